What follows belongs to an exercise in optimizing a design on an open flow for a short achievable clock period and few clock cycles; a production flow would make more cautious choices. RTL that was checked went through simulation tests only; none was proved equivalent to the original. Runs are listed by start time; runs that overlapped did not see each other's results, and the first one shown may already differ from the original design. The series may have gaps, and a smaller design here may also do less where the tests do not look. For run 2, only the layout was checked, not whether the RTL still works. No activity file was given, so power comes from the tool's default toggle rates.

==> design.v <==
`timescale 1ns/100ps
module AddressLogic (
  PCside, Rside, Iside, ALout, ResetPC, PCplusI, PCplus1, RplusI, Rplus0
);
input [15:0] PCside;
input [15:0] Rside;
input [7:0] Iside;
input ResetPC;
input PCplusI;
input PCplus1;
input RplusI;
input Rplus0;
output [15:0] ALout;
reg [15:0] ALout;
  always @(PCside or Rside or Iside or ResetPC or PCplusI or PCplus1 or RplusI or Rplus0)
    case ({ResetPC, PCplusI, PCplus1, RplusI, Rplus0})
      5'b10000: ALout = 0;
      5'b01000: ALout = PCside + Iside;
      5'b00100: ALout = PCside + 1;
      5'b00010: ALout = Rside + Iside;
      5'b00001: ALout = Rside;
      default: ALout = PCside;
    endcase
endmodule
`timescale 1ns/100ps
module ProgramCounter (in, enable, clk, out);
input [15:0] in;
input enable;
input clk;
output [15:0] out;
reg [15:0] out;
  always @(posedge clk)
    if (enable) out <= in;
endmodule
`timescale 1ns/100ps
module AddressingUnit (
  Rside, Iside, Address, clk, ResetPC, PCplusI, PCplus1, RplusI, Rplus0, PCenable
);
input [15:0] Rside;
input [7:0] Iside;
input ResetPC;
input PCplusI;
input PCplus1;
input RplusI;
input Rplus0;
input PCenable;
input clk;
output [15:0] Address;
wire [15:0] PCout;
  ProgramCounter PC (Address, PCenable, clk, PCout);
  AddressLogic AL (PCout, Rside, Iside, Address, ResetPC, PCplusI, PCplus1, RplusI, Rplus0);
endmodule
`timescale 1ns/100ps
module ArithmeticUnit (
  A, B, 
  B15to0, AandB, AorB, notB, shlB, shrB, AaddB, AsubB, AmulB, AcmpB,  
  aluout, cin, zout, cout
);
input [15:0] A;
input [15:0] B;
input B15to0;
input AandB;
input AorB;
input notB;
input shlB;
input shrB;
input AaddB;
input AsubB;
input AmulB;
input AcmpB;
input cin;
output [15:0] aluout;
output zout;
output cout;
reg [15:0] aluout;
reg zout;
reg cout;
  always @(
    A or B or B15to0 or AandB or AorB or notB or shlB or shrB or AaddB or AsubB  or AmulB  or AcmpB or cin
  ) 
  begin
    zout = 0; cout = 0; aluout = 0;
    case ({B15to0, AandB, AorB, notB, shlB, shrB, AaddB, AsubB, AmulB, AcmpB})
      10'b1000000000:aluout = B;
      10'b0100000000: aluout = A & B;
      10'b0010000000:  aluout = A | B;
      10'b0001000000:  aluout = ~B;
      10'b0000100000:  aluout = {B[14:0], B[0]};
      10'b0000010000:  aluout = {B[15], B[15:1]};
      10'b0000001000: {cout, aluout} = A + B + cin;
      10'b0000000100:  {cout, aluout} = A - B - cin;
      10'b0000000010:  aluout = A[7:0] * B[7:0];
      10'b0000000001: begin
          aluout = A;
        if (A> B) cout = 1; else cout = 0;
        if (A==B) zout = 1; else zout = 0;
      end
      default: aluout = 0;
    endcase
    if (aluout == 0) zout = 1'b1;
    end
endmodule
`timescale 1ns/1ns
module RegisterFile (in, clk, Laddr, Raddr, Base, RFLwrite, RFHwrite, Lout, Rout);
input [15:0] in;
input clk;
input RFLwrite;
input RFHwrite;
input [1:0] Laddr;
input [1:0] Raddr;
input [5:0] Base;
output [15:0] Lout;
output [15:0] Rout;
reg [15:0] MemoryFile [0:63];  
wire [5:0] Laddress = Base + Laddr;
wire [5:0] Raddress = Base + Raddr;
assign Lout = MemoryFile [Laddress];
assign Rout = MemoryFile [Raddress];
  always @(posedge clk) begin
    if (RFLwrite) MemoryFile [Laddress][7:0] <= in [7:0];
    if (RFHwrite) MemoryFile [Laddress][15:8] <= in [15:8];
  end
endmodule
`timescale 1ns/100ps
module InstructionRegister (in, IRload, clk, out);
input [15:0] in;
input IRload;
input clk;
output [15:0] out;
reg [15:0] out;
  always @(posedge clk)
    if (IRload == 1) out <= in;
endmodule
`timescale 1ns/100ps
module StatusRegister (Cin, Zin, SRload, clk, Cset, Creset, Zset, Zreset, Cout, Zout);
input Cin;
input Zin;
input Cset;
input Creset;
input Zset;
input Zreset;
input SRload;
input clk;
output Cout;
output Zout;
reg Cout;
reg Zout;
  always @(posedge clk) 
    if (SRload == 1) begin
      Cout <= Cin;
      Zout <= Zin;
    end else if (Cset)
      Cout <= 1;
    else if (Creset)
      Cout <= 0;
    else if (Zset)
      Zout <= 1;
    else if (Zreset)
      Zout <= 0;
endmodule
`timescale 1ns/100ps
module WindowPointer (in, clk, WPreset, WPadd, out);
input [5:0] in;
input clk;
input WPreset;
input WPadd;
output [5:0] out;
reg [5:0] out;
  always @(posedge clk)
    if (WPreset == 1) out <= 0;
    else if (WPadd == 1) begin
      out <= out + in;
    end
endmodule
`timescale 1ns/100ps
module DataPath (
  clk, Addressbus, 
    ResetPC, PCplusI, PCplus1, RplusI, Rplus0,
    Rs_on_AddressUnitRSide, Rd_on_AddressUnitRSide, EnablePC,
    B15to0, AandB, AorB, notB, shlB, shrB, AaddB, AsubB, AmulB, AcmpB,
    RFLwrite, RFHwrite,
    WPreset, WPadd, IRload, SRload, 
    Address_on_Databus, ALU_on_Databus, IR_on_LOpndBus, IR_on_HOpndBus, RFright_on_OpndBus,
    Cset, Creset, Zset, Zreset, Shadow, 
    Instruction, Cout, Zout, Databus_in, Databus_out
);
input clk;
input [15:0] Databus_in;
output [15:0] Addressbus;
input ResetPC;
input PCplusI;
input PCplus1;
input RplusI;
input Rplus0;
input Rs_on_AddressUnitRSide;
input Rd_on_AddressUnitRSide;
input EnablePC;
input B15to0;
input AandB;
input AorB;
input notB;
input shlB;
input shrB;
input AaddB;
input AsubB;
input AmulB;
input AcmpB;
input RFLwrite;
input RFHwrite;
input WPreset;
input WPadd;
input IRload;
input SRload;
input Address_on_Databus;
input ALU_on_Databus;
input IR_on_LOpndBus;
input IR_on_HOpndBus;
input RFright_on_OpndBus;
input Cset;
input Creset;
input Zset;
input Zreset;
input Shadow;
output [15:0] Databus_out;
output [15:0] Instruction;
output Cout;
output Zout;
wire [15:0] Right, Left, OpndBus, IRout, Address, AddressUnitRSideBus, ALUout;
wire SRCin, SRZin, SRZout, SRCout;  
wire [5:0] WPout;
wire 
  ResetPC, PCplusI, PCplus1, RplusI, Rplus0,
  Rs_on_AddressUnitRSide, Rd_on_AddressUnitRSide, EnablePC,
  B15to0, AandB, AorB, notB, shlB, shrB, AaddB, AsubB, AmulB, AcmpB,
  RFHwrite,
  WPreset, WPadd, IRload, SRload, 
  Address_on_Databus, ALU_on_Databus, IR_on_LOpndBus, IR_on_HOpndBus, RFright_on_OpndBus,
  Cset, Creset, Zset, Zreset, Shadow;
wire [1:0] Raddr, Laddr;
wire [15:0]intermediateWire;
  AddressingUnit AU (
    AddressUnitRSideBus, IRout[7:0], Address, clk, ResetPC, PCplusI, PCplus1, RplusI, Rplus0, EnablePC
  );
  ArithmeticUnit AL (
    Left, OpndBus, B15to0, AandB, AorB, notB, shlB, shrB, AaddB, AsubB, AmulB, AcmpB,
    ALUout, SRCout, SRZin, SRCin
  );
  RegisterFile RF (
    intermediateWire, clk, Laddr, Raddr, WPout, RFLwrite, RFHwrite, Left, Right
  );
  InstructionRegister IR (intermediateWire, IRload, clk, IRout);
  StatusRegister SR (SRCin, SRZin, SRload, clk, Cset, Creset, Zset, Zreset, SRCout, SRZout);
  WindowPointer WP (IRout[5:0], clk, WPreset, WPadd, WPout);
  assign AddressUnitRSideBus = 
    (Rs_on_AddressUnitRSide) ? Right : (Rd_on_AddressUnitRSide) ? Left : 16'd 0;
  assign Addressbus = Address;
  assign intermediateWire = (Address_on_Databus) ? Address : (ALU_on_Databus) ? ALUout : Databus_in;
  assign Databus_out = (Address_on_Databus) ? Address : (ALU_on_Databus) ? ALUout : 16'd 0;
  assign OpndBus[7:0] = IR_on_LOpndBus == 1 ? IRout[7:0] :
						RFright_on_OpndBus == 1 ? Right[7:0] : 8'd 0;
  assign OpndBus[15:8] = IR_on_HOpndBus == 1 ? IRout[7:0] :
						RFright_on_OpndBus == 1 ? Right[15:8] : 8'd 0;
  assign Zout = SRZout;
  assign Cout = SRCout;
  assign Instruction = IRout[15:0];
  assign Laddr = (~Shadow) ? IRout[11:10] : IRout[3:2];
  assign Raddr = (~Shadow) ? IRout[09:08] : IRout[1:0];
endmodule
`timescale 1ns/100ps
module controller (
  ExternalReset, clk,
    ResetPC, PCplusI, PCplus1, RplusI, Rplus0,
    Rs_on_AddressUnitRSide, Rd_on_AddressUnitRSide, EnablePC, 
    B15to0, AandB, AorB, notB, shlB, shrB, AaddB, AsubB, AmulB, AcmpB,
    RFLwrite, RFHwrite,
    WPreset, WPadd, IRload, SRload, 
    Address_on_Databus, ALU_on_Databus, IR_on_LOpndBus, IR_on_HOpndBus, RFright_on_OpndBus,
    ReadMem, WriteMem, ReadIO, WriteIO, Cset, Creset, Zset, Zreset, Shadow,
  Instruction,
  Cflag, Zflag, memDataReady
);
input ExternalReset;
input clk;
input[15:0] Instruction;
input Cflag;
input Zflag;
input memDataReady;
output ResetPC;
output PCplusI;
output PCplus1;
output RplusI;
output Rplus0;
output Rs_on_AddressUnitRSide;
output Rd_on_AddressUnitRSide;
output EnablePC;
output B15to0;
output AandB;
output AorB;
output notB;
output shlB;
output shrB;
output AaddB;
output AsubB;
output AmulB;
output AcmpB;
output RFLwrite;
output RFHwrite;
output WPreset;
output WPadd;
output IRload;
output SRload;
output Address_on_Databus;
output ALU_on_Databus;
output IR_on_LOpndBus;
output IR_on_HOpndBus;
output RFright_on_OpndBus;
output ReadMem;
output WriteMem;
output ReadIO;
output WriteIO;
output Cset;
output Creset;
output Zset;
output Zreset;
output Shadow;
reg ResetPC;
reg PCplusI;
reg PCplus1;
reg RplusI;
reg Rplus0;
reg Rs_on_AddressUnitRSide;
reg Rd_on_AddressUnitRSide;
reg EnablePC;
reg B15to0;
reg AandB;
reg AorB;
reg notB;
reg shlB;
reg shrB;
reg AaddB;
reg AsubB;
reg AmulB;
reg AcmpB;
reg RFLwrite;
reg RFHwrite;
reg WPreset;
reg WPadd;
reg IRload;
reg SRload;
reg Address_on_Databus;
reg ALU_on_Databus;
reg IR_on_LOpndBus;
reg IR_on_HOpndBus;
reg RFright_on_OpndBus;
reg ReadMem;
reg WriteMem;
reg ReadIO;
reg WriteIO;
reg Cset;
reg Creset;
reg Zset;
reg Zreset;
reg Shadow;
reg[3:0] Pstate, Nstate;
reg Regd_MemDataReady;
wire ShadowEn = ~(Instruction[7:0] == 8'b00001111);
  always @ (Instruction or Pstate or ExternalReset or Cflag or Zflag or Regd_MemDataReady)
  begin    
    ResetPC 			   = 1'b0;
    PCplusI 			   = 1'b0;
    PCplus1 			   = 1'b0;
    RplusI 				   = 1'b0;
    Rplus0  			   = 1'b0;
    EnablePC 			   = 1'b0;
    B15to0 				   = 1'b0;
    AandB 				   = 1'b0;
    AorB 				   = 1'b0;
    notB 				   = 1'b0;
    shrB 				   = 1'b0;
    shlB 				   = 1'b0;
    AaddB  				   = 1'b0;
    AsubB 				   = 1'b0;
    AmulB  				   = 1'b0;
    AcmpB  				   = 1'b0;
    RFLwrite			   = 1'b0;
    RFHwrite 			   = 1'b0;
    WPreset				   = 1'b0;
    WPadd				   = 1'b0;
    IRload 				   = 1'b0;
    SRload  			   = 1'b0;
    Address_on_Databus 	   = 1'b0;
    ALU_on_Databus 		   = 1'b0;
    IR_on_LOpndBus 		   = 1'b0;
    IR_on_HOpndBus		   = 1'b0;
    RFright_on_OpndBus 	   = 1'b0;
    ReadMem 			   = 1'b0;
    WriteMem 			   = 1'b0;
    ReadIO 				   = 1'b0;
    WriteIO 			   = 1'b0;
    Shadow				   = 1'b0;
    Cset				   = 1'b0;
    Creset				   = 1'b0;
    Zset				   = 1'b0;
    Zreset				   = 1'b0;
    Rs_on_AddressUnitRSide = 1'b0;
    Rd_on_AddressUnitRSide = 1'b0;
    case (Pstate)
    4'b0000 :  
      if(ExternalReset == 1'b1) begin
        WPreset = 1'b1;
        ResetPC = 1'b1;
        EnablePC=1'b1;
        Creset = 1'b1;
        Zreset = 1'b1;
        Nstate = 4'b0000;
      end
      else
        Nstate = 4'b0010;
    4'b0001 :  
      if(ExternalReset == 1'b1)
        Nstate = 4'b0010;
      else
        Nstate = 4'b0001;
    4'b0010 :  
      if(ExternalReset == 1'b1)
        Nstate = 4'b0000;
      else begin
        ReadMem = 1'b1;
        Nstate = 4'b0011;
      end 
    4'b0011 :  
      if(ExternalReset == 1'b1)
        Nstate = 4'b0000;
      else begin
        if (Regd_MemDataReady == 1'b0) begin
          ReadMem = 1'b1;
          Nstate = 4'b0011;
        end
        else begin   
          ReadMem = 1'b1;
          IRload = 1'b1;   
          Nstate = 4'b0100;
        end
      end
    4'b0100 :  
      if(ExternalReset == 1'b1)
        Nstate = 4'b0000;
      else begin
        case (Instruction[15:12])
        4'b0000 :
          case (Instruction[11:8]) 
          4'b0000 :
            if (ShadowEn==1'b1)  
              Nstate = 4'b0101;
            else begin
              PCplus1 = 1'b1;
              EnablePC=1'b1;
              Nstate = 4'b0010;
            end
          4'b0001 :
            Nstate = 4'b0001;
          4'b0010 : begin
            Zset = 1'b1;
            if (ShadowEn==1'b1)  
              Nstate = 4'b0101;
            else begin
              PCplus1 = 1'b1;
              EnablePC=1'b1;
              Nstate = 4'b0010; 
            end
          end
          4'b0011 : begin
            Zreset = 1'b1;
            if (ShadowEn==1'b1)  
              Nstate = 4'b0101;
            else begin
              PCplus1 = 1'b1;
              EnablePC=1'b1;
              Nstate = 4'b0010; 
            end
          end
          4'b0100 : begin
            Cset = 1'b1;
            if (ShadowEn==1'b1)  
              Nstate = 4'b0101;
            else begin
              PCplus1 = 1'b1;
              EnablePC=1'b1;
              Nstate = 4'b0010; 
            end
          end
          4'b0101 : begin
            Creset = 1'b1;
            if (ShadowEn==1'b1)  
              Nstate = 4'b0101;
            else begin
              PCplus1 = 1'b1;
              EnablePC=1'b1;
              Nstate = 4'b0010; 
            end
          end
          4'b0110 : begin
            WPreset = 1'b1;
            if (ShadowEn==1'b1)  
              Nstate = 4'b0101;
            else begin
              PCplus1 = 1'b1;
              EnablePC=1'b1;
              Nstate = 4'b0010; 
            end
          end
          4'b0111 : begin
            PCplusI = 1'b1;
            EnablePC=1'b1;
            Nstate = 4'b0010;
          end
          4'b1000 : begin
            if(Zflag == 1'b1) begin
              PCplusI = 1'b1;
              EnablePC=1'b1;
            end
            else begin
              PCplus1 = 1'b1;
              EnablePC=1'b1;
            end
            Nstate = 4'b0010;
          end
          4'b1001 : begin
            if(Cflag == 1'b1) begin 
              PCplusI = 1'b1;
              EnablePC=1'b1;
            end
            else begin
              PCplus1 = 1'b1;
              EnablePC=1'b1;
            end  
            Nstate = 4'b0010;
          end
          4'b1010 : begin
            PCplus1 = 1'b1;
            EnablePC = 1'b1;
            WPadd = 1'b1;
            Nstate = 4'b0010;
          end
          default: begin
            PCplus1 = 1'b1;
            EnablePC = 1'b1;
            Nstate = 4'b0010;
          end
          endcase
        4'b0001 : begin
          RFright_on_OpndBus = 1'b1;
          B15to0 = 1'b1;
          ALU_on_Databus = 1'b1;
          RFLwrite = 1'b1;
          RFHwrite = 1'b1;
          SRload = 1'b1;
          if (ShadowEn==1'b1)  
            Nstate = 4'b0101;
          else begin
            PCplus1 = 1'b1;
            EnablePC=1'b1;
            Nstate = 4'b0010; 
          end
        end
        4'b0010 : begin
          Rplus0 = 1'b1;
          Rs_on_AddressUnitRSide = 1'b1;
          ReadMem = 1'b1;
            RFLwrite = 1'b1;
            RFHwrite = 1'b1;
          Nstate = 4'b0110;
        end
        4'b0011 : begin
          Rplus0 = 1'b1;
          Rd_on_AddressUnitRSide = 1'b1;
          RFright_on_OpndBus = 1'b1;
          B15to0 = 1'b1;
          ALU_on_Databus = 1'b1;
          WriteMem = 1'b1;
            Nstate = 4'b1001;
        end
        4'b0100 : begin
          Rplus0 = 1'b1;
          Rs_on_AddressUnitRSide = 1'b1;
          ReadIO = 1'b1;
          RFLwrite = 1'b1;
          RFHwrite = 1'b1;
          SRload = 1'b1;
          if (ShadowEn==1'b1)  
            Nstate = 4'b0101;
          else
            Nstate = 4'b1000; 
        end
        4'b0101 : begin
          Rplus0 = 1'b1;
          Rd_on_AddressUnitRSide = 1'b1;
          B15to0 = 1'b1;
          ALU_on_Databus = 1'b1;
          RFright_on_OpndBus = 1'b1;
          WriteIO = 1'b1;
          if (ShadowEn==1'b1)  
            Nstate = 4'b0101;
          else
            Nstate = 4'b1000; 
        end
        4'b0110 : begin
          RFright_on_OpndBus = 1'b1;
          AandB = 1'b1;
          ALU_on_Databus = 1'b1;
          RFLwrite = 1'b1;
          RFHwrite = 1'b1;
          SRload = 1'b1;
          if (ShadowEn==1'b1)  
            Nstate = 4'b0101;
          else begin
            PCplus1 = 1'b1;
            EnablePC=1'b1;
            Nstate = 4'b0010; 
          end
        end
        4'b0111 : begin
          RFright_on_OpndBus = 1'b1;
          AorB = 1'b1;
          ALU_on_Databus = 1'b1;
          RFLwrite = 1'b1;
          RFHwrite = 1'b1;
          SRload = 1'b1;
          if (ShadowEn==1'b1)  
            Nstate = 4'b0101;
          else begin
            PCplus1 = 1'b1;
            EnablePC=1'b1;
            Nstate = 4'b0010; 
          end
        end
        4'b1000 : begin
          RFright_on_OpndBus = 1'b1;
          notB = 1'b1;
          ALU_on_Databus = 1'b1;
          RFLwrite = 1'b1;
          RFHwrite = 1'b1;
          SRload = 1'b1;
          if (ShadowEn==1'b1)
            Nstate = 4'b0101;
          else begin
            PCplus1 = 1'b1;
            EnablePC=1'b1;
            Nstate = 4'b0010; 
          end
        end
        4'b1001 : begin
          RFright_on_OpndBus = 1'b1;
          shlB = 1'b1;
          ALU_on_Databus = 1'b1;
          RFLwrite = 1'b1;
          RFHwrite = 1'b1;
          SRload = 1'b1;
          if (ShadowEn==1'b1)  
            Nstate = 4'b0101;
          else begin
            PCplus1 = 1'b1;
            EnablePC=1'b1;
            Nstate = 4'b0010; 
          end
        end
        4'b1010 : begin
          RFright_on_OpndBus = 1'b1;
          shrB = 1'b1;
          ALU_on_Databus = 1'b1;
          RFLwrite = 1'b1;
          RFHwrite = 1'b1;
          SRload = 1'b1;
          if (ShadowEn==1'b1)  
            Nstate = 4'b0101;
          else begin
            PCplus1 = 1'b1;
            EnablePC=1'b1;
            Nstate = 4'b0010; 
          end
        end
        4'b1011 : begin
          RFright_on_OpndBus = 1'b1;
          AaddB = 1'b1;
          ALU_on_Databus = 1'b1;
          RFLwrite = 1'b1;
          RFHwrite = 1'b1;
          SRload = 1'b1;
          if (ShadowEn==1'b1)  
            Nstate = 4'b0101;
          else begin
            PCplus1 = 1'b1;
            EnablePC=1'b1;
            Nstate = 4'b0010; 
          end
        end
        4'b1100 : begin
          RFright_on_OpndBus = 1'b1;
          AsubB = 1'b1;
          ALU_on_Databus = 1'b1;
          RFLwrite = 1'b1;
          RFHwrite = 1'b1;
          SRload = 1'b1;
          if (ShadowEn==1'b1)  
            Nstate = 4'b0101;
          else begin
            PCplus1 = 1'b1;
            EnablePC=1'b1;
            Nstate = 4'b0010; 
          end
        end
        4'b1101 : begin
          RFright_on_OpndBus = 1'b1;
          AmulB = 1'b1;
          ALU_on_Databus = 1'b1;
          RFLwrite = 1'b1;
          RFHwrite = 1'b1;
          SRload = 1'b1;
          if (ShadowEn==1'b1)  
            Nstate = 4'b0101;
          else begin
            PCplus1 = 1'b1;
            EnablePC=1'b1;
            Nstate = 4'b0010; 
          end
        end
        4'b1110 : begin
          RFright_on_OpndBus = 1'b1;
          AcmpB = 1'b1;
          SRload = 1'b1;
          if (ShadowEn==1'b1)  
            Nstate = 4'b0101;
          else begin
            PCplus1 = 1'b1;
            EnablePC=1'b1;
            Nstate = 4'b0010; 
          end
        end
        4'b1111 :
          case (Instruction[9: 8]) 
          2'b00 : begin
            IR_on_LOpndBus = 1'b1;
            ALU_on_Databus = 1'b1;
            B15to0 = 1'b1;
            RFLwrite = 1'b1;
            SRload = 1'b1;
            PCplus1 = 1'b1;
            EnablePC=1'b1;
            Nstate = 4'b0010;
          end
          2'b01 : begin
            IR_on_HOpndBus = 1'b1;
            ALU_on_Databus = 1'b1;
            B15to0 = 1'b1;
            RFHwrite = 1'b1;
            SRload = 1'b1;
            PCplus1 = 1'b1;
            EnablePC=1'b1;
            Nstate = 4'b0010;
          end
          2'b10 : begin
            PCplusI = 1'b1;
            Address_on_Databus = 1'b1;
            RFLwrite = 1'b1;
            RFHwrite = 1'b1;
		   Nstate = 4'b1000;  
          end
          2'b11 : begin
            Rd_on_AddressUnitRSide = 1'b1;
            RplusI = 1'b1;
            EnablePC=1'b1;
            Nstate = 4'b0010; 
          end
          default:
            Nstate = 4'b0010;
          endcase
        default :
          Nstate = 4'b0010;
        endcase
      end 
    4'b0110 : 
      if(ExternalReset == 1'b1)
        Nstate = 4'b0000;
      else begin
        if (Regd_MemDataReady == 1'b0) begin
          Rplus0 = 1'b1;
          Rs_on_AddressUnitRSide = 1'b1;
          ReadMem = 1'b1;
           RFLwrite = 1'b1;
            RFHwrite = 1'b1;
            Nstate = 4'b0110;
        end
        else begin  
          if (ShadowEn==1'b1)  
            Nstate = 4'b0101;
          else begin
            PCplus1 = 1'b1;
            EnablePC=1'b1;
            Nstate = 4'b0010;
          end
        end
      end
    4'b1001 :
     if (ExternalReset ==1'b1) 
            Nstate = 4'b0000;
     else begin
       if (Regd_MemDataReady == 1'b0) begin
             Rplus0 = 1'b1;
             Rd_on_AddressUnitRSide = 1'b1;
             RFright_on_OpndBus = 1'b1;
             B15to0 = 1'b1;
             ALU_on_Databus = 1'b1;
             WriteMem = 1'b1;
             Nstate = 4'b1001;
        end
        else begin  
         if (ShadowEn == 1'b1)
              Nstate = 4'b0101;
         else
            Nstate = 4'b1000; 
        end
    end
    4'b0101 : begin  
      Shadow=1'b1;
      if(ExternalReset == 1'b1)
        Nstate = 4'b0000;
      else begin
        case (Instruction[7:4])
        4'b0000 :
          case (Instruction[3: 0]) 
          4'b0001 :
            Nstate = 4'b0001;
          4'b0010 : begin
            Zset = 1'b1;
            PCplus1 = 1'b1;
            EnablePC = 1'b1;
            Nstate = 4'b0010;
          end
          4'b0011 : begin
            Zreset = 1'b1;
            PCplus1 = 1'b1;
            EnablePC = 1'b1;
            Nstate = 4'b0010; 
          end
          4'b0100 : begin
            Cset = 1'b1;
            PCplus1 = 1'b1;
            EnablePC = 1'b1;
            Nstate = 4'b0010; 
          end
          4'b0101 : begin
            Creset = 1'b1;
            PCplus1 = 1'b1;
            EnablePC = 1'b1;
            Nstate = 4'b0010; 
          end
          4'b0110 : begin
            WPreset = 1'b1;
            PCplus1 = 1'b1;
            EnablePC = 1'b1;
            Nstate = 4'b0010; 
          end
          default : begin
            PCplus1 = 1'b1;
            EnablePC = 1'b1;
            Nstate = 4'b0010;
          end
          endcase
        4'b0001 : begin
          RFright_on_OpndBus = 1'b1;
          B15to0 = 1'b1;
          ALU_on_Databus = 1'b1;
          RFLwrite = 1'b1;
          RFHwrite = 1'b1;
          SRload = 1'b1;
          PCplus1 = 1'b1;
          EnablePC = 1'b1;
          Nstate = 4'b0010; 
        end
        4'b0010 : begin
          Rplus0 = 1'b1;
          Rs_on_AddressUnitRSide = 1'b1;
          ReadMem = 1'b1;
           RFLwrite = 1'b1;
            RFHwrite = 1'b1;
          Nstate = 4'b0111;
        end
        4'b0011 : begin
          Rplus0 = 1'b1;
          Rd_on_AddressUnitRSide = 1'b1;
          RFright_on_OpndBus = 1'b1;
          B15to0 = 1'b1;
          ALU_on_Databus = 1'b1;
          WriteMem = 1'b1;
          Nstate = 4'b1010; 
        end
        4'b0100 : begin
          Rplus0 = 1'b1;
          Rs_on_AddressUnitRSide = 1'b1;
          ReadIO = 1'b1;
          RFLwrite = 1'b1;
          RFHwrite = 1'b1;
          SRload = 1'b1;
          Nstate = 4'b1000; 
        end
        4'b0101 : begin
          Rplus0 = 1'b1;
          Rd_on_AddressUnitRSide = 1'b1;
          B15to0 = 1'b1;
          ALU_on_Databus = 1'b1;
          RFright_on_OpndBus = 1'b1;
          WriteIO = 1'b1;
          Nstate = 4'b1000; 
        end
        4'b0110 : begin
          RFright_on_OpndBus = 1'b1;
          AandB = 1'b1;
          ALU_on_Databus = 1'b1;
          RFLwrite = 1'b1;
          RFHwrite = 1'b1;
          SRload = 1'b1;
          PCplus1 = 1'b1;
          EnablePC = 1'b1;
          Nstate = 4'b0010; 
        end
        4'b0111 : begin
          RFright_on_OpndBus = 1'b1;
          AorB = 1'b1;
          ALU_on_Databus = 1'b1;
          RFLwrite = 1'b1;
          RFHwrite = 1'b1;
          SRload = 1'b1;
          PCplus1 = 1'b1;
          EnablePC = 1'b1;
          Nstate = 4'b0010; 
        end
        4'b1000 : begin
          RFright_on_OpndBus = 1'b1;
          notB = 1'b1;
          ALU_on_Databus = 1'b1;
          RFLwrite = 1'b1;
          RFHwrite = 1'b1;
          SRload = 1'b1;
          PCplus1 = 1'b1;
          EnablePC = 1'b1;
          Nstate = 4'b0010; 
        end
        4'b1001 : begin
          RFright_on_OpndBus = 1'b1;
          shlB = 1'b1;
          ALU_on_Databus = 1'b1;
          RFLwrite = 1'b1;
          RFHwrite = 1'b1;
          SRload = 1'b1;
          PCplus1 = 1'b1;
          EnablePC = 1'b1;
          Nstate = 4'b0010; 
        end
        4'b1010 : begin
          RFright_on_OpndBus = 1'b1;
          shrB = 1'b1;
          ALU_on_Databus = 1'b1;
          RFLwrite = 1'b1;
          RFHwrite = 1'b1;
          SRload = 1'b1;
          PCplus1 = 1'b1;
          EnablePC = 1'b1;
          Nstate = 4'b0010; 
        end
        4'b1011 : begin
          RFright_on_OpndBus = 1'b1;
          AaddB = 1'b1;
          ALU_on_Databus = 1'b1;
          RFLwrite = 1'b1;
          RFHwrite = 1'b1;
          SRload = 1'b1;
          PCplus1 = 1'b1;
          EnablePC = 1'b1;
          Nstate = 4'b0010; 
        end
        4'b1100 : begin
          RFright_on_OpndBus = 1'b1;
          AsubB = 1'b1;
          ALU_on_Databus = 1'b1;
          RFLwrite = 1'b1;
          RFHwrite = 1'b1;
          SRload = 1'b1;
          PCplus1 = 1'b1;
          EnablePC = 1'b1;
          Nstate = 4'b0010; 
        end
        4'b1101 : begin
          RFright_on_OpndBus = 1'b1;
          AmulB = 1'b1;
          ALU_on_Databus = 1'b1;
          RFLwrite = 1'b1;
          RFHwrite = 1'b1;
          SRload = 1'b1;
          PCplus1 = 1'b1;
          EnablePC = 1'b1;
          Nstate = 4'b0010; 
        end
        4'b1110 : begin
          RFright_on_OpndBus = 1'b1;
          AcmpB = 1'b1;
          SRload = 1'b1;
          PCplus1 = 1'b1;
          EnablePC = 1'b1;
          Nstate = 4'b0010; 
        end
        default:
          Nstate = 4'b0010;
        endcase
      end
    end
    4'b0111 : begin
      Shadow=1'b1;
      if(ExternalReset == 1'b1)
        Nstate = 4'b0000;
      else begin
        if (Regd_MemDataReady == 1'b0) begin
          Rplus0 = 1'b1;
          Rs_on_AddressUnitRSide = 1'b1;
          ReadMem = 1'b1;
            RFLwrite = 1'b1;
            RFHwrite = 1'b1;
          Nstate = 4'b0111;
        end
        else begin   
          PCplus1 = 1'b1;
          EnablePC = 1'b1;
          Nstate = 4'b0010;
        end
      end
    end
    4'b1010 : begin
     Shadow = 1'b1;
     if (ExternalReset == 1'b1) 
            Nstate = 4'b0000;
     else begin
       if (Regd_MemDataReady == 1'b0) begin
             Rplus0 = 1'b1;
             Rd_on_AddressUnitRSide = 1'b1;
             RFright_on_OpndBus = 1'b1;
             B15to0 = 1'b1;
             ALU_on_Databus = 1'b1;
             WriteMem = 1'b1;
             Nstate = 4'b1001;
        end
        else begin  
             Nstate = 4'b1000; 
        end
      end
    end
    4'b1000 : begin
      PCplus1 = 1'b1;
      EnablePC = 1'b1;
      Nstate = 4'b0010;
    end
    default:  Nstate = 4'b0000;
    endcase
  end
  always @ (posedge clk) begin
    Regd_MemDataReady <= memDataReady;
    Pstate <= Nstate;
  end
endmodule
`timescale 1ns/100ps
module Sayeh (
  clk,
  ReadMem, WriteMem, ReadIO, WriteIO,
  Addressbus,
  ExternalReset, MemDataready, Databus_in, Databus_out
);
input clk;
output ReadMem;
output WriteMem;
output ReadIO;
output WriteIO;
input [15: 0] Databus_in;
output [15: 0] Databus_out;
output [15: 0] Addressbus;
input ExternalReset;
input MemDataready;
reg [49:0] temp;
wire[15:0] Instruction;
wire
  ResetPC, PCplusI, PCplus1, RplusI, Rplus0,
  Rs_on_AddressUnitRSide, Rd_on_AddressUnitRSide, EnablePC,
  B15to0, AandB, AorB, notB, shlB, shrB, AaddB, AsubB, AmulB, AcmpB,
  RFHwrite, RFLwrite, 
  WPreset, WPadd, IRload, SRload, 
  Address_on_Databus, ALU_on_Databus, IR_on_LOpndBus, IR_on_HOpndBus, RFright_on_OpndBus,
  Cset, Creset, Zset, Zreset, Shadow,
  Cflag, Zflag;  
  DataPath dp (
    clk, Addressbus, ResetPC, PCplusI, PCplus1, RplusI, Rplus0,
    Rs_on_AddressUnitRSide, Rd_on_AddressUnitRSide, EnablePC,
    B15to0, AandB, AorB, notB, shlB, shrB, AaddB, AsubB, AmulB, AcmpB,
    RFLwrite, RFHwrite,
    WPreset, WPadd, IRload, SRload, 
    Address_on_Databus, ALU_on_Databus, IR_on_LOpndBus, IR_on_HOpndBus, RFright_on_OpndBus,
    Cset, Creset, Zset, Zreset, Shadow,
    Instruction, Cflag, Zflag, Databus_in, Databus_out
  );
  controller ctrl (
    ExternalReset, clk,
    ResetPC, PCplusI, PCplus1, RplusI, Rplus0, 
    Rs_on_AddressUnitRSide, Rd_on_AddressUnitRSide, EnablePC, 
    B15to0, AandB, AorB, notB, shlB, shrB, AaddB, AsubB, AmulB, AcmpB,
    RFLwrite, RFHwrite,
    WPreset, WPadd,IRload, SRload, 
    Address_on_Databus, ALU_on_Databus, IR_on_LOpndBus, IR_on_HOpndBus, RFright_on_OpndBus,
    ReadMem, WriteMem,ReadIO, WriteIO, Cset, Creset, Zset, Zreset, Shadow, 
    Instruction, Cflag, Zflag, MemDataready
  );
endmodule 
==> run.sh <==
#!/bin/bash
# synth_recipe.tcl (not shown) runs the flow's synth.tcl, then flattens the netlist and writes it again
# the make line also repeats each setting of config.mk as NAME=value (left out here)
make -C /OpenROAD-flow-scripts/flow DESIGN_CONFIG=/design/flow/config.mk WORK_HOME=/design/flow/orfs CLKGATE_MAP_FILE= SYNTH_SCRIPT=/design/flow/synth_recipe.tcl finish
==> config.mk <==
export PLATFORM = sky130hd
export DESIGN_NAME = Sayeh
export DESIGN_NICKNAME = Sayeh
export VERILOG_FILES = /design/flow/design.v
export SDC_FILE = /design/flow/constraint.sdc
export NUM_CORES = 4
export LEC_CHECK = 0
export CAP_MARGIN = 20
export CORE_MARGIN = 2
export CORE_UTILIZATION = 40
export SLEW_MARGIN = 20
==> constraint.sdc <==
create_clock -name core_clock -period 13.0 [get_ports {clk}]
set_input_delay 2.6000 -clock core_clock [delete_from_list [all_inputs] [get_ports {clk}]]
set_output_delay 2.6000 -clock core_clock [all_outputs]
set_load 0.01 [all_outputs]
==> run summary, run 1 <==
Run status:
- The flow ran to the end and the layout has no timing, DRC or antenna violations.

Floorplan:
- The initial utilization of the core area, before any placement, comes to 0.402.
- The overall die area is 154000 um2.
- Row generation in the floorplan step produced 142 rows.
- The die outline height is 392 um.
- The overall die width is 392 um.
- Pin placement for this block handled 55 I/O pins.
- The floorplan core area is 150000 um2.

Place:
- Prior to clock tree synthesis, the placed netlist has a worst setup slack of -0.258 ns.
- Routability-driven placement finished with a final weighted congestion of 1.01.
- The number of buffer cells added on primary ports is 54.
- After detailed placement, the design holds a cell count of 6833.
- Once detailed placement completed, the half-perimeter wirelength came to 158000 um.
- After detailed placement, the total cell area comes to 64400 um2.

Timing:
- The remaining max-slew budget at the tightest pin is 0.203.
- The post-route minimum period is 12.75 ns.
- In the finished design, the share of the clock period the worst path needs comes to 0.981.
- The worst hold margin is 0.610 ns.
- The setup clock skew after layout is 0.0728 ns.
- The actual transition at the worst max-transition pin is 1.20 ns.
- For this run, the top clock speed supported by timing is 78.4 MHz.
- The setup violation total in the final timing report is 0.
- The number of slew-limit violations in the final report is 0.
- The smallest setup slack after layout is 0.246 ns.
- Setup repair after global routing left no endpoint under its margin.
- The number of failing hold endpoints at the final stage was 0.

Pwr:
- IR analysis of the VDD net gives a maximum drop of 0.116 mV.
- The leakage component of the power is 23.4 nW.
- The power density over the cells is 120 nW/um2.

Worst setup path:
- For the worst setup path, the data arrival time is 10.15 ns.
- The endpoint type of the worst setup path is an output pin.
- On the critical path, the stage with the largest delay is an instance of sky130_fd_sc_hd__mux4_2.
- The type of the worst setup path is reg2out.
- The worst register-to-register path has a depth of 40.
- The largest single stage delay on the critical path is 0.57 ns.
- The largest driver fanout on the critical path is 12.
- The capturing point of the worst reg2reg path is dp.SR.Zout.
- The minimum setup slack among reg-to-reg paths is 2.78 ns.
- STA classifies the critical path startpoint as a flop.
- The cell with the most instances on the worst path is sky130_fd_sc_hd__buf_4.
- The worst register-to-register path begins at ctrl.Pstate[3].
- The required time of the worst setup path is 10.40 ns.

Flow run:
- Max-cap violations in this run came to 0.

Clock network:
- After clock tree synthesis, the clock-pin slew on the worst setup and hold paths is 0.06 ns.
- The deepest level of the CTS H-tree is 3.
- For this design, the sink count on the clock tree is 1069.
- The buffer levels on the longest clock path is 3.
- The number of CTS-inserted buffers is 110.
- The later pin in the worst-skew pair is clocked with a latency of 0.80 ns.
- TritonCTS built the clock tree.
- The library cell used as clock root buffer is sky130_fd_sc_hd__clkbuf_16.

GRT:
- The number of antenna violations at the first check in global routing is 8.
- The total congestion overflow after global routing is 0.
- The via count of the first global-routing pass is 43900.
- The first global-routing pass estimated 324000 um of wire.
- Entering global routing, the biggest net connects 109 pins.
- The overall routing resource usage is 0.294.

Yosys:
- The count of flip-flops with a built-in enable after synthesis is 1058.
- The most used flip-flop cell after synthesis is sky130_fd_sc_hd__edfxtp_1.
- The synthesized area per cell is 12.6 um2.
- The most common cell in the synthesized netlist is sky130_fd_sc_hd__edfxtp_1.
- The combined area of all synthesized cells is 60200 um2.
- In the synthesized netlist, the number of instances is 4767.
- The number of different library cells used by synthesis comes to 112.
- The synthesized design contains 1069 register bits.
- In the synthesized netlist the async set-or-reset flop fraction comes to 0.
- Counting instances in the post-synthesis netlist gives the leading cell types as sky130_fd_sc_hd__edfxtp_1, sky130_fd_sc_hd__nand2_1, sky130_fd_sc_hd__nor2_1.
- Yosys attributes the largest share of cell area to sky130_fd_sc_hd__edfxtp_1, sky130_fd_sc_hd__mux4_2, sky130_fd_sc_hd__nand2_1.
- The largest total area in the synthesized netlist belongs to sky130_fd_sc_hd__edfxtp_1.
- Yosys printed 8 warnings.
- Of the synthesized area, sequential elements account for 0.532.
- Of the post-synthesis cell area, the dominant cell type holds 0.528.
- The number of nets in the synthesized netlist is 4965.

Route:
- The first-pass detailed-route iteration total is 6.
- The detailed-route vias per instance is 6.52.
- The post-detailed-route wirelength per cell is 32.5 um.
- Once detail routing completed, the nets flagged for antenna violations numbered 0.
- The detailed router's first-iteration violation count is 6893.
- In the routed design, unresolved DRC markers number 0.
- The final wirelength is 230000 um.
- The count of vias placed by the detailed router is 46200.

Finish:
- The footprint of the multi-input gates is 26400 um2.
- The share of post-route cells with drive strength above 1 is 0.198.
- The storage element area is 32000 um2.
- The layout filler cell count is 13400.
- Leaving out filler cells and counting taps, the final layout contains 7082.
- The final cell area excluding filler cells is 69000 um2.
- The final layout contains 5170 nets.
- The synthesis-to-layout area growth is 14.6%.

Min path:
- The worst hold-check path type is reg2reg.
- The worst hold path was traced through 2 stages.
- The worst hold path terminates at dp.WP.out[1].
- The origin of the worst min-delay path is dp.WP.out[1].
## area by class of cell
class / count / share of cell area
antenna: 4 / 0.000145
clock inverter: 71 / 0.0101
multi-input combinational: 3219 / 0.383
timing repair buffer: 429 / 0.0568
tap: 2016 / 0.0366
sequential: 1069 / 0.464
clock buffer: 131 / 0.0415
inverter: 143 / 0.00789
## registers in the layout (all words and copies together) (netlist names)
register / cells
ctrl.Regd_MemDataReady: 1
dp.IR.out: 16
dp.RF.MemoryFile: 1024
dp.AU.PC.out: 16
dp.SR.Cout: 1
dp.SR.Zout: 1
dp.WP.out: 6
ctrl.Pstate: 4
## logic make-up after synthesis
| group | share of synthesized area |
|---|---|
| adder cells (fa/ha/maj) | 0.0427 |
| multiplexers | 0.155 |
| AO/OA/AOI/OAI | 0.107 |
| buffers and inverters | 0.0388 |
| AND/OR/NAND/NOR | 0.114 |
| XOR/XNOR | 0.0102 |
| flip-flops | 0.532 |
## critical path: cells and delay by family (launching register included)
kind,cells,cell delay [ns]
adders and majority gates,7,3.01
AOI/OAI and AO/OA,11,2.09
buffers and inverters,11,1.87
muxes,2,0.83
and+or+nand+nor,6,0.82
xor gates and xnor gates,2,0.37
DFF,1,0.32
## what timing repair did
action,in CTS,in global routing
pin swaps,13,16
endpoints found under the setup margin,8,9
buffers inserted,21,17
resized for setup,55,51
hold buffers,0,0
gates cloned,3,2
## worst max path at each step
stage | cells after the start | slack, ns | end | startpoint
2_1_floorplan | 36 | 1.30 | Databus_out[14] | ctrl.Pstate[3]
3_3_place_gp | 30 | -0.08 | Databus_out[14] | ExternalReset
3_5_place_dp | 30 | -0.26 | Databus_out[14] | ExternalReset
4_1_cts | 40 | 0.03 | Databus_out[10] | ctrl.Pstate[3]
5_1_grt | 38 | 0.008 | Databus_out[14] | ctrl.Pstate[3]
6_report | 39 | 0.25 | Databus_out[14] | ctrl.Pstate[3]
## cells in the final DEF, fill, tap and decap left out, types with 54 or more instances in the layout
| cell type | instances |
|---|---|
| sky130_fd_sc_hd__edfxtp_1 | 1058 |
| sky130_fd_sc_hd__nand2_1 | 623 |
| sky130_fd_sc_hd__buf_4 | 331 |
| sky130_fd_sc_hd__nor2_1 | 317 |
| sky130_fd_sc_hd__mux4_2 | 301 |
| sky130_fd_sc_hd__mux2i_1 | 218 |
| sky130_fd_sc_hd__nand3_1 | 184 |
| sky130_fd_sc_hd__a21oi_1 | 143 |
| sky130_fd_sc_hd__inv_1 | 135 |
| sky130_fd_sc_hd__o21ai_0 | 134 |
| sky130_fd_sc_hd__ha_1 | 132 |
| sky130_fd_sc_hd__nor3_1 | 121 |
| sky130_fd_sc_hd__clkbuf_16 | 113 |
| sky130_fd_sc_hd__o22ai_1 | 71 |
| sky130_fd_sc_hd__a31oi_1 | 56 |
| sky130_fd_sc_hd__o221ai_1 | 54 |
## layer usage
metal	wire length, um	global-route usage
met1	86500	0.389
met2	102000	0.448
met3	27000	0.0689
met4	14700	0.161
met5	75	0
## stage by stage
step            util  power [W]  TNS [ns]
2_1_floorplan      -    0.00464         0
3_5_place_dp   0.431    0.00513    -0.629
5_1_grt        0.461    0.00849         0
6_report       0.461    0.00830         0
3_3_place_gp   0.431    0.00512   -0.0886
4_1_cts        0.458    0.00827         0
## where the power goes
part | internal [W] | switching [W] | total, W
Sequential | 0.00384 | 0.0000246 | 0.00386
Combinational | 0.000466 | 0.000801 | 0.00127
Clock | 0.00174 | 0.00143 | 0.00317
Total | 0.00604 | 0.00226 | 0.00830
Testbench counts, summed over its fixed seeds: cycles 68,670.
==> inputs of run 2 (changes only) <==
==> design.v (replaced) <==
`timescale 1ns/100ps
module Sayeh (
  clk,
  ReadMem, WriteMem, ReadIO, WriteIO,
  Addressbus,
  ExternalReset, MemDataready, Databus_in, Databus_out
);
input clk;
output ReadMem;
output WriteMem;
output ReadIO;
output WriteIO;
input [15: 0] Databus_in;
output [15: 0] Databus_out;
output [15: 0] Addressbus;
input ExternalReset;
input MemDataready;
wire rst = ExternalReset;
reg b_rm, b_wm, b_ri, b_wi;
reg [15:0] b_addr, b_dout;
assign ReadMem = b_rm;
assign WriteMem = b_wm;
assign ReadIO = b_ri;
assign WriteIO = b_wi;
assign Addressbus = b_addr;
assign Databus_out = b_dout;
reg [15:0] rf [0:63];
reg [15:0] win0, win1, win2, win3;
reg [5:0] wp;
reg cf, zf;
reg halted;
reg pw_v, pv_v;                  
reg [5:0] pw_a, pv_a;
reg [15:0] pw_d, pv_d;
reg [15:0] fa;                   
reg inf;                         
reg q0v, q1v;
reg [15:0] q0w, q1w, q0a, q1a;
reg xv;                          
reg xup;                         
reg xlo;                         
reg xpair;                       
reg xfirst;                      
reg xph2;                        
reg [7:0] xi;                    
reg [7:0] ximm;                  
reg [15:0] xpc;                  
reg [3:0] stale;                 
reg bar;                         
reg rl_pend;                     
reg [5:0] ld0, ld1, ld2, ld3;    
function [15:0] wsel;
  input [1:0] n;
  input [15:0] w0, w1, w2, w3;
  begin
    case (n)
      2'd0: wsel = w0;
      2'd1: wsel = w1;
      2'd2: wsel = w2;
      default: wsel = w3;
    endcase
  end
endfunction
function up_ok;
  input [7:0] u;
  begin
    up_ok = (u[7:4] != 4'h0 && u[7:4] != 4'hF) || (u == 8'h00) ||
            (u >= 8'h02 && u <= 8'h06);
  end
endfunction
function lo_ok;
  input [7:0] l;
  begin
    lo_ok = (l[7:4] != 4'h0 && l[7:4] != 4'hF) || (l >= 8'h01 && l <= 8'h06);
  end
endfunction
function pairable;
  input [7:0] u, l;
  reg [3:0] uo, lo;
  reg uok, lok, uw, lrd, lrs, ubus, lbus, lrc, uwc;
  begin
    uo = u[7:4]; lo = l[7:4];
    uok = (u == 8'h00) || (u >= 8'h02 && u <= 8'h05) || (uo == 4'h1) || (uo == 4'h3) ||
          (uo >= 4'h6 && uo <= 4'hE);
    lok = (l >= 8'h02 && l <= 8'h05) || (lo == 4'h1) || (lo == 4'h3) || (lo == 4'h5) ||
          (lo >= 4'h6 && lo <= 4'hE);
    uw = (uo == 4'h1) || (uo >= 4'h6 && uo <= 4'hD);
    lrd = (lo == 4'h3) || (lo == 4'h5) || (lo == 4'h6) || (lo == 4'h7) ||
          (lo >= 4'hB && lo <= 4'hE);
    lrs = (lo != 4'h0);
    ubus = (uo == 4'h3) || (uo == 4'h5);
    lbus = (lo == 4'h3) || (lo == 4'h5);
    lrc = (lo == 4'hB) || (lo == 4'hC);
    uwc = (uo == 4'hB) || (uo == 4'hC) || (uo == 4'hE);
    pairable = uok && lok && !(ubus && lbus) &&
               !(uw && ((lrd && l[3:2] == u[3:2]) || (lrs && l[1:0] == u[3:2]))) &&
               !(lrc && uwc);
  end
endfunction
function [31:0] csa_mul;
  input [7:0] a, b;
  reg [15:0] r0, r1, r2, r3, r4, r5, r6, r7;
  reg [15:0] s1, c1, s2, c2, s3, c3, s4, c4, s5, c5, s6, c6;
  begin
    r0 = b[0] ? {8'd0, a}       : 16'd0;
    r1 = b[1] ? {7'd0, a, 1'b0} : 16'd0;
    r2 = b[2] ? {6'd0, a, 2'b0} : 16'd0;
    r3 = b[3] ? {5'd0, a, 3'b0} : 16'd0;
    r4 = b[4] ? {4'd0, a, 4'b0} : 16'd0;
    r5 = b[5] ? {3'd0, a, 5'b0} : 16'd0;
    r6 = b[6] ? {2'd0, a, 6'b0} : 16'd0;
    r7 = b[7] ? {1'd0, a, 7'b0} : 16'd0;
    s1 = r0 ^ r1 ^ r2; c1 = ((r0 & r1) | (r0 & r2) | (r1 & r2)) << 1;
    s2 = r3 ^ r4 ^ r5; c2 = ((r3 & r4) | (r3 & r5) | (r4 & r5)) << 1;
    s3 = s1 ^ c1 ^ s2; c3 = ((s1 & c1) | (s1 & s2) | (c1 & s2)) << 1;
    s4 = c2 ^ r6 ^ r7; c4 = ((c2 & r6) | (c2 & r7) | (r6 & r7)) << 1;
    s5 = s3 ^ c3 ^ s4; c5 = ((s3 & c3) | (s3 & s4) | (c3 & s4)) << 1;
    s6 = s5 ^ c5 ^ c4; c6 = ((s5 & c5) | (s5 & c4) | (c5 & c4)) << 1;
    csa_mul = {s6, c6};
  end
endfunction
reg [31:0] p00, p01, p02, p03, p11, p12, p13, p22, p23, p33;
always @(posedge clk) begin
  p00 <= csa_mul(win0[7:0], win0[7:0]);
  p01 <= csa_mul(win0[7:0], win1[7:0]);
  p02 <= csa_mul(win0[7:0], win2[7:0]);
  p03 <= csa_mul(win0[7:0], win3[7:0]);
  p11 <= csa_mul(win1[7:0], win1[7:0]);
  p12 <= csa_mul(win1[7:0], win2[7:0]);
  p13 <= csa_mul(win1[7:0], win3[7:0]);
  p22 <= csa_mul(win2[7:0], win2[7:0]);
  p23 <= csa_mul(win2[7:0], win3[7:0]);
  p33 <= csa_mul(win3[7:0], win3[7:0]);
end
function [31:0] psel;
  input [3:0] rr;
  begin
    case (rr)
      4'b0000: psel = p00;
      4'b0001, 4'b0100: psel = p01;
      4'b0010, 4'b1000: psel = p02;
      4'b0011, 4'b1100: psel = p03;
      4'b0101: psel = p11;
      4'b0110, 4'b1001: psel = p12;
      4'b0111, 4'b1101: psel = p13;
      4'b1010: psel = p22;
      4'b1011, 4'b1110: psel = p23;
      default: psel = p33;
    endcase
  end
endfunction
function [20:0] alu;
  input [7:0] op;
  input [15:0] a, b;
  input cin;
  input [31:0] pp;
  reg [16:0] s;
  reg [15:0] r;
  reg wr, wc, c, wz, z;
  begin
    wr = 1'b0; wc = 1'b0; c = 1'b0; wz = 1'b0; z = 1'b0; r = 16'd0;
    case (op[7:4])
      4'h0: begin
        case (op[3:0])
          4'h2: begin wz = 1'b1; z = 1'b1; end
          4'h3: begin wz = 1'b1; z = 1'b0; end
          4'h4: begin wc = 1'b1; c = 1'b1; end
          4'h5: begin wc = 1'b1; c = 1'b0; end
          default: ;
        endcase
      end
      4'h1: begin wr = 1'b1; r = b; end
      4'h4: begin wc = 1'b1; wz = 1'b1; z = 1'b1; end      
      4'h6: begin wr = 1'b1; r = a & b; end
      4'h7: begin wr = 1'b1; r = a | b; end
      4'h8: begin wr = 1'b1; r = ~b; end
      4'h9: begin wr = 1'b1; r = {b[14:0], b[0]}; end
      4'hA: begin wr = 1'b1; r = {b[15], b[15:1]}; end
      4'hB: begin wr = 1'b1; s = {1'b0, a} + {1'b0, b} + {16'd0, cin}; r = s[15:0]; c = s[16]; end
      4'hC: begin wr = 1'b1; s = {1'b0, a} - {1'b0, b} - {16'd0, cin}; r = s[15:0]; c = s[16]; end
      4'hD: begin wr = 1'b1; r = pp[31:16] + pp[15:0]; end
      4'hE: begin wc = 1'b1; wz = 1'b1; c = (a > b); z = (a == b) | (a == 16'd0); end
      default: ;
    endcase
    if (wr) begin
      wc = 1'b1; wz = 1'b1; z = (r == 16'd0);
    end
    alu = {wr, r, wc, c, wz, z};
  end
endfunction
wire [3:0] xop = xi[7:4];
wire [1:0] xrd = xi[3:2];
wire [1:0] xrs = xi[1:0];
wire x_ctl = (xop == 4'h0);
wire d_hlt = x_ctl & (xi[3:0] == 4'h1);
wire d_cwp = x_ctl & (xi[3:0] == 4'h6);
wire d_jpr = xup & x_ctl & (xi[3:0] == 4'h7);
wire d_brz = xup & x_ctl & (xi[3:0] == 4'h8);
wire d_brc = xup & x_ctl & (xi[3:0] == 4'h9);
wire d_awp = xup & x_ctl & (xi[3:0] == 4'hA);
wire d_lda = (xop == 4'h2);
wire d_sta = (xop == 4'h3);
wire d_inp = (xop == 4'h4);
wire d_oup = (xop == 4'h5);
wire d_mul = (xop == 4'hD);
wire d_f   = xup & (xop == 4'hF);
wire d_mil = d_f & (xi[1:0] == 2'b00);
wire d_mih = d_f & (xi[1:0] == 2'b01);
wire d_spc = d_f & (xi[1:0] == 2'b10);
wire d_jpa = d_f & (xi[1:0] == 2'b11);
wire lv = xup & xpair;           
wire [1:0] lrd = ximm[3:2];
wire [1:0] lrs = ximm[1:0];
wire l_sta = (ximm[7:4] == 4'h3);
wire l_oup = (ximm[7:4] == 4'h5);
wire l_mul = (ximm[7:4] == 4'hD);
wire mstall = (d_mul & (stale[xrd] | stale[xrs])) |
              (lv & l_mul & (stale[lrd] | stale[lrs]));
wire run = xv & ~halted & ~mstall & ~bar;
wire [15:0] A = wsel(xrd, win0, win1, win2, win3);
wire [15:0] B = wsel(xrs, win0, win1, win2, win3);
wire [15:0] LA = wsel(lrd, win0, win1, win2, win3);
wire [15:0] LB = wsel(lrs, win0, win1, win2, win3);
wire u_setc = x_ctl & (xi[3:0] == 4'h4);
wire u_clrc = (x_ctl & (xi[3:0] == 4'h5)) | (xop == 4'h1) | (xop >= 4'h6 && xop <= 4'hA) | d_mul;
wire l_cin = u_setc | (~u_clrc & cf);
wire [20:0] au = alu(xi, A, B, cf, psel({xrd, xrs}));
wire [20:0] al = alu(ximm, LA, LB, l_cin, psel({lrd, lrs}));
wire [15:0] pc_imm = xpc + {8'd0, ximm};
wire [15:0] rd_imm = A + {8'd0, ximm};
wire u_wr = au[20] | d_mil | d_mih | d_spc;
wire [15:0] u_res = d_mil ? {A[15:8], ximm} :
                    d_mih ? {ximm, A[7:0]} :
                    d_spc ? pc_imm : au[19:4];
wire u_wc = au[3] | d_mil | d_mih;
wire u_c  = au[2] & ~(d_mil | d_mih);
wire u_wz = au[1] | d_mil | d_mih;
wire u_z  = (d_mil | d_mih) ? (ximm == 8'd0) : au[0];
wire inph1 = (d_lda | d_inp) & ~xph2;                 
wire wr_u = run & ((u_wr & ~d_lda & ~d_inp) | ((d_lda | d_inp) & xph2));
wire [15:0] wd_u = ((d_lda | d_inp) & xph2) ? Databus_in : u_res;
wire wr_l = run & lv & al[20];
wire [15:0] wd_l = al[19:4];
wire taken = run & (d_jpr | (d_brz & zf) | (d_brc & cf) | d_jpa);
wire [15:0] target = d_jpa ? rd_imm : pc_imm;
wire u_bus = inph1 | d_sta | d_oup;
wire iss = run & (u_bus | (lv & (l_sta | l_oup)));
wire [15:0] iss_addr = u_bus ? ((d_lda | d_inp) ? B : A) : LA;
wire [15:0] iss_data = u_bus ? B : LB;
wire [15:0] st_addr = d_sta ? A : LA;
wire st = run & (d_sta | (lv & l_sta));
wire smc = st & ((q0v & (q0a == st_addr)) | (q1v & (q1a == st_addr)) | (inf & (b_addr == st_addr)));
wire bar_set = run & ((d_oup & (A == 16'hFFFF)) | (lv & l_oup & (LA == 16'hFFFF)));
wire x_adv = run & ~inph1 & ~d_hlt;
wire to_lo = x_adv & xup & xlo;
wire need = ~xv | (x_adv & ~to_lo);
wire arr = inf;                          
wire [15:0] nw = q0v ? q0w : Databus_in;
wire [15:0] na = q0v ? q0a : b_addr;
wire nwv = q0v | arr;
wire n_lo = lo_ok(nw[7:0]);
wire n_skip = (nw[15:8] == 8'h00) & n_lo;           
wire n_has = up_ok(nw[15:8]) & n_lo & ~n_skip;
wire n_pair = n_has & pairable(nw[15:8], nw[7:0]);
wire flush = taken | smc;
wire pop = need & q0v;
wire direct = need & ~q0v;               
wire push = arr & ~direct;
wire [1:0] qcnt = {1'b0, q0v} + {1'b0, q1v};
wire fetch = ~halted & ~(run & d_hlt) & ({1'b0, qcnt} + {2'b0, inf} < 3'd2);
wire reload = rl_pend | (run & (d_awp | d_cwp));
wire wp_upd = reload & ~(rst & ~rl_pend);
wire [5:0] wp_next = reload ? ld0 : wp;
always @(posedge clk) begin
  if (pop & q1v) begin
    q0w <= q1w; q0a <= q1a;
  end else if (pop | ~q0v) begin
    q0w <= Databus_in; q0a <= b_addr;
  end
  if (q0v & ~(pop ^ q1v)) begin
    q1w <= Databus_in; q1a <= b_addr;
  end
  if (rst || flush) begin
    q0v <= 1'b0;
    q1v <= 1'b0;
  end else begin
    case ({pop, push})
      2'b10: begin q0v <= q1v; q1v <= 1'b0; end
      2'b01: begin q0v <= 1'b1; q1v <= q0v; end
      2'b11: begin q0v <= 1'b1; q1v <= q1v; end
      default: ;
    endcase
  end
  if (to_lo) begin
    xup <= 1'b0;
    xlo <= 1'b0;
    xfirst <= 1'b0;
    xi <= ximm;
  end else if (need) begin
    xup <= ~n_skip;
    xlo <= n_has & ~n_pair;
    xpair <= n_pair;
    xfirst <= 1'b1;
    xi <= n_skip ? nw[7:0] : nw[15:8];
    ximm <= nw[7:0];
    xpc <= na;
  end else if (run) begin
    xfirst <= 1'b0;
  end
  xph2 <= ~rst & run & inph1;
  if (rst | to_lo | (need & (n_skip | (nw[15:8] != 8'h0A)))) begin
    ld0 <= 6'd0; ld1 <= 6'd1; ld2 <= 6'd2; ld3 <= 6'd3;
  end else if (need) begin
    ld0 <= wp_next + nw[5:0];
    ld1 <= wp_next + nw[5:0] + 6'd1;
    ld2 <= wp_next + nw[5:0] + 6'd2;
    ld3 <= wp_next + nw[5:0] + 6'd3;
  end
  if (rst || taken) xv <= 1'b0;
  else if (need) xv <= nwv & ~smc;
  if (rst) bar <= 1'b0;
  else if (bar_set) bar <= 1'b1;
  else if (b_rm & MemDataready) bar <= 1'b0;
  if (rst) halted <= 1'b0;
  else if (run & d_hlt) halted <= 1'b1;
  b_addr <= taken ? target : iss ? iss_addr : fa;
  b_dout <= iss_data;
  if (rst) begin
    b_rm <= 1'b0; b_wm <= 1'b0; b_ri <= 1'b0; b_wi <= 1'b0;
    inf <= 1'b0;
  end else begin
    b_rm <= taken | (run & d_lda & ~xph2) | (~iss & (fetch | bar));
    b_wm <= run & (d_sta | (lv & l_sta));
    b_ri <= run & d_inp & ~xph2;
    b_wi <= run & (d_oup | (lv & l_oup));
    inf <= taken | (~iss & fetch);
  end
  if (rst) fa <= 16'd0;
  else if (taken) fa <= target + 16'd1;
  else if (smc) fa <= xpc + 16'd1;
  else if (~iss & fetch) fa <= fa + 16'd1;
end
always @(posedge clk) begin
  if (rst) cf <= 1'b0;
  else if (run) begin
    if (lv & al[3]) cf <= al[2];
    else if (u_wc & ~xph2) cf <= u_c;
    if (lv & al[1]) zf <= al[0];
    else if (u_wz & ~xph2) zf <= u_z;
  end
end
function [15:0] rf_eff;
  input [5:0] i;
  begin
    rf_eff = (pv_v && pv_a == i) ? pv_d : (pw_v && pw_a == i) ? pw_d : rf[i];
  end
endfunction
always @(posedge clk) begin
  if (pw_v) rf[pw_a] <= pw_d;
  if (pv_v) rf[pv_a] <= pv_d;
  pw_v <= ~rst & wr_u;
  pw_a <= wp + {4'd0, xrd};
  pw_d <= wd_u;
  pv_v <= ~rst & wr_l;
  pv_a <= wp + {4'd0, lrd};
  pv_d <= wd_l;
  rl_pend <= rst;
  stale[0] <= wp_upd | (~rst & ((wr_u & (xrd == 2'd0)) | (wr_l & (lrd == 2'd0))));
  stale[1] <= wp_upd | (~rst & ((wr_u & (xrd == 2'd1)) | (wr_l & (lrd == 2'd1))));
  stale[2] <= wp_upd | (~rst & ((wr_u & (xrd == 2'd2)) | (wr_l & (lrd == 2'd2))));
  stale[3] <= wp_upd | (~rst & ((wr_u & (xrd == 2'd3)) | (wr_l & (lrd == 2'd3))));
  if (wp_upd) begin
    wp <= ld0;
    win0 <= rf_eff(ld0);
    win1 <= rf_eff(ld1);
    win2 <= rf_eff(ld2);
    win3 <= rf_eff(ld3);
  end else if (~rst) begin
    if (wr_l & (lrd == 2'd0)) win0 <= wd_l; else if (wr_u & (xrd == 2'd0)) win0 <= wd_u;
    if (wr_l & (lrd == 2'd1)) win1 <= wd_l; else if (wr_u & (xrd == 2'd1)) win1 <= wd_u;
    if (wr_l & (lrd == 2'd2)) win2 <= wd_l; else if (wr_u & (xrd == 2'd2)) win2 <= wd_u;
    if (wr_l & (lrd == 2'd3)) win3 <= wd_l; else if (wr_u & (xrd == 2'd3)) win3 <= wd_u;
  end
end
endmodule
==> flow/run.sh (new file) <==
#!/bin/bash
set -euo pipefail
export SETUP_SLACK_MARGIN=9.0
bash standard.sh > standard_flow.log 2>&1
==> standard.sh (new file) <==
#!/bin/bash
# synth_recipe.tcl (not shown) runs the flow's synth.tcl, then flattens the netlist and writes it again
# the make line also repeats each setting of config.mk as NAME=value (left out here)
make -C /OpenROAD-flow-scripts/flow DESIGN_CONFIG=/design/flow/config.mk WORK_HOME=/design/flow/orfs CLKGATE_MAP_FILE= SYNTH_SCRIPT=/design/flow/synth_recipe.tcl "${@:-finish}"
--- a/config.mk
+++ b/config.mk
@@ -5,6 +5,7 @@
 export SDC_FILE = /design/flow/constraint.sdc
 export NUM_CORES = 4
 export LEC_CHECK = 0
+export ABC_CLOCK_PERIOD_IN_PS = 3000
 export CAP_MARGIN = 20
 export CORE_MARGIN = 2
 export CORE_UTILIZATION = 40
removed: run.sh
==> run summary, run 2 <==
Finish:
- The count of placed standard cells in the final layout, fillers left out was 14200 (+100%).
- The storage element area is 44200 um2 (+38%).
- The layout filler cell count is 27100 (+100%).
- The number of flip-flops under the largest register name is 1024 (unchanged).
- The synthesis-to-layout area growth is 18.9%.
- The register with the most flip-flops in the final layout is rf.
- Leaving out fill and tap cells, the most frequent cell in the layout is sky130_fd_sc_hd__mux4_2.
- The footprint of the multi-input gates is 80800 um2 (+210%).
- The post-layout net count is 10600 (+110%).
- The share of post-route cells with drive strength above 1 came to 0.446 (+0.249).
- The top cell types in the final layout, fill and taps aside, are sky130_fd_sc_hd__mux4_2, sky130_fd_sc_hd__edfxtp_1, sky130_fd_sc_hd__mux2_2, sky130_fd_sc_hd__buf_4, sky130_fd_sc_hd__inv_1.
- The post-layout utilization of the core is 0.477 (+0.0161).

Pwr:
- The leakage component of the power came to 54.0 nW (+130%).
- The power density over the cells is 206 nW/um2 (+71%).
- The overall power of the completed layout was 0.0309 W (+270%).
- The peak supply drop is 0.171 mV (+47%).

Clock network:
- The number of sinks handled by clock tree synthesis is 1605 (+50%).
- The clock-pin transition on the worst setup and hold timing paths is 0.06 ns (about the same).
- The deepest level of the CTS H-tree came to 4 (+1).
- The clock latency on the worst-skew pair is 0.95 ns (+0.15 ns).
- The buffer levels on the longest clock path is 4 (+1).
- The number of CTS-inserted buffers is 197 (+79%).
- TritonCTS built the clock tree.
- The library cell used as clock root buffer is sky130_fd_sc_hd__clkbuf_16.
- The quantity of hold-fixing buffers added after cts was 0 (unchanged).

Yosys:
- The synthesized netlist cell count is 9730 (+100%).
- The count of yosys warnings during synthesis is 1 (-7).
- The number of nets in the synthesized netlist is 10500 (+110%).
- The register area share after synthesis is 0.349 (-0.182).
- The number of synthesized register bits is 1605 (+50%).
- The most common cell in the synthesized netlist is sky130_fd_sc_hd__mux4_2.
- Among all flip-flop cells after synthesis, the most frequent one is sky130_fd_sc_hd__edfxtp_1.
- Summed over all instances, the cell type with the most area after synthesis is sky130_fd_sc_hd__edfxtp_1.
- The combined area of all synthesized cells came to 126000 um2 (+110%).
- Sorting the synthesized cells by area gives the leading types as sky130_fd_sc_hd__edfxtp_1, sky130_fd_sc_hd__mux4_2, sky130_fd_sc_hd__mux2_2.
- The count of flip-flops with a built-in enable after synthesis came to 1192 (+13%).
- Ranked by instance count, the synthesized netlist is headed by sky130_fd_sc_hd__mux4_2, sky130_fd_sc_hd__edfxtp_1, sky130_fd_sc_hd__mux2_2.
- The synthesized area per cell is 13.0 um2 (+2.7%).
- The share of flip-flops with an asynchronous set or reset is 0 (unchanged).
- The count of unique library cells instantiated by Yosys is 100 (-11%).
- The area share of the largest cell type after synthesis is 0.284 (-0.244).

Worst setup path:
- The arrival time of data at the critical path endpoint is 5.91 ns (-4.24 ns).
- The largest driver fanout on the critical path came to 7 (-5).
- STA classifies the critical path startpoint as a flop.
- The endpoint type of the worst setup path is a flop.
- The required time of the worst setup path is 13.70 ns (+3.30 ns).
- The type of the worst setup path is reg2reg.

Timing:
- The setup clock skew after layout is 0.127 ns (+0.0538 ns).
- The setup violation total in the final timing report was 0 (unchanged).
- The achievable frequency is 192 MHz (+150%).
- Setup repair after global routing could not meet its margin everywhere.
- The worst hold margin came to 0.512 ns (-0.0975 ns).
- The final period utilization is 0.400 (-0.581).
- The actual transition at the worst max-transition pin came to 1.22 ns (+0.0239 ns).
- The number of failing hold endpoints at the final stage is 0 (unchanged).
- The remaining max-slew budget at the tightest pin is 0.187 (-0.0159).
- The post-route minimum period is 5.20 ns (-7.55 ns).
- The number of slew-limit violations in the final report was 0 (unchanged).
- The total negative slack is 0 ns (unchanged).

Floorplan:
- The die outline height came to 565 um (+44%).
- The overall die width is 565 um (+44%).
- The standard-cell row count was 206 (+45%).
- The overall die area is 320000 um2 (+110%).
- The starting density of the core is 0.401 (-0.000928).
- The floorplan core area came to 314000 um2 (+110%).
- The total I/O pin count is 55 (unchanged).

Run status:
- The run finished with no timing, DRC or antenna violations.

GRT:
- The total congestion overflow after global routing is 0 (unchanged).
- The wire length of the first global-routing pass is 802000 um (+150%).
- The pin count of the biggest net entering global routing is 69 (-37%).
- The overall routing resource usage is 0.362 (+0.0680).
- The via count of the first global-routing pass is 96900 (+120%).
- The number of antenna violations at the first check in global routing is 60 (+52).

Min path:
- The worst hold-check path type is reg2reg.

Route:
- The detailed router's first-iteration violation count was 16900 (+150%).
- The count of vias placed by the detailed router came to 101000 (+120%).
- The residual DRC count is 0 (unchanged).
- The post-detailed-route wirelength per cell came to 41.7 um (+28%).
- The detailed-route vias per instance was 7.10 (+8.9%).
- The post-route antenna net violation count is 0 (unchanged).
- The first-pass detailed-route iteration total is 11 (+5).
- The final wirelength is 593000 um (+160%).

Place:
- The number of buffer cells added on primary ports is 54 (unchanged).
- The HPWL after detailed placement is 365000 um (+130%).
- The last weighted congestion value of the routability-driven placer came to 1.04 (+2.9%).
- The number of cells in the design after placement is 13300 (+94%).

Flow run:
- The reported max-cap violation count was 0 (unchanged).
-- run 2: changes by cell type in the layout (fill, tap and decap cells not counted), moves of 86 or more --
cell                        before   now
sky130_fd_sc_hd__buf_4         331   590
sky130_fd_sc_hd__mux2_2         30  1083
sky130_fd_sc_hd__nand2_1       623   461
sky130_fd_sc_hd__mux4_2        301  1408
sky130_fd_sc_hd__ha_1          132   318
sky130_fd_sc_hd__a21oi_1       143   239
sky130_fd_sc_hd__dfxtp_1        10   347
sky130_fd_sc_hd__fa_1           42   336
sky130_fd_sc_hd__xnor2_1        28   141
sky130_fd_sc_hd__and2_1         15   359
sky130_fd_sc_hd__edfxtp_1     1058  1192
sky130_fd_sc_hd__clkbuf_16     113   211
sky130_fd_sc_hd__mux2i_1       218   132
sky130_fd_sc_hd__inv_1         135   496
-- run 2: final cells by class --
class / count / share of cell area
clock inverters: 114 / 0.00860
repair buffers: 935 / 0.0722
multi-input cells: 6586 / 0.539
repair inverters: 1 / 0.0000584
well taps: 4160 / 0.0347
clock buffers: 247 / 0.0354
inverters: 551 / 0.0146
diodes: 31 / 0.000517
flip-flops and latches: 1605 / 0.295
-- run 2: timing repair --
item	4_1_cts	5_1_grt
cloned	68	8
setup endpoints to repair	425	290
resized for setup	880	297
setup buffers	359	139
pin swaps	145	124
-- run 2: where the power goes --
group          internal (W)  switching, W  leakage (nW)  total [W]
Combinational       0.00700        0.0105          36.3     0.0175
Sequential          0.00663      0.000941          14.5    0.00757
Clock               0.00334       0.00248          3.23    0.00583
Total                0.0170        0.0139          54.0     0.0309
-- run 2: through the flow --
| step | worst slack (ns) | cell area, um2 |
|---|---|---|
| after floorplan | 8.36 | 127000 |
| after global placement | 6.23 | 132000 |
| after detailed placement | 6.48 | 132000 |
| after CTS | 8.00 | 147000 |
| after global routing | 7.80 | 150000 |
| final | 7.80 | 150000 |
-- run 2: layer usage --
layer / global-route usage / up-vias / wire, um
li1: - / 38200 / -
met1: 0.430 / 51600 / 199000
met2: 0.534 / 8672 / 254000
met3: 0.138 / 2496 / 83200
met4: 0.271 / 48 / 56300
met5: 0.00461 / - / 522
-- run 2: path summary, 6_finish.rpt --
| kind | startpoint | cells past startpoint | endpoint | slack [ns] |
|---|---|---|---|---|
| worst min-delay path | fa[14] | 2 | fa[14] | 0.51 |
| worst max register to register | xi[3] | 23 | win2[14] | 7.80 |
| worst max-delay path | xi[3] | 23 | win2[14] | 7.80 |
| worst min register to register | fa[14] | 2 | fa[14] | 0.51 |
-- run 2: critical path, stage by stage (launching register included) --
cell	delay (ns)
sky130_fd_sc_hd__edfxtp_1	0.56
sky130_fd_sc_hd__buf_12	0.23
sky130_fd_sc_hd__nor2b_4	0.13
sky130_fd_sc_hd__a22o_4	0.27
sky130_fd_sc_hd__buf_12	0.16
sky130_fd_sc_hd__a222oi_1	0.30
sky130_fd_sc_hd__nand3_1	0.14
sky130_fd_sc_hd__a211o_1	0.30
sky130_fd_sc_hd__o21a_1	0.13
sky130_fd_sc_hd__ha_1	0.29
sky130_fd_sc_hd__a21o_1	0.18
sky130_fd_sc_hd__a21oi_4	0.23
sky130_fd_sc_hd__o21ai_2	0.10
sky130_fd_sc_hd__a2111o_1	0.43
sky130_fd_sc_hd__a31o_2	0.23
sky130_fd_sc_hd__a21oi_2	0.13
sky130_fd_sc_hd__xnor2_1	0.13
sky130_fd_sc_hd__nand2_1	0.13
sky130_fd_sc_hd__o211ai_1	0.16
sky130_fd_sc_hd__a211oi_2	0.05
sky130_fd_sc_hd__buf_4	0.19
sky130_fd_sc_hd__buf_6	0.12
sky130_fd_sc_hd__mux2_4	0.26
sky130_fd_sc_hd__a21oi_2	0.13
-- run 2: cell families (layout without fill, tap and decap cells) --
logic type,Yosys count,count (layout),share of synthesized area
buffers and inverters,1545,1848,0.0468
flip-flops,1605,1605,0.349
XOR/XNOR,222,222,0.0154
AND/OR/NAND/NOR,1760,1766,0.0699
AO/OA/AOI/OAI,1230,1230,0.0656
adder cells (fa/ha/maj),709,709,0.0910
other,0,31,0
multiplexers,2659,2659,0.362
==> inputs of run 3 (changes only) <==
--- a/design.v
+++ b/design.v
@@ -33,15 +33,18 @@
 reg [5:0] pw_a, pv_a;
 reg [15:0] pw_d, pv_d;
 reg [15:0] fa;                   
+reg fa_lazy;                     
 reg inf;                         
-reg q0v, q1v;
-reg [15:0] q0w, q1w, q0a, q1a;
+reg [1:0] qn;                    
+reg qh;                          
+reg [15:0] qw0, qw1, qa0, qa1;   
 reg xv;                          
 reg xup;                         
 reg xlo;                         
 reg xpair;                       
 reg xfirst;                      
 reg xph2;                        
+reg xpre;                        
 reg [7:0] xi;                    
 reg [7:0] ximm;                  
 reg [15:0] xpc;                  
@@ -149,16 +152,30 @@
     endcase
   end
 endfunction
+function zsum;
+  input [15:0] x, y;
+  input c;
+  reg [15:0] p, k;
+  begin
+    p = x ^ y;
+    k = x | y;
+    zsum = (p[0] == c) && (p[15:1] == k[14:0]);
+  end
+endfunction
 function [20:0] alu;
   input [7:0] op;
+  input up, ph2;
   input [15:0] a, b;
   input cin;
   input [31:0] pp;
+  input [7:0] imm;
+  input [15:0] pcimm;
+  input [15:0] din;
   reg [16:0] s;
   reg [15:0] r;
   reg wr, wc, c, wz, z;
   begin
-    wr = 1'b0; wc = 1'b0; c = 1'b0; wz = 1'b0; z = 1'b0; r = 16'd0;
+    wr = 1'b0; wc = 1'b0; c = 1'b0; wz = 1'b0; z = 1'b0; r = 16'd0; s = 17'd0;
     case (op[7:4])
       4'h0: begin
         case (op[3:0])
@@ -169,22 +186,39 @@
           default: ;
         endcase
       end
-      4'h1: begin wr = 1'b1; r = b; end
-      4'h4: begin wc = 1'b1; wz = 1'b1; z = 1'b1; end      
-      4'h6: begin wr = 1'b1; r = a & b; end
-      4'h7: begin wr = 1'b1; r = a | b; end
-      4'h8: begin wr = 1'b1; r = ~b; end
-      4'h9: begin wr = 1'b1; r = {b[14:0], b[0]}; end
-      4'hA: begin wr = 1'b1; r = {b[15], b[15:1]}; end
-      4'hB: begin wr = 1'b1; s = {1'b0, a} + {1'b0, b} + {16'd0, cin}; r = s[15:0]; c = s[16]; end
-      4'hC: begin wr = 1'b1; s = {1'b0, a} - {1'b0, b} - {16'd0, cin}; r = s[15:0]; c = s[16]; end
-      4'hD: begin wr = 1'b1; r = pp[31:16] + pp[15:0]; end
+      4'h1: begin wr = 1'b1; r = b; wc = 1'b1; wz = 1'b1; z = (b == 16'd0); end
+      4'h2: begin wr = ph2; r = din; end
+      4'h4: begin wr = ph2; r = din; wc = ph2; wz = ph2; z = 1'b1; end
+      4'h6: begin wr = 1'b1; r = a & b; wc = 1'b1; wz = 1'b1; z = ((a & b) == 16'd0); end
+      4'h7: begin wr = 1'b1; r = a | b; wc = 1'b1; wz = 1'b1; z = ((a | b) == 16'd0); end
+      4'h8: begin wr = 1'b1; r = ~b; wc = 1'b1; wz = 1'b1; z = (b == 16'hFFFF); end
+      4'h9: begin wr = 1'b1; r = {b[14:0], b[0]}; wc = 1'b1; wz = 1'b1; z = (b[14:0] == 15'd0); end
+      4'hA: begin wr = 1'b1; r = {b[15], b[15:1]}; wc = 1'b1; wz = 1'b1; z = (b[15:1] == 15'd0); end
+      4'hB: begin
+        wr = 1'b1; s = {1'b0, a} + {1'b0, b} + {16'd0, cin}; r = s[15:0];
+        wc = 1'b1; c = s[16]; wz = 1'b1; z = zsum(a, b, cin);
+      end
+      4'hC: begin
+        wr = 1'b1; s = {1'b0, a} - {1'b0, b} - {16'd0, cin}; r = s[15:0];
+        wc = 1'b1; c = s[16]; wz = 1'b1; z = zsum(a, ~b, ~cin);
+      end
+      4'hD: begin
+        wr = 1'b1; r = pp[31:16] + pp[15:0];
+        wc = 1'b1; wz = 1'b1; z = (a[7:0] == 8'd0) | (b[7:0] == 8'd0);
+      end
       4'hE: begin wc = 1'b1; wz = 1'b1; c = (a > b); z = (a == b) | (a == 16'd0); end
+      4'hF: begin
+        if (up) begin
+          case (op[1:0])
+            2'b00: begin wr = 1'b1; r = {a[15:8], imm}; wc = 1'b1; wz = 1'b1; z = (imm == 8'd0); end
+            2'b01: begin wr = 1'b1; r = {imm, a[7:0]}; wc = 1'b1; wz = 1'b1; z = (imm == 8'd0); end
+            2'b10: begin wr = 1'b1; r = pcimm; end
+            default: ;
+          endcase
+        end
+      end
       default: ;
     endcase
-    if (wr) begin
-      wc = 1'b1; wz = 1'b1; z = (r == 16'd0);
-    end
     alu = {wr, r, wc, c, wz, z};
   end
 endfunction
@@ -224,37 +258,65 @@
 wire u_setc = x_ctl & (xi[3:0] == 4'h4);
 wire u_clrc = (x_ctl & (xi[3:0] == 4'h5)) | (xop == 4'h1) | (xop >= 4'h6 && xop <= 4'hA) | d_mul;
 wire l_cin = u_setc | (~u_clrc & cf);
-wire [20:0] au = alu(xi, A, B, cf, psel({xrd, xrs}));
-wire [20:0] al = alu(ximm, LA, LB, l_cin, psel({lrd, lrs}));
-wire [15:0] pc_imm = xpc + {8'd0, ximm};
-wire [15:0] rd_imm = A + {8'd0, ximm};
-wire u_wr = au[20] | d_mil | d_mih | d_spc;
-wire [15:0] u_res = d_mil ? {A[15:8], ximm} :
-                    d_mih ? {ximm, A[7:0]} :
-                    d_spc ? pc_imm : au[19:4];
-wire u_wc = au[3] | d_mil | d_mih;
-wire u_c  = au[2] & ~(d_mil | d_mih);
-wire u_wz = au[1] | d_mil | d_mih;
-wire u_z  = (d_mil | d_mih) ? (ximm == 8'd0) : au[0];
+function [15:0] addcs;
+  input [15:0] base;
+  input [7:0] hi1;
+  input [7:0] imm;
+  input c;
+  reg [8:0] lo;
+  begin
+    lo = {1'b0, base[7:0]} + {1'b0, imm} + {8'd0, c};
+    addcs = {lo[8] ? hi1 : base[15:8], lo[7:0]};
+  end
+endfunction
+function [7:0] wsel8;
+  input [1:0] n;
+  input [7:0] w0, w1, w2, w3;
+  begin
+    case (n)
+      2'd0: wsel8 = w0;
+      2'd1: wsel8 = w1;
+      2'd2: wsel8 = w2;
+      default: wsel8 = w3;
+    endcase
+  end
+endfunction
+wire [7:0] w0_hi1 = win0[15:8] + 8'd1;
+wire [7:0] w1_hi1 = win1[15:8] + 8'd1;
+wire [7:0] w2_hi1 = win2[15:8] + 8'd1;
+wire [7:0] w3_hi1 = win3[15:8] + 8'd1;
+wire [7:0] xpc_hi1 = xpc[15:8] + 8'd1;
+wire [15:0] pc_imm = addcs(xpc, xpc_hi1, ximm, 1'b0);
+wire [15:0] t_base = d_jpa ? A : xpc;
+wire [7:0] t_hi1 = d_jpa ? wsel8(xrd, w0_hi1, w1_hi1, w2_hi1, w3_hi1) : xpc_hi1;
+wire [15:0] target = addcs(t_base, t_hi1, ximm, 1'b0);
+wire [20:0] au = alu(xi, xup, xph2, A, B, cf, psel({xrd, xrs}), ximm, pc_imm, Databus_in);
+wire [20:0] al = alu(ximm, 1'b0, 1'b0, LA, LB, l_cin, psel({lrd, lrs}), 8'd0, 16'd0, 16'd0);
+wire u_wc = au[3];
+wire u_c  = au[2];
+wire u_wz = au[1];
+wire u_z  = au[0];
 wire inph1 = (d_lda | d_inp) & ~xph2;                 
-wire wr_u = run & ((u_wr & ~d_lda & ~d_inp) | ((d_lda | d_inp) & xph2));
-wire [15:0] wd_u = ((d_lda | d_inp) & xph2) ? Databus_in : u_res;
+wire wr_u = run & au[20];
+wire [15:0] wd_u = au[19:4];
 wire wr_l = run & lv & al[20];
 wire [15:0] wd_l = al[19:4];
-wire taken = run & (d_jpr | (d_brz & zf) | (d_brc & cf) | d_jpa);
-wire [15:0] target = d_jpa ? rd_imm : pc_imm;
+wire taken = run & ~xpre & (d_jpr | (d_brz & zf) | (d_brc & cf) | d_jpa);
 wire u_bus = inph1 | d_sta | d_oup;
 wire iss = run & (u_bus | (lv & (l_sta | l_oup)));
 wire [15:0] iss_addr = u_bus ? ((d_lda | d_inp) ? B : A) : LA;
 wire [15:0] iss_data = u_bus ? B : LB;
 wire [15:0] st_addr = d_sta ? A : LA;
 wire st = run & (d_sta | (lv & l_sta));
-wire smc = st & ((q0v & (q0a == st_addr)) | (q1v & (q1a == st_addr)) | (inf & (b_addr == st_addr)));
+wire smc = st & (((qn != 2'd0) & (qa0 == st_addr)) | ((qn != 2'd0) & (qa1 == st_addr)) | (inf & (b_addr == st_addr)));
 wire bar_set = run & ((d_oup & (A == 16'hFFFF)) | (lv & l_oup & (LA == 16'hFFFF)));
 wire x_adv = run & ~inph1 & ~d_hlt;
 wire to_lo = x_adv & xup & xlo;
 wire need = ~xv | (x_adv & ~to_lo);
 wire arr = inf;                          
+wire q0v = (qn != 2'd0);
+wire [15:0] q0w = qh ? qw1 : qw0;
+wire [15:0] q0a = qh ? qa1 : qa0;
 wire [15:0] nw = q0v ? q0w : Databus_in;
 wire [15:0] na = q0v ? q0a : b_addr;
 wire nwv = q0v | arr;
@@ -266,37 +328,59 @@
 wire pop = need & q0v;
 wire direct = need & ~q0v;               
 wire push = arr & ~direct;
-wire [1:0] qcnt = {1'b0, q0v} + {1'b0, q1v};
+wire [1:0] qcnt = qn;
 wire fetch = ~halted & ~(run & d_hlt) & ({1'b0, qcnt} + {2'b0, inf} < 3'd2);
+wire u_wr_dec = (xop == 4'h1) | (xop >= 4'h6 && xop <= 4'hD) | d_mil | d_mih | d_spc |
+                ((d_lda | d_inp) & xph2);
+wire l_wr_dec = lv & ((ximm[7:4] == 4'h1) | (ximm[7:4] >= 4'h6 && ximm[7:4] <= 4'hD));
+wire x_wp = rl_pend | (xv & (d_awp | d_cwp));
+wire [3:0] xw_may;
+assign xw_may[0] = x_wp | (xv & ((u_wr_dec & (xrd == 2'd0)) | (l_wr_dec & (lrd == 2'd0))));
+assign xw_may[1] = x_wp | (xv & ((u_wr_dec & (xrd == 2'd1)) | (l_wr_dec & (lrd == 2'd1))));
+assign xw_may[2] = x_wp | (xv & ((u_wr_dec & (xrd == 2'd2)) | (l_wr_dec & (lrd == 2'd2))));
+assign xw_may[3] = x_wp | (xv & ((u_wr_dec & (xrd == 2'd3)) | (l_wr_dec & (lrd == 2'd3))));
+wire xwz = xv & (u_wz | (lv & al[1]));
+wire xwc = xv & (u_wc | (lv & al[3]));
+wire nxt_v = to_lo | (need & nwv);
+wire [7:0] nb = to_lo ? ximm : nw[15:8];
+wire ok_e = nxt_v & ~flush & ~bar_set & ~bar & ~halted & ~iss;
+wire nb_ld = (nb[7:4] == 4'h2);
+wire nb_in = (nb[7:4] == 4'h4);
+wire e_ld = ok_e & (nb_ld | nb_in) & ~xw_may[nb[1:0]];
+wire [15:0] e_ld_addr = wsel(nb[1:0], win0, win1, win2, win3);
+wire nw_jpa = (nw[15:12] == 4'hF) & (nw[9:8] == 2'b11);
+wire [7:0] nwu = nw[15:8];
+wire e_br = ok_e & ~to_lo & ((nwu == 8'h07) | ((nwu == 8'h08) & ~xwz & zf) |
+                             ((nwu == 8'h09) & ~xwc & cf) | (nw_jpa & ~xw_may[nw[11:10]]));
+wire [7:0] na_hi1 = q0v ? (q0a[15:8] + 8'd1) : (b_addr[15:8] + 8'd1);
+wire [15:0] j_base = wsel(nw[11:10], win0, win1, win2, win3);
+wire [7:0] j_hi1 = wsel8(nw[11:10], w0_hi1, w1_hi1, w2_hi1, w3_hi1);
+wire [15:0] e_t0 = addcs(win0, w0_hi1, nw[7:0], 1'b0);
+wire [15:0] e_t1 = addcs(win1, w1_hi1, nw[7:0], 1'b0);
+wire [15:0] e_t2 = addcs(win2, w2_hi1, nw[7:0], 1'b0);
+wire [15:0] e_t3 = addcs(win3, w3_hi1, nw[7:0], 1'b0);
+wire [15:0] e_tj = wsel(nw[11:10], e_t0, e_t1, e_t2, e_t3);
+wire [15:0] e_target = nw_jpa ? e_tj : addcs(na, na_hi1, nw[7:0], 1'b0);
+wire [15:0] fa_eff = fa_lazy ? b_addr + 16'd1 : fa;
 wire reload = rl_pend | (run & (d_awp | d_cwp));
 wire wp_upd = reload & ~(rst & ~rl_pend);
 wire [5:0] wp_next = reload ? ld0 : wp;
 always @(posedge clk) begin
-  if (pop & q1v) begin
-    q0w <= q1w; q0a <= q1a;
-  end else if (pop | ~q0v) begin
-    q0w <= Databus_in; q0a <= b_addr;
-  end
-  if (q0v & ~(pop ^ q1v)) begin
-    q1w <= Databus_in; q1a <= b_addr;
-  end
-  if (rst || flush) begin
-    q0v <= 1'b0;
-    q1v <= 1'b0;
+  if (arr & (qh ^ qn[0]) == 1'b0) begin qw0 <= Databus_in; qa0 <= b_addr; end
+  if (arr & (qh ^ qn[0]) == 1'b1) begin qw1 <= Databus_in; qa1 <= b_addr; end
+  if (rst || flush || e_br) begin
+    qn <= 2'd0;
   end else begin
-    case ({pop, push})
-      2'b10: begin q0v <= q1v; q1v <= 1'b0; end
-      2'b01: begin q0v <= 1'b1; q1v <= q0v; end
-      2'b11: begin q0v <= 1'b1; q1v <= q1v; end
-      default: ;
-    endcase
+    qn <= qn + {1'b0, push} - {1'b0, pop};
   end
+  if (pop) qh <= ~qh;
   if (to_lo) begin
     xup <= 1'b0;
     xlo <= 1'b0;
     xfirst <= 1'b0;
     xi <= ximm;
   end else if (need) begin
+    xpre <= e_br;
     xup <= ~n_skip;
     xlo <= n_has & ~n_pair;
     xpair <= n_pair;
@@ -307,7 +391,7 @@
   end else if (run) begin
     xfirst <= 1'b0;
   end
-  xph2 <= ~rst & run & inph1;
+  xph2 <= ~rst & ((run & inph1) | e_ld);
   if (rst | to_lo | (need & (n_skip | (nw[15:8] != 8'h0A)))) begin
     ld0 <= 6'd0; ld1 <= 6'd1; ld2 <= 6'd2; ld3 <= 6'd3;
   end else if (need) begin
@@ -323,30 +407,37 @@
   else if (b_rm & MemDataready) bar <= 1'b0;
   if (rst) halted <= 1'b0;
   else if (run & d_hlt) halted <= 1'b1;
-  b_addr <= taken ? target : iss ? iss_addr : fa;
+  b_addr <= taken ? target : iss ? iss_addr : e_br ? e_target : e_ld ? e_ld_addr : fa_eff;
   b_dout <= iss_data;
   if (rst) begin
     b_rm <= 1'b0; b_wm <= 1'b0; b_ri <= 1'b0; b_wi <= 1'b0;
     inf <= 1'b0;
   end else begin
-    b_rm <= taken | (run & d_lda & ~xph2) | (~iss & (fetch | bar));
+    b_rm <= taken | (run & d_lda & ~xph2) | e_br | (e_ld & nb_ld) | (~iss & ~e_ld & (fetch | bar));
     b_wm <= run & (d_sta | (lv & l_sta));
-    b_ri <= run & d_inp & ~xph2;
+    b_ri <= (run & d_inp & ~xph2) | (e_ld & nb_in);
     b_wi <= run & (d_oup | (lv & l_oup));
-    inf <= taken | (~iss & fetch);
+    inf <= taken | e_br | (~iss & ~e_ld & fetch);
+  end
+  if (rst) begin
+    fa <= 16'd0; fa_lazy <= 1'b0;
+  end else if (taken | e_br) begin
+    fa_lazy <= 1'b1;
+  end else if (smc) begin
+    fa <= xpc + 16'd1; fa_lazy <= 1'b0;
+  end else if (~iss & ~e_ld & fetch) begin
+    fa_lazy <= 1'b1;
+  end else begin
+    fa <= fa_eff; fa_lazy <= 1'b0;
   end
-  if (rst) fa <= 16'd0;
-  else if (taken) fa <= target + 16'd1;
-  else if (smc) fa <= xpc + 16'd1;
-  else if (~iss & fetch) fa <= fa + 16'd1;
 end
 always @(posedge clk) begin
   if (rst) cf <= 1'b0;
   else if (run) begin
     if (lv & al[3]) cf <= al[2];
-    else if (u_wc & ~xph2) cf <= u_c;
+    else if (u_wc) cf <= u_c;
     if (lv & al[1]) zf <= al[0];
-    else if (u_wz & ~xph2) zf <= u_z;
+    else if (u_wz) zf <= u_z;
   end
 end
 function [15:0] rf_eff;
==> config.mk (replaced) <==
export PLATFORM = sky130hd
export DESIGN_NAME = Sayeh
export DESIGN_NICKNAME = Sayeh
export VERILOG_FILES = /design/flow/design.v
export SDC_FILE = /design/flow/constraint.sdc
export NUM_CORES = 4
export LEC_CHECK = 0
export ABC_CLOCK_PERIOD_IN_PS = 1000
export CAP_MARGIN = 30
export CORE_MARGIN = 2
export CORE_UTILIZATION = 40
export SLEW_MARGIN = 30
==> run summary, run 3 <==
Clock network:
- The clock latency on the worst-skew pair is 0.97 ns (+0.02 ns).
- Clock tree synthesis selected as its root buffer the cell sky130_fd_sc_hd__clkbuf_16.
- TritonCTS built the clock tree.
- The deepest level of the CTS H-tree was 4 (unchanged).
- The clock-pin transition on the worst setup and hold timing paths is 0.06 ns (about the same).
- The number of sinks handled by clock tree synthesis is 1608 (+0.19%).
- The quantity of hold-fixing buffers added after cts came to 0 (unchanged).
- The buffer levels on the longest clock path was 4 (unchanged).
- The number of CTS-inserted buffers was 189 (-4.1%).

Place:
- The number of buffer cells added on primary ports is 54 (unchanged).
- The last weighted congestion value of the routability-driven placer is 1.04 (about the same).
- The HPWL after detailed placement came to 379000 um (+3.9%).
- The number of cells in the design after placement is 14100 (+6.0%).

Worst setup path:
- The startpoint identified for the worst register-to-register timing path is win1[14].
- The largest driver fanout on the critical path came to 5 (-2).
- The endpoint type of the worst setup path is a flop.
- The worst setup path is launched from an input pin.
- The type of the worst setup path is in2reg.
- The longest individual stage delay on the worst path is 0.52 ns (-0.04 ns).
- The master of the slowest instance on the critical path is sky130_fd_sc_hd__a2111o_1.
- The number of cells on the worst reg-to-reg path is 11 (-52%).
- The required time of the worst setup path is 13.78 ns (+0.08 ns).
- The minimum setup slack among reg-to-reg paths is 8.04 ns (+0.24 ns).
- The critical path starts at Databus_in[2].
- The most critical setup path has its endpoint at b_addr[14].
- In this run the critical register-to-register path is captured at win1[14].
- Traced cell by cell, the critical path runs through buf_2, a21oi_4, clkinvlp_4, buf_8, ha_4, a211oi_2, o21bai_2, a2111o_1, buf_6, nand3_2, xor2_1, o22ai_1, a211o_1, a21oi_2, a221o_1, a21oi_1.
- The arrival time of data at the critical path endpoint came to 5.77 ns (-0.14 ns).

Finish:
- Leaving out fill and tap cells, the most frequent cells in the layout are sky130_fd_sc_hd__mux4_2, sky130_fd_sc_hd__edfxtp_1, sky130_fd_sc_hd__mux2_2, sky130_fd_sc_hd__buf_4, sky130_fd_sc_hd__inv_1.
- The post-layout net count came to 11200 (+6.0%).
- The share of post-route cells with drive strength above 1 is 0.430 (-0.0163).
- The library cell used most frequently in the layout, excluding fill and tap cells, is sky130_fd_sc_hd__mux4_2.
- The synthesis-to-layout area growth is 18.6%.
- The most flop-heavy register is rf.
- The count of placed standard cells in the final layout, fillers left out was 15000 (+5.4%).
- The number of flip-flops under the largest register name came to 1024 (unchanged).

Route:
- The detailed-route vias per instance was 7.14 (+0.60%).
- The final wirelength is 611000 um (+3.1%).
- The post-route antenna net violation count is 0 (unchanged).
- The count of vias placed by the detailed router is 107000 (+6.0%).
- The first-pass detailed-route iteration total is 9 (-2).
- The post-detailed-route wirelength per cell is 40.8 um (-2.2%).
- The residual DRC count was 0 (unchanged).
- The detailed router's first-iteration violation count was 18800 (+11%).

Yosys:
- The number of synthesized register bits came to 1608 (+0.19%).
- The synthesized netlist cell count is 10400 (+6.9%).
- After synthesis, the cell types taking the most area are sky130_fd_sc_hd__edfxtp_1, sky130_fd_sc_hd__mux4_2, sky130_fd_sc_hd__mux2_2.
- The combined area of all synthesized cells was 131000 um2 (+3.9%).
- The count of flip-flops with a built-in enable after synthesis was 1194 (+0.17%).
- The register area share after synthesis came to 0.337 (-0.0124).
- The area share of the largest cell type after synthesis is 0.274 (-0.0101).
- By count the netlist is led by sky130_fd_sc_hd__mux4_2, sky130_fd_sc_hd__edfxtp_1, sky130_fd_sc_hd__mux2_2.
- sky130_fd_sc_hd__edfxtp_1 takes more of the synthesized area than any other cell.
- The count of yosys warnings during synthesis came to 1 (unchanged).
- The count of unique library cells instantiated by Yosys is 96 (-4.0%).
- The number of nets in the synthesized netlist is 11200 (+6.9%).
- The synthesized area per cell is 12.6 um2 (-2.8%).
- The share of flip-flops with an asynchronous set or reset is 0 (unchanged).
- Yosys instantiated no cell more often than sky130_fd_sc_hd__mux4_2.
- The most used flip-flop cell after synthesis is sky130_fd_sc_hd__edfxtp_1.

Flow run:
- The reported max-cap violation count is 0 (unchanged).

Timing:
- The remaining max-slew budget at the tightest pin came to 0.255 (+0.0682).
- The setup clock skew after layout is 0.0999 ns (-0.0266 ns).
- The number of slew-limit violations in the final report is 0 (unchanged).
- The total negative slack came to 0 ns (unchanged).
- The number of failing hold endpoints at the final stage is 0 (unchanged).
- The post-route minimum period is 4.99 ns (-0.213 ns).
- Setup repair after global routing could not meet its margin everywhere.
- The setup violation total in the final timing report is 0 (unchanged).
- The achievable frequency is 200 MHz (+4.3%).
- The final period utilization was 0.384 (-0.0164).
- The actual transition at the worst max-transition pin is 1.11 ns (-0.105 ns).

Floorplan:
- The total I/O pin count is 55 (unchanged).
- The starting density of the core is 0.401 (about the same).
- The overall die area was 332000 um2 (+3.9%).
- The die outline height came to 576 um (+1.9%).
- The standard-cell row count is 210 (+1.9%).
- The floorplan core area is 327000 um2 (+3.9%).
- The overall die width is 576 um (+1.9%).

GRT:
- The pin count of the biggest net entering global routing came to 104 (+51%).
- The number of antenna violations at the first check in global routing is 84 (+40%).
- The wire length of the first global-routing pass was 832000 um (+3.7%).
- The total congestion overflow after global routing is 0 (unchanged).
- The via count of the first global-routing pass is 103000 (+5.8%).
- The overall routing resource usage is 0.358 (-0.00491).

Run status:
- The run finished with no timing, DRC or antenna violations.

Min path:
- The min-delay analysis places its worst path in the category reg2reg.
## run 3: cell types whose count changed in the layout (fill, tap and decap cells not counted), moves of 42 or more
| cell | before | now |
|---|---|---|
| sky130_fd_sc_hd__nor2_1 | 346 | 388 |
| sky130_fd_sc_hd__xnor2_1 | 141 | 221 |
| sky130_fd_sc_hd__a222oi_1 | 83 | 32 |
| sky130_fd_sc_hd__nand4_1 | 46 | 90 |
| sky130_fd_sc_hd__xor2_1 | 43 | 160 |
| sky130_fd_sc_hd__buf_6 | 87 | 131 |
| sky130_fd_sc_hd__mux2_2 | 1083 | 1012 |
| sky130_fd_sc_hd__a22o_1 | 7 | 75 |
| sky130_fd_sc_hd__mux2i_1 | 132 | 233 |
## run 3: cell families (layout without fill, tap and decap cells)
logic type / count (synthesis) / after routing / share of synthesized area
AND/OR/NAND/NOR: 1898 / 1901 / 0.0716
adder cells (fa/ha/maj): 763 / 763 / 0.0931
other: 0 / 37 / 0
multiplexers: 2678 / 2678 / 0.350
AO/OA/AOI/OAI: 1418 / 1423 / 0.0729
flip-flops: 1608 / 1608 / 0.337
buffers and inverters: 1608 / 1812 / 0.0470
XOR/XNOR: 428 / 428 / 0.0286
## run 3: critical path: cells and delay by family
| family | cells | cell delay [ns] |
|---|---|---|
| and+or+nand+nor | 1 | 0.06 |
| xor gates and xnor gates | 1 | 0.16 |
| buffers and inverters | 4 | 0.66 |
| adders and majority gates | 1 | 0.24 |
| AOI/OAI and AO/OA | 9 | 2.02 |
## run 3: worst min-delay path by stage
stage	start	cells past startpoint	slack, ns	to
2_1_floorplan	win0[0]	0	0.37	p00[16]
3_3_place_gp	fa[12]	1	0.46	fa[12]
3_5_place_dp	fa[12]	1	0.46	fa[12]
4_1_cts	fa[12]	1	0.48	fa[12]
5_1_grt	fa[2]	1	0.49	fa[2]
6_report	fa[2]	1	0.48	fa[2]
## run 3: what timing repair did
action,in CTS,in global routing
setup endpoints to repair,374,249
pin swaps,255,248
buffers inserted,369,122
cloned,53,11
gates resized for setup,1077,341
## run 3: final cells by class
type,instances,area (um2)
timing repair buffer,931,10600
sequential,1608,44300
fill,28200,171000
multi-input combinational,7193,86300
timing repair inverter,2,11.3
clock buffer,225,5070
antenna,37,92.6
clock inverter,118,1390
inverter,536,2110
tap,4346,5440
## run 3: metrics by stage
stage / hold WS (ns) / worst slack (ns) / area [um2] / utilization
final: 0.480 / 8.01 / 155000 / 0.476
after global routing: 0.493 / 7.98 / 155000 / 0.475
after CTS: 0.479 / 8.10 / 153000 / 0.467
after detailed placement: 0.461 / 5.93 / 137000 / 0.421
after global placement: 0.457 / 5.86 / 137000 / 0.419
after floorplan: 0.375 / 7.58 / 132000 / -
## run 3: metal layers
layer	track usage	share of wire	routed length [um]
met1	0.446	0.35	211000
met2	0.500	0.41	251000
met3	0.160	0.16	99100
met4	0.229	0.081	49300
met5	0.0106	0.0012	750
Testbench counts for the RTL of run 3, summed over its fixed seeds: cycles 24,360.
Power of run 3 is not shown: the default activity estimate is doubtful for this run.
==> inputs of run 4 (changes only) <==
==> design.v (replaced) <==
`timescale 1ns/100ps
module Sayeh (
  clk,
  ReadMem, WriteMem, ReadIO, WriteIO,
  Addressbus,
  ExternalReset, MemDataready, Databus_in, Databus_out
);
input clk;
output ReadMem;
output WriteMem;
output ReadIO;
output WriteIO;
input [15: 0] Databus_in;
output [15: 0] Databus_out;
output [15: 0] Addressbus;
input ExternalReset;
input MemDataready;
wire rst = ExternalReset;
reg b_rm, b_wm, b_ri, b_wi;
reg [15:0] b_addr, b_dout;
assign ReadMem = b_rm;
assign WriteMem = b_wm;
assign ReadIO = b_ri;
assign WriteIO = b_wi;
assign Addressbus = b_addr;
assign Databus_out = b_dout;
reg [15:0] rf [0:63];
reg [15:0] win0, win1, win2, win3;
reg [5:0] wp;
reg cf, zf;
reg halted;
reg pw_v, pv_v;                  
reg [5:0] pw_a, pv_a;
reg [15:0] pw_d, pv_d;
reg [15:0] fa;                   
reg fa_lazy;                     
reg [15:0] fadr;                 
reg inf;                         
reg [31:0] cv;
reg [10:0] ct [0:31];
reg [15:0] cd [0:31];
reg cfv;                         
reg [2:0] qn;                    
reg [1:0] qh;                    
reg [15:0] qw [0:3];             
reg [15:0] qa [0:3];             
wire [1:0] qt = qh + qn[1:0];    
reg xv;                          
reg xup;                         
reg xlo;                         
reg xpair;                       
reg xfirst;                      
reg xph2;                        
reg xpre;                        
reg [7:0] xi;                    
reg [7:0] ximm;                  
reg [15:0] xpc;                  
reg [3:0] u_rdo, u_rso, l_rdo, l_rso;    
reg [15:0] u_opo, l_opo;         
reg u_setc, u_clrc;              
reg [2:0] u_fsel;                
reg [3:0] stale;                 
reg bar;                         
reg rl_pend;                     
reg [5:0] ld0, ld1, ld2, ld3;    
function [15:0] wsel;
  input [1:0] n;
  input [15:0] w0, w1, w2, w3;
  begin
    case (n)
      2'd0: wsel = w0;
      2'd1: wsel = w1;
      2'd2: wsel = w2;
      default: wsel = w3;
    endcase
  end
endfunction
function up_ok;
  input [7:0] u;
  begin
    up_ok = (u[7:4] != 4'h0 && u[7:4] != 4'hF) || (u == 8'h00) ||
            (u >= 8'h02 && u <= 8'h06);
  end
endfunction
function lo_ok;
  input [7:0] l;
  begin
    lo_ok = (l[7:4] != 4'h0 && l[7:4] != 4'hF) || (l >= 8'h01 && l <= 8'h06);
  end
endfunction
function pairable;
  input [7:0] u, l;
  reg [3:0] uo, lo;
  reg uok, lok, uw, lrd, lrs, ubus, lbus, lrc, uwc;
  begin
    uo = u[7:4]; lo = l[7:4];
    uok = (u == 8'h00) || (u >= 8'h02 && u <= 8'h05) || (uo == 4'h1) || (uo == 4'h3) ||
          (uo >= 4'h6 && uo <= 4'hE) || (((uo == 4'h2) || (uo == 4'h4)) && (lo != 4'hD));
    lok = (l >= 8'h02 && l <= 8'h05) || (lo == 4'h1) || (lo == 4'h3) || (lo == 4'h5) ||
          (lo >= 4'h6 && lo <= 4'hE);
    uw = (uo == 4'h1) || (uo == 4'h2) || (uo == 4'h4) || (uo >= 4'h6 && uo <= 4'hD);
    lrd = (lo == 4'h3) || (lo == 4'h5) || (lo == 4'h6) || (lo == 4'h7) ||
          (lo >= 4'hB && lo <= 4'hE);
    lrs = (lo != 4'h0);
    ubus = (uo == 4'h3) || (uo == 4'h5);
    lbus = (lo == 4'h3) || (lo == 4'h5);
    lrc = (lo == 4'hB) || (lo == 4'hC);
    uwc = (uo == 4'hB) || (uo == 4'hC) || (uo == 4'hE);
    pairable = uok && lok && !(ubus && lbus) &&
               !(uw && ((lrd && l[3:2] == u[3:2]) || (lrs && l[1:0] == u[3:2]))) &&
               !(lrc && uwc);
  end
endfunction
function [31:0] csa_mul;
  input [7:0] a, b;
  reg [15:0] r0, r1, r2, r3, r4, r5, r6, r7;
  reg [15:0] s1, c1, s2, c2, s3, c3, s4, c4, s5, c5, s6, c6;
  begin
    r0 = b[0] ? {8'd0, a}       : 16'd0;
    r1 = b[1] ? {7'd0, a, 1'b0} : 16'd0;
    r2 = b[2] ? {6'd0, a, 2'b0} : 16'd0;
    r3 = b[3] ? {5'd0, a, 3'b0} : 16'd0;
    r4 = b[4] ? {4'd0, a, 4'b0} : 16'd0;
    r5 = b[5] ? {3'd0, a, 5'b0} : 16'd0;
    r6 = b[6] ? {2'd0, a, 6'b0} : 16'd0;
    r7 = b[7] ? {1'd0, a, 7'b0} : 16'd0;
    s1 = r0 ^ r1 ^ r2; c1 = ((r0 & r1) | (r0 & r2) | (r1 & r2)) << 1;
    s2 = r3 ^ r4 ^ r5; c2 = ((r3 & r4) | (r3 & r5) | (r4 & r5)) << 1;
    s3 = s1 ^ c1 ^ s2; c3 = ((s1 & c1) | (s1 & s2) | (c1 & s2)) << 1;
    s4 = c2 ^ r6 ^ r7; c4 = ((c2 & r6) | (c2 & r7) | (r6 & r7)) << 1;
    s5 = s3 ^ c3 ^ s4; c5 = ((s3 & c3) | (s3 & s4) | (c3 & s4)) << 1;
    s6 = s5 ^ c5 ^ c4; c6 = ((s5 & c5) | (s5 & c4) | (c5 & c4)) << 1;
    csa_mul = {s6, c6};
  end
endfunction
reg [31:0] p00, p01, p02, p03, p11, p12, p13, p22, p23, p33;
always @(posedge clk) begin
  p00 <= csa_mul(win0[7:0], win0[7:0]);
  p01 <= csa_mul(win0[7:0], win1[7:0]);
  p02 <= csa_mul(win0[7:0], win2[7:0]);
  p03 <= csa_mul(win0[7:0], win3[7:0]);
  p11 <= csa_mul(win1[7:0], win1[7:0]);
  p12 <= csa_mul(win1[7:0], win2[7:0]);
  p13 <= csa_mul(win1[7:0], win3[7:0]);
  p22 <= csa_mul(win2[7:0], win2[7:0]);
  p23 <= csa_mul(win2[7:0], win3[7:0]);
  p33 <= csa_mul(win3[7:0], win3[7:0]);
end
function [9:0] pair_oh;
  input [1:0] rd, rs;
  begin
    case ({rd, rs})
      4'b0000: pair_oh = 10'b0000000001;
      4'b0001, 4'b0100: pair_oh = 10'b0000000010;
      4'b0010, 4'b1000: pair_oh = 10'b0000000100;
      4'b0011, 4'b1100: pair_oh = 10'b0000001000;
      4'b0101: pair_oh = 10'b0000010000;
      4'b0110, 4'b1001: pair_oh = 10'b0000100000;
      4'b0111, 4'b1101: pair_oh = 10'b0001000000;
      4'b1010: pair_oh = 10'b0010000000;
      4'b1011, 4'b1110: pair_oh = 10'b0100000000;
      default: pair_oh = 10'b1000000000;
    endcase
  end
endfunction
function [9:0] pso_of;
  input [3:0] d, s;
  begin
    pso_of = {d[3] & s[3],
              (d[2] & s[3]) | (d[3] & s[2]),
              d[2] & s[2],
              (d[1] & s[3]) | (d[3] & s[1]),
              (d[1] & s[2]) | (d[2] & s[1]),
              d[1] & s[1],
              (d[0] & s[3]) | (d[3] & s[0]),
              (d[0] & s[2]) | (d[2] & s[0]),
              (d[0] & s[1]) | (d[1] & s[0]),
              d[0] & s[0]};
  end
endfunction
function [31:0] psel_oh;
  input [9:0] o;
  begin
    psel_oh = ({32{o[0]}} & p00) | ({32{o[1]}} & p01) | ({32{o[2]}} & p02) | ({32{o[3]}} & p03) |
              ({32{o[4]}} & p11) | ({32{o[5]}} & p12) | ({32{o[6]}} & p13) | ({32{o[7]}} & p22) |
              ({32{o[8]}} & p23) | ({32{o[9]}} & p33);
  end
endfunction
function [30:0] udec;
  input [7:0] u;
  input up;
  reg [3:0] o;
  begin
    o = u[7:4];
    udec = {onehot4(u[3:2]), onehot4(u[1:0]), onehot16(o),
            (u == 8'h04),
            (u == 8'h05) | (o == 4'h1) | (o == 4'h4) | (o >= 4'h6 && o <= 4'hA) | (o == 4'hD),
            up & (o == 4'hF) & (u[1:0] == 2'b10),
            up & (o == 4'hF) & (u[1:0] == 2'b01),
            up & (o == 4'hF) & (u[1:0] == 2'b00)};
  end
endfunction
function [23:0] ldec;
  input [7:0] l;
  begin
    ldec = {onehot4(l[3:2]), onehot4(l[1:0]), onehot16(l[7:4])};
  end
endfunction
function [31:0] psel;
  input [3:0] rr;
  begin
    case (rr)
      4'b0000: psel = p00;
      4'b0001, 4'b0100: psel = p01;
      4'b0010, 4'b1000: psel = p02;
      4'b0011, 4'b1100: psel = p03;
      4'b0101: psel = p11;
      4'b0110, 4'b1001: psel = p12;
      4'b0111, 4'b1101: psel = p13;
      4'b1010: psel = p22;
      4'b1011, 4'b1110: psel = p23;
      default: psel = p33;
    endcase
  end
endfunction
function zsum;
  input [15:0] x, y;
  input c;
  reg [15:0] p, k;
  begin
    p = x ^ y;
    k = x | y;
    zsum = (p[0] == c) && (p[15:1] == k[14:0]);
  end
endfunction
function [20:0] alu;
  input [15:0] oh;
  input [3:0] sub;               
  input [2:0] fsel;              
  input ph2;
  input [15:0] a, b;
  input cin;
  input [31:0] pp;
  input [7:0] imm;
  input [15:0] pcimm;
  input [15:0] din;
  reg [16:0] sa, ss;
  reg [15:0] r;
  reg wr, wc, c, wz, z, f_mil, f_mih, f_spc, ldin, logic_op;
  begin
    sa = ks16(a, b, cin);
    ss = ks16(a, ~b, ~cin);
    ss[16] = ~ss[16];
    f_mil = fsel[0];
    f_mih = fsel[1];
    f_spc = fsel[2];
    ldin = (oh[2] | oh[4]) & ph2;
    r = ({16{oh[1]}} & b) |
        ({16{ldin}} & din) |
        ({16{oh[6]}} & (a & b)) |
        ({16{oh[7]}} & (a | b)) |
        ({16{oh[8]}} & ~b) |
        ({16{oh[9]}} & {b[14:0], b[0]}) |
        ({16{oh[10]}} & {b[15], b[15:1]}) |
        ({16{oh[11]}} & sa[15:0]) |
        ({16{oh[12]}} & ss[15:0]) |
        ({16{oh[13]}} & (pp[31:16] + pp[15:0])) |
        ({16{f_mil}} & {a[15:8], imm}) |
        ({16{f_mih}} & {imm, a[7:0]}) |
        ({16{f_spc}} & pcimm);
    logic_op = oh[1] | oh[6] | oh[7] | oh[8] | oh[9] | oh[10] | oh[13];
    wr = logic_op | ldin | oh[11] | oh[12] | f_mil | f_mih | f_spc;
    wc = logic_op | oh[11] | oh[12] | oh[14] | f_mil | f_mih | (oh[4] & ph2) |
         (oh[0] & (sub == 4'h4 || sub == 4'h5));
    c = (oh[11] & sa[16]) | (oh[12] & ss[16]) | (oh[14] & (a > b)) | (oh[0] & (sub == 4'h4));
    wz = logic_op | oh[11] | oh[12] | oh[14] | f_mil | f_mih | (oh[4] & ph2) |
         (oh[0] & (sub == 4'h2 || sub == 4'h3));
    z = (oh[1] & (b == 16'd0)) |
        (oh[4]) |
        (oh[6] & ((a & b) == 16'd0)) |
        (oh[7] & ((a | b) == 16'd0)) |
        (oh[8] & (b == 16'hFFFF)) |
        (oh[9] & (b[14:0] == 15'd0)) |
        (oh[10] & (b[15:1] == 15'd0)) |
        (oh[11] & zsum(a, b, cin)) |
        (oh[12] & zsum(a, ~b, ~cin)) |
        (oh[13] & ((a[7:0] == 8'd0) | (b[7:0] == 8'd0))) |
        (oh[14] & ((a == b) | (a == 16'd0))) |
        ((f_mil | f_mih) & (imm == 8'd0)) |
        (oh[0] & (sub == 4'h2));
    alu = {wr, r, wc, c, wz, z};
  end
endfunction
function [15:0] onehot16;
  input [3:0] v;
  begin
    onehot16 = 16'd1 << v;
  end
endfunction
function [3:0] onehot4;
  input [1:0] v;
  begin
    onehot4 = 4'd1 << v;
  end
endfunction
function [15:0] wsel_oh;
  input [3:0] o;
  input [15:0] w0, w1, w2, w3;
  begin
    wsel_oh = ({16{o[0]}} & w0) | ({16{o[1]}} & w1) | ({16{o[2]}} & w2) | ({16{o[3]}} & w3);
  end
endfunction
wire [3:0] xop = xi[7:4];
wire [1:0] xrd = xi[3:2];
wire [1:0] xrs = xi[1:0];
wire x_ctl = (xop == 4'h0);
wire d_hlt = x_ctl & (xi[3:0] == 4'h1);
wire d_cwp = x_ctl & (xi[3:0] == 4'h6);
wire d_jpr = xup & x_ctl & (xi[3:0] == 4'h7);
wire d_brz = xup & x_ctl & (xi[3:0] == 4'h8);
wire d_brc = xup & x_ctl & (xi[3:0] == 4'h9);
wire d_awp = xup & x_ctl & (xi[3:0] == 4'hA);
wire d_lda = (xop == 4'h2);
wire d_sta = (xop == 4'h3);
wire d_inp = (xop == 4'h4);
wire d_oup = (xop == 4'h5);
wire d_mul = (xop == 4'hD);
wire d_f   = xup & (xop == 4'hF);
wire d_mil = d_f & (xi[1:0] == 2'b00);
wire d_mih = d_f & (xi[1:0] == 2'b01);
wire d_spc = d_f & (xi[1:0] == 2'b10);
wire d_jpa = d_f & (xi[1:0] == 2'b11);
wire lv = xup & xpair & ~((xop == 4'h2 || xop == 4'h4) & ~xph2);    
wire [1:0] lrd = ximm[3:2];
wire [1:0] lrs = ximm[1:0];
wire l_sta = (ximm[7:4] == 4'h3);
wire l_oup = (ximm[7:4] == 4'h5);
wire l_mul = (ximm[7:4] == 4'hD);
wire mstall = (u_opo[13] & |(stale & (u_rdo | u_rso))) |
              (lv & l_opo[13] & |(stale & (l_rdo | l_rso)));
wire run = xv & ~halted & ~mstall & ~bar;
wire [15:0] A = wsel_oh(u_rdo, win0, win1, win2, win3);
wire [15:0] B = wsel_oh(u_rso, win0, win1, win2, win3);
wire [15:0] LA = wsel_oh(l_rdo, win0, win1, win2, win3);
wire [15:0] LB = wsel_oh(l_rso, win0, win1, win2, win3);
wire [7:0] w0_hi1 = win0[15:8] + 8'd1;
wire [7:0] w1_hi1 = win1[15:8] + 8'd1;
wire [7:0] w2_hi1 = win2[15:8] + 8'd1;
wire [7:0] w3_hi1 = win3[15:8] + 8'd1;
wire l_cin = u_setc | (~u_clrc & cf);
function [4:0] cla4;
  input [3:0] a, b;
  input c0;
  reg [3:0] g, p;
  reg c1, c2, c3, c4;
  begin
    g = a & b;
    p = a ^ b;
    c1 = g[0] | (p[0] & c0);
    c2 = g[1] | (p[1] & g[0]) | (p[1] & p[0] & c0);
    c3 = g[2] | (p[2] & g[1]) | (p[2] & p[1] & g[0]) | (p[2] & p[1] & p[0] & c0);
    c4 = g[3] | (p[3] & g[2]) | (p[3] & p[2] & g[1]) | (p[3] & p[2] & p[1] & g[0]) |
         (p[3] & p[2] & p[1] & p[0] & c0);
    cla4 = {c4, p ^ {c3, c2, c1, c0}};
  end
endfunction
function [8:0] cla8;
  input [7:0] a, b;
  input c0;
  reg [4:0] l, h0, h1;
  begin
    l = cla4(a[3:0], b[3:0], c0);
    h0 = cla4(a[7:4], b[7:4], 1'b0);
    h1 = cla4(a[7:4], b[7:4], 1'b1);
    cla8 = l[4] ? {h1, l[3:0]} : {h0, l[3:0]};
  end
endfunction
function [5:0] add6;
  input [5:0] a, b;
  reg [4:0] l;
  reg [2:0] g, p;
  reg [2:0] h0, h1;
  begin
    l = cla4({1'b0, a[2:0]}, {1'b0, b[2:0]}, 1'b0);
    g = a[5:3] & b[5:3];
    p = a[5:3] ^ b[5:3];
    h0 = p ^ {g[1] | (p[1] & g[0]), g[0], 1'b0};
    h1 = p ^ {g[1] | (p[1] & g[0]) | (p[1] & p[0]), g[0] | p[0], 1'b1};
    add6 = {l[3] ? h1 : h0, l[2:0]};
  end
endfunction
function [16:0] ks16;
  input [15:0] a, b;
  input c0;
  reg [16:0] g, p, g2, p2;
  integer i, d;
  begin
    g = {a & b, c0};
    p = {a ^ b, 1'b0};
    for (d = 1; d < 17; d = d * 2) begin
      g2 = g; p2 = p;
      for (i = d; i < 17; i = i + 1) begin
        g2[i] = g[i] | (p[i] & g[i - d]);
        p2[i] = p[i] & p[i - d];
      end
      g = g2; p = p2;
    end
    ks16 = {g[16], (a ^ b) ^ g[15:0]};
  end
endfunction
function [15:0] addcs;
  input [15:0] base;
  input [7:0] hi1;
  input [7:0] imm;
  input c;
  reg [8:0] lo;
  begin
    lo = cla8(base[7:0], imm, c);
    addcs = {lo[8] ? hi1 : base[15:8], lo[7:0]};
  end
endfunction
function [7:0] wsel8;
  input [1:0] n;
  input [7:0] w0, w1, w2, w3;
  begin
    case (n)
      2'd0: wsel8 = w0;
      2'd1: wsel8 = w1;
      2'd2: wsel8 = w2;
      default: wsel8 = w3;
    endcase
  end
endfunction
wire [7:0] xpc_hi1 = xpc[15:8] + 8'd1;
wire [15:0] pc_imm = addcs(xpc, xpc_hi1, ximm, 1'b0);
wire [15:0] t_base = d_jpa ? A : xpc;
wire [7:0] t_hi1 = d_jpa ? wsel8(xrd, w0_hi1, w1_hi1, w2_hi1, w3_hi1) : xpc_hi1;
wire [15:0] target = addcs(t_base, t_hi1, ximm, 1'b0);
wire [20:0] au = alu(u_opo, xi[3:0], u_fsel, xph2, A, B, cf, psel_oh(pso_of(u_rdo, u_rso)), ximm, pc_imm, Databus_in);
wire [20:0] al = alu(l_opo, ximm[3:0], 3'b000, 1'b1, LA, LB, l_cin, psel_oh(pso_of(l_rdo, l_rso)), 8'd0, 16'd0, Databus_in);
wire u_wc = au[3];
wire u_c  = au[2];
wire u_wz = au[1];
wire u_z  = au[0];
wire inph1 = (d_lda | d_inp) & ~xph2;                 
wire wr_u = run & au[20];
wire [15:0] wd_u = au[19:4];
wire wr_l = run & lv & al[20];
wire [15:0] wd_l = al[19:4];
wire taken = run & ~xpre & (d_jpr | (d_brz & zf) | (d_brc & cf) | d_jpa);
wire u_bus = inph1 | d_sta | d_oup;
wire iss = run & (u_bus | (lv & (l_sta | l_oup)));
wire [15:0] iss_addr = u_bus ? ((d_lda | d_inp) ? B : A) : LA;
wire [15:0] iss_data = u_bus ? B : LB;
wire [15:0] st_addr = d_sta ? A : LA;
wire st = run & (d_sta | (lv & l_sta));
wire smc = st & ((qn != 3'd0) & ((qa[0] == st_addr) | (qa[1] == st_addr) | (qa[2] == st_addr) |
                                  (qa[3] == st_addr)) |
                 ((inf | cfv) & (fadr == st_addr)));
wire bar_set = run & ((d_oup & (A == 16'hFFFF)) | (lv & l_oup & (LA == 16'hFFFF)));
wire x_adv = run & ~inph1 & ~d_hlt;
wire to_lo = x_adv & xup & xlo;
wire need = ~xv | (x_adv & ~to_lo);
wire [15:0] cw = cd[fadr[4:0]];
wire hit = cfv & cv[fadr[4:0]] & (ct[fadr[4:0]] == fadr[15:5]);
wire arr = inf | hit;                    
wire q0v = (qn != 3'd0);
wire [15:0] q0w = qw[qh];
wire [15:0] q0a = qa[qh];
wire [15:0] nw = q0v ? q0w : inf ? Databus_in : cw;
wire [15:0] na = q0v ? q0a : fadr;
wire nwv = q0v | arr;
function pairable_ld;
  input [7:0] u, l;
  reg [3:0] uo;
  reg uok, uw;
  begin
    uo = u[7:4];
    uok = (u == 8'h00) || (u >= 8'h02 && u <= 8'h05) || (uo == 4'h1) ||
          (uo >= 4'h6 && uo <= 4'hC) || (uo == 4'hE);
    uw = (uo == 4'h1) || (uo >= 4'h6 && uo <= 4'hC);
    pairable_ld = uok && ((l[7:4] == 4'h2) || (l[7:4] == 4'h4)) && !(uw && (l[1:0] == u[3:2]));
  end
endfunction
function [3:0] wdec;
  input [15:0] w;
  reg lo, sk, hs;
  begin
    lo = lo_ok(w[7:0]);
    sk = (w[15:8] == 8'h00) & lo;
    hs = up_ok(w[15:8]) & lo & ~sk;
    wdec = {sk, hs, hs & pairable(w[15:8], w[7:0]), hs & pairable_ld(w[15:8], w[7:0])};
  end
endfunction
wire [3:0] wd_q0 = wdec(q0w);
wire [3:0] wd_d0 = wdec(Databus_in);
wire [3:0] wd_c0 = wdec(cw);
wire [2:0] wd_q = wd_q0[3:1];
wire [2:0] wd_d = wd_d0[3:1];
wire [2:0] wd_c = wd_c0[3:1];
wire [2:0] wdn = q0v ? wd_q : inf ? wd_d : wd_c;
wire n_skip = wdn[2];
wire n_has = wdn[1];
wire n_pair_b = wdn[0];
wire [30:0] ud_q = wd_q[2] ? udec(q0w[7:0], 1'b0) : udec(q0w[15:8], 1'b1);
wire [30:0] ud_d = wd_d[2] ? udec(Databus_in[7:0], 1'b0) : udec(Databus_in[15:8], 1'b1);
wire [30:0] ud_c = wd_c[2] ? udec(cw[7:0], 1'b0) : udec(cw[15:8], 1'b1);
wire [30:0] ud_n = to_lo ? udec(ximm, 1'b0) : (q0v ? ud_q : inf ? ud_d : ud_c);
wire [23:0] ld_n = q0v ? ldec(q0w[7:0]) : inf ? ldec(Databus_in[7:0]) : ldec(cw[7:0]);
wire [7:0] xi_q = wd_q[2] ? q0w[7:0] : q0w[15:8];
wire [7:0] xi_d = wd_d[2] ? Databus_in[7:0] : Databus_in[15:8];
wire [7:0] xi_c = wd_c[2] ? cw[7:0] : cw[15:8];
wire flush = taken | smc;
wire pop = need & q0v;
wire direct = need & ~q0v;               
wire push = arr & ~direct;
wire [2:0] qcnt = qn;
wire fetch = ~halted & ~(run & d_hlt) & (qcnt + {2'b0, inf | cfv} < 3'd4);
wire u_wr_dec = (xop == 4'h1) | (xop >= 4'h6 && xop <= 4'hD) | d_mil | d_mih | d_spc |
                ((d_lda | d_inp) & xph2);
wire l_wr_dec = lv & ((ximm[7:4] == 4'h1) | (ximm[7:4] == 4'h2) | (ximm[7:4] == 4'h4) |
                      (ximm[7:4] >= 4'h6 && ximm[7:4] <= 4'hD));
wire x_wp = rl_pend | (xv & (d_awp | d_cwp));
wire [3:0] xw_may;
assign xw_may[0] = x_wp | (xv & ((u_wr_dec & (xrd == 2'd0)) | (l_wr_dec & (lrd == 2'd0))));
assign xw_may[1] = x_wp | (xv & ((u_wr_dec & (xrd == 2'd1)) | (l_wr_dec & (lrd == 2'd1))));
assign xw_may[2] = x_wp | (xv & ((u_wr_dec & (xrd == 2'd2)) | (l_wr_dec & (lrd == 2'd2))));
assign xw_may[3] = x_wp | (xv & ((u_wr_dec & (xrd == 2'd3)) | (l_wr_dec & (lrd == 2'd3))));
wire xwz = xv & (u_wz | (lv & al[1]));
wire xwc = xv & (u_wc | (lv & al[3]));
wire nxt_v = to_lo | (need & nwv);
wire ok_e = nxt_v & ~flush & ~bar_set & ~bar & ~halted & ~iss;
function [16:0] eld;
  input [7:0] b;
  input [3:0] busy;
  input [15:0] w0, w1, w2, w3;
  begin
    eld = {((b[7:4] == 4'h2) | (b[7:4] == 4'h4)) & ~busy[b[1:0]], wsel(b[1:0], w0, w1, w2, w3)};
  end
endfunction
wire [16:0] eld_lo = eld(ximm, xw_may, win0, win1, win2, win3);
wire [16:0] eld_q = eld(q0w[15:8], xw_may, win0, win1, win2, win3);
wire [16:0] eld_d = eld(Databus_in[15:8], xw_may, win0, win1, win2, win3);
wire [16:0] eld_n = to_lo ? eld_lo : (q0v ? eld_q : inf ? eld_d : 17'd0);
wire [7:0] nb = to_lo ? ximm : nw[15:8];
wire nb_ld = (nb[7:4] == 4'h2);
wire nb_in = (nb[7:4] == 4'h4);
wire e_ld = ok_e & eld_n[16];
wire [15:0] e_ld_addr = eld_n[15:0];
wire [17:0] eldL_q = {wd_q0[0] & ~xw_may[q0w[1:0]], q0w[6], wsel(q0w[1:0], win0, win1, win2, win3)};
wire [17:0] eldL_d = {wd_d0[0] & ~xw_may[Databus_in[1:0]], Databus_in[6],
                      wsel(Databus_in[1:0], win0, win1, win2, win3)};
wire [17:0] eldL_n = q0v ? eldL_q : inf ? eldL_d : 18'd0;
wire e_ldL = ok_e & ~to_lo & eldL_n[17];
wire n_pair = n_pair_b | e_ldL;
wire e_lda = e_ld | e_ldL;               
function [16:0] ebr;
  input [15:0] w;
  input [15:0] a;
  input [7:0] a_hi1;
  input [3:0] busy;
  input wz, wc, z, c;
  input [15:0] w0, w1, w2, w3;
  input [7:0] h0, h1, h2, h3;
  reg jpa;
  reg [15:0] t0, t1, t2, t3;
  begin
    jpa = (w[15:12] == 4'hF) & (w[9:8] == 2'b11);
    t0 = addcs(w0, h0, w[7:0], 1'b0);
    t1 = addcs(w1, h1, w[7:0], 1'b0);
    t2 = addcs(w2, h2, w[7:0], 1'b0);
    t3 = addcs(w3, h3, w[7:0], 1'b0);
    ebr = {(w[15:8] == 8'h07) | ((w[15:8] == 8'h08) & ~wz & z) | ((w[15:8] == 8'h09) & ~wc & c) |
           (jpa & ~busy[w[11:10]]),
           jpa ? wsel(w[11:10], t0, t1, t2, t3) : addcs(a, a_hi1, w[7:0], 1'b0)};
  end
endfunction
wire [16:0] ebr_q = ebr(q0w, q0a, q0a[15:8] + 8'd1, xw_may, xwz, xwc, zf, cf,
                        win0, win1, win2, win3, w0_hi1, w1_hi1, w2_hi1, w3_hi1);
wire [16:0] ebr_d = ebr(Databus_in, fadr, fadr[15:8] + 8'd1, xw_may, xwz, xwc, zf, cf,
                        win0, win1, win2, win3, w0_hi1, w1_hi1, w2_hi1, w3_hi1);
wire [16:0] ebr_n = q0v ? ebr_q : inf ? ebr_d : 17'd0;
wire e_br = ok_e & ~to_lo & ebr_n[16];
wire [15:0] e_target = ebr_n[15:0];
wire [15:0] fa_eff = (fa_lazy | hit) ? fadr + 16'd1 : fa;
function [23:0] eawp;
  input [5:0] imm;
  input [5:0] b0, b1, b2, b3;
  begin
    eawp = {add6(b3, imm), add6(b2, imm), add6(b1, imm), add6(b0, imm)};
  end
endfunction
wire reload = rl_pend | (run & (d_awp | d_cwp));
wire wp_upd = reload & ~(rst & ~rl_pend);
wire [5:0] wp_next = reload ? ld0 : wp;
wire reload_dec = rl_pend | (xv & (d_awp | d_cwp));
wire [5:0] lb0 = reload_dec ? ld0 : wp;
wire [5:0] lb1 = reload_dec ? ld1 : wp + 6'd1;
wire [5:0] lb2 = reload_dec ? ld2 : wp + 6'd2;
wire [5:0] lb3 = reload_dec ? ld3 : wp + 6'd3;
always @(posedge clk) begin
  if (arr) begin qw[qt] <= inf ? Databus_in : cw; qa[qt] <= fadr; end
  if (inf & MemDataready) begin
    cd[fadr[4:0]] <= Databus_in;
    ct[fadr[4:0]] <= fadr[15:5];
  end
  if (rst) cv <= 32'd0;
  else if (st) cv[st_addr[4:0]] <= 1'b0;
  else if (inf & MemDataready) cv[fadr[4:0]] <= 1'b1;
  if (rst || flush || e_br) begin
    qn <= 3'd0;
  end else begin
    qn <= qn + {2'b0, push} - {2'b0, pop};
  end
  if (pop) qh <= qh + 2'd1;
  if (to_lo | need) {u_rdo, u_rso, u_opo, u_setc, u_clrc, u_fsel} <= ud_n;
  if (to_lo) begin
    xup <= 1'b0;
    xlo <= 1'b0;
    xfirst <= 1'b0;
    xi <= ximm;
  end else if (need) begin
    {l_rdo, l_rso, l_opo} <= ld_n;
    xpre <= e_br;
    xup <= ~n_skip;
    xlo <= n_has & ~n_pair;
    xpair <= n_pair;
    xfirst <= 1'b1;
    xi <= q0v ? xi_q : inf ? xi_d : xi_c;
    ximm <= nw[7:0];
    xpc <= na;
  end else if (run) begin
    xfirst <= 1'b0;
  end
  xph2 <= ~rst & ((run & inph1) | e_ld);
  if (rst | to_lo | (need & ~(q0v ? (~wd_q[2] & (q0w[15:8] == 8'h0A)) :
                               inf ? (~wd_d[2] & (Databus_in[15:8] == 8'h0A)) :
                                     (~wd_c[2] & (cw[15:8] == 8'h0A))))) begin
    ld0 <= 6'd0; ld1 <= 6'd1; ld2 <= 6'd2; ld3 <= 6'd3;
  end else if (need) begin
    {ld3, ld2, ld1, ld0} <= q0v ? eawp(q0w[5:0], lb0, lb1, lb2, lb3) :
                            inf ? eawp(Databus_in[5:0], lb0, lb1, lb2, lb3) : eawp(cw[5:0], lb0, lb1, lb2, lb3);
  end
  if (rst || taken) xv <= 1'b0;
  else if (need) xv <= nwv & ~smc;
  if (rst) bar <= 1'b0;
  else if (bar_set) bar <= 1'b1;
  else if (b_rm & MemDataready) bar <= 1'b0;
  if (rst) halted <= 1'b0;
  else if (run & d_hlt) halted <= 1'b1;
  b_addr <= ({16{taken}} & target) | ({16{iss}} & iss_addr) | ({16{e_br}} & e_target) |
            ({16{e_ld}} & e_ld_addr) | ({16{e_ldL}} & eldL_n[15:0]) |
            ({16{~(taken | iss | e_br | e_lda)}} & fa_eff);
  fadr <= ({16{taken}} & target) | ({16{e_br}} & e_target) | ({16{~(taken | e_br)}} & fa_eff);
  b_dout <= iss_data;
  if (rst) begin
    b_rm <= 1'b0; b_wm <= 1'b0; b_ri <= 1'b0; b_wi <= 1'b0;
    inf <= 1'b0;
    cfv <= 1'b0;
  end else begin
    cfv <= ~taken & ~e_br & (iss | e_lda) & ~smc & fetch;
    b_rm <= taken | (run & d_lda & ~xph2) | e_br | (e_ld & nb_ld) | (e_ldL & ~eldL_n[16]) |
            (~iss & ~e_lda & (fetch | bar));
    b_wm <= run & (d_sta | (lv & l_sta));
    b_ri <= (run & d_inp & ~xph2) | (e_ld & nb_in) | (e_ldL & eldL_n[16]);
    b_wi <= run & (d_oup | (lv & l_oup));
    inf <= taken | e_br | (~iss & ~e_lda & fetch);
  end
  if (rst) begin
    fa <= 16'd0; fa_lazy <= 1'b0;
  end else if (taken | e_br) begin
    fa_lazy <= 1'b1;
  end else if (smc) begin
    fa <= xpc + 16'd1; fa_lazy <= 1'b0;
  end else if (~iss & ~e_lda & fetch) begin
    fa_lazy <= 1'b1;
  end else begin
    fa <= fa_eff; fa_lazy <= 1'b0;
  end
end
always @(posedge clk) begin
  if (rst) cf <= 1'b0;
  else if (run) begin
    if (lv & al[3]) cf <= al[2];
    else if (u_wc) cf <= u_c;
    if (lv & al[1]) zf <= al[0];
    else if (u_wz) zf <= u_z;
  end
end
function [15:0] rf_eff;
  input [5:0] i;
  begin
    rf_eff = (pv_v && pv_a == i) ? pv_d : (pw_v && pw_a == i) ? pw_d : rf[i];
  end
endfunction
always @(posedge clk) begin
  if (pw_v) rf[pw_a] <= pw_d;
  if (pv_v) rf[pv_a] <= pv_d;
  pw_v <= ~rst & wr_u;
  pw_a <= wp + {4'd0, xrd};
  pw_d <= wd_u;
  pv_v <= ~rst & wr_l;
  pv_a <= wp + {4'd0, lrd};
  pv_d <= wd_l;
  rl_pend <= rst;
  stale[0] <= wp_upd | (~rst & ((wr_u & (xrd == 2'd0)) | (wr_l & (lrd == 2'd0))));
  stale[1] <= wp_upd | (~rst & ((wr_u & (xrd == 2'd1)) | (wr_l & (lrd == 2'd1))));
  stale[2] <= wp_upd | (~rst & ((wr_u & (xrd == 2'd2)) | (wr_l & (lrd == 2'd2))));
  stale[3] <= wp_upd | (~rst & ((wr_u & (xrd == 2'd3)) | (wr_l & (lrd == 2'd3))));
  if (wp_upd) begin
    wp <= ld0;
    win0 <= rf_eff(ld0);
    win1 <= rf_eff(ld1);
    win2 <= rf_eff(ld2);
    win3 <= rf_eff(ld3);
  end else if (~rst) begin
    if (wr_l & l_rdo[0]) win0 <= wd_l; else if (wr_u & u_rdo[0]) win0 <= wd_u;
    if (wr_l & l_rdo[1]) win1 <= wd_l; else if (wr_u & u_rdo[1]) win1 <= wd_u;
    if (wr_l & l_rdo[2]) win2 <= wd_l; else if (wr_u & u_rdo[2]) win2 <= wd_u;
    if (wr_l & l_rdo[3]) win3 <= wd_l; else if (wr_u & u_rdo[3]) win3 <= wd_u;
  end
end
endmodule
==> run summary, run 4 <==
Place:
- The post-placement setup slack came to 6.16 ns (+0.222 ns).
- The last weighted congestion value of the routability-driven placer came to 1.05 (+1.0%).
- The standard cell area after detailed placement is 192000 um2 (+40%).
- The number of buffer cells added on primary ports came to 54 (unchanged).
- The HPWL after detailed placement came to 551000 um (+45%).

Clock network:
- The number of sinks handled by clock tree synthesis came to 2640 (+64%).
- The clock-pin transition on the worst setup and hold timing paths is 0.06 ns (about the same).
- TritonCTS built the clock tree.
- The number of CTS-inserted buffers is 310 (+64%).
- The clock latency on the worst-skew pair is 1.02 ns (+0.05 ns).
- The library cell used as clock root buffer is sky130_fd_sc_hd__clkbuf_16.
- The deepest level of the CTS H-tree is 5 (+1).
- The buffer levels on the longest clock path is 4 (unchanged).

Yosys:
- The count of yosys warnings during synthesis is 1 (unchanged).
- The xor and xnor fraction of the mapped netlist area is 0.0232 (-0.00539).
- The combined area of all synthesized cells came to 182000 um2 (+39%).
- The simple-gate share of the synthesized area is 0.0754 (+0.00384).
- The synthesized netlist cell count came to 14400 (+39%).
- In the post-synthesis netlist, the biggest area contributors are sky130_fd_sc_hd__edfxtp_1, sky130_fd_sc_hd__mux4_2, sky130_fd_sc_hd__mux2_2.
- The area share of fa/ha/maj cells after synthesis was 0.0753 (-0.0179).
- sky130_fd_sc_hd__edfxtp_1 is the most common cell in the netlist.
- The synthesized area per cell is 12.6 um2 (+0.22%).
- The count of unique library cells instantiated by Yosys is 109 (+14%).
- The main combinational cell family by area after synthesis is multiplexers.
- By count the netlist is led by sky130_fd_sc_hd__edfxtp_1, sky130_fd_sc_hd__mux4_2, sky130_fd_sc_hd__mux2_2.
- The register area share after synthesis is 0.409 (+0.0724).
- The multiplexer share of the synthesized area was 0.279 (-0.0705).
- The top flip-flop cell by instance count after synthesis is sky130_fd_sc_hd__edfxtp_1.
- The share of the synthesized area in compound gates (AO/OA/AOI/OAI) is 0.0937 (+0.0208).
- The count of flip-flops with a built-in enable after synthesis is 2170 (+82%).
- The number of synthesized register bits came to 2640 (+64%).
- The biggest area consumer among synthesized cells is sky130_fd_sc_hd__edfxtp_1.
- The share of flip-flops with an asynchronous set or reset is 0 (unchanged).
- The number of nets in the synthesized netlist is 15300 (+37%).
- The area share of the largest cell type after synthesis came to 0.358 (+0.0840).

Worst setup path:
- The required time of the worst setup path came to 13.72 ns (-0.06 ns).
- The origin of the worst setup path is l_rso[1].
- The worst setup path is captured at a flop.
- The critical register-to-register path startpoint is l_rso[1].
- The largest driver fanout on the critical path came to 21 (+16).
- The setup path with the least slack is of type reg2reg.
- The arrival time of data at the critical path endpoint is 5.60 ns (-0.17 ns).
- The type of element launching the critical path is a flop.

Route:
- The count of vias placed by the detailed router was 150000 (+40%).
- The final wirelength came to 894000 um (+46%).
- The detailed-route vias per instance is 7.12 (-0.28%).
- The post-route antenna net violation count was 0 (unchanged).
- The post-detailed-route wirelength per cell is 42.4 um (+4.0%).
- The first-pass detailed-route iteration total is 10 (+1).
- The residual DRC count came to 0 (unchanged).
- The detailed router's first-iteration violation count is 27700 (+47%).

Floorplan:
- The starting density of the core is 0.402 (+0.000964).
- The standard-cell row count was 247 (+18%).
- The die outline height is 679 um (+18%).
- The total I/O pin count is 55 (unchanged).
- The overall die width is 679 um (+18%).
- The floorplan core area was 453000 um2 (+39%).
- The overall die area came to 461000 um2 (+39%).

Finish:
- The footprint of the multi-input gates is 108000 um2 (+25%).
- The most flop-heavy register is rf.
- The layout filler cell count came to 39300 (+40%).
- The number of flip-flops under the largest register name is 1024 (unchanged).
- The post-layout net count came to 15700 (+40%).
- The final cell area excluding filler cells is 221000 um2 (+42%).
- The storage element area was 74800 um2 (+69%).
- The library cell used most frequently in the layout, excluding fill and tap cells, is sky130_fd_sc_hd__edfxtp_1.
- The synthesis-to-layout area growth is 21.2%.
- The share of post-route cells with drive strength above 1 was 0.379 (-0.0508).
- The top cell types in the final layout, fill and taps aside, are sky130_fd_sc_hd__edfxtp_1, sky130_fd_sc_hd__mux4_2, sky130_fd_sc_hd__mux2_2, sky130_fd_sc_hd__buf_4, sky130_fd_sc_hd__nand2_1.

Timing:
- The actual transition at the worst max-transition pin is 1.21 ns (+0.0992 ns).
- The total negative slack is 0 ns (unchanged).
- The final period utilization is 0.376 (-0.00828).
- The number of failing hold endpoints at the final stage came to 0 (unchanged).
- The remaining max-slew budget at the tightest pin is 0.187 (-0.0682).
- The post-route minimum period is 4.88 ns (-0.108 ns).
- Setup repair after global routing could not meet its margin everywhere.
- The setup violation total in the final timing report came to 0 (unchanged).
- The number of slew-limit violations in the final report is 0 (unchanged).
- The achievable frequency is 205 MHz (+2.2%).
- The smallest setup slack after layout is 8.12 ns (+0.108 ns).
- The setup clock skew after layout came to 0.103 ns (+0.00312 ns).

Run status:
- The flow ran to the end and the layout has no timing, DRC or antenna violations.

GRT:
- The wire length of the first global-routing pass came to 1190000 um (+44%).
- The pin count of the biggest net entering global routing was 112 (+7.7%).
- The total congestion overflow after global routing is 0 (unchanged).
- The overall routing resource usage is 0.373 (+0.0158).
- The via count of the first global-routing pass was 140000 (+36%).
- The number of antenna violations at the first check in global routing is 93 (+11%).

Min path:
- The origin of the worst min-delay path is cv[13].
- The worst hold-check path type is reg2reg.

Flow run:
- The reported max-cap violation count is 0 (unchanged).
[run 4: changes by cell type after synthesis, moves of 135 or more]
cell / delta
sky130_fd_sc_hd__edfxtp_1: +976
sky130_fd_sc_hd__mux2i_1: +339
sky130_fd_sc_hd__nor2_1: +220
sky130_fd_sc_hd__o21ai_0: +135
sky130_fd_sc_hd__nand2_1: +315
sky130_fd_sc_hd__o22ai_1: +232
sky130_fd_sc_hd__a21oi_1: +135
sky130_fd_sc_hd__a22oi_1: +236
sky130_fd_sc_hd__clkbuf_1: +203
[run 4: per-layer routing]
layer | vias up | track usage | share of wire
li1 | 57200 | - | -
met1 | 76900 | 0.479 | 0.36
met2 | 13100 | 0.513 | 0.40
met3 | 3011 | 0.158 | 0.16
met4 | 54 | 0.242 | 0.083
met5 | - | 0.00364 | 0.00062
[run 4: cell families (layout without fill, tap and decap cells)]
group | Yosys count | in the layout
other | 0 | 55
AOI/OAI and AO/OA | 2506 | 2507
buffers and inverters | 2001 | 2632
adders and majority gates | 876 | 876
DFF | 2640 | 2640
and+or+nand+nor | 2805 | 2808
xor gates and xnor gates | 483 | 483
muxes | 3120 | 3122
[run 4: path summary, 6_finish.rpt]
kind               to  slack [ns]  cells past startpoint
max          win0[14]        8.12                     14
min            cv[13]        0.48                      2
max reg2reg  win0[14]        8.12                     14
min reg2reg    cv[13]        0.48                      2
[run 4: per-stage QoR]
stage / utilization / instances / hold WS, ns
after floorplan: - / 14400 / 0.437
after global placement: 0.422 / 19600 / 0.458
after detailed placement: 0.423 / 19600 / 0.467
after CTS: 0.476 / 20800 / 0.474
after global routing: 0.487 / 21100 / 0.499
final: 0.487 / 21100 / 0.476
[run 4: what timing repair did]
action / 4_1_cts / 5_1_grt
setup endpoints to repair: 1505 / 818
cloned: 115 / 14
resized for setup: 1547 / 537
endpoints found under the hold margin: 0 / 0
setup buffers: 498 / 248
pin swaps: 252 / 289
hold buffers: 0 / 0
[run 4: critical path: stages, from the launching register on]
cell and delay [ns]:
sky130_fd_sc_hd__edfxtp_1 0.36, sky130_fd_sc_hd__buf_4 0.25, sky130_fd_sc_hd__and2_4 0.23, sky130_fd_sc_hd__buf_12 0.14
sky130_fd_sc_hd__buf_4 0.18, sky130_fd_sc_hd__a22o_1 0.18, sky130_fd_sc_hd__a221oi_1 0.49, sky130_fd_sc_hd__nand4_1 0.30
sky130_fd_sc_hd__ha_1 0.46, sky130_fd_sc_hd__a21o_1 0.26, sky130_fd_sc_hd__a21oi_4 0.24, sky130_fd_sc_hd__nor4b_2 0.08
sky130_fd_sc_hd__a211o_1 0.38, sky130_fd_sc_hd__or4_4 0.63, sky130_fd_sc_hd__a221o_1 0.35
[run 4: cell type report]
cell class | instances | area share
tap | 5976 | 0.0339
sequential | 2640 | 0.339
inverter | 594 | 0.0108
antenna | 55 | 0.000623
multi-input combinational | 9796 | 0.488
timing repair buffer | 1481 | 0.0839
clock buffer | 420 | 0.0384
clock inverter | 137 | 0.00590
Testbench counts for the RTL of run 4, summed over its fixed seeds: cycles 23,386.
Power of run 4 is not shown: the default activity estimate is doubtful for this run.
==> inputs of run 5 (changes only) <==
--- a/design.v
+++ b/design.v
@@ -56,6 +56,7 @@
 reg [7:0] ximm;                  
 reg [15:0] xpc;                  
 reg [3:0] u_rdo, u_rso, l_rdo, l_rso;    
+reg [9:0] u_pso, l_pso;          
 reg [15:0] u_opo, l_opo;         
 reg u_setc, u_clrc;              
 reg [2:0] u_fsel;                
@@ -186,7 +187,7 @@
               ({32{o[8]}} & p23) | ({32{o[9]}} & p33);
   end
 endfunction
-function [30:0] udec;
+function [28:0] udec;
   input [7:0] u;
   input up;
   reg [3:0] o;
@@ -244,13 +245,14 @@
   input [7:0] imm;
   input [15:0] pcimm;
   input [15:0] din;
-  reg [16:0] sa, ss;
+  reg [16:0] sa, ss, pm;
   reg [15:0] r;
   reg wr, wc, c, wz, z, f_mil, f_mih, f_spc, ldin, logic_op;
   begin
     sa = ks16(a, b, cin);
     ss = ks16(a, ~b, ~cin);
     ss[16] = ~ss[16];
+    pm = ks16(pp[31:16], pp[15:0], 1'b0);
     f_mil = fsel[0];
     f_mih = fsel[1];
     f_spc = fsel[2];
@@ -264,7 +266,7 @@
         ({16{oh[10]}} & {b[15], b[15:1]}) |
         ({16{oh[11]}} & sa[15:0]) |
         ({16{oh[12]}} & ss[15:0]) |
-        ({16{oh[13]}} & (pp[31:16] + pp[15:0])) |
+        ({16{oh[13]}} & pm[15:0]) |
         ({16{f_mil}} & {a[15:8], imm}) |
         ({16{f_mih}} & {imm, a[7:0]}) |
         ({16{f_spc}} & pcimm);
@@ -436,8 +438,8 @@
 wire [15:0] t_base = d_jpa ? A : xpc;
 wire [7:0] t_hi1 = d_jpa ? wsel8(xrd, w0_hi1, w1_hi1, w2_hi1, w3_hi1) : xpc_hi1;
 wire [15:0] target = addcs(t_base, t_hi1, ximm, 1'b0);
-wire [20:0] au = alu(u_opo, xi[3:0], u_fsel, xph2, A, B, cf, psel_oh(pso_of(u_rdo, u_rso)), ximm, pc_imm, Databus_in);
-wire [20:0] al = alu(l_opo, ximm[3:0], 3'b000, 1'b1, LA, LB, l_cin, psel_oh(pso_of(l_rdo, l_rso)), 8'd0, 16'd0, Databus_in);
+wire [20:0] au = alu(u_opo, xi[3:0], u_fsel, xph2, A, B, cf, psel_oh(u_pso), ximm, pc_imm, Databus_in);
+wire [20:0] al = alu(l_opo, ximm[3:0], 3'b000, 1'b1, LA, LB, l_cin, psel_oh(l_pso), 8'd0, 16'd0, Databus_in);
 wire u_wc = au[3];
 wire u_c  = au[2];
 wire u_wz = au[1];
@@ -502,11 +504,36 @@
 wire n_skip = wdn[2];
 wire n_has = wdn[1];
 wire n_pair_b = wdn[0];
-wire [30:0] ud_q = wd_q[2] ? udec(q0w[7:0], 1'b0) : udec(q0w[15:8], 1'b1);
-wire [30:0] ud_d = wd_d[2] ? udec(Databus_in[7:0], 1'b0) : udec(Databus_in[15:8], 1'b1);
-wire [30:0] ud_c = wd_c[2] ? udec(cw[7:0], 1'b0) : udec(cw[15:8], 1'b1);
-wire [30:0] ud_n = to_lo ? udec(ximm, 1'b0) : (q0v ? ud_q : inf ? ud_d : ud_c);
+wire [28:0] ud_q = wd_q[2] ? udec(q0w[7:0], 1'b0) : udec(q0w[15:8], 1'b1);
+wire [28:0] ud_d = wd_d[2] ? udec(Databus_in[7:0], 1'b0) : udec(Databus_in[15:8], 1'b1);
+wire [28:0] ud_c = wd_c[2] ? udec(cw[7:0], 1'b0) : udec(cw[15:8], 1'b1);
+wire [28:0] ud_n = to_lo ? udec(ximm, 1'b0) : (q0v ? ud_q : inf ? ud_d : ud_c);
 wire [23:0] ld_n = q0v ? ldec(q0w[7:0]) : inf ? ldec(Databus_in[7:0]) : ldec(cw[7:0]);
+wire [3:0] u_nd = ud_n[28:25];
+wire [3:0] u_ns = ud_n[24:21];
+wire [3:0] l_nd = ld_n[23:20];
+wire [3:0] l_ns = ld_n[19:16];
+wire [9:0] u_pso_n, l_pso_n;
+assign u_pso_n[0] = u_nd[0] & u_ns[0];
+assign u_pso_n[1] = (u_nd[0] & u_ns[1]) | (u_nd[1] & u_ns[0]);
+assign u_pso_n[2] = (u_nd[0] & u_ns[2]) | (u_nd[2] & u_ns[0]);
+assign u_pso_n[3] = (u_nd[0] & u_ns[3]) | (u_nd[3] & u_ns[0]);
+assign u_pso_n[4] = u_nd[1] & u_ns[1];
+assign u_pso_n[5] = (u_nd[1] & u_ns[2]) | (u_nd[2] & u_ns[1]);
+assign u_pso_n[6] = (u_nd[1] & u_ns[3]) | (u_nd[3] & u_ns[1]);
+assign u_pso_n[7] = u_nd[2] & u_ns[2];
+assign u_pso_n[8] = (u_nd[2] & u_ns[3]) | (u_nd[3] & u_ns[2]);
+assign u_pso_n[9] = u_nd[3] & u_ns[3];
+assign l_pso_n[0] = l_nd[0] & l_ns[0];
+assign l_pso_n[1] = (l_nd[0] & l_ns[1]) | (l_nd[1] & l_ns[0]);
+assign l_pso_n[2] = (l_nd[0] & l_ns[2]) | (l_nd[2] & l_ns[0]);
+assign l_pso_n[3] = (l_nd[0] & l_ns[3]) | (l_nd[3] & l_ns[0]);
+assign l_pso_n[4] = l_nd[1] & l_ns[1];
+assign l_pso_n[5] = (l_nd[1] & l_ns[2]) | (l_nd[2] & l_ns[1]);
+assign l_pso_n[6] = (l_nd[1] & l_ns[3]) | (l_nd[3] & l_ns[1]);
+assign l_pso_n[7] = l_nd[2] & l_ns[2];
+assign l_pso_n[8] = (l_nd[2] & l_ns[3]) | (l_nd[3] & l_ns[2]);
+assign l_pso_n[9] = l_nd[3] & l_ns[3];
 wire [7:0] xi_q = wd_q[2] ? q0w[7:0] : q0w[15:8];
 wire [7:0] xi_d = wd_d[2] ? Databus_in[7:0] : Databus_in[15:8];
 wire [7:0] xi_c = wd_c[2] ? cw[7:0] : cw[15:8];
@@ -528,6 +555,8 @@
 assign xw_may[3] = x_wp | (xv & ((u_wr_dec & (xrd == 2'd3)) | (l_wr_dec & (lrd == 2'd3))));
 wire xwz = xv & (u_wz | (lv & al[1]));
 wire xwc = xv & (u_wc | (lv & al[3]));
+wire z_next = ~xv ? zf : (lv & al[1]) ? al[0] : u_wz ? u_z : zf;
+wire c_next = ~xv ? cf : (lv & al[3]) ? al[2] : u_wc ? u_c : cf;
 wire nxt_v = to_lo | (need & nwv);
 wire ok_e = nxt_v & ~flush & ~bar_set & ~bar & ~halted & ~iss;
 function [16:0] eld;
@@ -575,9 +604,9 @@
            jpa ? wsel(w[11:10], t0, t1, t2, t3) : addcs(a, a_hi1, w[7:0], 1'b0)};
   end
 endfunction
-wire [16:0] ebr_q = ebr(q0w, q0a, q0a[15:8] + 8'd1, xw_may, xwz, xwc, zf, cf,
+wire [16:0] ebr_q = ebr(q0w, q0a, q0a[15:8] + 8'd1, xw_may, 1'b0, 1'b0, z_next, c_next,
                         win0, win1, win2, win3, w0_hi1, w1_hi1, w2_hi1, w3_hi1);
-wire [16:0] ebr_d = ebr(Databus_in, fadr, fadr[15:8] + 8'd1, xw_may, xwz, xwc, zf, cf,
+wire [16:0] ebr_d = ebr(Databus_in, fadr, fadr[15:8] + 8'd1, xw_may, 1'b0, 1'b0, z_next, c_next,
                         win0, win1, win2, win3, w0_hi1, w1_hi1, w2_hi1, w3_hi1);
 wire [16:0] ebr_n = q0v ? ebr_q : inf ? ebr_d : 17'd0;
 wire e_br = ok_e & ~to_lo & ebr_n[16];
@@ -614,6 +643,7 @@
   end
   if (pop) qh <= qh + 2'd1;
   if (to_lo | need) {u_rdo, u_rso, u_opo, u_setc, u_clrc, u_fsel} <= ud_n;
+  if (to_lo | need) u_pso <= u_pso_n;
   if (to_lo) begin
     xup <= 1'b0;
     xlo <= 1'b0;
@@ -621,6 +651,7 @@
     xi <= ximm;
   end else if (need) begin
     {l_rdo, l_rso, l_opo} <= ld_n;
+    l_pso <= l_pso_n;
     xpre <= e_br;
     xup <= ~n_skip;
     xlo <= n_has & ~n_pair;
==> run summary, run 5 <==
Run status:
- The flow ran to the end and the layout has no timing, DRC or antenna violations.

Floorplan:
- The die outline height came to 677 um (-0.34%).
- The total I/O pin count is 55 (unchanged).
- The overall die area is 458000 um2 (-0.68%).
- The standard-cell row count is 246 (-0.40%).
- The starting density of the core is 0.402 (about the same).
- The floorplan core area is 450000 um2 (-0.74%).
- The overall die width is 677 um (-0.34%).

Min path:
- The worst hold-check path type is reg2reg.
- The hold path depth came to 2 (unchanged).

Place:
- The number of cells in the design after placement is 19200 (-2.0%).
- The HPWL after detailed placement is 526000 um (-4.4%).
- The last weighted congestion value of the routability-driven placer is 1.08 (+2.9%).
- The number of buffer cells added on primary ports came to 54 (unchanged).

GRT:
- The via count of the first global-routing pass is 136000 (-3.1%).
- The number of antenna violations at the first check in global routing is 65 (-30%).
- The total congestion overflow after global routing is 0 (unchanged).
- The wire length of the first global-routing pass is 1140000 um (-4.8%).
- The overall routing resource usage is 0.354 (-0.0190).
- The pin count of the biggest net entering global routing is 80 (-29%).

Timing:
- The actual transition at the worst max-transition pin is 1.23 ns (+0.0203 ns).
- The setup clock skew after layout came to 0.0835 ns (-0.0196 ns).
- The post-route minimum period is 4.67 ns (-0.209 ns).
- The number of slew-limit violations in the final report is 0 (unchanged).
- The achievable frequency is 214 MHz (+4.5%).
- The remaining max-slew budget at the tightest pin is 0.172 (-0.0147).
- The final period utilization is 0.360 (-0.0161).
- Setup repair after global routing could not meet its margin everywhere.
- The setup violation total in the final timing report came to 0 (unchanged).
- The number of failing hold endpoints at the final stage is 0 (unchanged).
- The total negative slack came to 0 ns (unchanged).

Finish:
- The count of placed standard cells in the final layout, fillers left out is 20600 (-2.3%).
- Leaving out fill and tap cells, the most frequent cells in the layout are sky130_fd_sc_hd__edfxtp_1, sky130_fd_sc_hd__mux4_2, sky130_fd_sc_hd__mux2_2, sky130_fd_sc_hd__buf_4, sky130_fd_sc_hd__nand2_1.
- The area growth from synthesis to layout is 19.9%.
- The number of flip-flops under the largest register name is 1024 (unchanged).
- The library cell used most frequently in the layout, excluding fill and tap cells, is sky130_fd_sc_hd__edfxtp_1.
- The share of post-route cells with drive strength above 1 is 0.385 (+0.00547).
- The post-layout net count is 15300 (-2.8%).
- rf holds more flip-flops than any other register.

Route:
- The post-route antenna net violation count is 0 (unchanged).
- The residual DRC count came to 0 (unchanged).
- The count of vias placed by the detailed router is 145000 (-3.7%).
- The detailed-route vias per instance is 7.02 (-1.4%).
- The post-detailed-route wirelength per cell is 41.1 um (-3.1%).
- The detailed router's first-iteration violation count was 24200 (-13%).
- The final wirelength is 847000 um (-5.3%).
- The first-pass detailed-route iteration total is 10 (unchanged).

Yosys:
- By count the netlist is led by sky130_fd_sc_hd__edfxtp_1, sky130_fd_sc_hd__mux4_2, sky130_fd_sc_hd__mux2_2.
- The register area share after synthesis came to 0.416 (+0.00614).
- The number of synthesized register bits came to 2660 (+0.76%).
- The synthesized area per cell came to 12.9 um2 (+2.2%).
- The combined area of all synthesized cells is 181000 um2 (-0.68%).
- The count of unique library cells instantiated by Yosys was 114 (+4.6%).
- Ranked by total cell area, the synthesized netlist is headed by sky130_fd_sc_hd__edfxtp_1, sky130_fd_sc_hd__mux4_2, sky130_fd_sc_hd__mux2_2.
- The number of nets in the synthesized netlist is 14900 (-2.6%).
- The area share of the largest cell type after synthesis came to 0.364 (+0.00578).
- The biggest area consumer among synthesized cells is sky130_fd_sc_hd__edfxtp_1.
- The top flip-flop cell by instance count after synthesis is sky130_fd_sc_hd__edfxtp_1.
- The share of flip-flops with an asynchronous set or reset is 0 (unchanged).
- The count of yosys warnings during synthesis is 1 (unchanged).
- The count of flip-flops with a built-in enable after synthesis is 2190 (+0.92%).
- The synthesized netlist cell count is 14000 (-2.8%).
- In the post-synthesis netlist, the cell with the most instances is sky130_fd_sc_hd__edfxtp_1.

Worst setup path:
- The critical path goes through nor4_1, nand4_1, or2_2, o21ai_1, inv_1, o31ai_4, buf_12, nand3_4, a221oi_4, o31ai_4, buf_6, buf_12, or3b_4, nor3b_2.
- The largest driver fanout on the critical path is 5 (-76%).
- On the critical path, the stage with the largest delay is an instance of sky130_fd_sc_hd__o21ai_1.
- The required time of the worst setup path is 13.92 ns (+0.20 ns).
- The count of cell instances traversed by the critical path is 14 (unchanged).
- The arrival time of data at the critical path endpoint is 5.59 ns (about the same).
- The worst setup path is launched from a flop.
- The number of buffers and inverters on the critical path is 4 (+1).
- The endpoint type of the worst setup path is a flop.
- The type of the worst setup path is reg2reg.
- The cell family contributing the most delay on the critical path is simple AND/OR/NAND/NOR gates.
- The number of cells on the worst reg-to-reg path is 14 (unchanged).
- The longest individual stage delay on the worst path is 0.79 ns (+0.16 ns).

Clock network:
- The buffer levels on the longest clock path is 4 (unchanged).
- CTS placed an instance of sky130_fd_sc_hd__clkbuf_16 at the clock tree root.
- The number of sinks handled by clock tree synthesis is 2660 (+0.76%).
- The clock latency on the worst-skew pair is 1.04 ns (+0.02 ns).
- The clock-pin transition on the worst setup and hold timing paths is 0.06 ns (about the same).
- The number of CTS-inserted buffers came to 313 (+0.97%).
- The deepest level of the CTS H-tree is 5 (unchanged).
- The quantity of hold-fixing buffers added after cts is 0 (unchanged).
- The CTS tree is done.

Flow run:
- The reported max-cap violation count is 0 (unchanged).
run 5: metrics by stage:
stage	hold WS (ns)	cell area, um2	utilization	setup WS (ns)
final	0.479	217000	0.482	8.33
after global routing	0.497	217000	0.482	8.41
after detailed placement	0.469	190000	0.422	6.23
after global placement	0.459	189000	0.421	6.26
after CTS	0.478	211000	0.470	8.53
after floorplan	0.438	183000	-	7.94
run 5: worst register-to-register path: cells and delay by family (launching register included):
family	cells	cell delay (ns)
compound gates	4	1.41
buf+inv	4	0.73
flops	1	0.65
simple gates	6	1.85
run 5: cells by family after synthesis:
| group | Yosys count | synth area share |
|---|---|---|
| compound gates | 2336 | 0.0865 |
| xor+xnor | 572 | 0.0277 |
| fa+ha+maj | 878 | 0.0759 |
| buf+inv | 1931 | 0.0425 |
| flops | 2660 | 0.416 |
| mux | 3117 | 0.284 |
| simple gates | 2534 | 0.0683 |
run 5: final cells by class:
| cell class | count | area [um2] |
|---|---|---|
| clock buffers | 404 | 8430 |
| fillers | 38900 | 233000 |
| inverters | 577 | 2310 |
| multi-input cells | 9440 | 105000 |
| diodes | 40 | 100 |
| clock inverters | 160 | 1640 |
| well taps | 5952 | 7450 |
| flip-flops and latches | 2660 | 75400 |
| repair buffers | 1384 | 16500 |
run 5: what timing repair did:
action | CTS | global route
pin swaps | 217 | 220
gates cloned | 77 | 34
buffers inserted | 463 | 216
gates resized for setup | 1286 | 568
endpoints found under the setup margin | 1299 | 319
run 5: per-layer routing:
| layer | vias to the layer above | share of wire | track usage |
|---|---|---|---|
| met4 | 38 | 0.096 | 0.257 |
| met2 | 12500 | 0.41 | 0.506 |
| met1 | 73600 | 0.35 | 0.444 |
| met3 | 3192 | 0.14 | 0.124 |
| li1 | 55400 | - | - |
| met5 | - | 0.00086 | 0.00396 |
run 5: worst paths after layout:
check                              start    end  slack, ns
worst max register to register  l_opo[7]    cfv       8.33
worst min register to register     cv[6]  cv[6]       0.48
worst min-delay path               cv[6]  cv[6]       0.48
worst max-delay path            l_opo[7]    cfv       8.33
Testbench counts for the RTL of run 5, summed over its fixed seeds: cycles 23,092.
Power of run 5 is not shown: the default activity estimate is doubtful for this run.
==> inputs of run 6 (changes only) <==
--- a/design.v
+++ b/design.v
@@ -96,7 +96,7 @@
   begin
     uo = u[7:4]; lo = l[7:4];
     uok = (u == 8'h00) || (u >= 8'h02 && u <= 8'h05) || (uo == 4'h1) || (uo == 4'h3) ||
-          (uo >= 4'h6 && uo <= 4'hE) || (((uo == 4'h2) || (uo == 4'h4)) && (lo != 4'hD));
+          (uo == 4'h5) || (uo >= 4'h6 && uo <= 4'hE) || (((uo == 4'h2) || (uo == 4'h4)) && (lo != 4'hD));
     lok = (l >= 8'h02 && l <= 8'h05) || (lo == 4'h1) || (lo == 4'h3) || (lo == 4'h5) ||
           (lo >= 4'h6 && lo <= 4'hE);
     uw = (uo == 4'h1) || (uo == 4'h2) || (uo == 4'h4) || (uo >= 4'h6 && uo <= 4'hD);
@@ -447,7 +447,9 @@
 wire inph1 = (d_lda | d_inp) & ~xph2;                 
 wire wr_u = run & au[20];
 wire [15:0] wd_u = au[19:4];
-wire wr_l = run & lv & al[20];
+wire u_fin = d_oup & (A == 16'hFFFF);
+wire lv2 = lv & ~u_fin;
+wire wr_l = run & lv2 & al[20];
 wire [15:0] wd_l = al[19:4];
 wire taken = run & ~xpre & (d_jpr | (d_brz & zf) | (d_brc & cf) | d_jpa);
 wire u_bus = inph1 | d_sta | d_oup;
@@ -461,7 +463,7 @@
                  ((inf | cfv) & (fadr == st_addr)));
 wire bar_set = run & ((d_oup & (A == 16'hFFFF)) | (lv & l_oup & (LA == 16'hFFFF)));
 wire x_adv = run & ~inph1 & ~d_hlt;
-wire to_lo = x_adv & xup & xlo;
+wire to_lo = x_adv & xup & (xlo | (xpair & u_fin));
 wire need = ~xv | (x_adv & ~to_lo);
 wire [15:0] cw = cd[fadr[4:0]];
 wire hit = cfv & cv[fadr[4:0]] & (ct[fadr[4:0]] == fadr[15:5]);
@@ -712,9 +714,9 @@
 always @(posedge clk) begin
   if (rst) cf <= 1'b0;
   else if (run) begin
-    if (lv & al[3]) cf <= al[2];
+    if (lv2 & al[3]) cf <= al[2];
     else if (u_wc) cf <= u_c;
-    if (lv & al[1]) zf <= al[0];
+    if (lv2 & al[1]) zf <= al[0];
     else if (u_wz) zf <= u_z;
   end
 end
==> run summary, run 6 <==
Timing:
- The setup violation total in the final timing report is 0 (unchanged).
- The remaining max-slew budget at the tightest pin is 0.197 (+0.0241).
- The setup clock skew after layout is 0.0822 ns (-0.00128 ns).
- Setup repair after global routing could not meet its margin everywhere.
- The post-route minimum period is 4.95 ns (+0.272 ns).
- The total negative slack was 0 ns (unchanged).
- The achievable frequency is 202 MHz (-5.5%).
- The number of failing hold endpoints at the final stage is 0 (unchanged).
- The final period utilization is 0.381 (+0.0209).
- The number of slew-limit violations in the final report came to 0 (unchanged).
- The actual transition at the worst max-transition pin is 1.21 ns (-0.0287 ns).

Clock network:
- The quantity of hold-fixing buffers added after cts is 0 (unchanged).
- The number of CTS-inserted buffers is 305 (-2.6%).
- The clock latency on the worst-skew pair came to 1.01 ns (-0.03 ns).
- The deepest level of the CTS H-tree was 5 (unchanged).
- The library cell used as clock root buffer is sky130_fd_sc_hd__clkbuf_16.
- The buffer levels on the longest clock path is 4 (unchanged).
- The number of sinks handled by clock tree synthesis is 2660 (unchanged).
- The clock-pin transition on the worst setup and hold timing paths is 0.08 ns (+0.02 ns).
- TritonCTS built the clock tree.

Yosys:
- The xor and xnor fraction of the mapped netlist area is 0.0272 (-0.000528).
- The count of flip-flops with a built-in enable after synthesis is 2190 (unchanged).
- The multiplexer share of the synthesized area was 0.285 (+0.000948).
- The biggest area consumer among synthesized cells is sky130_fd_sc_hd__edfxtp_1.
- The commonest cells after synthesis are sky130_fd_sc_hd__edfxtp_1, sky130_fd_sc_hd__mux4_2, sky130_fd_sc_hd__mux2_2.
- The area share of fa/ha/maj cells after synthesis is 0.0759 (about the same).
- The area share of the largest cell type after synthesis is 0.364 (about the same).
- The count of yosys warnings during synthesis is 1 (unchanged).
- The synthesized netlist cell count is 13800 (-1.3%).
- The register area share after synthesis came to 0.416 (about the same).
- Yosys instantiated no cell more often than sky130_fd_sc_hd__edfxtp_1.
- The count of unique library cells instantiated by Yosys came to 120 (+5.3%).
- The number of synthesized register bits is 2660 (unchanged).
- In the post-synthesis netlist, the biggest area contributors are sky130_fd_sc_hd__edfxtp_1, sky130_fd_sc_hd__mux4_2, sky130_fd_sc_hd__mux2_2.
- The simple-gate share of the synthesized area is 0.0688 (+0.000489).
- The main combinational cell family by area after synthesis is multiplexers.
- The share of flip-flops with an asynchronous set or reset came to 0 (unchanged).
- The share of the synthesized area in compound gates (AO/OA/AOI/OAI) is 0.0859 (-0.000532).
- The top flip-flop cell by instance count after synthesis is sky130_fd_sc_hd__edfxtp_1.
- The synthesized area per cell is 13.1 um2 (+1.3%).
- The combined area of all synthesized cells is 181000 um2 (about the same).
- The number of nets in the synthesized netlist was 14700 (-1.2%).

Floorplan:
- The floorplan core area is 450000 um2 (unchanged).
- The total I/O pin count is 55 (unchanged).
- The standard-cell row count is 246 (unchanged).
- The starting density of the core came to 0.402 (about the same).
- The overall die area came to 458000 um2 (about the same).
- The overall die width came to 676 um (about the same).
- The die outline height is 676 um (about the same).

Worst setup path:
- The critical path is of the reg2reg type.
- The count of cell instances traversed by the critical path is 16 (+2).
- The slowest stage of the critical path belongs to the cell sky130_fd_sc_hd__edfxtp_1.
- The origin of the worst setup path is u_opo[7].
- The required time of the worst setup path is 13.87 ns (-0.05 ns).
- Among cell families on the critical path, the largest total delay comes from simple AND/OR/NAND/NOR gates.
- The number of cells on the worst reg-to-reg path is 16 (+2).
- The arrival time of data at the critical path endpoint is 5.82 ns (+0.23 ns).
- The minimum setup slack among reg-to-reg paths came to 8.05 ns (-0.27 ns).
- The largest driver fanout on the critical path is 5 (unchanged).
- The critical register-to-register path startpoint is u_opo[7].
- The cell with the most instances on the worst path is sky130_fd_sc_hd__buf_12.
- The longest individual stage delay on the worst path is 0.76 ns (-0.03 ns).
- The critical path goes through nor4_1, nand4_1, nor2_1, a2111o_1, nand4b_1, o41ai_4, buf_6, mux2i_1, a211oi_2, buf_4, o31ai_4, buf_12, buf_12, buf_12, nor3b_1, or4_4.
- The worst setup path is launched from a flop.
- The capture point of the worst path is b_addr[10].
- STA classifies the critical path endpoint as a flop.
- The number of buffers and inverters on the critical path came to 5 (+1).
- The worst register-to-register path ends at b_addr[10].

Finish:
- The number of flip-flops under the largest register name was 1024 (unchanged).
- The most common cell after layout, fill and taps aside is sky130_fd_sc_hd__edfxtp_1.
- The layout filler cell count came to 38700 (-0.56%).
- The post-layout net count is 15200 (-0.18%).
- The synthesis-to-layout area growth is 20.8%.
- The post-layout utilization of the core is 0.486 (+0.00328).
- The top cell types in the final layout, fill and taps aside, are sky130_fd_sc_hd__edfxtp_1, sky130_fd_sc_hd__mux4_2, sky130_fd_sc_hd__mux2_2, sky130_fd_sc_hd__buf_4, sky130_fd_sc_hd__nand2_1.
- The most flop-heavy register is rf.
- The share of post-route cells with drive strength above 1 is 0.402 (+0.0174).
- The final cell area excluding filler cells is 218000 um2 (+0.68%).

Min path:
- The worst hold path belongs to the class reg2reg.

Route:
- The post-route antenna net violation count was 0 (unchanged).
- The final wirelength came to 862000 um (+1.8%).
- The detailed-route vias per instance is 7.06 (+0.60%).
- The first-pass detailed-route iteration total is 12 (+2).
- The detailed router's first-iteration violation count is 25800 (+6.7%).
- The count of vias placed by the detailed router came to 145000 (+0.55%).
- The post-detailed-route wirelength per cell is 41.8 um (+1.9%).
- The residual DRC count is 0 (unchanged).

Place:
- The last weighted congestion value of the routability-driven placer came to 1.06 (-1.9%).
- The number of buffer cells added on primary ports is 54 (unchanged).
- The HPWL after detailed placement is 528000 um (+0.39%).
- The standard cell area after detailed placement came to 190000 um2 (about the same).

GRT:
- The overall routing resource usage was 0.361 (+0.00672).
- The pin count of the biggest net entering global routing is 109 (+36%).
- The total congestion overflow after global routing is 0 (unchanged).
- The via count of the first global-routing pass was 136000 (+0.54%).
- The wire length of the first global-routing pass came to 1150000 um (+1.2%).
- The number of antenna violations at the first check in global routing was 100 (+54%).

Run status:
- The flow ran to the end and the layout has no timing, DRC or antenna violations.

Flow run:
- The reported max-cap violation count is 0 (unchanged).
[run 6: cell count changes after synthesis, sizes merged, moves of 16 or more]
| cell | delta |
|---|---|
| mux2i | -196 |
| o22ai | -135 |
| mux4 | +98 |
| a22oi | +65 |
| a21oi | -53 |
| nor3 | +25 |
| nor4 | -25 |
| a221o | +24 |
| o221ai | +23 |
| o31ai | -22 |
| a211o | +16 |
| o21ai | +16 |
[run 6: logic make-up (layout without fill, tap and decap cells)]
logic type | Yosys count | after routing
AO/OA/AOI/OAI | 2281 | 2283
XOR/XNOR | 561 | 561
adder cells (fa/ha/maj) | 878 | 878
buffers and inverters | 1920 | 2660
flip-flops | 2660 | 2660
multiplexers | 3006 | 3008
other | 0 | 62
AND/OR/NAND/NOR | 2539 | 2543
[run 6: final cells by class]
cell class	instances	area (um2)	share of cell area
repair buffers	1530	17500	0.0801
clock buffers	377	8310	0.0380
flip-flops and latches	2660	75400	0.345
diodes	62	155	0.000710
multi-input cells	9273	105000	0.482
inverters	580	2340	0.0107
clock inverters	173	1900	0.00872
well taps	5952	7450	0.0341
[run 6: per-stage QoR]
stage                     hold WS [ns]  setup WS [ns]  instances
after global routing             0.478           8.24      20600
after CTS                        0.460           8.43      20200
final                            0.462           8.05      20600
after detailed placement         0.451           6.14      19000
after floorplan                  0.431           8.00      13800
after global placement           0.441           6.12      19000
[run 6: repair_timing]
item	CTS	global route
endpoints found under the hold margin	0	0
setup endpoints to repair	1505	669
setup buffers	594	273
resized for setup	1412	536
pin swaps	295	293
gates cloned	76	25
[run 6: worst min-delay path by stage]
stage          slack [ns]  startpoint  cells past startpoint  endpoint
2_1_floorplan        0.43      fa[13]                      2    fa[13]
3_3_place_gp         0.44      fa[10]                      2    fa[10]
3_5_place_dp         0.45       fa[9]                      2     fa[9]
4_1_cts              0.46       fa[9]                      2     fa[9]
5_1_grt              0.48      fa[11]                      2    fa[11]
6_report             0.46      fa[14]                      2    fa[14]
[run 6: metal layers]
layer,vias to the layer above,track usage,part of all wire,wire (um)
met4,90,0.224,0.081,70000
met1,74100,0.450,0.35,299000
met2,12900,0.501,0.41,350000
met5,-,0.00156,0.0014,1190
met3,3218,0.174,0.17,143000
li1,55300,-,-,-
[run 6: worst min-delay path, delay by kind of cell, from the launching register on]
| family | cells | cell delay (ns) |
|---|---|---|
| simple gates | 1 | 0.05 |
| flops | 1 | 0.31 |
| mux | 1 | 0.05 |
Testbench counts for the RTL of run 6, summed over its fixed seeds: cycles 23,007.
Power of run 6 is not shown: the default activity estimate is doubtful for this run.

-- port drivers added, routing unchanged --
The flow's constraints put no driver on any port. The routed layouts listed below were extracted and timed again, unchanged, in two steps.
Step 1 assumes that a clkbuf_16 drives the clock port and a buf_2 every other input.
Step 2 adds t to the input delays and takes it off the output delays; t is the mean of the earliest and latest rising clock arrival at the registers after step 1. Input paths then give back, and output paths get back, about the clock's delay inside the block.
a / b / c = ideal ports / drivers / drivers and shift; a / b = the first two.
| run | t (ns) | slack for setup (ns) | worst hold slack (ns) |
|---|---|---|---|
| run 1 | 0.848 | 0.246 / 0.162 / 0.444 | 0.610 / 0.610 / 0.610 |
| run 2 | 0.990 | 7.795 / 7.795 / 7.715 | 0.512 / 0.512 / 0.512 |
| run 3 | 1.034 | 8.009 / 8.037 / 7.056 | 0.480 / 0.480 / 0.480 |
| run 4 | 1.082 | 8.116 / 8.072 / 6.990 | 0.476 / 0.476 / 0.476 |
| run 5 | 1.115 | 8.325 / 8.325 / 7.342 | 0.479 / 0.479 / 0.479 |
| run 6 | 1.088 | 8.053 / 8.053 / 7.039 | 0.462 / 0.462 / 0.462 |
After both steps setup and hold are still met in every run listed. The setup slack of run 4, which loses most, moves by -0.044 ns with the drivers and by -1.126 ns with both steps.
